This design comes from an exercise in tuning for small area, a short achievable clock period and few clock cycles per item on the open sky130 flow, not from production work. RTL that was checked went through simulation tests only; none was proved equivalent to the original. Order is by start time. A run may have started before the one above it ended, and the first run may already hold edits. Not every run is shown, and edits may drop behaviour that the tests do not exercise. No functional check of the RTL was part of runs 2, 8 to 10, 21, 22, 28 and 29. No activity file was given, so power comes from the tool's default toggle rates.

[flow/config.mk]
export PLATFORM = sky130hd
export DESIGN_NAME = mod
export DESIGN_NICKNAME = mod
export VERILOG_FILES = /design/flow/design.v
export SDC_FILE = /design/flow/constraint.sdc
export NUM_CORES = 4
export LEC_CHECK = 0
export CAP_MARGIN = 20
export CORE_MARGIN = 2
export CORE_UTILIZATION = 40
export SLEW_MARGIN = 20
[flow/constraint.sdc]
create_clock -name core_clock -period 4.5 [get_ports {clk}]
set_input_delay 0.9000 -clock core_clock [delete_from_list [all_inputs] [get_ports {clk}]]
set_output_delay 0.9000 -clock core_clock [all_outputs]
set_load 0.01 [all_outputs]
[flow/design.v]
module mod_cu (
	input clk,
	input reset,
	input less_than, 
	output reg write_temp, 
	output reg write_result
);
reg [1:0] curr_state, next_state;
localparam 	START 	= 2'b00,
				SUB		= 2'b01,
				END 		= 2'b10;
always @ (posedge clk) begin
	if(reset)
		curr_state <= START;
	else
		curr_state <= next_state;
end
always @ (*) begin
	if(!reset) begin
		case (curr_state)
			START:  next_state = SUB;
			SUB: begin
					if (less_than)
						next_state = END;
					else
						next_state = SUB;
			end
			END:	begin
						next_state = END;
					end
			default: next_state = START;
		endcase
	end
	else begin
		next_state = START;  
	end
end
always @ (*) begin
	case (curr_state)
		START: 	begin
						write_temp = 1'b1;
						write_result = 1'b0;
					end
		SUB:	   begin
						write_temp = 1'b0;
						write_result = 1'b1;
					end
		END: 		begin
						write_temp = 1'b0;
						write_result = 1'b1;
					end
		default: begin
						write_temp = 1'b0;
						write_result = 1'b0;
					end
	endcase
end
endmodule
module mod_dp (
	input clk, 
	input [31:0] A, 
	input [31:0] B, 
	input write_temp, 
	input write_result, 
	output reg less_than, 
	output reg [31:0] R
); 
	reg [31:0] temp;
	always @(posedge clk) begin
		if (write_temp) begin
			temp <= A;
			less_than <= 1'b0;
		end
		if (write_result) begin
			if (temp >= B) begin
				 less_than <= 1'b0;
				 temp <= temp - B;
			end
			else begin
				less_than <= 1'b1;
				R <= temp; 
			end
		end
    end
endmodule
module mod(
	input [31:0] A,
	input [31:0] B,
	input clk,
	input reset,
	output [31:0] Result,
	output done
);
	wire isLessThan, writeTemp, writeResult;
	mod_cu io(.reset(reset), .clk(clk), .less_than(isLessThan), .write_temp(writeTemp), .write_result(writeResult));
	mod_dp i1(.clk(clk), .A(A), .B(B), .write_temp(writeTemp), .write_result(writeResult), .less_than(isLessThan), .R(Result));
	assign done = isLessThan & ~writeTemp;
endmodule
[flow/run.sh]
#!/bin/bash
# synth_recipe.tcl (not shown) runs the flow's synth.tcl, then flattens the netlist and writes it again
# the make line also repeats each setting of config.mk as NAME=value (left out here)
make -C /OpenROAD-flow-scripts/flow DESIGN_CONFIG=/design/flow/config.mk WORK_HOME=/design/flow/orfs CLKGATE_MAP_FILE= SYNTH_SCRIPT=/design/flow/synth_recipe.tcl finish
==> results of run 1 <==
[flip-flops by register name, summed over array words and instances (netlist names)]
| register | flops |
|---|---|
| i1.R | 32 |
| i1.less_than | 1 |
| i1.temp | 32 |
| io.curr_state | 2 |
[power breakdown]
group	switching (uW)	total (uW)	leakage (uW)	internal, uW
clock	233	485	0.0000894	252
combinational	1370	2510	0.00181	1140
sequential	162	1160	0.000597	999
[stage by stage]
stage	hold WS (ps)	util (%)	setup WS, ps
2_1_floorplan	429	-	559
3_3_place_gp	445	51.6	467
3_5_place_dp	448	51.6	348
4_1_cts	464	53.3	709
5_1_grt	489	53.3	444
6_report	465	53.3	771
[per-layer routing]
layer	global-route usage (%)	up-vias	part of all wire, %
li1	-	1908	-
met1	27.0	1776	47
met2	31.2	117	45
met3	3.82	16	5.9
met4	6.33	0	1.8
met5	0	-	0
[kinds of logic after synthesis]
logic type,count (synthesis),share of synthesized area (%)
AO/OA/AOI/OAI,121,17.7
AND/OR/NAND/NOR,110,12.2
flip-flops,67,37.1
buffers and inverters,65,6.00
multiplexers,53,11.9
adder cells (fa/ha/maj),36,10.2
XOR/XNOR,25,4.87
[cells in the final DEF, fill, tap and decap left out, drive strengths merged, types with 4 or more instances in the layout]
master | Yosys | layout
nand2 | 27 | 27
xor2 | 6 | 6
o21a | 4 | 4
a211oi | 7 | 7
nand4 | 8 | 8
o211ai | 6 | 6
a21boi | 4 | 4
inv | 43 | 43
xnor2 | 19 | 19
nand3 | 8 | 8
o21bai | 4 | 4
a31oi | 4 | 4
buf | 9 | 8
dfxtp | 34 | 34
mux2i | 48 | 48
clkdlybuf4s50 | 0 | 98
nor3 | 11 | 11
clkbuf | 13 | 12
a21o | 5 | 5
edfxtp | 33 | 33
nor2 | 28 | 28
mux2 | 5 | 5
a21oi | 42 | 42
nand2b | 6 | 6
o31ai | 6 | 6
ha | 35 | 35
o21ai | 27 | 27
[worst paths after layout]
kind / startpoint / to / slack, ps / cells past startpoint
max: B[28] / i1.temp[19] / 770 / 11
min: i1.temp[19] / i1.R[19] / 470 / 0
min reg2reg: i1.temp[19] / i1.R[19] / 470 / 0
max reg2reg: i1.temp[0] / i1.temp[30] / 1440 / 10
[final cells by class]
type | instances | area share, %
timing repair buffer | 106 | 17.9
clock inverter | 4 | 0.733
inverter | 43 | 2.78
clock buffer | 12 | 2.33
sequential | 67 | 28.8
multi-input combinational | 345 | 44.4
tap | 140 | 3.02
==> metrics.csv, run 1 <==
metric,value,unit
status,finished clean,
Die Wd,110,um
largest net degree at the start of global routing,34,
Pwr Density,717,mW/mm^2
max-slew violations,0,
full die area,0.0121,mm^2
layout net count,674,
worst-path maximum fanout,13,
clock latency (worst-skew pair),360,ps
chip height,110,um
synth-to-layout area growth,28.9,%
Num CTS Buffers,9,
Tmin final,3730,ps
"EDFF count, synth",33,
number of setup buffers added after CTS,0,
Final Skew,10.7,ps
DP HPWL,8.61,mm
"Primary FF master, synth",dfxtp_1,
vias per cell,5.32,
Synth area leader,edfxtp_1,
Setup Crit Path Kind,input port to register,
cells after synthesis,477,
CTS HTree Levels,3,
CP arrival,4000,ps
"Reg clk slew, reported paths",70,ps
io pins,99,
Cell Rows,38,
area occupied by multi-input gates,0.00257,mm^2
WP data required,4780,ps
drt first pass iters,5,
initial antenna violation count,0,
# fillers,1060,
"CP delay by family, top",compound AO/OA/AOI/OAI gates,
Final Total Pwr,4160,uW
TritonCTS clock tree,yes,
Root Driver,clkbuf_8,
Area contributors post-synth,"edfxtp_1, dfxtp_1, mux2i_1",
first-pass GRT wire length,18.5,mm
most common library cells after synthesis,"mux2i_1, inv_1, a21oi_1",
Final Hold Vio Count,0,
"Remaining Overflow, GRT",0,
syn_nets,579,
"IR drop worst, VDD",0.331,mV
TNS Setup,0,ps
final instance area,0.00580,mm^2
Worst setup SP type,input port,
top cell type's share of synthesized area,22.0,%
crit path cell chain,clkdlybuf4s50_1 > inv_1 > ha_1 > a21o_1 > a211oi_2 > o21ai_1 > a31o_2 > a211oi_2 > or2_1 > buf_4 > mux2i_1,
Placer Congestion,0.892,
GRT Total Usage,19.7,%
core area,0.0109,mm^2
period utilization,82.9,%
Iteration-0 DRC Markers,151,
"most used cell, CP",a211oi_2,
Max Root-Sink Buffers,2,
cts repair resizes,0,
Yosys cell types,58,
Lkg Pwr,0.00250,uW
IO buf count,98,
Placed Instance Area,0.00562,mm^2
dpl cells,701,
Least-Margin Pin Slew,764,ps
antenna cells,0,
Buf/Inv on CP,3,
Mean Syn Cell Area,9.44,um^2
Setup Viol. Count Final,0,
synth warn,2,
Hold Crit Class,register to register,
Residual DRC,0,
Critical Path Max Stage Delay,660,ps
starting density of the core,41.3,%
most frequent cell after synthesis,mux2i_1,
share of layout cells above drive strength 1,6.93,%
CTS sink cnt,67,
Rel. slew slack,49.0,%
Critical Path Sink Type,register,
routed wire length,11.3,mm
via count of the first global-routing pass,3847,
Yosys reg bits,67,
non-filler instance count after layout,717,
Mapped Area,0.00450,mm^2
post-synthesis sequential area ratio,37.1,%
RSZ-0062 raised after global routing,no,
post-route antenna net violation count,0,
hold buffer count at cts,0,
max cap viols,0,
drt wl/cell,15.7,um
Synth async-reset ratio,0,%
Register Area,0.00167,mm^2
slowest CP cell,a211oi_2,
via count,3817,
fmax,268,MHz
Testbench counts, summed over its fixed seeds: cycles 164,005, items 720.
==> run 2: changes to the inputs <==
==> flow/design.v (replaced) <==
module mod_cu (
	input clk,
	input reset,
	input fit1,
	input fit2,
	input last,
	output reg busy,
	output reg p1
);
always @(posedge clk) begin
	if (reset) begin
		busy <= 1'b1;
		p1 <= 1'b1;
	end else if (busy) begin
		if (!(p1 & fit1)) begin
			p1 <= 1'b0;
			if (last)
				busy <= 1'b0;
		end
	end
end
endmodule
module mod_dp (
	input clk,
	input reset,
	input [31:0] A,
	input [31:0] B,
	input busy,
	input p1,
	output fit1,
	output fit2,
	output last,
	output [31:0] R
);
	reg [31:0] r, d;
	reg [4:0] cnt;
	wire [31:0] s;
	genvar i;
	generate
		for (i = 0; i < 32; i = i + 1) begin : g_s
			assign s[i] = |r[31:i];
		end
	endgenerate
	assign fit1 = ~d[31] & ~|(d[30:0] & ~s[31:1]);
	assign fit2 = ~|d[31:30] & ~|(d[29:0] & ~s[31:2]);
	assign last = (cnt == 5'd0);
	wire [32:0] diff = {1'b0, r} - {1'b0, d};
	wire ge = ~diff[32];
	always @(posedge clk) begin
		if (reset) begin
			r <= A;
			d <= B;
			cnt <= 5'd0;
		end else if (busy) begin
			if (p1 & fit2) begin
				d <= {d[29:0], 2'b00};
				cnt <= cnt + 5'd2;
			end else if (p1 & fit1) begin
				d <= {d[30:0], 1'b0};
				cnt <= cnt + 5'd1;
			end else begin
				if (ge)
					r <= diff[31:0];
				if (!last) begin
					d <= {1'b0, d[31:1]};
					cnt <= cnt - 5'd1;
				end
			end
		end
	end
	assign R = r;
endmodule
module mod(
	input [31:0] A,
	input [31:0] B,
	input clk,
	input reset,
	output [31:0] Result,
	output done
);
	wire busy, p1, fit1, fit2, ge, last;
	mod_cu io(.clk(clk), .reset(reset), .fit1(fit1), .fit2(fit2), .last(last),
	          .busy(busy), .p1(p1));
	mod_dp i1(.clk(clk), .reset(reset), .A(A), .B(B), .busy(busy), .p1(p1),
	          .fit1(fit1), .fit2(fit2), .last(last), .R(Result));
	assign done = ~busy;
endmodule
==> run 2 against run 1 <==
Clock power is 35% higher. Final cell count is 35% higher. Via count is 43% higher. Core utilization is 3.0 points lower. Design area is 25% higher. Global-route usage is 1.8 points higher. Still clean on timing, DRC and antenna. Setup slack worse by 47 ps. Critical path type is now register to register. Area after synthesis is 30% higher. Register-to-register slack worse by 720 ps. Sequential share of layout area is 0.36 points lower. Sequential power is 43% higher.
==> metrics.csv, run 2 <==
metric,value,unit,change
hold buffer count at cts,0,,unchanged
Mean Syn Cell Area,8.43,um^2,-11%
Num CTS Buffers,9,,unchanged
Hold Crit Start,io.p1,,
Tmin final,3780,ps,+47.5 ps
top flop regs,"i1.d: 32 flops, i1.r: 32 flops, i1.cnt: 5 flops",,
post-synthesis sequential area ratio,35.2,%,-1.9 points
Register Area,0.00206,mm^2,+23%
final design utilization,50.2,%,-3.0 points
Worst setup SP type,register,,
cts repair resizes,0,,unchanged
"commonest non-fill, non-tap cells in the layout","clkdlybuf4s50_1, nand2_1, a21oi_1",,
Final Skew,9.55,ps,-1.20 ps
"Reg clk slew, reported paths",60,ps,about the same
CTS HTree Levels,3,,unchanged
Critical Path Sink Type,register,,
"commonest non-fill, non-tap cell in the layout",clkdlybuf4s50_1,,
routed wire length,16.5,mm,+47%
vias per cell,5.64,,+5.9%
first-pass GRT wire length,27.1,mm,+47%
Setup Crit Path Kind,register to register,,
flop-to-flop setup slack,720,ps,-720 ps
synth warn,2,,unchanged
crit path launch,i1.d[0],,
number of setup buffers added after CTS,0,,unchanged
Area contributors post-synth,"edfxtp_1, ha_1, a21oi_1",,
# fillers,1401,,+32%
starting density of the core,40.6,%,-0.77 points
Cell Rows,44,,+16%
drt wl/cell,17.0,um,+8.5%
Least-Margin Pin Slew,834,ps,+69.5 ps
via count,5471,,+43%
max cap viols,0,,unchanged
most frequent cell after synthesis,nand2_1,,
status,finished clean,,
reg2reg end,i1.r[12],,
GRT Total Usage,21.5,%,+1.8 points
TNS Setup,0,ps,unchanged
Iteration-0 DRC Markers,461,,+210%
Max Root-Sink Buffers,2,,unchanged
CP arrival,3770,ps,-230 ps
Root Driver,clkbuf_16,,
cells after synthesis,694,,+45%
Reg-to-Reg Start,i1.d[0],,
Synth area leader,edfxtp_1,,
area occupied by multi-input gates,0.00350,mm^2,+36%
Placer Congestion,0.902,,+1.1%
post-route antenna net violation count,0,,unchanged
via count of the first global-routing pass,5319,,+38%
final instance area,0.00724,mm^2,+25%
CP Capture Point,i1.r[12],,
DP HPWL,12.0,mm,+39%
layout net count,885,,+31%
"IR drop worst, VDD",0.354,mV,+7.1%
"Primary FF master, synth",edfxtp_1,,
worst hold slack,475,ps,+9.86 ps
Rel. slew slack,44.4,%,-4.5 points
Die Wd,125,um,+14%
CTS sink cnt,71,,+6.0%
fmax,265,MHz,-1.3%
chip height,125,um,+14%
Pwr Density,960,mW/mm^2,+34%
Placed Instance Area,0.00699,mm^2,+24%
most common library cells after synthesis,"nand2_1, a21oi_1, o21ai_0",,
WP data required,4490,ps,-290 ps
io pins,99,,unchanged
share of layout cells above drive strength 1,3.82,%,-3.1 points
Yosys cell types,56,,-3.4%
RSZ-0062 raised after global routing,no,,
Synth async-reset ratio,0,%,unchanged
"Remaining Overflow, GRT",0,,unchanged
max-slew violations,0,,unchanged
core area,0.0144,mm^2,+32%
Lkg Pwr,0.00287,uW,+15%
Setup Viol. Count Final,0,,unchanged
IO buf count,98,,unchanged
full die area,0.0156,mm^2,+29%
drt first pass iters,4,,-1
Yosys reg bits,71,,+6.0%
TritonCTS clock tree,yes,,
"EDFF count, synth",64,,+94%
antenna cells,0,,unchanged
period utilization,83.9,%,+1.1 points
top cell type's share of synthesized area,32.8,%,+11 points
clock latency (worst-skew pair),360,ps,about the same
largest net degree at the start of global routing,92,,+170%
worst-path maximum fanout,32,,+19
initial antenna violation count,0,,unchanged
r2r worst-path depth,12,,+2
synth-to-layout area growth,23.8,%,
Hold Crit Class,register to register,,
Final Hold Vio Count,0,,unchanged
Residual DRC,0,,unchanged
Mapped Area,0.00585,mm^2,+30%
syn_nets,798,,+38%
## run 2: cell type report
class                   instances  share of cell area [%]
clock buffers                  12                    3.26
clock inverters                 4                   0.207
inverters                      46                    2.38
multi-input cells             548                    48.3
flip-flops and latches         71                    28.5
well taps                     184                    3.18
repair buffers                105                    14.2
## run 2: per-stage QoR
stage                     total power, uW  cells  setup WS, ps
final                                6960    970           724
after global routing                 7580    970           427
after CTS                            6950    970           747
after detailed placement             6260    954           756
after global placement               6190    954           861
after floorplan                      4940    694           714
## run 2: per-layer routing
| metal | share of wire (%) | up-vias | GRT usage [%] |
|---|---|---|---|
| met5 | 0 | - | 0 |
| met4 | 1.8 | 0 | 7.32 |
| met3 | 5.4 | 21 | 4.45 |
| met2 | 45 | 157 | 33.3 |
| met1 | 47 | 2586 | 30.0 |
| li1 | - | 2707 | - |
## run 2: worst min-delay path by stage
stage	to	slack, ps	depth (start not counted)
2_1_floorplan	io.p1	440	2
3_3_place_gp	io.p1	460	2
3_5_place_dp	io.p1	460	2
4_1_cts	io.p1	470	2
5_1_grt	io.p1	500	2
6_report	io.p1	480	2
## run 2: logic make-up (layout without fill, tap and decap cells)
family | after synthesis | count (layout) | share of synthesized area, %
AOI/OAI and AO/OA | 247 | 247 | 25.3
and+or+nand+nor | 208 | 208 | 16.7
buffers and inverters | 75 | 167 | 5.43
DFF | 71 | 71 | 35.2
adders and majority gates | 38 | 38 | 8.38
muxes | 32 | 32 | 5.52
xor gates and xnor gates | 23 | 23 | 3.44
## run 2: power breakdown
part | internal, uW | switching [uW]
Combinational | 2010 | 2630
Clock | 366 | 288
Sequential | 1300 | 368
Total | 3670 | 3290
## run 2: worst max-delay path, stage by stage (launching register included)
cell and delay, ps:
edfxtp_1 450, ha_1 240, fa_1 400, nor2b_1 160, o31a_1 200, o31a_1 220
o21ai_1 160, a21oi_1 300, o22ai_1 170, o21ai_1 300, nand3_1 170, a31oi_4 170
buf_4 440
==> run 3: changes to the inputs <==
==> flow/design.v (replaced) <==
module mod_cu (
	input clk,
	input reset,
	input fit1,
	input fit3,
	input last,
	output reg busy,
	output reg p1
);
always @(posedge clk) begin
	if (reset) begin
		busy <= 1'b1;
		p1 <= 1'b1;
	end else if (busy) begin
		if (!(p1 & fit1)) begin
			p1 <= 1'b0;
			if (last)
				busy <= 1'b0;
		end
	end
end
endmodule
module mod_dp (
	input clk,
	input reset,
	input [31:0] A,
	input [31:0] B,
	input busy,
	input p1,
	output fit1,
	output fit3,
	output last,
	output [31:0] R
);
	reg [31:0] r, d;
	reg [4:0] cnt;
	wire [31:0] s;
	genvar i;
	generate
		for (i = 0; i < 32; i = i + 1) begin : g_s
			assign s[i] = |r[31:i];
		end
	endgenerate
	assign fit1 = ~d[31] & ~|(d[30:0] & ~s[31:1]);
	assign fit3 = ~|d[31:29] & ~|(d[28:0] & ~s[31:3]);
	assign last = (cnt == 5'd0);
	wire [32:0] diff = {1'b0, r} - {1'b0, d};
	wire ge = ~diff[32];
	wire sh3 = p1 & fit3;
	wire sh1 = p1 & fit1;
	always @(posedge clk) begin
		if (reset) begin
			d <= B;
			cnt <= 5'd0;
		end else if (sh3) begin
			d <= {d[28:0], 3'b000};
			cnt <= cnt + 5'd3;
		end else if (sh1) begin
			d <= {d[30:0], 1'b0};
			cnt <= cnt + 5'd1;
		end else begin
			d <= {1'b0, d[31:1]};
			cnt <= cnt - 5'd1;
		end
	end
	always @(posedge clk) begin
		if (reset)
			r <= A;
		else if (busy & ~sh1 & ge)
			r <= diff[31:0];
	end
	assign R = r;
endmodule
module mod(
	input [31:0] A,
	input [31:0] B,
	input clk,
	input reset,
	output [31:0] Result,
	output done
);
	wire busy, p1, fit1, fit3, ge, last;
	mod_cu io(.clk(clk), .reset(reset), .fit1(fit1), .fit3(fit3), .last(last),
	          .busy(busy), .p1(p1));
	mod_dp i1(.clk(clk), .reset(reset), .A(A), .B(B), .busy(busy), .p1(p1),
	          .fit1(fit1), .fit3(fit3), .last(last), .R(Result));
	assign done = ~busy;
endmodule
==> run 3 against run 2 <==
Routed wire length fell by 0.45%. Critical path type unchanged. Sequential power decreased by 12%. Clock skew hardly changed. Via count decreased by 5.0%. Global-route usage grew 1.4 points. Still clean on timing, DRC and antenna. Combinational power down 27%. Design area is 4.2% lower. Sequential share of layout area down 3.4 points.
==> metrics.csv, run 3 <==
metric,value,unit,change
"Reg clk slew, reported paths",60,ps,about the same
"commonest non-fill, non-tap cells in the layout","clkdlybuf4s50_1, nand2_1, o21ai_0",,
Lkg Pwr,0.00280,uW,-2.5%
GRT Total Usage,22.8,%,+1.4 points
grt met2 use,37.5,%,+4.1 points
full die area,0.0147,mm^2,-5.7%
CTS HTree Levels,3,,unchanged
GRT busiest layer,met2,,
Yosys cell types,76,,+36%
layout net count,826,,-6.7%
top cell type's share of synthesized area,17.4,%,-15 points
Die Wd,121,um,-2.9%
core area,0.0133,mm^2,-7.5%
Least-Margin Pin Slew,610,ps,-224 ps
CTS sink cnt,71,,unchanged
Register Area,0.00174,mm^2,-16%
hold buffer count at cts,0,,unchanged
met3 GRT Util,5.73,%,+1.3 points
max cap viols,0,,unchanged
drt first pass iters,5,,+1
# fillers,1277,,-8.9%
CP arrival,3700,ps,-70 ps
io pins,99,,unchanged
post-synthesis sequential area ratio,31.6,%,-3.6 points
Max Root-Sink Buffers,2,,unchanged
Rel. slew slack,59.0,%,+15 points
top flop regs,"i1.d: 32 flops, i1.r: 32 flops, i1.cnt: 5 flops",,
number of setup buffers added after CTS,0,,unchanged
post-route antenna net violation count,0,,unchanged
flop-to-flop setup slack,790,ps,+70 ps
via count of the first global-routing pass,5072,,-4.6%
"IR drop worst, VDD",0.369,mV,+4.3%
Iteration-0 DRC Markers,478,,+3.7%
TNS Setup,0,ps,unchanged
share of layout cells above drive strength 1,8.64,%,+4.8 points
fmax,270,MHz,+1.9%
Area contributors post-synth,"edfxtp_1, dfxtp_1, ha_1",,
WP data required,4490,ps,about the same
final design utilization,52.0,%,+1.8 points
Critical Path Sink Type,register,,
IO buf count,98,,unchanged
Worst setup SP type,register,,
starting density of the core,41.3,%,+0.71 points
Synth area leader,edfxtp_1,,
synth-to-layout area growth,26.0,%,
Final Hold Vio Count,0,,unchanged
cts repair resizes,0,,unchanged
initial antenna violation count,0,,unchanged
chip height,121,um,-2.9%
"commonest non-fill, non-tap cell in the layout",clkdlybuf4s50_1,,
"Primary FF master, synth",dfxtp_1,,
"EDFF count, synth",32,,-50%
Hold Crit Class,register to register,,
TritonCTS clock tree,yes,,
drt wl/cell,18.2,um,+6.7%
Setup Crit Path Kind,register to register,,
adder-cell area share of the yosys netlist,8.45,%,+0.066 points
worst-path maximum fanout,32,,unchanged
status,finished clean,,
RSZ-0062 raised after global routing,no,,
Cell Rows,42,,-4.5%
most frequent cell after synthesis,nand2_1,,
Num CTS Buffers,9,,unchanged
synth warn,2,,unchanged
largest net degree at the start of global routing,68,,-26%
max-slew violations,0,,unchanged
via count,5195,,-5.0%
Mapped Area,0.00551,mm^2,-5.8%
M1 GR Usage,30.4,%,+0.40 points
first-pass GRT wire length,26.3,mm,-3.1%
simple-gate area share of the yosys netlist,16.4,%,-0.35 points
Placer Congestion,0.892,,-1.2%
Yosys reg bits,71,,unchanged
syn_nets,739,,-7.4%
Pwr Density,805,mW/mm^2,-16%
area occupied by multi-input gates,0.00345,mm^2,-1.3%
Mean Syn Cell Area,8.65,um^2,+2.6%
worst hold slack,485,ps,+9.70 ps
cells after synthesis,637,,-8.2%
XOR/XNOR Fraction of Synth Area,4.13,%,+0.69 points
Setup Viol. Count Final,0,,unchanged
Tmin final,3710,ps,-69.7 ps
most common library cells after synthesis,"nand2_1, o21ai_0, inv_1",,
Synth async-reset ratio,0,%,unchanged
Residual DRC,0,,unchanged
compound-cell area share of the yosys netlist,32.5,%,+7.3 points
main combinational cell family by area after synthesis,compound AO/OA/AOI/OAI gates,,
mux share of post-synthesis cell area,0.954,%,-4.6 points
routed wire length,16.5,mm,-0.45%
antenna cells,0,,unchanged
DP HPWL,12.1,mm,+1.0%
vias per cell,5.74,,+1.8%
period utilization,82.4,%,-1.5 points
"Remaining Overflow, GRT",0,,unchanged
clock latency (worst-skew pair),350,ps,about the same
Final Skew,9.41,ps,-0.146 ps
Root Driver,clkbuf_16,,
[run 3: changes by cell type after synthesis, sizes merged, moves of 27 or more]
cell / delta
a21oi: -45
a221oi: +27
a2bb2oi: +27
dfxtp: +32
edfxtp: -32
mux2i: -27
[run 3: per-stage QoR]
step	total power, uW	cells	worst slack (ps)	cell area [um^2]
after detailed placement	4810	889	770	6630
after floorplan	3750	637	93.7	5510
after CTS	5580	905	753	6940
final	5580	905	793	6940
after global routing	6030	905	626	6940
after global placement	4760	889	844	6630
[run 3: layout make-up]
class,count,area share [%]
repair buffers,104,14.7
well taps,176,3.17
multi-input cells,486,49.8
clock buffers,14,4.27
clock inverters,2,0.144
flip-flops and latches,71,25.1
inverters,52,2.81
[run 3: path summary, 6_finish.rpt]
check,startpoint,to,cells after the start
worst max-delay path,i1.r[0],i1.r[12],12
worst min-delay path,i1.cnt[0],i1.cnt[0],1
worst max register to register,i1.r[0],i1.r[12],12
worst min register to register,i1.cnt[0],i1.cnt[0],1
[run 3: cell families after synthesis]
logic type | count (synthesis)
and+or+nand+nor | 187
xor gates and xnor gates | 26
buffers and inverters | 80
AOI/OAI and AO/OA | 232
adders and majority gates | 36
muxes | 5
DFF | 71
[run 3: critical path, cell delays in order, from the launching register on]
cell,delay [ps]
edfxtp_1,340
inv_1,50
ha_1,220
fa_1,420
and2b_1,230
o31a_2,180
o31ai_2,90
o211a_1,270
o31a_2,400
o311ai_4,330
a31oi_1,180
o31ai_4,180
buf_4,440
[run 3: where the power goes]
group	leakage (uW)	total (uW)	switching (uW)	internal (uW)
sequential	0.000653	1460	407	1050
clock	0.000153	736	282	454
combinational	0.00200	3390	1870	1510
total	0.00280	5580	2560	3020
[run 3: layer usage]
metal / vias up / wire, um
li1: 2548 / -
met1: 2475 / 7650
met2: 153 / 7700
met3: 19 / 866
met4: 0 / 238
met5: - / 0
Testbench counts for the RTL of run 3, summed over its fixed seeds: cycles 6,090, items 720.
==> run 4: changes to the inputs <==
--- a/flow/config.mk
+++ b/flow/config.mk
@@ -10,2 +10,3 @@
 export CORE_UTILIZATION = 40
+export CTS_BUF_LIST = sky130_fd_sc_hd__clkbuf_8
 export SLEW_MARGIN = 20
==> run 4 against run 3 <==
Total power fell by 2.9%. Area after synthesis did not move. Clock skew rose by 6.8 ps. Sequential cell count did not move. Final cell count did not move. Fmax barely moved. Die area did not move. Critical endpoint is now i1.r[15]. Via count fell by 0.13%.
==> metrics.csv, run 4 <==
metric,value,unit,change
Yosys reg bits,71,,unchanged
Max Used Layer,met4,,
number of setup buffers added after CTS,0,,unchanged
full die area,0.0147,mm^2,unchanged
largest net degree at the start of global routing,68,,unchanged
synth-to-layout area growth,24.3,%,
Max Root-Sink Buffers,2,,unchanged
DP HPWL,12.1,mm,unchanged
Mapped Area,0.00551,mm^2,unchanged
Synth area leader,edfxtp_1,,
power share of the sequential group,26.8,%,+0.7 points
RSZ-0062 raised after global routing,no,,
max-slew violations,0,,unchanged
TNS Setup,0,ps,unchanged
share of layout cells above drive strength 1,8.64,%,unchanged
Critical Path Max Stage Delay,440,ps,about the same
Worst setup SP type,register,,
cells after synthesis,637,,unchanged
Hold Crit Class,register to register,,
Lkg Pwr,0.00277,uW,-1.2%
"EDFF count, synth",32,,unchanged
TritonCTS clock tree,yes,,
Int Power,2890,uW,-4.5%
GRT Total Usage,22.9,%,about the same
io pins,99,,unchanged
top flop regs,"i1.d: 32 flops, i1.r: 32 flops, i1.cnt: 5 flops",,
antenna cells,0,,unchanged
crit path cell chain,inv_1 > ha_1 > fa_1 > and2b_1 > o31a_2 > o31ai_2 > o211a_1 > o31a_2 > o311ai_4 > a31oi_1 > o31ai_4 > buf_4,,
starting density of the core,41.3,%,unchanged
Setup Viol. Count Final,0,,unchanged
final design utilization,51.3,%,-0.68 points
IO buf count,98,,unchanged
Iteration-0 DRC Markers,457,,-4.4%
XOR/XNOR Fraction of Synth Area,4.13,%,unchanged
post-route antenna net violation count,0,,unchanged
via count,5188,,-0.13%
Placer Congestion,0.892,,unchanged
synth warn,2,,unchanged
vias per cell,5.73,,-0.13%
"commonest non-fill, non-tap cells in the layout","clkdlybuf4s50_1, nand2_1, o21ai_0",,
CP arrival,3720,ps,+20 ps
Area contributors post-synth,"edfxtp_1, dfxtp_1, ha_1",,
Tmin final,3710,ps,+3.17 ps
most frequent cell after synthesis,nand2_1,,
clock latency (worst-skew pair),380,ps,+30 ps
"Primary FF master, synth",dfxtp_1,,
Num CTS Buffers,9,,unchanged
Critical Path Sink Type,register,,
Setup Crit Path Kind,register to register,,
fmax,270,MHz,about the same
core area,0.0133,mm^2,unchanged
"Reg clk slew, reported paths",90,ps,+30 ps
cts repair resizes,0,,unchanged
mux share of post-synthesis cell area,0.954,%,unchanged
most common library cells after synthesis,"nand2_1, o21ai_0, inv_1",,
# fillers,1289,,+0.94%
Cell Rows,42,,unchanged
"commonest non-fill, non-tap cell in the layout",clkdlybuf4s50_1,,
Final Hold Vio Count,0,,unchanged
NetSw,2540,uW,-1.1%
compound-cell area share of the yosys netlist,32.5,%,unchanged
post-synthesis sequential area ratio,31.6,%,unchanged
drt wl/cell,18.2,um,-0.13%
Rel. slew slack,58.4,%,-0.60 points
initial antenna violation count,0,,unchanged
status,finished clean,,
simple-gate area share of the yosys netlist,16.4,%,unchanged
routed wire length,16.4,mm,-0.13%
Final Skew,16.2,ps,+6.83 ps
worst-path maximum fanout,32,,unchanged
Yosys cell types,76,,unchanged
main combinational cell family by area after synthesis,compound AO/OA/AOI/OAI gates,,
period utilization,82.4,%,about the same
met3 wire len,906,um,+4.6%
Pwr Density,792,mW/mm^2,-1.6%
DRT met1 WL,7.60,mm,-0.73%
WP data required,4520,ps,+30 ps
Die Wd,121,um,unchanged
Clock power frac,10.7,%,-2.5 points
Residual DRC,0,,unchanged
"Remaining Overflow, GRT",0,,unchanged
Switching Share,46.8,%,+0.86 points
syn_nets,739,,unchanged
Mean Syn Cell Area,8.65,um^2,unchanged
"IR drop worst, VDD",0.402,mV,+8.8%
drt first pass iters,5,,unchanged
top cell type's share of synthesized area,17.4,%,unchanged
chip height,121,um,unchanged
Comb power frac,62.5,%,+1.8 points
layout net count,826,,unchanged
length of routed met2 wiring,7.75,mm,+0.56%
CTS sink cnt,71,,unchanged
max cap viols,0,,unchanged
Least-Margin Pin Slew,624,ps,+14.3 ps
slowest CP cell,buf_4,,
hold buffer count at cts,0,,unchanged
"most used cell, CP",o31a_2,,
Synth async-reset ratio,0,%,unchanged
CTS HTree Levels,3,,unchanged
via count of the first global-routing pass,5050,,-0.43%
Root Driver,clkbuf_8,,
adder-cell area share of the yosys netlist,8.45,%,unchanged
first-pass GRT wire length,26.2,mm,about the same
## run 4: final timing paths
check	cells after the start	slack (ps)	from	to
min reg2reg	1	490	i1.cnt[0]	i1.cnt[0]
max	12	790	i1.r[0]	i1.r[15]
min	1	490	i1.cnt[0]	i1.cnt[0]
max reg2reg	12	790	i1.r[0]	i1.r[15]
## run 4: critical path, delay by kind of cell, from the launching register on
| kind | cells | cell delay (ps) |
|---|---|---|
| and+or+nand+nor | 1 | 230 |
| DFF | 1 | 350 |
| AOI/OAI and AO/OA | 7 | 1620 |
| adders and majority gates | 2 | 650 |
| buffers and inverters | 2 | 490 |
## run 4: stage by stage
stage          hold WS [ps]  area (um^2)  setup slack, ps  total power (uW)  std cells
3_5_place_dp            473         6630              770              4810        889
4_1_cts                 493         6850              758              5420        905
6_report                491         6850              790              5420        905
3_3_place_gp            465         6630              844              4760        889
5_1_grt                 501         6850              615              5870        905
2_1_floorplan           440         5510             93.7              3750        637
## run 4: power by group through the flow
stage / combinational [uW] / sequential (uW) / clock, uW
CTS: 3380 / 1450 / 597
global route: 3750 / 1500 / 618
floorplan: 2360 / 1390 / 0
finish: 3390 / 1460 / 578
detailed placement: 3350 / 1460 / 0
global placement: 3310 / 1460 / 0
## run 4: per-layer routing
layer  track usage [%]  up-vias
li1                  -     2554
met1              30.3     2456
met2              37.6      164
met3              5.40       14
met4              5.46        0
met5                 0        -
## run 4: cell type report
| class | instances | area (um^2) | share of cell area, % |
|---|---|---|---|
| tap | 176 | 220 | 3.22 |
| clock buffer | 10 | 138 | 2.01 |
| inverter | 52 | 195 | 2.85 |
| timing repair buffer | 104 | 1020 | 14.9 |
| clock inverter | 6 | 77.6 | 1.13 |
| sequential | 71 | 1740 | 25.4 |
| multi-input combinational | 486 | 3450 | 50.4 |
## run 4: cell families (layout without fill, tap and decap cells)
family	Yosys count	after routing
AO/OA/AOI/OAI	232	232
AND/OR/NAND/NOR	187	187
buffers and inverters	80	172
flip-flops	71	71
adder cells (fa/ha/maj)	36	36
XOR/XNOR	26	26
multiplexers	5	5
==> run 5: changes to the inputs <==
--- a/flow/config.mk
+++ b/flow/config.mk
@@ -10,3 +10,3 @@
 export CORE_UTILIZATION = 40
-export CTS_BUF_LIST = sky130_fd_sc_hd__clkbuf_8
+export SETUP_SLACK_MARGIN = 1.0
 export SLEW_MARGIN = 20
==> run 5 against run 4 <==
Critical path type unchanged. Clock-buffer cell count did not move. Synthesized cell count did not move. Sequential power is essentially flat. Critical endpoint is now i1.r[14].
==> metrics.csv, run 5 <==
metric,value,unit,change
status,finished clean,,
TNS Setup,0,ps,unchanged
Pwr Density,799,mW/mm^2,+0.99%
clock latency (worst-skew pair),350,ps,-30 ps
M1 GR Usage,31.5,%,+1.2 points
worst hold slack,485,ps,-6.51 ps
Setup Crit Path Kind,register to register,,
starting density of the core,41.3,%,unchanged
DP HPWL,12.6,mm,+4.2%
Comb power frac,61.9,%,-0.6 points
Num CTS Buffers,9,,unchanged
Critical Path Sink Type,register,,
max cap viols,0,,unchanged
Cell Rows,42,,unchanged
first-pass GRT wire length,26.5,mm,+1.0%
"commonest non-fill, non-tap cells in the layout","clkdlybuf4s50_1, nand2_1, o21ai_0",,
Mean Syn Cell Area,8.65,um^2,unchanged
full die area,0.0147,mm^2,unchanged
initial antenna violation count,0,,unchanged
Lkg Pwr,0.00281,uW,+1.4%
top flop regs,"i1.d: 32 flops, i1.r: 32 flops, i1.cnt: 5 flops",,
io pins,99,,unchanged
GRT busiest layer,met2,,
Rel. slew slack,57.9,%,-0.46 points
via count of the first global-routing pass,5049,,-0.020%
Least-Margin Pin Slew,626,ps,+1.60 ps
Int Power,2980,uW,+3.2%
Die Wd,121,um,unchanged
vias per cell,5.69,,-0.72%
post-route antenna net violation count,0,,unchanged
via count,5162,,-0.50%
Area contributors post-synth,"edfxtp_1, dfxtp_1, ha_1",,
met3 GRT Util,4.93,%,-0.47 points
most frequent cell after synthesis,nand2_1,,
Yosys cell types,76,,unchanged
Iteration-0 DRC Markers,355,,-22%
largest net degree at the start of global routing,62,,-8.8%
RSZ-0062 raised after global routing,yes,,
power share of the sequential group,26.1,%,-0.7 points
WP data required,4540,ps,+20 ps
NetSw,2600,uW,+2.4%
Synth async-reset ratio,0,%,unchanged
synth-to-layout area growth,26.6,%,
Final Skew,10.3,ps,-5.96 ps
post-synthesis sequential area ratio,31.6,%,unchanged
period utilization,74.4,%,-8.0 points
max-slew violations,0,,unchanged
CP arrival,3390,ps,-330 ps
Worst setup SP type,register,,
routed wire length,16.6,mm,+1.2%
Hold Crit Class,register to register,,
grt met2 use,37.0,%,-0.56 points
worst-path maximum fanout,15,,-53%
share of layout cells above drive strength 1,9.99,%,+1.3 points
final instance area,0.00697,mm^2,+1.8%
"EDFF count, synth",32,,unchanged
GRT Total Usage,23.3,%,+0.46 points
Mapped Area,0.00551,mm^2,unchanged
Residual DRC,0,,unchanged
cells after synthesis,637,,unchanged
"IR drop worst, VDD",0.345,mV,-14%
CTS HTree Levels,3,,unchanged
top cell type's share of synthesized area,17.4,%,unchanged
hold buffer count at cts,0,,unchanged
Max Root-Sink Buffers,2,,unchanged
syn_nets,739,,unchanged
"Primary FF master, synth",dfxtp_1,,
Switching Share,46.6,%,-0.19 points
Synth area leader,edfxtp_1,,
Placer Congestion,0.876,,-1.7%
Final Hold Vio Count,0,,unchanged
fmax,299,MHz,+11%
Setup Viol. Count Final,0,,unchanged
Tmin final,3350,ps,-362 ps
Clock power frac,11.9,%,+1.2 points
Yosys reg bits,71,,unchanged
"Remaining Overflow, GRT",0,,unchanged
layout net count,828,,+0.24%
CTS sink cnt,71,,unchanged
Root Driver,clkbuf_16,,
drt first pass iters,5,,unchanged
"Reg clk slew, reported paths",60,ps,-30 ps
Placed Instance Area,0.00665,mm^2,+0.28%
most common library cells after synthesis,"nand2_1, o21ai_0, inv_1",,
IO buf count,98,,unchanged
TritonCTS clock tree,yes,,
drt wl/cell,18.3,um,+0.98%
synth warn,2,,unchanged
chip height,121,um,unchanged
core area,0.0133,mm^2,unchanged
antenna cells,0,,unchanged
"commonest non-fill, non-tap cell in the layout",clkdlybuf4s50_1,,
-- run 5: cell count changes in the layout (fill, tap and decap cells not counted), sizes merged --
cell / delta
bufinv: -2
clkinv: +2
buf: +2
-- run 5: cells by family (layout without fill, tap and decap cells) --
group	count (synthesis)	after routing	synth area share (%)
AOI/OAI and AO/OA	232	232	32.5
adders and majority gates	36	36	8.45
buffers and inverters	80	174	5.95
and+or+nand+nor	187	187	16.4
xor gates and xnor gates	26	26	4.13
DFF	71	71	31.6
muxes	5	5	0.954
-- run 5: final timing paths --
path	startpoint	end	slack [ps]	depth (start not counted)
max reg2reg	i1.r[0]	i1.r[14]	1150	12
min	io.p1	io.p1	480	1
max	i1.r[0]	i1.r[14]	1150	12
min reg2reg	io.p1	io.p1	480	1
-- run 5: per-stage QoR --
step                      util, %  setup slack (ps)  cells  total power [uW]
after detailed placement     49.8              1070    890              4840
final                        52.2              1150    907              5580
after floorplan                 -               797    637              3770
after global routing         52.2               973    907              6030
after global placement       49.8              1120    890              4810
after CTS                    51.8              1060    906              5540
-- run 5: worst max-delay path, cell delays in order (launching register included) --
cell and delay [ps]:
edfxtp_1 340, inv_1 50, ha_2 190, fa_2 350, and2b_1 230, o31a_2 190, o31ai_2 90, o211a_1 270
o31a_2 350, o311ai_4 280, a31oi_2 180, o31ai_4 270, buf_6 260
-- run 5: layer usage --
metal	vias up	routed length, um
met5	-	0
met4	0	279
met3	20	962
met2	132	7680
met1	2460	7710
li1	2550	-
-- run 5: what timing repair did --
| item | CTS | global route |
|---|---|---|
| setup buffers | 0 | 1 |
| gates resized for setup | 0 | 12 |
| endpoints found under the setup margin | 0 | 34 |
| endpoints found under the hold margin | 0 | 0 |
-- run 5: cell type report --
cell class	count	area (um^2)
timing repair buffer	106	1050
multi-input combinational	486	3500
fill	1310	6370
clock inverter	6	36.3
sequential	71	1740
inverter	52	195
clock buffer	10	229
tap	176	220
-- run 5: power by group through the flow --
| stage | clock network (uW) | registers, uW | logic [uW] |
|---|---|---|---|
| 6_report | 666 | 1460 | 3450 |
| 5_1_grt | 708 | 1500 | 3820 |
| 4_1_cts | 682 | 1440 | 3420 |
| 3_5_place_dp | 0 | 1450 | 3390 |
| 3_3_place_gp | 0 | 1440 | 3370 |
| 2_1_floorplan | 0 | 1390 | 2380 |
==> run 6: changes to the inputs <==
--- a/flow/config.mk
+++ b/flow/config.mk
@@ -10,3 +10,3 @@
 export CORE_UTILIZATION = 40
-export SETUP_SLACK_MARGIN = 1.0
+export SETUP_SLACK_MARGIN = 1.6
 export SLEW_MARGIN = 20
==> run 6 against run 5 <==
Still clean. Worst hold slack better by 18 ps. Global-route usage is 0.33 points higher. Fmax is 0.85% higher. Setup slack better by 28 ps. Die area stayed put. Clock skew is 0.79 ps lower. Non-clock buffer count is 46 higher. Combinational power is 27% higher. Area after synthesis stayed put. Final cell count is 5.1% higher. Sequential share of layout area is 2.5 points lower.
==> metrics.csv, run 6 <==
metric,value,unit,change
status,finished clean,,
"Reg clk slew, reported paths",60,ps,about the same
via count of the first global-routing pass,5257,,+4.1%
top flop regs,"i1.d: 32 flops, i1.r: 32 flops, i1.cnt: 5 flops",,
fmax,301,MHz,+0.85%
"Remaining Overflow, GRT",0,,unchanged
r2r worst-path depth,13,,+1
starting density of the core,41.3,%,unchanged
"commonest non-fill, non-tap cells in the layout","clkdlybuf4s50_1, nand2_1, inv_1",,
Reg-to-Reg Start,i1.r[0],,
"Primary FF master, synth",dfxtp_1,,
synth-to-layout area growth,41.4,%,
WP data required,4560,ps,+20 ps
post-route antenna net violation count,0,,unchanged
via count,5484,,+6.2%
"commonest non-fill, non-tap cell in the layout",clkdlybuf4s50_1,,
Cell Rows,42,,unchanged
hold buffer count at cts,0,,unchanged
Yosys reg bits,71,,unchanged
Lkg Pwr,0.00314,uW,+12%
most common library cells after synthesis,"nand2_1, o21ai_0, inv_1",,
Setup Viol. Count Final,0,,unchanged
largest net degree at the start of global routing,69,,+11%
Register Area,0.00175,mm^2,+0.50%
chip height,121,um,unchanged
Final Skew,9.50,ps,-0.785 ps
CTS HTree Levels,3,,unchanged
period utilization,73.8,%,-0.63 points
Critical Path Sink Type,register,,
endpoint with the worst hold slack,io.p1,,
Mean Syn Cell Area,8.65,um^2,unchanged
most frequent cell after synthesis,nand2_1,,
drt first pass iters,5,,unchanged
Die Wd,121,um,unchanged
layout net count,874,,+5.6%
Worst setup SP type,register,,
io pins,99,,unchanged
Synth area leader,edfxtp_1,,
CP arrival,3380,ps,about the same
Iteration-0 DRC Markers,421,,+19%
DP HPWL,11.8,mm,-6.5%
Root Driver,clkbuf_16,,
Hold Crit Class,register to register,,
Tmin final,3320,ps,-28.4 ps
"EDFF count, synth",32,,unchanged
Max Root-Sink Buffers,2,,unchanged
GRT Total Usage,23.6,%,+0.33 points
routed wire length,17.7,mm,+6.1%
flop-to-flop setup slack,1180,ps,+30 ps
max cap viols,0,,unchanged
"IR drop worst, VDD",0.399,mV,+16%
Residual DRC,0,,unchanged
Rel. slew slack,42.3,%,-16 points
TritonCTS clock tree,yes,,
RSZ-0062 raised after global routing,yes,,
Pwr Density,841,mW/mm^2,+5.2%
CTS sink cnt,71,,unchanged
IO buf count,98,,unchanged
area occupied by multi-input gates,0.00380,mm^2,+8.7%
Cells on Worst Hold Path,1,,unchanged
worst hold slack,503,ps,+18.0 ps
first-pass GRT wire length,27.2,mm,+2.7%
Hold Crit Start,io.p1,,
top cell type's share of synthesized area,17.4,%,unchanged
Synth async-reset ratio,0,%,unchanged
antenna cells,0,,unchanged
worst-path maximum fanout,8,,-7
synth warn,2,,unchanged
Yosys cell types,76,,unchanged
Final Hold Vio Count,0,,unchanged
reg2reg end,i1.r[31],,
Least-Margin Pin Slew,865,ps,+239 ps
# fillers,1191,,-9.1%
Mapped Area,0.00551,mm^2,unchanged
Setup Crit Path Kind,register to register,,
drt wl/cell,18.5,um,+0.99%
max-slew violations,0,,unchanged
syn_nets,739,,unchanged
share of layout cells above drive strength 1,21.5,%,+12 points
cells after synthesis,637,,unchanged
initial antenna violation count,0,,unchanged
post-synthesis sequential area ratio,31.6,%,unchanged
Placer Congestion,0.901,,+2.9%
full die area,0.0147,mm^2,unchanged
vias per cell,5.75,,+1.1%
TNS Setup,0,ps,unchanged
Num CTS Buffers,9,,unchanged
core area,0.0133,mm^2,unchanged
clock latency (worst-skew pair),350,ps,about the same
Area contributors post-synth,"edfxtp_1, dfxtp_1, ha_1",,
-- run 6: layout make-up --
class,instances,share of cell area (%)
multi-input cells,486,48.8
flip-flops and latches,71,22.5
repair buffers,152,19.6
clock buffers,12,3.44
well taps,176,2.83
inverters,52,2.54
clock inverters,4,0.321
-- run 6: routing by layer --
| metal | share of wire (%) | up-vias | global-route usage [%] |
|---|---|---|---|
| met3 | 5.3 | 26 | 4.51 |
| met5 | 0 | - | 0 |
| met4 | 2.0 | 0 | 7.97 |
| met2 | 47 | 179 | 38.4 |
| met1 | 45 | 2631 | 31.5 |
| li1 | - | 2648 | - |
-- run 6: power breakdown --
part / internal (uW) / leakage, uW / switching [uW]
combinational: 2120 / 0.00234 / 2280
sequential: 1050 / 0.000653 / 394
clock: 422 / 0.000145 / 291
total: 3590 / 0.00314 / 2960
-- run 6: kinds of logic (layout without fill, tap and decap cells) --
group	after synthesis	in the layout	share of synthesized area [%]
adders and majority gates	36	36	8.45
AOI/OAI and AO/OA	232	232	32.5
and+or+nand+nor	187	187	16.4
DFF	71	71	31.6
xor gates and xnor gates	26	26	4.13
muxes	5	5	0.954
buffers and inverters	80	220	5.95
-- run 6: worst max-delay path by stage --
stage                            to  depth (start not counted)      from
after global placement     i1.r[11]                         12   i1.r[0]
final                      i1.r[31]                         13   i1.r[0]
after CTS                   i1.r[8]                         13   i1.r[0]
after global routing      i1.cnt[4]                         14  i1.r[23]
after floorplan             i1.r[0]                         11   i1.r[0]
after detailed placement   i1.r[12]                         12   i1.r[0]
-- run 6: critical path, stage by stage, from the launching register on --
cell and delay, ps:
edfxtp_1 340, inv_1 50, ha_2 190, fa_2 330, and2b_1 230, o31a_2 180, o31ai_4 80, o211a_1 290
o31a_4 320, o311ai_4 280, a31oi_2 160, o31ai_4 220, buf_12 170, clkbuf_16 170
-- run 6: stage by stage --
step	utilization [%]	area [um^2]	std cells	total power (uW)	setup WS, ps
3_5_place_dp	50.2	6700	888	4850	889
2_1_floorplan	-	5600	637	3830	797
3_3_place_gp	50.2	6700	888	4780	958
4_1_cts	55.8	7450	938	6070	1150
6_report	58.4	7790	953	6550	1180
5_1_grt	58.4	7790	953	7010	1070
-- run 6: timing repair --
| item | CTS | global route |
|---|---|---|
| buffers inserted | 32 | 13 |
| pin swaps | 21 | 31 |
| endpoints found under the setup margin | 74 | 68 |
| gates cloned | 2 | 2 |
| resized for setup | 37 | 51 |
| hold endpoints to repair | 0 | 0 |
==> run 7: changes to the inputs <==
==> flow/flow/run.sh (new file) <==
#!/bin/bash
# The standard layout, with the smallest buffer on each port instead of the
# delay cell buffer_ports picks by default.
set -euo pipefail
export BUFFER_PORTS_ARGS="-buffer_cell sky130_fd_sc_hd__buf_1"
bash standard.sh finish > standard.log 2>&1
==> flow/standard.sh (new file) <==
#!/bin/bash
# synth_recipe.tcl (not shown) runs the flow's synth.tcl, then flattens the netlist and writes it again
# the make line also repeats each setting of config.mk as NAME=value (left out here)
make -C /OpenROAD-flow-scripts/flow DESIGN_CONFIG=/design/flow/config.mk WORK_HOME=/design/flow/orfs CLKGATE_MAP_FILE= SYNTH_SCRIPT=/design/flow/synth_recipe.tcl "${@:-finish}"
--- a/flow/config.mk
+++ b/flow/config.mk
@@ -10,3 +10,4 @@
 export CORE_UTILIZATION = 40
-export SETUP_SLACK_MARGIN = 1.6
+export CTS_BUF_LIST = sky130_fd_sc_hd__clkbuf_8
+export SETUP_SLACK_MARGIN = 1.0
 export SLEW_MARGIN = 20
removed: flow/run.sh
==> run 7 against run 6 <==
Still clean. Sequential cell count stayed put. Setup slack worse by 100 ps. Register-to-register slack worse by 100 ps. Worst hold slack worse by 1.9 ps. Critical path depth is 1 lower. Routed wire length is 5.0% lower. Final cell count is 3.8% lower. Sequential share of layout area is 4.7 points higher. Clock skew is 4.4 ps higher. Die area stayed put. Largest power group unchanged.
==> metrics.csv, run 7 <==
metric,value,unit,change
"commonest non-fill, non-tap cells in the layout","buf_1, nand2_1, o21ai_0",,
Synth area leader,edfxtp_1,,
Comb power frac,62.8,%,-4.2 points
Hold Crit Class,register to register,,
most common library cells after synthesis,"nand2_1, o21ai_0, inv_1",,
Setup Viol. Count Final,0,,unchanged
TritonCTS clock tree,yes,,
core area,0.0133,mm^2,unchanged
main combinational cell family by area after synthesis,compound AO/OA/AOI/OAI gates,,
synth-to-layout area growth,16.5,%,
chip height,121,um,unchanged
most frequent cell after synthesis,nand2_1,,
Die Wd,121,um,unchanged
"IR drop worst, VDD",0.320,mV,-20%
drt wl/cell,18.3,um,-1.3%
initial antenna violation count,0,,unchanged
post-route antenna net violation count,0,,unchanged
largest net degree at the start of global routing,109,,+58%
Clock power frac,10.2,%,-0.7 points
fmax,292,MHz,-2.9%
via count,5309,,-3.2%
Critical Path Max Stage Delay,490,ps,+150 ps
"Reg clk slew, reported paths",90,ps,+30 ps
"Remaining Overflow, GRT",0,,unchanged
io pins,99,,unchanged
CTS HTree Levels,3,,unchanged
Mapped Area,0.00551,mm^2,unchanged
Area contributors post-synth,"edfxtp_1, dfxtp_1, ha_1",,
Mean Syn Cell Area,8.65,um^2,unchanged
Pwr Density,841,mW/mm^2,about the same
slowest CP cell,fa_1,,
CP arrival,3710,ps,+330 ps
Iteration-0 DRC Markers,394,,-6.4%
Rel. slew slack,30.6,%,-12 points
WP data required,4790,ps,+230 ps
TNS Setup,0,ps,unchanged
Placer Congestion,0.901,,unchanged
antenna cells,0,,unchanged
DP HPWL,11.9,mm,+1.1%
GRT busiest layer,met2,,
IO buf count,98,,unchanged
Setup Crit Path Kind,register to register,,
Int Power,2740,uW,-24%
Critical Path Sink Type,register,,
Reg-to-Reg Start,i1.r[18],,
"commonest non-fill, non-tap cell in the layout",buf_1,,
max-slew violations,0,,unchanged
period utilization,76.0,%,+2.2 points
layout net count,838,,-4.1%
"EDFF count, synth",32,,unchanged
final design utilization,48.1,%,-10 points
via count of the first global-routing pass,5175,,-1.6%
Cell Rows,42,,unchanged
RSZ-0062 raised after global routing,yes,,
crit path cell chain,or3_4 > o32ai_2 > a311o_1 > a211oi_1 > o2111a_1 > and4b_1 > inv_1 > fa_1 > o21ai_0 > nand2b_1 > mux2i_1 > mux2_2,,
NetSw,2660,uW,-10%
top cell type's share of synthesized area,17.4,%,unchanged
routed wire length,16.8,mm,-5.0%
Buf/Inv on CP,1,,-2
worst-path maximum fanout,4,,-4
power share of the sequential group,27.1,%,+5.0 points
CTS sink cnt,71,,unchanged
Tmin final,3420,ps,+99.7 ps
Least-Margin Pin Slew,1040,ps,+176 ps
Switching Share,49.3,%,+4.1 points
Lkg Pwr,0.00258,uW,-18%
"Primary FF master, synth",dfxtp_1,,
share of layout cells above drive strength 1,11.6,%,-9.9 points
compound-cell area share of the yosys netlist,32.5,%,unchanged
vias per cell,5.79,,+0.61%
Synth async-reset ratio,0,%,unchanged
mux share of post-synthesis cell area,0.954,%,unchanged
first-pass GRT wire length,26.3,mm,-3.4%
max cap viols,0,,unchanged
Residual DRC,0,,unchanged
"CP delay by family, top",compound AO/OA/AOI/OAI gates,,
worst hold slack,501,ps,-1.93 ps
cells after synthesis,637,,unchanged
Worst setup SP type,register,,
GRT Total Usage,22.8,%,-0.89 points
clock latency (worst-skew pair),390,ps,+40 ps
top flop regs,"i1.d: 32 flops, i1.r: 32 flops, i1.cnt: 5 flops",,
Hold Crit Start,i1.cnt[0],,
Max Root-Sink Buffers,2,,unchanged
drt first pass iters,5,,unchanged
Final Hold Vio Count,0,,unchanged
post-synthesis sequential area ratio,31.6,%,unchanged
Yosys reg bits,71,,unchanged
synth warn,2,,unchanged
status,finished clean,,
grt met2 use,36.6,%,-1.8 points
XOR/XNOR Fraction of Synth Area,4.13,%,unchanged
starting density of the core,41.3,%,unchanged
met3 GRT Util,3.62,%,-0.89 points
adder-cell area share of the yosys netlist,8.45,%,unchanged
M1 GR Usage,30.7,%,-0.87 points
Root Driver,clkbuf_8,,
simple-gate area share of the yosys netlist,16.4,%,unchanged
crit path launch,i1.r[18],,
Yosys cell types,76,,unchanged
syn_nets,739,,unchanged
Num CTS Buffers,9,,unchanged
Final Skew,13.9,ps,+4.41 ps
full die area,0.0147,mm^2,unchanged
[run 7: cell counts after synthesis]
No cell type changed its count.
[run 7: power groups by stage]
stage,clock [uW],sequential (uW),combinational [uW]
3_5_place_dp,0,1450,3140
3_3_place_gp,0,1450,3100
6_report,548,1460,3390
5_1_grt,576,1500,3750
2_1_floorplan,0,1390,2380
4_1_cts,554,1450,3180
[run 7: kinds of logic after synthesis]
| family | after synthesis |
|---|---|
| AO/OA/AOI/OAI | 232 |
| AND/OR/NAND/NOR | 187 |
| buffers and inverters | 80 |
| flip-flops | 71 |
| adder cells (fa/ha/maj) | 36 |
| XOR/XNOR | 26 |
| multiplexers | 5 |
[run 7: stage by stage]
step	power (uW)	setup WS [ps]	cells	area (um^2)
6_report	5400	1080	917	6420
5_1_grt	5820	936	917	6420
4_1_cts	5180	1010	904	6240
3_5_place_dp	4600	960	888	6030
3_3_place_gp	4550	956	888	6030
2_1_floorplan	3770	797	637	5530
[run 7: area by class of cell]
cell class | count | area [um^2]
Clock buffer | 9 | 124
Clock inverter | 7 | 73.8
Fill cell | 1332 | 6930
Inverter | 52 | 195
Multi-Input combinational cell | 486 | 3520
Sequential cell | 71 | 1740
Tap cell | 176 | 220
Timing Repair Buffer | 116 | 541
[run 7: what timing repair did]
action	CTS	global route
hold buffers	0	0
pin swaps	0	5
endpoints found under the hold margin	0	0
endpoints found under the setup margin	33	36
buffers inserted	0	11
cloned	0	2
gates resized for setup	2	16
[run 7: worst paths after layout]
path | endpoint | slack [ps] | cells past startpoint
setup / recovery | i1.cnt[4] | 1080 | 12
hold / removal | i1.cnt[0] | 500 | 1
setup reg to reg | i1.cnt[4] | 1080 | 12
hold reg to reg | i1.cnt[0] | 500 | 1
[run 7: metal layers]
layer / vias to the layer above / wire length (um)
met5: - / 0
met4: 0 / 344
met3: 28 / 899
met2: 180 / 7790
met1: 2522 / 7730
li1: 2579 / -
==> run 8: changes to the inputs <==
--- a/flow/design.v
+++ b/flow/design.v
@@ -46,4 +46,28 @@
 	assign last = (cnt == 5'd0);
-	wire [32:0] diff = {1'b0, r} - {1'b0, d};
-	wire ge = ~diff[32];
+	wire [31:0] diff = r - d;
+	wire [31:0] g0 = r & ~d;
+	wire [31:0] e0 = ~(r ^ d);
+	wire [15:0] g1, e1;
+	wire [7:0] g2, e2;
+	wire [3:0] g3, e3;
+	wire [1:0] g4, e4;
+	generate
+		for (i = 0; i < 16; i = i + 1) begin : g_c1
+			assign g1[i] = g0[2*i+1] | (e0[2*i+1] & g0[2*i]);
+			assign e1[i] = e0[2*i+1] & e0[2*i];
+		end
+		for (i = 0; i < 8; i = i + 1) begin : g_c2
+			assign g2[i] = g1[2*i+1] | (e1[2*i+1] & g1[2*i]);
+			assign e2[i] = e1[2*i+1] & e1[2*i];
+		end
+		for (i = 0; i < 4; i = i + 1) begin : g_c3
+			assign g3[i] = g2[2*i+1] | (e2[2*i+1] & g2[2*i]);
+			assign e3[i] = e2[2*i+1] & e2[2*i];
+		end
+		for (i = 0; i < 2; i = i + 1) begin : g_c4
+			assign g4[i] = g3[2*i+1] | (e3[2*i+1] & g3[2*i]);
+			assign e4[i] = e3[2*i+1] & e3[2*i];
+		end
+	endgenerate
+	wire ge = g4[1] | (e4[1] & (g4[0] | e4[0]));
 	wire sh3 = p1 & fit3;
@@ -69,3 +93,3 @@
 		else if (busy & ~sh1 & ge)
-			r <= diff[31:0];
+			r <= diff;
 	end
==> run 8 against run 7 <==
Critical endpoint unchanged. Area after synthesis decreased by 0.48%. Fmax increased by 0.91%. First-iteration DRC count increased by 32%. Die area decreased by 0.46%. Register-to-register slack improved by 30 ps. Combinational power increased by 13%. Global-route usage increased by 0.93 points. Via count increased by 2.9%. Still clean. Clock-buffer cell count increased by 1.
==> metrics.csv, run 8 <==
metric,value,unit,change
"EDFF count, synth",32,,unchanged
Mean Syn Cell Area,8.49,um^2,-1.9%
Area contributors post-synth,"edfxtp_1, dfxtp_1, ha_1",,
Int Power,3090,uW,+13%
layout net count,863,,+3.0%
via count,5464,,+2.9%
synth warn,2,,unchanged
vias per cell,5.81,,+0.29%
routed wire length,17.4,mm,+3.6%
Tmin final,3390,ps,-30.9 ps
Switching Share,48.3,%,-0.94 points
"IR drop worst, VDD",0.349,mV,+9.1%
Lkg Pwr,0.00266,uW,+3.3%
Rel. slew slack,52.8,%,+22 points
worst-path maximum fanout,18,,+14
GRT Total Usage,23.7,%,+0.93 points
status,finished clean,,
top cell type's share of synthesized area,17.5,%,+0.084 points
final instance area,0.00668,mm^2,+4.0%
Hold Crit Start,io.p1,,
Least-Margin Pin Slew,704,ps,-336 ps
Cells on Worst Hold Path,1,,unchanged
full die area,0.0147,mm^2,-0.46%
Residual DRC,0,,unchanged
post-route antenna net violation count,0,,unchanged
via count of the first global-routing pass,5152,,-0.44%
IO buf count,98,,unchanged
Root Driver,clkbuf_8,,
post-synthesis sequential area ratio,31.8,%,+0.15 points
"Primary FF master, synth",dfxtp_1,,
Die Wd,121,um,-0.23%
length of routed met2 wiring,8.05,mm,+3.3%
fmax,295,MHz,+0.91%
RSZ-0062 raised after global routing,no,,
TNS Setup,0,ps,unchanged
synth-to-layout area growth,21.7,%,
"commonest non-fill, non-tap cells in the layout","buf_1, o21ai_0, nand2_1",,
Placer Congestion,0.972,,+7.9%
Final Hold Vio Count,0,,unchanged
max cap viols,0,,unchanged
"Remaining Overflow, GRT",0,,unchanged
Worst setup SP type,register,,
Setup Viol. Count Final,0,,unchanged
hold buffer count at cts,0,,unchanged
most common library cells after synthesis,"o21ai_0, nand2_1, inv_1",,
reg2reg end,i1.cnt[4],,
cells after synthesis,646,,+1.4%
largest net degree at the start of global routing,60,,-45%
most frequent cell after synthesis,o21ai_0,,
drt first pass iters,5,,unchanged
Clock power frac,11.2,%,+1.0 points
TritonCTS clock tree,yes,,
io pins,99,,unchanged
chip height,121,um,-0.23%
# fillers,1283,,-3.7%
share of layout cells above drive strength 1,14.0,%,+2.4 points
Yosys cell types,59,,-22%
Synth async-reset ratio,0,%,unchanged
worst hold slack,459,ps,-41.6 ps
Cell Rows,42,,unchanged
top flop regs,"i1.d: 32 flops, i1.r: 32 flops, i1.cnt: 5 flops",,
drt wl/cell,18.5,um,+0.99%
endpoint with the worst hold slack,io.p1,,
clock latency (worst-skew pair),380,ps,about the same
max-slew violations,0,,unchanged
CTS HTree Levels,3,,unchanged
Max Root-Sink Buffers,2,,unchanged
Setup Crit Path Kind,register to register,,
Register Area,0.00174,mm^2,+0.14%
Synth area leader,edfxtp_1,,
Final Total Pwr,5990,uW,+11%
Max Used Layer,met4,,
Num CTS Buffers,9,,unchanged
Final Skew,15.5,ps,+1.64 ps
DRT met1 WL,8.01,mm,+3.7%
CTS sink cnt,71,,unchanged
initial antenna violation count,0,,unchanged
area occupied by multi-input gates,0.00359,mm^2,+1.9%
"commonest non-fill, non-tap cell in the layout",buf_1,,
Mapped Area,0.00548,mm^2,-0.48%
Reg-to-Reg Start,i1.r[29],,
CP arrival,3660,ps,-50 ps
core area,0.0133,mm^2,-0.39%
Yosys reg bits,71,,unchanged
Placed Instance Area,0.00599,mm^2,-0.66%
flop-to-flop setup slack,1110,ps,+30 ps
power share of the sequential group,24.6,%,-2.5 points
antenna cells,0,,unchanged
DP HPWL,12.1,mm,+1.4%
Critical Path Sink Type,register,,
Pwr Density,897,mW/mm^2,+6.6%
Comb power frac,64.2,%,+1.4 points
met3 wire len,970,um,+7.9%
starting density of the core,41.2,%,about the same
syn_nets,749,,+1.4%
period utilization,75.3,%,-0.69 points
NetSw,2890,uW,+8.8%
first-pass GRT wire length,27.3,mm,+3.7%
Hold Crit Class,register to register,,
Iteration-0 DRC Markers,522,,+32%
"Reg clk slew, reported paths",80,ps,about the same
WP data required,4770,ps,-20 ps
r2r worst-path depth,12,,unchanged
[run 8: cell types whose count changed after synthesis, sizes merged, moves of 6 or more]
cell / previous run / this run
a21o: 13 / 20
a2bb2oi: 27 / 0
o21ai: 62 / 87
nand2: 85 / 54
or3: 1 / 7
a221oi: 29 / 5
a22oi: 0 / 57
[run 8: kinds of logic (layout without fill, tap and decap cells)]
group	count (synthesis)	in the layout	synth area share, %
AO/OA/AOI/OAI	257	259	31.8
AND/OR/NAND/NOR	169	170	16.2
buffers and inverters	79	195	6.09
flip-flops	71	71	31.8
adder cells (fa/ha/maj)	37	37	8.72
XOR/XNOR	28	28	4.47
multiplexers	5	5	0.981
[run 8: area by class of cell]
type	instances	share of cell area (%)
clock buffer	10	2.06
timing repair buffer	131	10.3
tap	176	3.30
clock inverter	6	1.74
sequential	71	26.1
multi-input combinational	499	53.8
inverter	48	2.70
[run 8: routing by layer]
layer / global-route usage (%) / up-vias
li1: - / 2659
met2: 37.5 / 183
met5: 0 / -
met3: 2.68 / 23
met4: 8.07 / 0
met1: 33.4 / 2599
[run 8: through the flow]
| step | worst slack (ps) | std cells | util, % |
|---|---|---|---|
| after global placement | 855 | 895 | 45.1 |
| after floorplan | 1000 | 646 | - |
| after CTS | 985 | 930 | 48.9 |
| after global routing | 935 | 941 | 50.2 |
| after detailed placement | 735 | 895 | 45.1 |
| final | 1110 | 941 | 50.2 |
[run 8: worst max-delay path, cell delays in order, from the launching register on]
cell,delay (ps)
edfxtp_1,440
nor4_4,400
nand4b_4,190
or3_4,370
or3_1,420
nand4_4,120
or2_4,170
buf_12,150
ha_1,290
o21ai_2,80
nand2b_1,80
mux2i_1,210
mux2_1,350
[run 8: worst max-delay path by stage]
stage	from	to	depth (start not counted)
final	i1.r[29]	i1.cnt[4]	12
after CTS	i1.r[28]	i1.cnt[4]	12
after global routing	i1.r[6]	i1.cnt[4]	13
after floorplan	i1.r[30]	i1.cnt[4]	15
after global placement	i1.d[9]	i1.r[11]	11
after detailed placement	i1.r[30]	i1.cnt[4]	12
[run 8: power by group through the flow]
stage / clock (uW) / sequential [uW] / combinational (uW)
2_1_floorplan: 0 / 1430 / 2490
5_1_grt: 692 / 1510 / 4230
4_1_cts: 676 / 1460 / 3650
6_report: 668 / 1470 / 3840
3_3_place_gp: 0 / 1480 / 3270
3_5_place_dp: 0 / 1490 / 3320
[run 8: what timing repair did]
| item | CTS | global route |
|---|---|---|
| setup buffers | 16 | 10 |
| resized for setup | 15 | 18 |
| endpoints found under the setup margin | 35 | 41 |
| gates cloned | 3 | 1 |
| pin swaps | 7 | 15 |
==> run 9: changes to the inputs <==
--- a/flow/config.mk
+++ b/flow/config.mk
@@ -11,3 +11,3 @@
 export CTS_BUF_LIST = sky130_fd_sc_hd__clkbuf_8
-export SETUP_SLACK_MARGIN = 1.0
+export SETUP_SLACK_MARGIN = 2.0
 export SLEW_MARGIN = 20
==> run 9 against run 8 <==
Still clean on timing, DRC and antenna. Die area stayed put. Via count is 5.5% higher. Sequential share of layout area is 3.6 points lower. Design area is 17% higher. Total power is 22% higher. Final cell count is 6.4% higher. Register-to-register slack better by 80 ps. Area after synthesis stayed put. Setup slack better by 79 ps. Clock-buffer cell count stayed put. First-iteration DRC count is 26% lower. Clock skew is 6.7 ps lower.
==> metrics.csv, run 9 <==
metric,value,unit,change
status,finished clean,,
IO buf count,98,,unchanged
Yosys cell types,59,,unchanged
chip height,121,um,unchanged
Die Wd,121,um,unchanged
Cells on Worst Hold Path,1,,unchanged
worst-path maximum fanout,3,,-15
Buf/Inv on CP,1,,unchanged
syn_nets,749,,unchanged
Setup Viol. Count Final,0,,unchanged
Clock power frac,8.2,%,-3.0 points
flop-to-flop setup slack,1190,ps,+80 ps
most common library cells after synthesis,"o21ai_0, nand2_1, inv_1",,
Rel. slew slack,56.5,%,+3.7 points
Worst setup SP type,register,,
max cap viols,0,,unchanged
"commonest non-fill, non-tap cells in the layout","buf_1, buf_4, nand2_1",,
period utilization,73.6,%,-1.7 points
Synth async-reset ratio,0,%,unchanged
TNS Setup,0,ps,unchanged
Final Skew,8.87,ps,-6.67 ps
Synth area leader,edfxtp_1,,
Iteration-0 DRC Markers,384,,-26%
Area contributors post-synth,"edfxtp_1, dfxtp_1, ha_1",,
Critical Path Max Stage Delay,550,ps,+110 ps
reg2reg end,i1.cnt[4],,
max-slew violations,0,,unchanged
Reg-to-Reg Start,i1.r[6],,
crit path cell chain,or4_4 > nor3_4 > a31oi_1 > o221ai_1 > a21oi_2 > and4_4 > nor3_4 > inv_2 > fa_2 > o21ai_2 > nand2b_1 > mux2i_1 > mux2_1,,
first-pass GRT wire length,28.2,mm,+3.3%
Cell Rows,42,,unchanged
Mapped Area,0.00548,mm^2,unchanged
Pwr Density,939,mW/mm^2,+4.7%
share of layout cells above drive strength 1,29.9,%,+16 points
hold buffer count at cts,0,,unchanged
Placed Instance Area,0.00617,mm^2,+2.9%
starting density of the core,41.2,%,unchanged
Hold Crit Start,io.p1,,
layout net count,923,,+7.0%
# fillers,1177,,-8.3%
clock latency (worst-skew pair),380,ps,about the same
Tmin final,3310,ps,-78.7 ps
"CP delay by family, top",simple AND/OR/NAND/NOR gates,,
Critical Path Sink Type,register,,
post-synthesis sequential area ratio,31.8,%,unchanged
"commonest non-fill, non-tap cell in the layout",buf_1,,
Residual DRC,0,,unchanged
top cell type's share of synthesized area,17.5,%,unchanged
Placer Congestion,0.897,,-7.8%
Setup Crit Path Kind,register to register,,
drt first pass iters,5,,unchanged
Yosys reg bits,71,,unchanged
core area,0.0133,mm^2,unchanged
most frequent cell after synthesis,o21ai_0,,
Final Hold Vio Count,0,,unchanged
DP HPWL,12.2,mm,+1.3%
"Reg clk slew, reported paths",80,ps,about the same
TritonCTS clock tree,yes,,
"Remaining Overflow, GRT",0,,unchanged
via count of the first global-routing pass,5418,,+5.2%
NetSw,3430,uW,+19%
routed wire length,19.0,mm,+9.4%
full die area,0.0147,mm^2,unchanged
GRT Total Usage,24.7,%,+1.0 points
slowest CP cell,or4_4,,
Mean Syn Cell Area,8.49,um^2,unchanged
vias per cell,5.76,,-0.80%
endpoint with the worst hold slack,io.p1,,
Num CTS Buffers,9,,unchanged
CTS HTree Levels,3,,unchanged
Comb power frac,71.4,%,+7.2 points
via count,5766,,+5.5%
Lkg Pwr,0.00308,uW,+16%
cells after synthesis,646,,unchanged
drt wl/cell,19.0,um,+2.9%
RSZ-0062 raised after global routing,yes,,
fmax,302,MHz,+2.4%
Max Root-Sink Buffers,2,,unchanged
Int Power,3890,uW,+26%
Root Driver,clkbuf_8,,
CTS sink cnt,71,,unchanged
CP arrival,3580,ps,-80 ps
largest net degree at the start of global routing,64,,+6.7%
Least-Margin Pin Slew,653,ps,-51.0 ps
post-route antenna net violation count,0,,unchanged
Switching Share,46.9,%,-1.5 points
final instance area,0.00780,mm^2,+17%
r2r worst-path depth,13,,+1
synth warn,2,,unchanged
io pins,99,,unchanged
top flop regs,"i1.d: 32 flops, i1.r: 32 flops, i1.cnt: 5 flops",,
initial antenna violation count,0,,unchanged
"EDFF count, synth",32,,unchanged
synth-to-layout area growth,42.2,%,
antenna cells,0,,unchanged
"Primary FF master, synth",dfxtp_1,,
power share of the sequential group,20.4,%,-4.2 points
"most used cell, CP",nor3_4,,
Hold Crit Class,register to register,,
"IR drop worst, VDD",0.424,mV,+21%
WP data required,4770,ps,about the same
==> run 9: cell counts after synthesis <==
Identical to the previous run, type by type.
==> run 9: routing by layer <==
layer / global-route usage [%] / vias up / wire length (um)
met5: 0 / - / 0
met4: 9.45 / 0 / 505
met3: 4.51 / 40 / 1210
met2: 39.0 / 210 / 8940
met1: 33.4 / 2745 / 8350
li1: - / 2771 / -
==> run 9: power groups by stage <==
stage | sequential (uW) | combinational, uW | clock (uW)
floorplan | 1450 | 2760 | 0
CTS | 1480 | 4290 | 607
detailed placement | 1510 | 3550 | 0
finish | 1490 | 5230 | 603
global route | 1530 | 5620 | 639
global placement | 1500 | 3500 | 0
==> run 9: cells by family after synthesis <==
kind of cell             after synthesis  share of synthesized area (%)
flip-flops                            71                           31.8
AO/OA/AOI/OAI                        257                           31.8
adder cells (fa/ha/maj)               37                           8.72
XOR/XNOR                              28                           4.47
multiplexers                           5                          0.981
buffers and inverters                 79                           6.09
AND/OR/NAND/NOR                      169                           16.2
==> run 9: what timing repair did <==
item                       4_1_cts  5_1_grt
pin swaps                       27       42
cloned                           7        2
setup buffers                   40       43
resized for setup               65       90
setup endpoints to repair       88       89
==> run 9: worst max path at each step <==
stage                   from        end  slack (ps)  cells past startpoint
finish               i1.r[6]  i1.cnt[4]        1190                     13
global route         i1.r[6]  i1.cnt[3]        1000                     13
global placement    i1.r[24]  i1.cnt[4]         900                     12
detailed placement  i1.r[24]  i1.cnt[4]         770                     13
floorplan            i1.r[8]  i1.cnt[4]        1180                     15
CTS                  i1.r[8]  i1.cnt[4]        1210                     13
==> run 9: final cells by class <==
class	count	area, um^2	area share, %
multi-input cells	499	4140	53.1
flip-flops and latches	71	1760	22.5
well taps	176	220	2.82
clock inverters	6	83.8	1.08
clock buffers	10	138	1.77
repair buffers	191	1280	16.4
inverters	48	180	2.31
==> run 9: through the flow <==
step	setup slack (ps)	instances	hold slack, ps	utilization [%]	total power [uW]
final	1190	1001	483	58.6	7320
after global routing	1000	1001	504	58.6	7790
after CTS	1210	956	462	53.2	6380
after detailed placement	773	893	441	46.4	5060
after global placement	904	893	437	46.4	5000
after floorplan	1180	646	426	-	4210
==> run 10: changes to the inputs <==
--- a/flow/config.mk
+++ b/flow/config.mk
@@ -11,3 +11,3 @@
 export CTS_BUF_LIST = sky130_fd_sc_hd__clkbuf_8
-export SETUP_SLACK_MARGIN = 2.0
+export SETUP_SLACK_MARGIN = 1.5
 export SLEW_MARGIN = 20
==> run 10 against run 9 <==
First-iteration DRC count grew 28%. Clock skew grew 3.4 ps. Sequential cell count is the same. Sequential share of layout area grew 2.8 points. Clock-buffer cell count is the same. Synthesized cell count is the same. Worst hold slack lost 11 ps. Critical path type unchanged. Largest cell class unchanged. Highest routed layer unchanged.
==> metrics.csv, run 10 <==
metric,value,unit,change
Area contributors post-synth,"edfxtp_1, dfxtp_1, ha_1",,
initial antenna violation count,0,,unchanged
clock latency (worst-skew pair),380,ps,about the same
full die area,0.0147,mm^2,unchanged
Pwr Density,907,mW/mm^2,-3.4%
most common library cells after synthesis,"o21ai_0, nand2_1, inv_1",,
Final Skew,12.3,ps,+3.40 ps
synth warn,2,,unchanged
fmax,306,MHz,+1.2%
final design utilization,52.2,%,-6.4 points
Residual DRC,0,,unchanged
r2r worst-path depth,13,,unchanged
Reg-to-Reg Start,i1.r[9],,
GRT Total Usage,24.1,%,-0.55 points
via count,5615,,-2.6%
Levels on crit path,13,,unchanged
met3 wire len,1.12,mm,-7.3%
Placer Congestion,0.965,,+7.6%
Synth area leader,edfxtp_1,,
dpl cells,893,,unchanged
DP HPWL,12.2,mm,-0.29%
XOR/XNOR Fraction of Synth Area,4.47,%,unchanged
drt first pass iters,9,,+4
chip height,121,um,unchanged
mux share of post-synthesis cell area,0.981,%,unchanged
"Remaining Overflow, GRT",0,,unchanged
Rel. slew slack,33.1,%,-23 points
Setup Viol. Count Final,0,,unchanged
Hold Crit Start,io.p1,,
Least-Margin Pin Slew,1000,ps,+350 ps
"CP delay by family, top",simple AND/OR/NAND/NOR gates,,
drt wl/cell,18.9,um,-0.64%
"Primary FF master, synth",dfxtp_1,,
flop-to-flop setup slack,1230,ps,+40 ps
layout net count,875,,-5.2%
IO buf count,98,,unchanged
CTS sink cnt,71,,unchanged
via count of the first global-routing pass,5225,,-3.6%
Buf/Inv on CP,1,,unchanged
vias per cell,5.89,,+2.3%
Tmin final,3270,ps,-38.8 ps
Hold Crit Class,register to register,,
WP data required,4750,ps,-20 ps
starting density of the core,41.2,%,unchanged
Max Root-Sink Buffers,2,,unchanged
CP arrival,3520,ps,-60 ps
CP Capture Point,i1.cnt[4],,
largest net degree at the start of global routing,94,,+47%
Final Total Pwr,6300,uW,-14%
length of routed met2 wiring,8.20,mm,-8.3%
worst-path maximum fanout,4,,+1
Yosys reg bits,71,,unchanged
cells after synthesis,646,,unchanged
CTS HTree Levels,3,,unchanged
compound-cell area share of the yosys netlist,31.8,%,unchanged
DRT met1 WL,8.24,mm,-1.2%
slowest CP cell,edfxtp_1,,
Max Used Layer,met4,,
TritonCTS clock tree,yes,,
max-slew violations,0,,unchanged
Critical Path Max Stage Delay,490,ps,-60 ps
Yosys cell types,59,,unchanged
TNS Setup,0,ps,unchanged
"commonest non-fill, non-tap cells in the layout","buf_1, o21ai_0, nand2_1",,
"IR drop worst, VDD",0.383,mV,-9.8%
"most used cell, CP",nor3_4,,
simple-gate area share of the yosys netlist,16.2,%,unchanged
Lkg Pwr,0.00272,uW,-12%
post-synthesis sequential area ratio,31.8,%,unchanged
adder-cell area share of the yosys netlist,8.72,%,unchanged
main combinational cell family by area after synthesis,compound AO/OA/AOI/OAI gates,,
Worst setup SP type,register,,
Synth async-reset ratio,0,%,unchanged
Cell Rows,42,,unchanged
max cap viols,0,,unchanged
"Reg clk slew, reported paths",80,ps,about the same
Mapped Area,0.00548,mm^2,unchanged
synth-to-layout area growth,26.7,%,
first-pass GRT wire length,27.7,mm,-1.4%
"EDFF count, synth",32,,unchanged
Setup Crit Path Kind,register to register,,
status,finished clean,,
Num CTS Buffers,9,,unchanged
Root Driver,clkbuf_8,,
Critical Path Sink Type,register,,
io pins,99,,unchanged
crit path cell chain,or4_4 > nor3_4 > a31oi_1 > o221ai_1 > a21oi_2 > and4_4 > nor3_4 > inv_2 > fa_2 > o21ai_2 > nand2b_1 > mux2i_1 > mux2_1,,
post-route antenna net violation count,0,,unchanged
most frequent cell after synthesis,o21ai_0,,
core area,0.0133,mm^2,unchanged
antenna cells,0,,unchanged
share of layout cells above drive strength 1,20.5,%,-9.5 points
reg2reg end,i1.cnt[4],,
Final Hold Vio Count,0,,unchanged
RSZ-0062 raised after global routing,yes,,
Mean Syn Cell Area,8.49,um^2,unchanged
crit path launch,i1.r[9],,
top cell type's share of synthesized area,17.5,%,unchanged
routed wire length,18.0,mm,-5.4%
Die Wd,121,um,unchanged
Iteration-0 DRC Markers,490,,+28%
non-filler instance count after layout,953,,-4.8%
top flop regs,"i1.d: 32 flops, i1.r: 32 flops, i1.cnt: 5 flops",,
# fillers,1267,,+7.6%
syn_nets,749,,unchanged
period utilization,72.7,%,-0.86 points
"commonest non-fill, non-tap cell in the layout",buf_1,,
run 10: per-layer routing:
| metal | GRT usage [%] | vias to the layer above |
|---|---|---|
| li1 | - | 2673 |
| met1 | 34.2 | 2684 |
| met2 | 37.1 | 221 |
| met3 | 3.48 | 37 |
| met4 | 9.08 | 0 |
| met5 | 0 | - |
run 10: cell type report:
type	instances	area (um^2)	area share (%)
Multi-Input combinational cell	499	3840	55.3
Tap cell	176	220	3.17
Clock inverter	6	52.6	0.757
Timing Repair Buffer	143	752	10.8
Inverter	48	180	2.59
Sequential cell	71	1760	25.3
Clock buffer	10	138	1.98
run 10: kinds of logic after synthesis:
kind of cell             after synthesis
adder cells (fa/ha/maj)               37
XOR/XNOR                              28
flip-flops                            71
multiplexers                           5
buffers and inverters                 79
AO/OA/AOI/OAI                        257
AND/OR/NAND/NOR                      169
run 10: how the worst min path moves through the flow:
| stage | endpoint | slack (ps) | cells past startpoint |
|---|---|---|---|
| 3_3_place_gp | io.p1 | 440 | 1 |
| 6_report | io.p1 | 470 | 1 |
| 3_5_place_dp | io.p1 | 440 | 1 |
| 2_1_floorplan | io.p1 | 430 | 1 |
| 4_1_cts | io.p1 | 460 | 1 |
| 5_1_grt | io.p1 | 500 | 1 |
run 10: power by group:
part | internal (uW) | total (uW) | switching (uW) | leakage, uW
Sequential | 1070 | 1490 | 415 | 0.000655
Clock | 265 | 529 | 264 | 0.000108
Combinational | 1880 | 4290 | 2410 | 0.00195
run 10: what timing repair did:
action,CTS,global route
setup endpoints to repair,74,74
setup buffers,28,10
pin swaps,15,21
hold buffers,0,0
gates cloned,3,3
resized for setup,38,43
run 10: through the flow:
stage	hold slack [ps]	worst slack (ps)	cell area, um^2
finish	473	1230	6950
global route	499	1110	6950
CTS	462	1270	6640
detailed placement	445	712	6020
global placement	437	784	6020
floorplan	426	1180	5570
==> run 11: changes to the inputs <==
--- a/flow/design.v
+++ b/flow/design.v
@@ -74,2 +74,7 @@
 	wire sh1 = p1 & fit1;
+	wire [4:0] c = cnt;
+	wire [4:0] cnt_p1 = {c[4] ^ (&c[3:0]), c[3] ^ (&c[2:0]), c[2] ^ (&c[1:0]), c[1] ^ c[0], ~c[0]};
+	wire [4:0] cnt_m1 = {c[4] ^ ~|c[3:0], c[3] ^ ~|c[2:0], c[2] ^ ~|c[1:0], c[1] ^ ~c[0], ~c[0]};
+	wire k1 = c[1] | c[0];
+	wire [4:0] cnt_p3 = {c[4] ^ (c[3] & c[2] & k1), c[3] ^ (c[2] & k1), c[2] ^ k1, ~(c[1] ^ c[0]), ~c[0]};
 	always @(posedge clk) begin
@@ -80,9 +85,9 @@
 			d <= {d[28:0], 3'b000};
-			cnt <= cnt + 5'd3;
+			cnt <= cnt_p3;
 		end else if (sh1) begin
 			d <= {d[30:0], 1'b0};
-			cnt <= cnt + 5'd1;
+			cnt <= cnt_p1;
 		end else begin
 			d <= {1'b0, d[31:1]};
-			cnt <= cnt - 5'd1;
+			cnt <= cnt_m1;
 		end
--- a/flow/config.mk
+++ b/flow/config.mk
@@ -11,3 +11,3 @@
 export CTS_BUF_LIST = sky130_fd_sc_hd__clkbuf_8
-export SETUP_SLACK_MARGIN = 1.5
+export SETUP_SLACK_MARGIN = 1.0
 export SLEW_MARGIN = 20
==> run 11 against run 10 <==
Core utilization fell by 5.4 points. Combinational power fell by 19%. Critical path depth fell by 3. Critical path type unchanged. Largest power group unchanged.
==> metrics.csv, run 11 <==
metric,value,unit,change
routed wire length,17.0,mm,-5.2%
"most used cell, CP",a21oi_1,,
initial antenna violation count,0,,unchanged
most common library cells after synthesis,"nand2_1, o21ai_0, inv_1, mux2i_1, a21oi_1",,
layout net count,892,,+1.9%
"EDFF count, synth",32,,unchanged
CTS HTree Levels,3,,unchanged
period utilization,75.0,%,+2.3 points
via count,5599,,-0.28%
antenna cells,0,,unchanged
Worst setup SP type,register,,
starting density of the core,41.0,%,-0.24 points
Setup Viol. Count Final,0,,unchanged
worst-path maximum fanout,6,,+2
WP data required,4610,ps,-140 ps
Synth async-reset ratio,0,%,unchanged
"Primary FF master, synth",dfxtp_1,,
syn_nets,810,,+8.1%
first-pass GRT wire length,27.2,mm,-1.8%
DP HPWL,13.0,mm,+6.8%
power share of the sequential group,25.0,%,+1.4 points
Mapped Area,0.00571,mm^2,+4.2%
Least-Margin Pin Slew,638,ps,-365 ps
via count of the first global-routing pass,5418,,+3.7%
"CP delay by family, top",compound AO/OA/AOI/OAI gates,,
Lkg Pwr,0.00272,uW,+0.36%
Tmin final,3370,ps,+104 ps
# fillers,1405,,+11%
crit path cell chain,ha_1 > a21oi_1 > o221ai_1 > a21oi_1 > nor2b_1 > a311o_1 > o311ai_1 > and2_0 > xor2_1 > o21ai_0,,
"commonest non-fill, non-tap cells in the layout","buf_1, nand2_1, o21ai_0",,
Root Driver,clkbuf_8,,
Critical Path Sink Type,register,,
Residual DRC,0,,unchanged
Num CTS Buffers,9,,unchanged
Buf/Inv on CP,0,,-1
Final Hold Vio Count,0,,unchanged
core area,0.0139,mm^2,+4.8%
chip height,124,um,+2.0%
top flop regs,"i1.d: 32 flops, i1.r: 32 flops, i1.cnt: 5 flops",,
"IR drop worst, VDD",0.309,mV,-19%
Pwr Density,844,mW/mm^2,-7.0%
drt first pass iters,5,,-4
vias per cell,5.74,,-2.5%
Critical Path Max Stage Delay,490,ps,about the same
Int Power,2840,uW,-12%
Switching Share,48.5,%,-0.50 points
GRT Total Usage,23.0,%,-1.1 points
share of layout cells above drive strength 1,4.78,%,-16 points
Comb power frac,63.1,%,-4.9 points
synth-to-layout area growth,14.2,%,
max-slew violations,0,,unchanged
Yosys reg bits,71,,unchanged
fmax,296,MHz,-3.1%
Max Root-Sink Buffers,2,,unchanged
post-route antenna net violation count,0,,unchanged
Register Area,0.00174,mm^2,-1.0%
synth warn,2,,unchanged
Cell Rows,43,,+2.4%
TritonCTS clock tree,yes,,
status,finished clean,,
Mean Syn Cell Area,8.07,um^2,-4.9%
CTS sink cnt,71,,unchanged
TNS Setup,0,ps,unchanged
Final Total Pwr,5500,uW,-13%
Area contributors post-synth,"edfxtp_1, dfxtp_1, mux2i_1",,
IO buf count,98,,unchanged
Final Skew,9.79,ps,-2.48 ps
most frequent cell after synthesis,nand2_1,,
Synth area leader,edfxtp_1,,
Yosys cell types,67,,+14%
full die area,0.0153,mm^2,+4.1%
cells after synthesis,708,,+9.6%
NetSw,2670,uW,-14%
Setup Crit Path Kind,register to register,,
"Reg clk slew, reported paths",80,ps,about the same
RSZ-0062 raised after global routing,yes,,
number of setup buffers added after CTS,0,,-100%
"Remaining Overflow, GRT",0,,unchanged
Placer Congestion,0.920,,-4.7%
io pins,99,,unchanged
max cap viols,0,,unchanged
largest net degree at the start of global routing,73,,-22%
area occupied by multi-input gates,0.00368,mm^2,-4.3%
CP arrival,3490,ps,-30 ps
Hold Crit Class,register to register,,
drt wl/cell,17.5,um,-7.4%
Clock power frac,11.9,%,+3.5 points
post-synthesis sequential area ratio,30.5,%,-1.3 points
Die Wd,124,um,+2.0%
"commonest non-fill, non-tap cell in the layout",buf_1,,
clock latency (worst-skew pair),380,ps,about the same
Rel. slew slack,57.5,%,+24 points
top cell type's share of synthesized area,16.8,%,-0.71 points
slowest CP cell,o311ai_1,,
Iteration-0 DRC Markers,419,,-14%
hold buffer count at cts,0,,unchanged
-- run 11: cell count changes after synthesis, moves of 12 or more --
cell | previous run | this run
o21ai_1 | 20 | 8
a21oi_1 | 35 | 48
a22oi_2 | 20 | 0
a22oi_1 | 37 | 1
nand2_1 | 54 | 91
nor2_1 | 27 | 39
mux2i_1 | 2 | 52
-- run 11: power groups by stage --
stage	Clock, uW	Sequential (uW)	Combinational (uW)
after global routing	697	1420	3840
after detailed placement	0	1380	3390
after global placement	0	1370	3360
after floorplan	0	1340	2540
final	655	1370	3470
after CTS	668	1370	3410
-- run 11: worst paths after layout --
kind,startpoint,endpoint,slack (ps),cells past startpoint
setup / recovery,i1.r[11],i1.r[24],1130,10
hold / removal,i1.cnt[0],i1.cnt[0],440,1
setup reg to reg,i1.r[11],i1.r[24],1130,10
hold reg to reg,i1.cnt[0],i1.cnt[0],440,1
-- run 11: cells by family after synthesis --
logic type / after synthesis / synth area share [%]
adder cells (fa/ha/maj): 36 / 8.02
flip-flops: 71 / 30.5
buffers and inverters: 88 / 6.11
AO/OA/AOI/OAI: 220 / 24.1
XOR/XNOR: 25 / 3.83
multiplexers: 54 / 9.57
AND/OR/NAND/NOR: 214 / 17.9
-- run 11: cell type report --
| class | count | area share [%] |
|---|---|---|
| clock buffers | 10 | 2.11 |
| well taps | 180 | 3.45 |
| flip-flops and latches | 71 | 26.7 |
| clock inverters | 6 | 1.63 |
| multi-input cells | 549 | 56.4 |
| repair buffers | 105 | 6.62 |
| inverters | 54 | 3.11 |
-- run 11: repair_timing --
item | in CTS | in global routing
pin swaps | 0 | 0
resized for setup | 1 | 6
setup endpoints to repair | 25 | 52
-- run 11: through the flow --
step,utilization [%],instance area [um^2],cells,hold slack (ps),setup slack (ps)
final,46.8,6520,975,437,1130
after floorplan,-,5750,708,402,1010
after global routing,46.8,6520,975,451,963
after CTS,46.7,6500,975,441,1000
after detailed placement,44.9,6250,959,425,911
after global placement,44.9,6250,959,412,939
-- run 11: metal layers --
layer	vias up	GRT usage [%]	wire length [um]	part of all wire (%)
met1	2616	30.7	7940	47
met4	0	11.2	613	3.6
met2	185	36.4	7630	45
met3	42	3.37	854	5.0
li1	2756	-	-	-
met5	-	0	0	0
Testbench counts for the RTL of run 11, summed over its fixed seeds: cycles 6,090, items 720.
==> run 12: changes to the inputs <==
==> flow/design.v (replaced) <==
module mod_cu (
	input clk,
	input reset,
	input fit1,
	input fit3,
	input last,
	output reg busy,
	output reg p1
);
always @(posedge clk) begin
	if (reset) begin
		busy <= 1'b1;
		p1 <= 1'b1;
	end else if (busy) begin
		if (!(p1 & fit1)) begin
			p1 <= 1'b0;
			if (last)
				busy <= 1'b0;
		end
	end
end
endmodule
module mod_dp (
	input clk,
	input reset,
	input [31:0] A,
	input [31:0] B,
	input busy,
	input p1,
	output fit1,
	output fit3,
	output last,
	output [31:0] R
);
	reg [31:0] r, d;
	reg [4:0] cnt;
	wire [31:0] s;
	genvar i;
	generate
		for (i = 0; i < 32; i = i + 1) begin : g_s
			assign s[i] = |r[31:i];
		end
	endgenerate
	assign fit1 = ~d[31] & ~|(d[30:0] & ~s[31:1]);
	assign fit3 = ~|d[31:29] & ~|(d[28:0] & ~s[31:3]);
	assign last = (cnt == 5'd0);
	wire [32:0] diff = {1'b0, r} - {1'b0, d};
	wire ge = ~diff[32];
	wire sh3 = p1 & fit3;
	wire sh1 = p1 & fit1;
	always @(posedge clk) begin
		if (reset) begin
			d <= B;
			cnt <= 5'd0;
		end else if (sh3) begin
			d <= {d[28:0], 3'b000};
			cnt <= cnt + 5'd3;
		end else if (sh1) begin
			d <= {d[30:0], 1'b0};
			cnt <= cnt + 5'd1;
		end else begin
			d <= {1'b0, d[31:1]};
			cnt <= cnt - 5'd1;
		end
	end
	always @(posedge clk) begin
		if (reset)
			r <= A;
		else if (busy & ~sh1 & ge)
			r <= diff[31:0];
	end
	assign R = r;
endmodule
module mod(
	input [31:0] A,
	input [31:0] B,
	input clk,
	input reset,
	output [31:0] Result,
	output done
);
	wire busy, p1, fit1, fit3, ge, last;
	mod_cu io(.clk(clk), .reset(reset), .fit1(fit1), .fit3(fit3), .last(last),
	          .busy(busy), .p1(p1));
	mod_dp i1(.clk(clk), .reset(reset), .A(A), .B(B), .busy(busy), .p1(p1),
	          .fit1(fit1), .fit3(fit3), .last(last), .R(Result));
	assign done = ~busy;
endmodule
--- a/flow/config.mk
+++ b/flow/config.mk
@@ -9,3 +9,3 @@
 export CORE_MARGIN = 2
-export CORE_UTILIZATION = 40
+export CORE_UTILIZATION = 60
 export CTS_BUF_LIST = sky130_fd_sc_hd__clkbuf_8
==> run 12 against run 11 <==
First-iteration DRC count fell by 24%. Critical path depth rose by 3. Sequential cell count did not move. Largest cell class unchanged. Design area fell by 2.3%. Die area fell by 35%. Combinational power barely moved.
==> metrics.csv, run 12 <==
metric,value,unit,change
"EDFF count, synth",32,,unchanged
Hold Crit Start,io.busy,,
post-route antenna net violation count,0,,unchanged
IO buf count,98,,unchanged
"commonest non-fill, non-tap cells in the layout","buf_1, nand2_1, o21ai_0",,
Setup Crit Path Kind,register to register,,
post-synthesis sequential area ratio,31.6,%,+1.1 points
Cells on Worst Hold Path,2,,+1
CTS HTree Levels,3,,unchanged
"commonest non-fill, non-tap cell in the layout",buf_1,,
largest net degree at the start of global routing,67,,-8.2%
Rel. slew slack,56.9,%,-0.55 points
max-slew violations,0,,unchanged
drt wl/cell,19.1,um,+9.2%
most frequent cell after synthesis,nand2_1,,
worst-path maximum fanout,8,,+2
Tmin final,3420,ps,+42.1 ps
starting density of the core,62.6,%,+22 points
Critical Path Sink Type,register,,
Int Power,2730,uW,-3.9%
Mean Syn Cell Area,8.65,um^2,+7.2%
Placer Congestion,0.948,,+3.1%
Lkg Pwr,0.00258,uW,-5.5%
max cap viols,0,,unchanged
hold buffer count at cts,0,,unchanged
flop-to-flop setup slack,1080,ps,-40 ps
Final Skew,17.5,ps,+7.69 ps
# fillers,715,,-49%
RSZ-0062 raised after global routing,no,,
DP HPWL,11.4,mm,-12%
Switching Share,49.5,%,+1.0 points
r2r worst-path depth,13,,+3
cells after synthesis,637,,-10%
period utilization,75.9,%,+0.94 points
final instance area,0.00637,mm^2,-2.3%
Residual DRC,0,,unchanged
Synth async-reset ratio,0,%,unchanged
layout net count,835,,-6.4%
endpoint with the worst hold slack,io.busy,,
Synth area leader,edfxtp_1,,
Final Hold Vio Count,0,,unchanged
Hold Crit Class,register to register,,
Comb power frac,64.3,%,+1.2 points
Reg-to-Reg Start,i1.r[0],,
Least-Margin Pin Slew,646,ps,+8.19 ps
synth-to-layout area growth,15.6,%,
io pins,99,,unchanged
clock latency (worst-skew pair),370,ps,about the same
Die Wd,99.8,um,-19%
Clock power frac,8.7,%,-3.2 points
Num CTS Buffers,9,,unchanged
first-pass GRT wire length,25.3,mm,-7.2%
TritonCTS clock tree,yes,,
"IR drop worst, VDD",0.486,mV,+57%
CP arrival,3490,ps,about the same
routed wire length,16.1,mm,-5.3%
synth warn,2,,unchanged
WP data required,4580,ps,-30 ps
Cell Rows,34,,-21%
power share of the sequential group,27.0,%,+2.0 points
"Reg clk slew, reported paths",90,ps,about the same
share of layout cells above drive strength 1,11.4,%,+6.6 points
reg2reg end,i1.r[28],,
Mapped Area,0.00551,mm^2,-3.6%
via count,5407,,-3.4%
GRT Total Usage,31.6,%,+8.6 points
drt first pass iters,5,,unchanged
Area contributors post-synth,"edfxtp_1, dfxtp_1, ha_1",,
via count of the first global-routing pass,5074,,-6.3%
vias per cell,6.39,,+11%
core area,0.00881,mm^2,-37%
top flop regs,"i1.d: 32 flops, i1.r: 32 flops, i1.cnt: 5 flops",,
antenna cells,0,,unchanged
most common library cells after synthesis,"nand2_1, o21ai_0, inv_1",,
initial antenna violation count,0,,unchanged
"Remaining Overflow, GRT",0,,unchanged
syn_nets,739,,-8.8%
fmax,293,MHz,-1.2%
Worst setup SP type,register,,
Iteration-0 DRC Markers,320,,-24%
Pwr Density,847,mW/mm^2,+0.38%
chip height,99.8,um,-19%
full die area,0.00996,mm^2,-35%
status,finished clean,,
Max Root-Sink Buffers,2,,unchanged
Final Total Pwr,5400,uW,-2.0%
CTS sink cnt,71,,unchanged
NetSw,2670,uW,+0.12%
Root Driver,clkbuf_8,,
top cell type's share of synthesized area,17.4,%,+0.62 points
TNS Setup,0,ps,unchanged
Yosys cell types,76,,+13%
Placed Instance Area,0.00596,mm^2,-4.7%
Setup Viol. Count Final,0,,unchanged
"Primary FF master, synth",dfxtp_1,,
Yosys reg bits,71,,unchanged
## run 12: changes by cell type in the layout (fill, tap and decap cells not counted), sizes merged, moves of 5 or more
cell / change
nand2: -6
a21oi: -13
o211ai: +5
xor2: +5
nand4: -6
o31ai: +5
a21o: -7
o221ai: -5
mux2i: -49
nor2: -10
a2bb2oi: +26
o21ai: -19
a221oi: +25
buf: +5
## run 12: cell families after synthesis
logic type	Yosys count	synth area share (%)
and+or+nand+nor	187	16.4
xor gates and xnor gates	26	4.13
adders and majority gates	36	8.45
DFF	71	31.6
buffers and inverters	80	5.95
muxes	5	0.954
AOI/OAI and AO/OA	232	32.5
## run 12: worst max path at each step
| stage | start | to | slack (ps) |
|---|---|---|---|
| floorplan | i1.r[0] | i1.r[0] | 800 |
| finish | i1.r[0] | i1.r[28] | 1080 |
| global placement | i1.r[0] | i1.r[14] | 1110 |
| detailed placement | i1.r[1] | i1.r[13] | 1040 |
| global route | i1.r[1] | i1.r[28] | 980 |
| CTS | i1.r[1] | i1.r[13] | 990 |
## run 12: timing repair
action | 4_1_cts | 5_1_grt
cloned | 0 | 3
endpoints found under the setup margin | 18 | 35
gates resized for setup | 0 | 23
pin swaps | 0 | 7
buffers inserted | 0 | 5
## run 12: critical path: stages (launching register included)
cell	delay, ps
edfxtp_1	350
inv_1	50
ha_2	180
fa_2	340
and2b_1	250
o31a_4	180
o31ai_4	80
o211a_4	290
o31a_4	310
o311ai_4	370
a31oi_4	150
o31ai_4	220
buf_6	180
clkbuf_16	170
## run 12: layer usage
metal	track usage, %	routed length [um]	vias up
met2	50.3	7460	261
li1	-	-	2568
met3	4.81	1370	33
met4	11.9	318	0
met5	0	0	-
met1	43.8	6990	2545
## run 12: per-stage QoR
step	hold slack, ps	util (%)	setup slack (ps)	cells
after floorplan	440	-	797	637
after global placement	473	67.7	1110	822
after detailed placement	487	67.7	1040	822
after CTS	500	69.7	989	838
after global routing	537	72.3	978	846
final	507	72.3	1080	846
## run 12: power groups by stage
| stage | combinational, uW | sequential (uW) | clock [uW] |
|---|---|---|---|
| finish | 3470 | 1460 | 469 |
| global route | 3820 | 1490 | 502 |
| CTS | 3170 | 1430 | 470 |
| detailed placement | 3150 | 1440 | 0 |
| global placement | 3070 | 1420 | 0 |
| floorplan | 2380 | 1390 | 0 |
## run 12: area by class of cell
| type | instances | area [um^2] | share of cell area, % |
|---|---|---|---|
| Multi-Input combinational cell | 486 | 3560 | 55.8 |
| Tap cell | 108 | 135 | 2.12 |
| Inverter | 52 | 195 | 3.06 |
| Sequential cell | 71 | 1740 | 27.4 |
| Clock inverter | 7 | 50.0 | 0.786 |
| Timing Repair Buffer | 113 | 566 | 8.88 |
| Clock buffer | 9 | 124 | 1.94 |
Testbench counts for the RTL of run 12, summed over its fixed seeds: cycles 6,090, items 720.
==> run 13: changes to the inputs <==
--- a/flow/design.v
+++ b/flow/design.v
@@ -46,6 +46,35 @@
 	assign last = (cnt == 5'd0);
-	wire [32:0] diff = {1'b0, r} - {1'b0, d};
-	wire ge = ~diff[32];
+	wire [31:0] diff = r - d;
+	wire [31:0] g0 = r & ~d;
+	wire [31:0] e0 = ~(r ^ d);
+	wire [15:0] g1, e1;
+	wire [7:0] g2, e2;
+	wire [3:0] g3, e3;
+	wire [1:0] g4, e4;
+	generate
+		for (i = 0; i < 16; i = i + 1) begin : g_c1
+			assign g1[i] = g0[2*i+1] | (e0[2*i+1] & g0[2*i]);
+			assign e1[i] = e0[2*i+1] & e0[2*i];
+		end
+		for (i = 0; i < 8; i = i + 1) begin : g_c2
+			assign g2[i] = g1[2*i+1] | (e1[2*i+1] & g1[2*i]);
+			assign e2[i] = e1[2*i+1] & e1[2*i];
+		end
+		for (i = 0; i < 4; i = i + 1) begin : g_c3
+			assign g3[i] = g2[2*i+1] | (e2[2*i+1] & g2[2*i]);
+			assign e3[i] = e2[2*i+1] & e2[2*i];
+		end
+		for (i = 0; i < 2; i = i + 1) begin : g_c4
+			assign g4[i] = g3[2*i+1] | (e3[2*i+1] & g3[2*i]);
+			assign e4[i] = e3[2*i+1] & e3[2*i];
+		end
+	endgenerate
+	wire ge = g4[1] | (e4[1] & (g4[0] | e4[0]));
 	wire sh3 = p1 & fit3;
 	wire sh1 = p1 & fit1;
+	wire [4:0] c = cnt;
+	wire [4:0] cnt_p1 = {c[4] ^ (&c[3:0]), c[3] ^ (&c[2:0]), c[2] ^ (&c[1:0]), c[1] ^ c[0], ~c[0]};
+	wire [4:0] cnt_m1 = {c[4] ^ ~|c[3:0], c[3] ^ ~|c[2:0], c[2] ^ ~|c[1:0], c[1] ^ ~c[0], ~c[0]};
+	wire k1 = c[1] | c[0];
+	wire [4:0] cnt_p3 = {c[4] ^ (c[3] & c[2] & k1), c[3] ^ (c[2] & k1), c[2] ^ k1, ~(c[1] ^ c[0]), ~c[0]};
 	always @(posedge clk) begin
@@ -56,9 +85,9 @@
 			d <= {d[28:0], 3'b000};
-			cnt <= cnt + 5'd3;
+			cnt <= cnt_p3;
 		end else if (sh1) begin
 			d <= {d[30:0], 1'b0};
-			cnt <= cnt + 5'd1;
+			cnt <= cnt_p1;
 		end else begin
 			d <= {1'b0, d[31:1]};
-			cnt <= cnt - 5'd1;
+			cnt <= cnt_m1;
 		end
@@ -69,3 +98,3 @@
 		else if (busy & ~sh1 & ge)
-			r <= diff[31:0];
+			r <= diff;
 	end
--- a/flow/config.mk
+++ b/flow/config.mk
@@ -9,5 +9,5 @@
 export CORE_MARGIN = 2
-export CORE_UTILIZATION = 60
+export CORE_UTILIZATION = 40
 export CTS_BUF_LIST = sky130_fd_sc_hd__clkbuf_8
-export SETUP_SLACK_MARGIN = 1.0
+export SETUP_SLACK_MARGIN = 1.4
 export SLEW_MARGIN = 20
==> run 13 against run 12 <==
Still clean on timing, DRC and antenna. Total power grew 13%. First-iteration DRC count grew 48%. Area after synthesis grew 3.7%. Register-to-register slack gained 330 ps. Clock power grew 29%. Critical path depth shrank 4. Sequential cell count is the same. Clock-buffer cell count grew 2. Highest routed layer unchanged.
==> metrics.csv, run 13 <==
metric,value,unit,change
CP Capture Point,i1.cnt[4],,
layout net count,929,,+11%
post-synthesis sequential area ratio,30.5,%,-1.1 points
Root Driver,clkbuf_8,,
Synth area leader,edfxtp_1,,
Reg-to-Reg Start,i1.r[21],,
GRT busiest layer,met2,,
WP data required,4760,ps,+180 ps
Critical Path Sink Type,register,,
"commonest non-fill, non-tap cell in the layout",buf_1,,
"Reg clk slew, reported paths",80,ps,about the same
reg2reg end,i1.cnt[4],,
Iteration-0 DRC Markers,472,,+48%
non-filler instance count after layout,1012,,+20%
grt met2 use,38.7,%,-12 points
IO buf count,98,,unchanged
Setup Viol. Count Final,0,,unchanged
starting density of the core,41.0,%,-22 points
antenna cells,0,,unchanged
full die area,0.0153,mm^2,+53%
TritonCTS clock tree,yes,,
max-slew violations,0,,unchanged
compound-cell area share of the yosys netlist,24.1,%,-8.4 points
RSZ-0062 raised after global routing,yes,,
Register Area,0.00175,mm^2,+0.36%
# fillers,1340,,+87%
post-route antenna net violation count,0,,unchanged
Least-Margin Pin Slew,595,ps,-51.4 ps
Worst setup SP type,register,,
drt first pass iters,5,,unchanged
status,finished clean,,
Max Root-Sink Buffers,2,,unchanged
simple-gate area share of the yosys netlist,17.9,%,+1.5 points
"EDFF count, synth",32,,unchanged
TNS Setup,0,ps,unchanged
area occupied by multi-input gates,0.00393,mm^2,+10%
CTS sink cnt,71,,unchanged
Num CTS Buffers,9,,unchanged
clock latency (worst-skew pair),370,ps,about the same
XOR/XNOR Fraction of Synth Area,3.83,%,-0.30 points
via count of the first global-routing pass,5535,,+9.1%
initial antenna violation count,0,,unchanged
routed wire length,18.6,mm,+15%
Hold Crit Class,register to register,,
syn_nets,810,,+9.6%
"commonest non-fill, non-tap cells in the layout","buf_1, nand2_1, o21ai_0",,
Final Skew,10.7,ps,-6.76 ps
io pins,99,,unchanged
synth warn,2,,unchanged
final design utilization,50.9,%,-21 points
vias per cell,5.75,,-10%
Yosys reg bits,71,,unchanged
Synth async-reset ratio,0,%,unchanged
drt wl/cell,18.3,um,-3.9%
share of layout cells above drive strength 1,13.8,%,+2.4 points
"Remaining Overflow, GRT",0,,unchanged
Mapped Area,0.00571,mm^2,+3.7%
cells after synthesis,708,,+11%
Lkg Pwr,0.00295,uW,+15%
Cell Rows,43,,+26%
Pwr Density,859,mW/mm^2,+1.4%
worst-path maximum fanout,6,,-2
r2r worst-path depth,9,,-4
Placer Congestion,0.957,,+0.96%
Die Wd,124,um,+24%
Tmin final,3080,ps,-334 ps
crit path launch,i1.r[21],,
Final Hold Vio Count,0,,unchanged
M1 GR Usage,30.2,%,-14 points
most frequent cell after synthesis,nand2_1,,
via count,5816,,+7.6%
Mean Syn Cell Area,8.07,um^2,-6.7%
DP HPWL,13.2,mm,+16%
"Primary FF master, synth",dfxtp_1,,
Setup Crit Path Kind,register to register,,
CP arrival,3340,ps,-150 ps
fmax,324,MHz,+11%
max cap viols,0,,unchanged
Rel. slew slack,60.0,%,+3.1 points
Area contributors post-synth,"edfxtp_1, dfxtp_1, mux2i_1",,
Yosys cell types,67,,-12%
synth-to-layout area growth,24.0,%,
first-pass GRT wire length,27.6,mm,+9.1%
GRT Total Usage,23.3,%,-8.3 points
period utilization,68.5,%,-7.4 points
core area,0.0139,mm^2,+58%
top cell type's share of synthesized area,16.8,%,-0.62 points
chip height,124,um,+24%
mux share of post-synthesis cell area,9.57,%,+8.6 points
Residual DRC,0,,unchanged
most common library cells after synthesis,"nand2_1, o21ai_0, inv_1, mux2i_1, a21oi_1",,
adder-cell area share of the yosys netlist,8.02,%,-0.43 points
dpl cells,959,,+17%
"IR drop worst, VDD",0.314,mV,-35%
largest net degree at the start of global routing,60,,-10%
met3 GRT Util,3.09,%,-1.7 points
CTS HTree Levels,3,,unchanged
top flop regs,"i1.d: 32 flops, i1.r: 32 flops, i1.cnt: 5 flops",,
flop-to-flop setup slack,1420,ps,+330 ps
main combinational cell family by area after synthesis,compound AO/OA/AOI/OAI gates,,
[run 13: changes by cell type after synthesis, sizes merged, moves of 10 or more]
cell     previous run  this run
a221oi             29         4
mux2i               3        52
a2bb2oi            27         1
nor2               29        39
o21ai              62        81
a21oi              35        48
[run 13: cell families after synthesis]
logic type               count (synthesis)
XOR/XNOR                                25
multiplexers                            54
adder cells (fa/ha/maj)                 36
flip-flops                              71
buffers and inverters                   88
AND/OR/NAND/NOR                        214
AO/OA/AOI/OAI                          220
[run 13: repair_timing]
action,4_1_cts,5_1_grt
cloned,0,4
pin swaps,4,23
buffers inserted,4,29
hold buffers,0,0
setup endpoints to repair,71,64
gates resized for setup,17,48
[run 13: where the power goes]
part / switching [uW] / internal, uW
clock: 266 / 338
combinational: 2310 / 1790
sequential: 342 / 1050
[run 13: how the worst min path moves through the flow]
stage / start / to / slack (ps) / cells past startpoint
global route: i1.cnt[0] / i1.cnt[0] / 460 / 1
floorplan: i1.cnt[0] / i1.cnt[0] / 400 / 1
global placement: i1.cnt[0] / i1.cnt[0] / 410 / 1
finish: i1.cnt[0] / i1.cnt[0] / 440 / 1
detailed placement: i1.cnt[0] / i1.cnt[0] / 430 / 1
CTS: i1.cnt[0] / i1.cnt[0] / 440 / 1
[run 13: per-layer routing]
metal | part of all wire [%] | routed length, um
met2 | 47 | 8720
met4 | 2.8 | 528
met5 | 0 | 0
met1 | 45 | 8320
met3 | 5.3 | 977
[run 13: layout make-up]
type,count,area share (%)
clock buffers,11,2.14
inverters,54,2.86
repair buffers,141,10.7
multi-input cells,550,55.4
flip-flops and latches,71,24.7
well taps,180,3.18
clock inverters,5,1.02
[run 13: worst max-delay path, cell delays in order, from the launching register on]
cell	delay, ps
edfxtp_1	520
nor4_2	90
a21oi_1	140
o221ai_1	160
a221oi_2	350
o22ai_2	140
or4b_4	600
or4_4	520
o211a_1	160
mux2_4	290
[run 13: metrics by stage]
step	total power (uW)	hold WS (ps)	instance area (um^2)	worst slack [ps]
final	6090	444	7090	1420
after global routing	6520	464	7090	1330
after CTS	5530	445	6590	1390
after detailed placement	4800	431	6270	807
after global placement	4750	415	6270	891
after floorplan	3900	402	5770	1140
Testbench counts for the RTL of run 13, summed over its fixed seeds: cycles 6,090, items 720.
==> run 14: changes to the inputs <==
--- a/flow/config.mk
+++ b/flow/config.mk
@@ -11,3 +11,3 @@
 export CTS_BUF_LIST = sky130_fd_sc_hd__clkbuf_8
-export SETUP_SLACK_MARGIN = 1.4
+export SETUP_SLACK_MARGIN = 1.8
 export SLEW_MARGIN = 20
==> run 14 against run 13 <==
Still clean on timing, DRC and antenna. Routed wire length up 4.6%. Synthesized cell count unchanged. Sequential cell count unchanged. Core utilization up 6.2 points. Sequential share of layout area down 2.6 points. Worst hold slack worse by 5.9 ps. Clock-buffer cell count down 1. Via count up 5.6%. Design area up 12%. Largest power group unchanged.
==> metrics.csv, run 14 <==
metric,value,unit,change
top cell type's share of synthesized area,16.8,%,unchanged
max cap viols,0,,unchanged
Max Root-Sink Buffers,2,,unchanged
Pwr Density,889,mW/mm^2,+3.5%
antenna cells,0,,unchanged
first-pass GRT wire length,29.9,mm,+8.4%
Area contributors post-synth,"edfxtp_1, dfxtp_1, mux2i_1",,
compound-cell area share of the yosys netlist,24.1,%,unchanged
Worst setup SP type,register,,
full die area,0.0153,mm^2,unchanged
slowest CP cell,edfxtp_1,,
final design utilization,57.1,%,+6.2 points
Yosys cell types,67,,unchanged
Root Driver,clkbuf_8,,
Rel. slew slack,34.8,%,-25 points
"IR drop worst, VDD",0.458,mV,+46%
Max Used Layer,met4,,
Buf/Inv on CP,0,,unchanged
max-slew violations,0,,unchanged
"Primary FF master, synth",dfxtp_1,,
share of layout cells above drive strength 1,24.3,%,+11 points
hold buffer count at cts,0,,unchanged
period utilization,68.2,%,-0.34 points
chip height,124,um,unchanged
Lkg Pwr,0.00328,uW,+11%
Least-Margin Pin Slew,978,ps,+383 ps
non-filler instance count after layout,1059,,+4.6%
power share of the sequential group,19.6,%,-3.2 points
IO buf count,98,,unchanged
"commonest non-fill, non-tap cells in the layout","buf_1, nand2_1, buf_4",,
cells after synthesis,708,,unchanged
Switching Share,46.0,%,-2.0 points
TritonCTS clock tree,yes,,
Mean Syn Cell Area,8.07,um^2,unchanged
flop-to-flop setup slack,1430,ps,+20 ps
Comb power frac,71.1,%,+3.8 points
clock latency (worst-skew pair),380,ps,about the same
Iteration-0 DRC Markers,513,,+8.7%
Synth async-reset ratio,0,%,unchanged
"Remaining Overflow, GRT",0,,unchanged
most common library cells after synthesis,"nand2_1, o21ai_0, inv_1, mux2i_1, a21oi_1",,
DRT met1 WL,8.62,mm,+3.6%
top flop regs,"i1.d: 32 flops, i1.r: 32 flops, i1.cnt: 5 flops",,
Placer Congestion,0.912,,-4.7%
reg2reg end,i1.r[27],,
length of routed met2 wiring,9.21,mm,+5.6%
layout net count,976,,+5.1%
NetSw,3250,uW,+11%
main combinational cell family by area after synthesis,compound AO/OA/AOI/OAI gates,,
GRT Total Usage,25.2,%,+1.8 points
simple-gate area share of the yosys netlist,17.9,%,unchanged
Hold Crit Start,i1.cnt[0],,
starting density of the core,41.0,%,unchanged
initial antenna violation count,0,,unchanged
routed wire length,19.4,mm,+4.6%
Synth area leader,edfxtp_1,,
Mapped Area,0.00571,mm^2,unchanged
Cells on Worst Hold Path,1,,unchanged
worst-path maximum fanout,5,,-1
"CP delay by family, top",compound AO/OA/AOI/OAI gates,,
r2r worst-path depth,9,,unchanged
WP data required,4590,ps,-170 ps
Hold Crit Class,register to register,,
drt wl/cell,18.3,um,about the same
Tmin final,3070,ps,-15.5 ps
vias per cell,5.80,,+0.89%
"EDFF count, synth",32,,unchanged
post-synthesis sequential area ratio,30.5,%,unchanged
Yosys reg bits,71,,unchanged
synth warn,2,,unchanged
Clock power frac,9.3,%,-0.6 points
Cell Rows,43,,unchanged
Int Power,3820,uW,+21%
# fillers,1250,,-6.7%
Setup Viol. Count Final,0,,unchanged
Critical Path Sink Type,register,,
Final Hold Vio Count,0,,unchanged
CP arrival,3160,ps,-180 ps
TNS Setup,0,ps,unchanged
Num CTS Buffers,9,,unchanged
via count of the first global-routing pass,5874,,+6.1%
post-route antenna net violation count,0,,unchanged
dpl cells,958,,-0.10%
Critical Path Max Stage Delay,500,ps,-100 ps
DP HPWL,12.8,mm,-3.2%
io pins,99,,unchanged
fmax,326,MHz,+0.50%
crit path cell chain,ha_2 > a2111o_1 > o21ai_4 > o211ai_1 > a221o_1 > a211o_1 > a31oi_2 > xor2_1 > o21ai_1,,
worst hold slack,438,ps,-5.91 ps
syn_nets,810,,unchanged
status,finished clean,,
Setup Crit Path Kind,register to register,,
met3 wire len,1.08,mm,+10%
Reg-to-Reg Start,i1.r[4],,
most frequent cell after synthesis,nand2_1,,
adder-cell area share of the yosys netlist,8.02,%,unchanged
CTS HTree Levels,3,,unchanged
Die Wd,124,um,unchanged
core area,0.0139,mm^2,unchanged
XOR/XNOR Fraction of Synth Area,3.83,%,unchanged
"Reg clk slew, reported paths",90,ps,about the same
via count,6140,,+5.6%
"commonest non-fill, non-tap cell in the layout",buf_1,,
drt first pass iters,5,,unchanged
synth-to-layout area growth,39.2,%,
Final Skew,16.0,ps,+5.29 ps
RSZ-0062 raised after global routing,yes,,
Residual DRC,0,,unchanged
endpoint with the worst hold slack,i1.cnt[0],,
largest net degree at the start of global routing,97,,+62%
mux share of post-synthesis cell area,9.57,%,unchanged
CTS sink cnt,71,,unchanged
[run 14: per-stage QoR]
step                      setup WS [ps]  area (um^2)  total power, uW
after floorplan                    1140         5830             3970
after global placement             1080         6310             4790
after detailed placement            994         6310             4840
after CTS                          1390         7330             6280
after global routing               1330         7960             7550
final                              1430         7960             7080
[run 14: how the worst max path moves through the flow]
stage                      to  slack (ps)  depth (start not counted)  startpoint
CTS                  i1.r[27]        1390                         10     i1.r[1]
floorplan             i1.r[0]        1140                          9    i1.r[31]
global placement    i1.cnt[4]        1080                          9     i1.r[8]
finish               i1.r[27]        1430                          9     i1.r[4]
detailed placement  i1.cnt[3]         990                          9     i1.r[8]
global route          i1.r[0]        1330                         11    i1.r[11]
[run 14: final cells by class]
cell class | instances | area, um^2 | share of cell area [%]
Clock buffer | 10 | 138 | 1.73
Clock inverter | 6 | 106 | 1.34
Inverter | 54 | 203 | 2.55
Multi-Input combinational cell | 551 | 4270 | 53.6
Sequential cell | 71 | 1750 | 22.1
Tap cell | 180 | 225 | 2.83
Timing Repair Buffer | 187 | 1260 | 15.9
[run 14: timing repair]
item | in CTS | in global routing
pin swaps | 35 | 53
hold endpoints to repair | 0 | 0
cloned | 4 | 3
gates resized for setup | 70 | 99
setup endpoints to repair | 85 | 82
buffers inserted | 48 | 30
[run 14: logic make-up (layout without fill, tap and decap cells)]
| group | Yosys count | count (layout) |
|---|---|---|
| buffers and inverters | 88 | 257 |
| DFF | 71 | 71 |
| muxes | 54 | 54 |
| and+or+nand+nor | 214 | 216 |
| AOI/OAI and AO/OA | 220 | 220 |
| xor gates and xnor gates | 25 | 25 |
| adders and majority gates | 36 | 36 |
[run 14: metal layers]
| metal | vias up | track usage [%] |
|---|---|---|
| met3 | 42 | 5.03 |
| met4 | 0 | 8.03 |
| met2 | 241 | 41.2 |
| li1 | 2916 | - |
| met5 | - | 0 |
| met1 | 2941 | 33.2 |
[run 14: power groups by stage]
stage / clock network [uW] / logic (uW) / registers [uW]
4_1_cts: 669 / 4260 / 1350
6_report: 660 / 5030 / 1390
5_1_grt: 693 / 5440 / 1420
2_1_floorplan: 0 / 2620 / 1350
3_3_place_gp: 0 / 3400 / 1380
3_5_place_dp: 0 / 3440 / 1400
==> run 15: changes to the inputs <==
--- a/flow/config.mk
+++ b/flow/config.mk
@@ -11,3 +11,4 @@
 export CTS_BUF_LIST = sky130_fd_sc_hd__clkbuf_8
-export SETUP_SLACK_MARGIN = 1.8
+export SETUP_SLACK_MARGIN = 1.4
 export SLEW_MARGIN = 20
+export TNS_END_PERCENT = 0
==> run 15 against run 14 <==
Still clean on timing, DRC and antenna. First-iteration DRC count is 3.7% higher. Sequential cell count did not move. Clock-buffer cell count up 1. Sequential power hardly changed. Synthesized cell count stayed put. Fmax down 1.0%. Area after synthesis is the same. Register-to-register slack got worse by 30 ps. Combinational power down 19%. Routed wire length shrank 5.5%. Total power shrank 15%. Global-route usage shrank 1.8 points. Largest cell class unchanged. Highest routed layer unchanged.
==> metrics.csv, run 15 <==
metric,value,unit,change
status,finished clean,,
via count,5775,,-5.9%
Root Driver,clkbuf_8,,
Placer Congestion,0.957,,+4.9%
drt first pass iters,5,,unchanged
cells after synthesis,708,,unchanged
period utilization,68.8,%,+0.69 points
Tmin final,3100,ps,+31.0 ps
worst-path maximum fanout,6,,+1
Yosys cell types,67,,unchanged
reg2reg end,i1.r[7],,
"IR drop worst, VDD",0.307,mV,-33%
drt wl/cell,18.1,um,-1.3%
synth warn,2,,unchanged
antenna cells,0,,unchanged
r2r worst-path depth,10,,+1
Rel. slew slack,59.1,%,+24 points
clock latency (worst-skew pair),370,ps,about the same
"commonest non-fill, non-tap cell in the layout",buf_1,,
Mean Syn Cell Area,8.07,um^2,unchanged
routed wire length,18.3,mm,-5.5%
Area contributors post-synth,"edfxtp_1, dfxtp_1, mux2i_1",,
full die area,0.0153,mm^2,unchanged
worst hold slack,442,ps,+3.74 ps
Final Total Pwr,6030,uW,-15%
"EDFF count, synth",32,,unchanged
starting density of the core,41.0,%,unchanged
share of layout cells above drive strength 1,13.2,%,-11 points
Yosys reg bits,71,,unchanged
post-route antenna net violation count,0,,unchanged
Iteration-0 DRC Markers,532,,+3.7%
IO buf count,98,,unchanged
Hold Crit Start,i1.cnt[0],,
initial antenna violation count,0,,unchanged
"Remaining Overflow, GRT",0,,unchanged
Mapped Area,0.00571,mm^2,unchanged
Cell Rows,43,,unchanged
CP arrival,3200,ps,+40 ps
RSZ-0062 raised after global routing,yes,,
Die Wd,124,um,unchanged
GRT Total Usage,23.3,%,-1.8 points
via count of the first global-routing pass,5536,,-5.8%
most common library cells after synthesis,"nand2_1, o21ai_0, inv_1, mux2i_1, a21oi_1",,
Final Hold Vio Count,0,,unchanged
layout net count,931,,-4.6%
Synth async-reset ratio,0,%,unchanged
TritonCTS clock tree,yes,,
flop-to-flop setup slack,1400,ps,-30 ps
endpoint with the worst hold slack,i1.cnt[0],,
Pwr Density,850,mW/mm^2,-4.4%
CTS sink cnt,71,,unchanged
Final Skew,9.80,ps,-6.22 ps
Reg-to-Reg Start,i1.r[29],,
TNS Setup,0,ps,unchanged
Num CTS Buffers,9,,unchanged
Critical Path Sink Type,register,,
hold buffer count at cts,0,,unchanged
Cells on Worst Hold Path,1,,unchanged
Residual DRC,0,,unchanged
core area,0.0139,mm^2,unchanged
most frequent cell after synthesis,nand2_1,,
Hold Crit Class,register to register,,
vias per cell,5.70,,-1.8%
"Primary FF master, synth",dfxtp_1,,
post-synthesis sequential area ratio,30.5,%,unchanged
"Reg clk slew, reported paths",80,ps,about the same
CTS HTree Levels,3,,unchanged
top flop regs,"i1.d: 32 flops, i1.r: 32 flops, i1.cnt: 5 flops",,
Synth area leader,edfxtp_1,,
max-slew violations,0,,unchanged
Setup Viol. Count Final,0,,unchanged
io pins,99,,unchanged
fmax,323,MHz,-1.0%
first-pass GRT wire length,27.6,mm,-7.8%
synth-to-layout area growth,24.1,%,
top cell type's share of synthesized area,16.8,%,unchanged
chip height,124,um,unchanged
Setup Crit Path Kind,register to register,,
WP data required,4600,ps,about the same
"commonest non-fill, non-tap cells in the layout","buf_1, nand2_1, o21ai_0",,
max cap viols,0,,unchanged
DP HPWL,13.2,mm,+3.3%
Least-Margin Pin Slew,613,ps,-364 ps
syn_nets,810,,unchanged
Lkg Pwr,0.00297,uW,-9.5%
Worst setup SP type,register,,
largest net degree at the start of global routing,60,,-38%
Max Root-Sink Buffers,2,,unchanged
-- run 15: changes by cell type in the layout (fill, tap and decap cells not counted), sizes merged --
cell    change
buf        -44
bufinv      -1
clkbuf      +1
clkinv      +1
inv         -1
or4b        -1
-- run 15: worst max-delay path: stages (launching register included) --
cell and delay, ps:
edfxtp_1 390, or4_4 570, nand2b_4 210, or3_4 380, o22ai_4 210, or4b_4 210
buf_4 130, nand2_4 60, o31ai_4 320, buf_4 200, clkbuf_16 140
-- run 15: logic make-up (layout without fill, tap and decap cells) --
group,after synthesis,in the layout,share of synthesized area [%]
AOI/OAI and AO/OA,220,220,24.1
xor gates and xnor gates,25,25,3.83
adders and majority gates,36,36,8.02
buffers and inverters,88,213,6.11
DFF,71,71,30.5
muxes,54,54,9.57
and+or+nand+nor,214,215,17.9
-- run 15: worst max-delay path by stage --
stage	from	end	slack (ps)	cells after the start
final	i1.r[29]	i1.r[7]	1400	10
after global routing	i1.r[29]	i1.r[7]	1310	10
after CTS	i1.d[6]	i1.r[31]	1350	10
after detailed placement	i1.r[18]	i1.cnt[4]	810	10
after global placement	i1.r[18]	i1.cnt[4]	890	10
after floorplan	i1.r[31]	i1.r[0]	1140	9
-- run 15: final cells by class --
type                       count  area, um^2
clock buffer                  11         151
clock inverter                 5        72.6
fill                        1338        6840
inverter                      54         203
multi-input combinational    550        3910
sequential                    71        1750
tap                          180         225
timing repair buffer         143         781
-- run 15: metrics by stage --
stage,area [um^2],setup slack (ps),util (%),std cells
floorplan,5770,1140,-,708
global placement,6270,891,45.0,959
detailed placement,6270,807,45.0,959
CTS,6590,1350,47.3,979
global route,7090,1310,50.9,1014
finish,7090,1400,50.9,1014
-- run 15: metal layers --
metal / share of wire (%) / GRT usage [%] / vias up
met1: 45 / 30.2 / 2725
met4: 2.8 / 10.4 / 0
li1: - / - / 2824
met2: 47 / 38.7 / 188
met5: 0 / 0 / -
met3: 5.0 / 3.09 / 38
-- run 15: repair_timing --
item	4_1_cts	5_1_grt
resized for setup	15	45
buffers inserted	4	31
cloned	0	4
pin swaps	3	16
setup endpoints to repair	71	64
-- run 15: power by group --
| group | total (uW) | internal (uW) | switching, uW |
|---|---|---|---|
| Combinational | 4050 | 1770 | 2280 |
| Sequential | 1380 | 1040 | 335 |
| Clock | 605 | 338 | 267 |
| Total | 6030 | 3150 | 2880 |
==> run 16: changes to the inputs <==
--- a/flow/config.mk
+++ b/flow/config.mk
@@ -11,3 +11,3 @@
 export CTS_BUF_LIST = sky130_fd_sc_hd__clkbuf_8
-export SETUP_SLACK_MARGIN = 1.4
+export SETUP_SLACK_MARGIN = 1.2
 export SLEW_MARGIN = 20
==> run 16 against run 15 <==
Area after synthesis is the same. Worst hold slack gained 1.4 ps. Routed wire length shrank 5.4%. Register-to-register slack lost 160 ps. Still clean.
==> metrics.csv, run 16 <==
metric,value,unit,change
Place WS,807,ps,unchanged
TritonCTS clock tree,yes,,
RSZ-0062 raised after global routing,yes,,
IO buf count,98,,unchanged
Synth area leader,edfxtp_1,,
Die Wd,124,um,unchanged
via count,5607,,-2.9%
Yosys reg bits,71,,unchanged
via count of the first global-routing pass,5508,,-0.51%
Yosys cell types,67,,unchanged
Hold Crit Class,register to register,,
max cap viols,0,,unchanged
core area,0.0139,mm^2,unchanged
synth-to-layout area growth,14.8,%,
Num CTS Buffers,9,,unchanged
first-pass GRT wire length,27.6,mm,about the same
worst-path maximum fanout,22,,+16
top flop regs,"i1.d: 32 flops, i1.r: 32 flops, i1.cnt: 5 flops",,
drt first pass iters,5,,unchanged
vias per cell,5.74,,+0.77%
Reg-to-Reg Start,i1.r[31],,
DP HPWL,13.2,mm,unchanged
crit path cell chain,or4_4 > nand2b_4 > a2111oi_4 > a2111oi_0 > nor3b_2 > buf_4 > or4_1 > o211a_1 > mux2_4,,
antenna cells,0,,unchanged
Max Root-Sink Buffers,2,,unchanged
Iteration-0 DRC Markers,513,,-3.6%
GRT Total Usage,23.3,%,about the same
"Remaining Overflow, GRT",0,,unchanged
"commonest non-fill, non-tap cell in the layout",buf_1,,
Critical Path Max Stage Delay,600,ps,+30 ps
layout net count,894,,-4.0%
"Primary FF master, synth",dfxtp_1,,
Mean Syn Cell Area,8.07,um^2,unchanged
cells after synthesis,708,,unchanged
Final Skew,9.73,ps,-0.0670 ps
Hold Crit Start,i1.cnt[0],,
largest net degree at the start of global routing,60,,unchanged
CP arrival,3520,ps,+320 ps
"commonest non-fill, non-tap cells in the layout","buf_1, nand2_1, o21ai_0",,
most common library cells after synthesis,"nand2_1, o21ai_0, inv_1, mux2i_1, a21oi_1",,
post-route antenna net violation count,0,,unchanged
Synth async-reset ratio,0,%,unchanged
"CP delay by family, top",simple AND/OR/NAND/NOR gates,,
full die area,0.0153,mm^2,unchanged
status,finished clean,,
Tmin final,3260,ps,+161 ps
"Reg clk slew, reported paths",80,ps,about the same
CTS HTree Levels,3,,unchanged
Area contributors post-synth,"edfxtp_1, dfxtp_1, mux2i_1",,
Least-Margin Pin Slew,601,ps,-12.1 ps
TNS Setup,0,ps,unchanged
synth warn,2,,unchanged
WP data required,4760,ps,+160 ps
chip height,124,um,unchanged
initial antenna violation count,0,,unchanged
Root Driver,clkbuf_8,,
Pwr Density,841,mW/mm^2,-1.0%
Lkg Pwr,0.00273,uW,-7.9%
most frequent cell after synthesis,nand2_1,,
share of layout cells above drive strength 1,5.65,%,-7.5 points
final setup margin,1240,ps,-161 ps
Setup Viol. Count Final,0,,unchanged
starting density of the core,41.0,%,unchanged
CTS sink cnt,71,,unchanged
Setup Crit Path Kind,register to register,,
top cell type's share of synthesized area,16.8,%,unchanged
syn_nets,810,,unchanged
Final Hold Vio Count,0,,unchanged
drt wl/cell,17.8,um,-1.8%
Rel. slew slack,59.9,%,+0.81 points
Cell Rows,43,,unchanged
Placer Congestion,0.957,,unchanged
Worst setup SP type,register,,
max-slew violations,0,,unchanged
"IR drop worst, VDD",0.309,mV,+0.88%
slowest CP cell,or4_4,,
Critical Path Sink Type,register,,
Buf/Inv on CP,1,,-2
io pins,99,,unchanged
routed wire length,17.4,mm,-5.4%
post-synthesis sequential area ratio,30.5,%,unchanged
fmax,307,MHz,-4.9%
crit path launch,i1.r[31],,
period utilization,72.4,%,+3.6 points
clock latency (worst-skew pair),380,ps,about the same
Mapped Area,0.00571,mm^2,unchanged
Residual DRC,0,,unchanged
"EDFF count, synth",32,,unchanged
## run 16: cell counts after synthesis
No cell type changed its count.
## run 16: cell families (layout without fill, tap and decap cells)
kind of cell,count (synthesis),after routing,share of synthesized area [%]
buffers and inverters,88,177,6.11
AOI/OAI and AO/OA,220,220,24.1
and+or+nand+nor,214,214,17.9
adders and majority gates,36,36,8.02
xor gates and xnor gates,25,25,3.83
DFF,71,71,30.5
muxes,54,54,9.57
## run 16: per-layer routing
metal	wire length (um)	global-route usage [%]	part of all wire, %	vias to the layer above
met1	7710	30.4	44	2602
met4	468	9.80	2.7	0
met3	1070	2.91	6.2	30
met5	0	0	0	-
met2	8110	38.8	47	226
li1	-	-	-	2749
## run 16: per-stage QoR
step | hold WS [ps] | instance area, um^2 | std cells | utilization, % | power (uW)
after floorplan | 402 | 5770 | 708 | - | 3900
after global placement | 415 | 6270 | 959 | 45.0 | 4750
after detailed placement | 431 | 6270 | 959 | 45.0 | 4800
after CTS | 445 | 6500 | 975 | 46.6 | 5430
after global routing | 464 | 6560 | 977 | 47.1 | 5960
final | 443 | 6560 | 977 | 47.1 | 5520
## run 16: final cells by class
cell class / count / area (um^2)
inverter: 54 / 203
timing repair buffer: 107 / 443
sequential: 71 / 1740
multi-input combinational: 549 / 3720
clock buffer: 11 / 151
fill: 1391 / 7370
clock inverter: 5 / 72.6
tap: 180 / 225
## run 16: path summary, 6_finish.rpt
path,end,slack [ps],cells after the start
max reg2reg,i1.cnt[4],1240,9
min,i1.cnt[0],440,1
min reg2reg,i1.cnt[0],440,1
max,i1.cnt[4],1240,9
## run 16: power breakdown
part	internal, uW	switching [uW]
logic	1430	2090
registers	1040	346
clock network	338	270
## run 16: repair_timing
| action | CTS | global route |
|---|---|---|
| pin swaps | 0 | 2 |
| setup buffers | 0 | 2 |
| endpoints found under the hold margin | 0 | 0 |
| hold buffers | 0 | 0 |
| setup endpoints to repair | 17 | 67 |
| resized for setup | 4 | 8 |
## run 16: worst reg2reg max path: stages (launching register included)
cell,delay (ps)
edfxtp_1,500
or4_4,610
nand2b_4,200
a2111oi_4,370
a2111oi_0,110
nor3b_2,180
buf_4,240
or4_1,500
o211a_1,160
mux2_4,290
==> run 17: changes to the inputs <==
--- a/flow/config.mk
+++ b/flow/config.mk
@@ -10,3 +10,3 @@
 export CORE_UTILIZATION = 40
-export CTS_BUF_LIST = sky130_fd_sc_hd__clkbuf_8
+export CTS_BUF_LIST = sky130_fd_sc_hd__clkbuf_4 sky130_fd_sc_hd__clkbuf_8
 export SETUP_SLACK_MARGIN = 1.2
==> run 17 against run 16 <==
Non-clock buffer count did not move. Combinational power about the same. Final cell count did not move. Core utilization grew 0.054 points. Critical path depth unchanged. Die area unchanged. Sequential cell count did not move. Clock skew shrank 3.4 ps. Register-to-register slack is essentially flat. Design area increased by 0.11%. Critical endpoint unchanged. Largest power group unchanged.
==> metrics.csv, run 17 <==
metric,value,unit,change
Tmin final,3250,ps,-6.16 ps
Yosys cell types,67,,unchanged
hold buffer count at cts,0,,unchanged
"Primary FF master, synth",dfxtp_1,,
Residual DRC,0,,unchanged
CP arrival,3510,ps,about the same
vias per cell,5.73,,-0.11%
post-route antenna net violation count,0,,unchanged
Rel. slew slack,60.1,%,+0.21 points
"Reg clk slew, reported paths",80,ps,about the same
DP HPWL,13.2,mm,unchanged
"EDFF count, synth",32,,unchanged
period utilization,72.3,%,-0.14 points
crit path cell chain,or4_4 > nand2b_4 > a2111oi_4 > a2111oi_0 > nor3b_2 > buf_4 > or4_1 > o211a_1 > mux2_4,,
largest net degree at the start of global routing,60,,unchanged
"Remaining Overflow, GRT",0,,unchanged
flop-to-flop setup slack,1250,ps,about the same
reg2reg end,i1.cnt[4],,
most common library cells after synthesis,"nand2_1, o21ai_0, inv_1, mux2i_1, a21oi_1",,
Root Driver,clkbuf_8,,
synth-to-layout area growth,15.0,%,
Synth area leader,edfxtp_1,,
dpl cells,959,,unchanged
Area contributors post-synth,"edfxtp_1, dfxtp_1, mux2i_1",,
first-pass GRT wire length,27.6,mm,unchanged
slowest CP cell,or4_4,,
routed wire length,17.4,mm,unchanged
Synth async-reset ratio,0,%,unchanged
Setup Crit Path Kind,register to register,,
CTS sink cnt,71,,unchanged
starting density of the core,41.0,%,unchanged
Cells on Worst Hold Path,1,,unchanged
worst-path maximum fanout,22,,unchanged
antenna cells,0,,unchanged
Max Root-Sink Buffers,2,,unchanged
Hold Crit Class,register to register,,
"commonest non-fill, non-tap cell in the layout",buf_1,,
synth warn,2,,unchanged
"IR drop worst, VDD",0.309,mV,-0.28%
Mean Syn Cell Area,8.07,um^2,unchanged
drt first pass iters,5,,unchanged
cells after synthesis,708,,unchanged
Placer Congestion,0.957,,unchanged
GRT Total Usage,23.3,%,about the same
drt wl/cell,17.8,um,unchanged
Yosys reg bits,71,,unchanged
most frequent cell after synthesis,nand2_1,,
Worst setup SP type,register,,
Reg-to-Reg Start,i1.r[31],,
top cell type's share of synthesized area,16.8,%,unchanged
Final Skew,6.31,ps,-3.42 ps
core area,0.0139,mm^2,unchanged
fmax,307,MHz,+0.19%
Critical Path Sink Type,register,,
via count,5601,,-0.11%
"commonest non-fill, non-tap cells in the layout","buf_1, nand2_1, o21ai_0",,
chip height,124,um,unchanged
RSZ-0062 raised after global routing,yes,,
status,finished clean,,
io pins,99,,unchanged
clock latency (worst-skew pair),370,ps,about the same
max-slew violations,0,,unchanged
Least-Margin Pin Slew,598,ps,-3.08 ps
max cap viols,0,,unchanged
CTS HTree Levels,3,,unchanged
Lkg Pwr,0.00273,uW,about the same
TNS Setup,0,ps,unchanged
Mapped Area,0.00571,mm^2,unchanged
IO buf count,98,,unchanged
initial antenna violation count,0,,unchanged
share of layout cells above drive strength 1,5.90,%,+0.25 points
Final Hold Vio Count,0,,unchanged
endpoint with the worst hold slack,i1.cnt[0],,
Critical Path Max Stage Delay,600,ps,about the same
syn_nets,810,,unchanged
post-synthesis sequential area ratio,30.5,%,unchanged
Buf/Inv on CP,1,,unchanged
"CP delay by family, top",simple AND/OR/NAND/NOR gates,,
Setup Viol. Count Final,0,,unchanged
WP data required,4760,ps,about the same
TritonCTS clock tree,yes,,
full die area,0.0153,mm^2,unchanged
Hold Crit Start,i1.cnt[0],,
Cell Rows,43,,unchanged
Num CTS Buffers,9,,unchanged
crit path launch,i1.r[31],,
layout net count,894,,unchanged
non-filler instance count after layout,977,,unchanged
top flop regs,"i1.d: 32 flops, i1.r: 32 flops, i1.cnt: 5 flops",,
via count of the first global-routing pass,5513,,+0.091%
Die Wd,124,um,unchanged
Iteration-0 DRC Markers,489,,-4.7%
r2r worst-path depth,9,,unchanged
Pwr Density,843,mW/mm^2,+0.13%
==> run 17: cell families after synthesis <==
logic type	synth area share, %
compound gates	24.1
xor+xnor	3.83
fa+ha+maj	8.02
buf+inv	6.11
flops	30.5
mux	9.57
simple gates	17.9
==> run 17: layout make-up <==
class / count / area, um^2
Clock inverter: 3 / 65.1
Inverter: 54 / 203
Clock buffer: 13 / 166
Fill cell: 1394 / 7370
Multi-Input combinational cell: 549 / 3720
Sequential cell: 71 / 1740
Tap cell: 180 / 225
Timing Repair Buffer: 107 / 443
==> run 17: metal layers <==
layer / track usage [%] / routed length (um)
met1: 30.3 / 7800
met2: 38.8 / 8050
met3: 2.91 / 1020
met4: 9.80 / 490
met5: 0 / 0
==> run 17: how the worst max path moves through the flow <==
| stage | to | cells after the start |
|---|---|---|
| after CTS | i1.cnt[4] | 10 |
| after floorplan | i1.r[0] | 9 |
| final | i1.cnt[4] | 9 |
| after global routing | i1.cnt[4] | 9 |
| after global placement | i1.cnt[4] | 10 |
| after detailed placement | i1.cnt[4] | 10 |
==> run 17: stage by stage <==
stage	total power [uW]	setup slack, ps	cell area, um^2	util, %	hold slack (ps)
after floorplan	3900	1140	5770	-	402
after global placement	4750	891	6270	45.0	415
after detailed placement	4800	807	6270	45.0	431
after CTS	5450	1050	6510	46.7	445
after global routing	5980	1100	6570	47.1	464
final	5530	1250	6570	47.1	443
==> run 17: power breakdown <==
part	total [uW]	internal, uW	leakage (uW)	switching, uW
combinational	3530	1430	0.00196	2100
sequential	1390	1040	0.000651	346
clock	619	355	0.000120	265
==> run 17: what timing repair did <==
action / 4_1_cts / 5_1_grt
setup buffers: 0 / 2
pin swaps: 0 / 2
resized for setup: 4 / 8
endpoints found under the setup margin: 17 / 69
cloned: 0 / 0
==> run 18: changes to the inputs <==
==> flow/flow/run.sh (replaced) <==
#!/bin/bash
# The standard layout, with the smallest buffer on each port instead of the
# delay cell buffer_ports picks by default, and power recovery (downsizing
# of gates off the critical paths) after global routing.
set -euo pipefail
export BUFFER_PORTS_ARGS="-buffer_cell sky130_fd_sc_hd__buf_1"
export RECOVER_POWER=100
bash standard.sh finish > standard.log 2>&1
--- a/flow/config.mk
+++ b/flow/config.mk
@@ -10,3 +10,3 @@
 export CORE_UTILIZATION = 40
-export CTS_BUF_LIST = sky130_fd_sc_hd__clkbuf_4 sky130_fd_sc_hd__clkbuf_8
+export CTS_BUF_LIST = sky130_fd_sc_hd__clkbuf_8
 export SETUP_SLACK_MARGIN = 1.2
==> run 18 against run 17 <==
Clock skew increased by 3.3 ps. Routed wire length increased by 0.48%. Register-to-register slack got worse by 480 ps. Design area down 1.1%. Combinational power is 2% lower. Non-clock buffer count unchanged. Critical path type unchanged. Largest power group unchanged. Highest routed layer unchanged. Sequential power hardly changed. Clock power shrank 2%. Now fails the layout checks on max-capacitance violations, max-slew violations.
==> metrics.csv, run 18 <==
metric,value,unit,change
status,"complete, but fails checks",,
SO Viols,"max-capacitance violations, max-slew violations",,
post-synthesis sequential area ratio,30.5,%,unchanged
CTS HTree Levels,3,,unchanged
initial antenna violation count,0,,unchanged
Tmin final,3730,ps,+477 ps
"Reg clk slew, reported paths",80,ps,about the same
hold buffer count at cts,0,,unchanged
Area contributors post-synth,"edfxtp_1, dfxtp_1, mux2i_1",,
IO buf count,98,,unchanged
"commonest non-fill, non-tap cell in the layout",buf_1,,
Final Skew,9.62,ps,+3.31 ps
Yosys cell types,67,,unchanged
GRT Total Usage,23.3,%,about the same
r2r worst-path depth,8,,-1
DP HPWL,13.2,mm,unchanged
worst-path maximum fanout,19,,-14%
Cell Rows,43,,unchanged
top cell type's share of synthesized area,16.8,%,unchanged
cells after synthesis,708,,unchanged
Place WS,807,ps,unchanged
"commonest non-fill, non-tap cells in the layout","buf_1, nand2_1, o21ai_0",,
Placer Congestion,0.957,,unchanged
final design utilization,46.6,%,-0.52 points
synth warn,2,,unchanged
synth-to-layout area growth,13.7,%,
"IR drop worst, VDD",0.300,mV,-2.7%
Max Root-Sink Buffers,2,,unchanged
crit path cell chain,or4_1 > nand2b_1 > nor4_4 > a21boi_0 > or4b_1 > nand2_1 > o31ai_1 > buf_4,,
final setup margin,770,ps,-477 ps
Setup Crit Path Kind,register to register,,
slowest CP cell,or4_1,,
Mean Syn Cell Area,8.07,um^2,unchanged
simple-gate area share of the yosys netlist,17.9,%,unchanged
Synth area leader,edfxtp_1,,
routed wire length,17.4,mm,+0.48%
most common library cells after synthesis,"nand2_1, o21ai_0, inv_1, mux2i_1, a21oi_1",,
drt wl/cell,17.8,um,+0.48%
core area,0.0139,mm^2,unchanged
compound-cell area share of the yosys netlist,24.1,%,unchanged
post-route antenna net violation count,0,,unchanged
# fillers,1400,,+0.43%
Die Wd,124,um,unchanged
vias per cell,5.75,,+0.37%
Yosys reg bits,71,,unchanged
worst hold slack,444,ps,+0.209 ps
period utilization,82.9,%,+11 points
Final Hold Vio Count,0,,unchanged
largest net degree at the start of global routing,60,,unchanged
Mapped Area,0.00571,mm^2,unchanged
"Primary FF master, synth",dfxtp_1,,
Setup Viol. Count Final,0,,unchanged
main combinational cell family by area after synthesis,compound AO/OA/AOI/OAI gates,,
Residual DRC,0,,unchanged
TritonCTS clock tree,yes,,
syn_nets,810,,unchanged
max cap viols,1,,+1
Num CTS Buffers,9,,unchanged
antenna cells,0,,unchanged
top flop regs,"i1.d: 32 flops, i1.r: 32 flops, i1.cnt: 5 flops",,
mux share of post-synthesis cell area,9.57,%,unchanged
drt first pass iters,6,,+1
Worst setup SP type,register,,
Synth async-reset ratio,0,%,unchanged
"EDFF count, synth",32,,unchanged
Critical Path Max Stage Delay,630,ps,+30 ps
XOR/XNOR Fraction of Synth Area,3.83,%,unchanged
WP data required,4540,ps,-220 ps
"Remaining Overflow, GRT",0,,unchanged
Critical Path Sink Type,register,,
Hold Crit Class,register to register,,
Register Area,0.00174,mm^2,unchanged
chip height,124,um,unchanged
fmax,268,MHz,-13%
full die area,0.0153,mm^2,unchanged
clock latency (worst-skew pair),370,ps,about the same
Least-Margin Pin Slew,2460,ps,+1860 ps
via count of the first global-routing pass,5508,,-0.091%
layout net count,894,,unchanged
io pins,99,,unchanged
share of layout cells above drive strength 1,4.52,%,-1.4 points
CP arrival,3770,ps,+260 ps
most frequent cell after synthesis,nand2_1,,
adder-cell area share of the yosys netlist,8.02,%,unchanged
TNS Setup,0,ps,unchanged
first-pass GRT wire length,27.6,mm,unchanged
area occupied by multi-input gates,0.00366,mm^2,-1.6%
Root Driver,clkbuf_8,,
Pwr Density,839,mW/mm^2,-0.42%
via count,5622,,+0.37%
starting density of the core,41.0,%,unchanged
Lkg Pwr,0.00271,uW,-0.76%
Rel. slew slack,-64.0,%,-120 points
Iteration-0 DRC Markers,507,,+3.7%
Cells on Worst Hold Path,1,,unchanged
max-slew violations,60,,+60
CTS sink cnt,71,,unchanged
RSZ-0062 raised after global routing,yes,,
==> run 18: cell counts after synthesis <==
No cell type changed its count.
==> run 18: per-stage QoR <==
stage                     power (uW)  cells  instance area [um^2]
after floorplan                 3900    708                  5770
after global placement          4750    959                  6270
after detailed placement        4800    959                  6270
after CTS                       5430    975                  6500
after global routing            5890    977                  6490
final                           5450    977                  6490
==> run 18: power by group <==
| group | switching [uW] | internal, uW | leakage (uW) |
|---|---|---|---|
| combinational | 2060 | 1400 | 0.00194 |
| clock | 267 | 338 | 0.000122 |
| sequential | 343 | 1040 | 0.000651 |
| total | 2670 | 2780 | 0.00271 |
==> run 18: layout make-up <==
type / count / share of cell area, %
multi-input combinational: 549 / 56.4
sequential: 71 / 26.8
timing repair buffer: 107 / 6.72
tap: 180 / 3.47
inverter: 54 / 3.12
clock buffer: 11 / 2.33
clock inverter: 5 / 1.12
==> run 18: per-layer routing <==
metal	vias up	GRT usage, %	wire length [um]	share of wire [%]
li1	2741	-	-	-
met1	2626	30.4	7860	45
met2	221	38.8	8080	46
met3	34	2.91	1010	5.8
met4	0	9.80	497	2.8
met5	-	0	0	0
==> run 18: logic make-up after synthesis <==
family / after synthesis
compound gates: 220
xor+xnor: 25
fa+ha+maj: 36
buf+inv: 88
flops: 71
mux: 54
simple gates: 214
==> run 18: what timing repair did <==
action	CTS	global route
gates resized for setup	4	8
setup endpoints to repair	17	67
setup buffers	0	2
pin swaps	0	2
gates cloned	0	0
==> run 18: final timing paths <==
path              startpoint   endpoint  slack [ps]
setup / recovery    i1.r[31]   i1.r[19]         770
hold / removal     i1.cnt[0]  i1.cnt[0]         440
setup reg to reg    i1.r[31]   i1.r[19]         770
hold reg to reg    i1.cnt[0]  i1.cnt[0]         440
==> run 18: critical path: cells and delay by family, from the launching register on <==
family	cells	cell delay (ps)
and+or+nand+nor	5	1950
DFF	1	490
buffers and inverters	1	370
AOI/OAI and AO/OA	2	560
==> run 19: changes to the inputs <==
==> flow/design.v (replaced) <==
module mod_cu (
	input clk,
	input reset,
	input fit1,
	input fit3,
	input last,
	output reg busy,
	output reg p1
);
always @(posedge clk) begin
	if (reset) begin
		busy <= 1'b1;
		p1 <= 1'b1;
	end else if (busy) begin
		if (!(p1 & fit1)) begin
			p1 <= 1'b0;
			if (last)
				busy <= 1'b0;
		end
	end
end
endmodule
module mod_dp (
	input clk,
	input reset,
	input [31:0] A,
	input [31:0] B,
	input busy,
	input p1,
	output fit1,
	output fit3,
	output last,
	output [31:0] R
);
	reg [31:0] r, d;
	reg [4:0] cnt;
	wire [31:0] s;
	genvar i;
	generate
		for (i = 0; i < 32; i = i + 1) begin : g_s
			assign s[i] = |r[31:i];
		end
	endgenerate
	assign fit1 = ~d[31] & ~|(d[30:0] & ~s[31:1]);
	assign fit3 = ~|d[31:29] & ~|(d[28:0] & ~s[31:3]);
	assign last = (cnt == 5'd0);
	wire [32:0] diff = {1'b0, r} - {1'b0, d};
	wire ge = ~diff[32];
	wire sh3 = p1 & fit3;
	wire sh1 = p1 & fit1;
	always @(posedge clk) begin
		if (reset) begin
			d <= B;
			cnt <= 5'd0;
		end else if (sh3) begin
			d <= {d[28:0], 3'b000};
			cnt <= cnt + 5'd3;
		end else if (sh1) begin
			d <= {d[30:0], 1'b0};
			cnt <= cnt + 5'd1;
		end else begin
			d <= {1'b0, d[31:1]};
			cnt <= cnt - 5'd1;
		end
	end
	always @(posedge clk) begin
		if (reset)
			r <= A;
		else if (busy & ~sh1 & ge)
			r <= diff[31:0];
	end
	assign R = r;
endmodule
module mod(
	input [31:0] A,
	input [31:0] B,
	input clk,
	input reset,
	output [31:0] Result,
	output done
);
	wire busy, p1, fit1, fit3, ge, last;
	mod_cu io(.clk(clk), .reset(reset), .fit1(fit1), .fit3(fit3), .last(last),
	          .busy(busy), .p1(p1));
	mod_dp i1(.clk(clk), .reset(reset), .A(A), .B(B), .busy(busy), .p1(p1),
	          .fit1(fit1), .fit3(fit3), .last(last), .R(Result));
	assign done = ~busy;
endmodule
==> flow/flow/run.sh (replaced) <==
#!/bin/bash
# The standard layout, with the smallest buffer on each port instead of the
# delay cell buffer_ports picks by default.
set -euo pipefail
export BUFFER_PORTS_ARGS="-buffer_cell sky130_fd_sc_hd__buf_1"
bash standard.sh finish > standard.log 2>&1
==> run 19 against run 18 <==
Now clean on timing, DRC and antenna. Critical path depth increased by 4. Sequential power is 4% higher. Non-clock buffer count rose by 16. Die area down 3.5%. Final cell count down 5.4%. Critical path type unchanged.
==> metrics.csv, run 19 <==
metric,value,unit,change
Critical Path Sink Type,register,,
status,finished clean,,
Yosys reg bits,71,,unchanged
post-synthesis sequential area ratio,31.6,%,+1.1 points
WP data required,4780,ps,+240 ps
GRT Total Usage,23.3,%,about the same
Switching Share,48.9,%,about the same
largest net degree at the start of global routing,109,,+82%
Yosys cell types,76,,+13%
power share of the sequential group,26.2,%,+0.8 points
"IR drop worst, VDD",0.338,mV,+13%
initial antenna violation count,0,,unchanged
io pins,99,,unchanged
max-slew violations,0,,-100%
via count,5373,,-4.4%
chip height,121,um,-1.7%
Synth async-reset ratio,0,%,unchanged
final design utilization,49.0,%,+2.4 points
drt wl/cell,18.5,um,+3.5%
Lkg Pwr,0.00263,uW,-2.9%
RSZ-0062 raised after global routing,yes,,
clock latency (worst-skew pair),390,ps,+20 ps
Comb power frac,64.0,%,+0.5 points
final setup margin,1200,ps,+429 ps
CTS sink cnt,71,,unchanged
"Primary FF master, synth",dfxtp_1,,
most common library cells after synthesis,"nand2_1, o21ai_0, inv_1",,
Setup Crit Path Kind,register to register,,
Final Skew,13.0,ps,+3.34 ps
hold buffer count at cts,0,,unchanged
IO buf count,98,,unchanged
syn_nets,739,,-8.8%
period utilization,73.4,%,-9.5 points
antenna cells,0,,unchanged
fmax,303,MHz,+13%
vias per cell,5.81,,+1.1%
"commonest non-fill, non-tap cell in the layout",buf_1,,
Worst setup SP type,register,,
Place WS,960,ps,+153 ps
Least-Margin Pin Slew,1060,ps,-1400 ps
core area,0.0133,mm^2,-4.2%
Int Power,2830,uW,+1.8%
top cell type's share of synthesized area,17.4,%,+0.62 points
synth warn,2,,unchanged
"EDFF count, synth",32,,unchanged
Root Driver,clkbuf_8,,
top flop regs,"i1.d: 32 flops, i1.r: 32 flops, i1.cnt: 5 flops",,
Mapped Area,0.00551,mm^2,-3.6%
max cap viols,0,,-1
share of layout cells above drive strength 1,13.5,%,+9.0 points
# fillers,1330,,-5.0%
routed wire length,17.1,mm,-2.1%
NetSw,2710,uW,+1.6%
drt first pass iters,5,,-1
synth-to-layout area growth,18.8,%,
via count of the first global-routing pass,5266,,-4.4%
Die Wd,121,um,-1.7%
"Remaining Overflow, GRT",0,,unchanged
worst hold slack,502,ps,+58.4 ps
TritonCTS clock tree,yes,,
Iteration-0 DRC Markers,408,,-20%
Final Hold Vio Count,0,,unchanged
Cell Rows,42,,-2.3%
Setup Viol. Count Final,0,,unchanged
Clock power frac,9.8,%,-1.3 points
CTS HTree Levels,3,,unchanged
Area contributors post-synth,"edfxtp_1, dfxtp_1, ha_1",,
Tmin final,3300,ps,-429 ps
worst-path maximum fanout,3,,-16
Max Root-Sink Buffers,2,,unchanged
starting density of the core,41.3,%,+0.27 points
Placer Congestion,0.901,,-5.8%
most frequent cell after synthesis,nand2_1,,
cells after synthesis,637,,-10%
Residual DRC,0,,unchanged
CP arrival,3580,ps,-190 ps
DP HPWL,11.9,mm,-9.8%
Mean Syn Cell Area,8.65,um^2,+7.2%
Synth area leader,edfxtp_1,,
"Reg clk slew, reported paths",90,ps,about the same
layout net count,845,,-5.5%
"commonest non-fill, non-tap cells in the layout","buf_1, nand2_1, o21ai_0",,
full die area,0.0147,mm^2,-3.5%
TNS Setup,0,ps,unchanged
post-route antenna net violation count,0,,unchanged
Num CTS Buffers,9,,unchanged
Rel. slew slack,29.3,%,+93 points
Pwr Density,847,mW/mm^2,+0.93%
first-pass GRT wire length,27.0,mm,-2.2%
Hold Crit Class,register to register,,
## run 19: cell count changes after synthesis, moves of 10 or more
cell       delta
a21oi_1      -14
nor2_1       -10
mux2i_1      -49
o21ai_0      -14
a2bb2oi_2    +19
a221oi_1     +26
## run 19: through the flow
| step | total power, uW | cells | instance area [um^2] |
|---|---|---|---|
| 6_report | 5540 | 924 | 6540 |
| 5_1_grt | 5970 | 924 | 6540 |
| 4_1_cts | 5320 | 914 | 6370 |
| 3_5_place_dp | 4600 | 888 | 6030 |
| 3_3_place_gp | 4550 | 888 | 6030 |
| 2_1_floorplan | 3770 | 637 | 5530 |
## run 19: cell families after synthesis
| family | Yosys count | synth area share [%] |
|---|---|---|
| flip-flops | 71 | 31.6 |
| AND/OR/NAND/NOR | 187 | 16.4 |
| multiplexers | 5 | 0.954 |
| AO/OA/AOI/OAI | 232 | 32.5 |
| buffers and inverters | 80 | 5.95 |
| adder cells (fa/ha/maj) | 36 | 8.45 |
| XOR/XNOR | 26 | 4.13 |
## run 19: final cells by class
cell class	instances	area, um^2	area share, %
inverters	52	195	2.98
multi-input cells	486	3550	54.3
well taps	176	220	3.37
flip-flops and latches	71	1750	26.7
repair buffers	123	631	9.64
clock inverters	7	73.8	1.13
clock buffers	9	124	1.89
## run 19: final timing paths
| check | to | slack, ps | cells past startpoint | startpoint |
|---|---|---|---|---|
| max | i1.cnt[4] | 1200 | 12 | i1.r[19] |
| min | io.p1 | 500 | 1 | io.p1 |
| max reg2reg | i1.cnt[4] | 1200 | 12 | i1.r[19] |
| min reg2reg | io.p1 | 500 | 1 | io.p1 |
## run 19: timing repair
action / CTS / global route
pin swaps: 1 / 8
endpoints found under the setup margin: 36 / 49
setup buffers: 9 / 8
resized for setup: 13 / 15
cloned: 1 / 2
## run 19: worst max-delay path: stages (launching register included)
cell and delay, ps:
edfxtp_1 470, or3_4 410, o32ai_2 260, a311o_1 170, a211oi_1 100, o2111a_1 290, and4b_1 270, inv_1 80
fa_2 420, o21ai_0 170, nand2b_1 70, mux2i_1 140, mux2_2 340
## run 19: power groups by stage
stage / Combinational, uW / Sequential, uW / Clock [uW]
6_report: 3550 / 1450 / 543
5_1_grt: 3910 / 1480 / 575
4_1_cts: 3340 / 1430 / 554
3_5_place_dp: 3140 / 1450 / 0
3_3_place_gp: 3100 / 1450 / 0
2_1_floorplan: 2380 / 1390 / 0
## run 19: metal layers
metal  GRT usage (%)  part of all wire, %
met3            3.85                  5.9
met4            9.48                  2.2
met1            31.4                   46
met5               0                    0
met2            37.3                   46
Testbench counts for the RTL of run 19, summed over its fixed seeds: cycles 6,090, items 720.
==> run 20: changes to the inputs <==
--- a/flow/design.v
+++ b/flow/design.v
@@ -46,4 +46,5 @@
 	assign last = (cnt == 5'd0);
-	wire [32:0] diff = {1'b0, r} - {1'b0, d};
-	wire ge = ~diff[32];
+	wire [31:0] diff;
+	wire ge;
+	mod_sub_bk sub(.x(r), .y(d), .d(diff), .ge(ge));
 	wire sh3 = p1 & fit3;
@@ -69,5 +70,132 @@
 		else if (busy & ~sh1 & ge)
-			r <= diff[31:0];
+			r <= diff;
 	end
 	assign R = r;
+endmodule
+module mod_sub_bk (
+	input [31:0] x,
+	input [31:0] y,
+	output [31:0] d,
+	output ge
+);
+	wire [31:0] p0 = x ^ ~y;
+	wire [31:0] g0 = x & ~y;
+	wire c0_g = g0[0] | p0[0];
+	wire u0_g1 = g0[1] | (p0[1] & c0_g);
+	wire u0_p1 = p0[1] & p0[0];
+	wire u0_g3 = g0[3] | (p0[3] & g0[2]);
+	wire u0_p3 = p0[3] & p0[2];
+	wire u0_g5 = g0[5] | (p0[5] & g0[4]);
+	wire u0_p5 = p0[5] & p0[4];
+	wire u0_g7 = g0[7] | (p0[7] & g0[6]);
+	wire u0_p7 = p0[7] & p0[6];
+	wire u0_g9 = g0[9] | (p0[9] & g0[8]);
+	wire u0_p9 = p0[9] & p0[8];
+	wire u0_g11 = g0[11] | (p0[11] & g0[10]);
+	wire u0_p11 = p0[11] & p0[10];
+	wire u0_g13 = g0[13] | (p0[13] & g0[12]);
+	wire u0_p13 = p0[13] & p0[12];
+	wire u0_g15 = g0[15] | (p0[15] & g0[14]);
+	wire u0_p15 = p0[15] & p0[14];
+	wire u0_g17 = g0[17] | (p0[17] & g0[16]);
+	wire u0_p17 = p0[17] & p0[16];
+	wire u0_g19 = g0[19] | (p0[19] & g0[18]);
+	wire u0_p19 = p0[19] & p0[18];
+	wire u0_g21 = g0[21] | (p0[21] & g0[20]);
+	wire u0_p21 = p0[21] & p0[20];
+	wire u0_g23 = g0[23] | (p0[23] & g0[22]);
+	wire u0_p23 = p0[23] & p0[22];
+	wire u0_g25 = g0[25] | (p0[25] & g0[24]);
+	wire u0_p25 = p0[25] & p0[24];
+	wire u0_g27 = g0[27] | (p0[27] & g0[26]);
+	wire u0_p27 = p0[27] & p0[26];
+	wire u0_g29 = g0[29] | (p0[29] & g0[28]);
+	wire u0_p29 = p0[29] & p0[28];
+	wire u0_g31 = g0[31] | (p0[31] & g0[30]);
+	wire u0_p31 = p0[31] & p0[30];
+	wire u1_g3 = u0_g3 | (u0_p3 & u0_g1);
+	wire u1_p3 = u0_p3 & u0_p1;
+	wire u1_g7 = u0_g7 | (u0_p7 & u0_g5);
+	wire u1_p7 = u0_p7 & u0_p5;
+	wire u1_g11 = u0_g11 | (u0_p11 & u0_g9);
+	wire u1_p11 = u0_p11 & u0_p9;
+	wire u1_g15 = u0_g15 | (u0_p15 & u0_g13);
+	wire u1_p15 = u0_p15 & u0_p13;
+	wire u1_g19 = u0_g19 | (u0_p19 & u0_g17);
+	wire u1_p19 = u0_p19 & u0_p17;
+	wire u1_g23 = u0_g23 | (u0_p23 & u0_g21);
+	wire u1_p23 = u0_p23 & u0_p21;
+	wire u1_g27 = u0_g27 | (u0_p27 & u0_g25);
+	wire u1_p27 = u0_p27 & u0_p25;
+	wire u1_g31 = u0_g31 | (u0_p31 & u0_g29);
+	wire u1_p31 = u0_p31 & u0_p29;
+	wire u2_g7 = u1_g7 | (u1_p7 & u1_g3);
+	wire u2_p7 = u1_p7 & u1_p3;
+	wire u2_g15 = u1_g15 | (u1_p15 & u1_g11);
+	wire u2_p15 = u1_p15 & u1_p11;
+	wire u2_g23 = u1_g23 | (u1_p23 & u1_g19);
+	wire u2_p23 = u1_p23 & u1_p19;
+	wire u2_g31 = u1_g31 | (u1_p31 & u1_g27);
+	wire u2_p31 = u1_p31 & u1_p27;
+	wire u3_g15 = u2_g15 | (u2_p15 & u2_g7);
+	wire u3_p15 = u2_p15 & u2_p7;
+	wire u3_g31 = u2_g31 | (u2_p31 & u2_g23);
+	wire u3_p31 = u2_p31 & u2_p23;
+	wire u4_g31 = u3_g31 | (u3_p31 & u3_g15);
+	wire u4_p31 = u3_p31 & u3_p15;
+	wire v3_g23 = u2_g23 | (u2_p23 & u3_g15);
+	wire v3_p23 = u2_p23 & u3_p15;
+	wire v2_g11 = u1_g11 | (u1_p11 & u2_g7);
+	wire v2_p11 = u1_p11 & u2_p7;
+	wire v2_g19 = u1_g19 | (u1_p19 & u3_g15);
+	wire v2_p19 = u1_p19 & u3_p15;
+	wire v2_g27 = u1_g27 | (u1_p27 & v3_g23);
+	wire v2_p27 = u1_p27 & v3_p23;
+	wire v1_g5 = u0_g5 | (u0_p5 & u1_g3);
+	wire v1_p5 = u0_p5 & u1_p3;
+	wire v1_g9 = u0_g9 | (u0_p9 & u2_g7);
+	wire v1_p9 = u0_p9 & u2_p7;
+	wire v1_g13 = u0_g13 | (u0_p13 & v2_g11);
+	wire v1_p13 = u0_p13 & v2_p11;
+	wire v1_g17 = u0_g17 | (u0_p17 & u3_g15);
+	wire v1_p17 = u0_p17 & u3_p15;
+	wire v1_g21 = u0_g21 | (u0_p21 & v2_g19);
+	wire v1_p21 = u0_p21 & v2_p19;
+	wire v1_g25 = u0_g25 | (u0_p25 & v3_g23);
+	wire v1_p25 = u0_p25 & v3_p23;
+	wire v1_g29 = u0_g29 | (u0_p29 & v2_g27);
+	wire v1_p29 = u0_p29 & v2_p27;
+	wire v0_g2 = g0[2] | (p0[2] & u0_g1);
+	wire v0_p2 = p0[2] & u0_p1;
+	wire v0_g4 = g0[4] | (p0[4] & u1_g3);
+	wire v0_p4 = p0[4] & u1_p3;
+	wire v0_g6 = g0[6] | (p0[6] & v1_g5);
+	wire v0_p6 = p0[6] & v1_p5;
+	wire v0_g8 = g0[8] | (p0[8] & u2_g7);
+	wire v0_p8 = p0[8] & u2_p7;
+	wire v0_g10 = g0[10] | (p0[10] & v1_g9);
+	wire v0_p10 = p0[10] & v1_p9;
+	wire v0_g12 = g0[12] | (p0[12] & v2_g11);
+	wire v0_p12 = p0[12] & v2_p11;
+	wire v0_g14 = g0[14] | (p0[14] & v1_g13);
+	wire v0_p14 = p0[14] & v1_p13;
+	wire v0_g16 = g0[16] | (p0[16] & u3_g15);
+	wire v0_p16 = p0[16] & u3_p15;
+	wire v0_g18 = g0[18] | (p0[18] & v1_g17);
+	wire v0_p18 = p0[18] & v1_p17;
+	wire v0_g20 = g0[20] | (p0[20] & v2_g19);
+	wire v0_p20 = p0[20] & v2_p19;
+	wire v0_g22 = g0[22] | (p0[22] & v1_g21);
+	wire v0_p22 = p0[22] & v1_p21;
+	wire v0_g24 = g0[24] | (p0[24] & v3_g23);
+	wire v0_p24 = p0[24] & v3_p23;
+	wire v0_g26 = g0[26] | (p0[26] & v1_g25);
+	wire v0_p26 = p0[26] & v1_p25;
+	wire v0_g28 = g0[28] | (p0[28] & v2_g27);
+	wire v0_p28 = p0[28] & v2_p27;
+	wire v0_g30 = g0[30] | (p0[30] & v1_g29);
+	wire v0_p30 = p0[30] & v1_p29;
+	wire [31:0] gc = {u4_g31, v0_g30, v1_g29, v0_g28, v2_g27, v0_g26, v1_g25, v0_g24, v3_g23, v0_g22, v1_g21, v0_g20, v2_g19, v0_g18, v1_g17, v0_g16, u3_g15, v0_g14, v1_g13, v0_g12, v2_g11, v0_g10, v1_g9, v0_g8, u2_g7, v0_g6, v1_g5, v0_g4, u1_g3, v0_g2, u0_g1, c0_g};
+	assign d = p0 ^ {gc[30:0], 1'b1};
+	assign ge = gc[31];
 endmodule
==> run 20 against run 19 <==
Global-route usage shrank 3.6 points. Register-to-register slack improved by 30 ps. Design area shrank 9.2%. Non-clock buffer count down 12. Combinational power is 21% lower. Total power decreased by 15%. Worst hold slack worse by 24 ps. Clock power is 22% lower. Sequential cell count did not move. Largest power group unchanged.
==> metrics.csv, run 20 <==
metric,value,unit,change
status,finished clean,,
flop-to-flop setup slack,1230,ps,+30 ps
Final Total Pwr,4720,uW,-15%
Yosys reg bits,71,,unchanged
Synth area leader,edfxtp_1,,
# fillers,1280,,-3.8%
synth warn,2,,unchanged
Reg-to-Reg Start,i1.r[14],,
Tmin final,3270,ps,-26.4 ps
"Remaining Overflow, GRT",0,,unchanged
antenna cells,0,,unchanged
"commonest non-fill, non-tap cells in the layout","buf_1, nand2_1, inv_1",,
r2r worst-path depth,12,,unchanged
via count,4492,,-16%
CP Capture Point,i1.cnt[3],,
Worst setup SP type,register,,
routed wire length,13.3,mm,-22%
Setup Crit Path Kind,register to register,,
starting density of the core,40.9,%,-0.37 points
"commonest non-fill, non-tap cell in the layout",buf_1,,
"Primary FF master, synth",dfxtp_1,,
cells after synthesis,543,,-15%
most frequent cell after synthesis,nand2_1,,
Synth async-reset ratio,0,%,unchanged
DP HPWL,9.80,mm,-18%
"IR drop worst, VDD",0.382,mV,+13%
Mean Syn Cell Area,9.47,um^2,+9.5%
most common library cells after synthesis,"nand2_1, inv_1, o21ai_0",,
Rel. slew slack,41.0,%,+12 points
CP arrival,3500,ps,-80 ps
"Reg clk slew, reported paths",70,ps,-20 ps
largest net degree at the start of global routing,82,,-25%
Critical Path Sink Type,register,,
Cell Rows,41,,-2.4%
first-pass GRT wire length,22.4,mm,-17%
initial antenna violation count,0,,unchanged
clock latency (worst-skew pair),360,ps,-30 ps
io pins,99,,unchanged
Residual DRC,0,,unchanged
IO buf count,98,,unchanged
area occupied by multi-input gates,0.00315,mm^2,-11%
WP data required,4720,ps,-60 ps
Area contributors post-synth,"edfxtp_1, dfxtp_1, ha_1",,
Mapped Area,0.00514,mm^2,-6.7%
Num CTS Buffers,9,,unchanged
final design utilization,47.3,%,-1.7 points
synth-to-layout area growth,15.6,%,
non-filler instance count after layout,818,,-11%
max-slew violations,0,,unchanged
share of layout cells above drive strength 1,12.8,%,-0.65 points
max cap viols,0,,unchanged
GRT Total Usage,19.7,%,-3.6 points
via count of the first global-routing pass,4644,,-12%
drt wl/cell,16.3,um,-12%
post-route antenna net violation count,0,,unchanged
Root Driver,clkbuf_8,,
"EDFF count, synth",32,,unchanged
Least-Margin Pin Slew,885,ps,-176 ps
worst hold slack,478,ps,-23.7 ps
Iteration-0 DRC Markers,182,,-55%
core area,0.0126,mm^2,-5.8%
full die area,0.0138,mm^2,-6.5%
TNS Setup,0,ps,unchanged
Final Hold Vio Count,0,,unchanged
top flop regs,"i1.d: 32 flops, i1.r: 32 flops, i1.cnt: 5 flops",,
TritonCTS clock tree,yes,,
CTS HTree Levels,3,,unchanged
worst-path maximum fanout,2,,-1
layout net count,757,,-10%
Final Skew,8.33,ps,-4.64 ps
vias per cell,5.49,,-5.6%
Yosys cell types,59,,-22%
Lkg Pwr,0.00232,uW,-12%
syn_nets,659,,-11%
drt first pass iters,4,,-1
Hold Crit Class,register to register,,
Die Wd,117,um,-3.3%
Max Root-Sink Buffers,2,,unchanged
fmax,305,MHz,+0.81%
CTS sink cnt,71,,unchanged
Pwr Density,795,mW/mm^2,-6.1%
Placer Congestion,0.824,,-8.5%
Register Area,0.00174,mm^2,-0.21%
top cell type's share of synthesized area,18.7,%,+1.2 points
chip height,117,um,-3.3%
crit path launch,i1.r[14],,
dpl cells,794,,-11%
RSZ-0062 raised after global routing,yes,,
reg2reg end,i1.cnt[3],,
post-synthesis sequential area ratio,33.9,%,+2.3 points
Setup Viol. Count Final,0,,unchanged
period utilization,72.8,%,-0.59 points
-- run 20: kinds of logic (layout without fill, tap and decap cells) --
group | after synthesis | count (layout) | synth area share (%)
compound gates | 175 | 175 | 26.4
simple gates | 144 | 144 | 13.2
buf+inv | 77 | 180 | 7.08
flops | 71 | 71 | 33.9
fa+ha+maj | 51 | 51 | 14.8
xor+xnor | 19 | 19 | 3.24
mux | 6 | 6 | 1.29
-- run 20: how the worst min path moves through the flow --
stage,startpoint,endpoint,slack [ps],depth (start not counted)
6_report,io.p1,io.p1,480,1
5_1_grt,io.p1,io.p1,510,1
4_1_cts,io.p1,io.p1,480,1
3_5_place_dp,io.p1,io.p1,460,1
3_3_place_gp,io.p1,io.p1,460,1
2_1_floorplan,io.p1,io.p1,440,1
-- run 20: final cells by class --
type | count | share of cell area (%)
Clock buffer | 9 | 2.08
Tap cell | 172 | 3.62
Clock inverter | 7 | 0.463
Inverter | 53 | 3.35
Timing Repair Buffer | 111 | 8.23
Multi-Input combinational cell | 395 | 52.9
Sequential cell | 71 | 29.3
-- run 20: power breakdown --
group | total [uW] | internal, uW | switching [uW] | leakage [uW]
Combinational | 2820 | 1250 | 1570 | 0.00156
Clock | 425 | 187 | 238 | 0.000101
Sequential | 1480 | 1070 | 413 | 0.000652
Total | 4720 | 2500 | 2220 | 0.00232
-- run 20: timing repair --
action,CTS,global route
endpoints found under the setup margin,47,72
buffers inserted,5,3
hold buffers,0,0
resized for setup,9,12
pin swaps,3,10
-- run 20: layer usage --
| layer | part of all wire, % | wire length [um] | global-route usage, % | vias to the layer above |
|---|---|---|---|---|
| met1 | 45 | 6030 | 25.4 | 2188 |
| met5 | 0 | 0 | 0 | - |
| met2 | 49 | 6580 | 34.0 | 115 |
| met4 | 0.98 | 131 | 4.59 | 0 |
| met3 | 4.4 | 593 | 4.13 | 12 |
| li1 | - | - | - | 2177 |
-- run 20: critical path, cell delays in order (launching register included) --
cell      delay (ps)
edfxtp_1         420
or4_4            550
or4_4            430
nor2_2            90
nor2_1            40
a311o_1          360
a21oi_4          160
inv_2             60
ha_1             280
a21o_1           180
maj3_1           360
xnor2_1          160
nor2_1            50
-- run 20: stage by stage --
step / worst slack, ps / cell area (um^2)
4_1_cts: 1190 / 5870
3_3_place_gp: 834 / 5650
5_1_grt: 1130 / 5940
2_1_floorplan: 1170 / 5160
6_report: 1230 / 5940
3_5_place_dp: 682 / 5650
Testbench counts for the RTL of run 20, summed over its fixed seeds: cycles 6,090, items 720.
==> run 21: changes to the inputs <==
--- a/flow/design.v
+++ b/flow/design.v
@@ -34,3 +34,3 @@
 );
-	reg [31:0] r, d;
+	reg [31:0] r, dn;
 	reg [4:0] cnt;
@@ -43,4 +43,4 @@
 	endgenerate
-	assign fit1 = ~d[31] & ~|(d[30:0] & ~s[31:1]);
-	assign fit3 = ~|d[31:29] & ~|(d[28:0] & ~s[31:3]);
+	assign fit1 = dn[31] & &(dn[30:0] | s[31:1]);
+	assign fit3 = &dn[31:29] & &(dn[28:0] | s[31:3]);
 	assign last = (cnt == 5'd0);
@@ -48,3 +48,3 @@
 	wire ge;
-	mod_sub_bk sub(.x(r), .y(d), .d(diff), .ge(ge));
+	mod_sub_bk sub(.x(r), .yn(dn), .d(diff), .ge(ge));
 	wire sh3 = p1 & fit3;
@@ -53,12 +53,12 @@
 		if (reset) begin
-			d <= B;
+			dn <= ~B;
 			cnt <= 5'd0;
 		end else if (sh3) begin
-			d <= {d[28:0], 3'b000};
+			dn <= {dn[28:0], 3'b111};
 			cnt <= cnt + 5'd3;
 		end else if (sh1) begin
-			d <= {d[30:0], 1'b0};
+			dn <= {dn[30:0], 1'b1};
 			cnt <= cnt + 5'd1;
 		end else begin
-			d <= {1'b0, d[31:1]};
+			dn <= {1'b1, dn[31:1]};
 			cnt <= cnt - 5'd1;
@@ -76,3 +76,3 @@
 	input [31:0] x,
-	input [31:0] y,
+	input [31:0] yn,
 	output [31:0] d,
@@ -80,4 +80,4 @@
 );
-	wire [31:0] p0 = x ^ ~y;
-	wire [31:0] g0 = x & ~y;
+	wire [31:0] p0 = x ^ yn;
+	wire [31:0] g0 = x & yn;
 	wire c0_g = g0[0] | p0[0];
==> run 21 against run 20 <==
Design area down 0.48%. Setup slack worse by 220 ps. Global-route usage grew 2.9 points. Sequential power is 5% higher. Clock-buffer cell count is 1 higher. Non-clock buffer count up 11. Routed wire length increased by 4.8%. Combinational power is 11% higher. Register-to-register slack got worse by 220 ps. Clock skew about the same. Critical path depth increased by 3. Clock power up 5.9%. Critical path type unchanged.
==> metrics.csv, run 21 <==
metric,value,unit,change
post-route antenna net violation count,0,,unchanged
DP HPWL,9.86,mm,+0.64%
Max Root-Sink Buffers,2,,unchanged
io pins,99,,unchanged
Mean Syn Cell Area,9.65,um^2,+1.9%
drt wl/cell,17.5,um,+7.4%
Cell Rows,40,,-2.4%
share of layout cells above drive strength 1,12.7,%,-0.15 points
Reg-to-Reg Start,i1.r[0],,
"CP delay by family, top",compound AO/OA/AOI/OAI gates,,
Pwr Density,867,mW/mm^2,+9.0%
first-pass GRT wire length,23.5,mm,+5.0%
TritonCTS clock tree,yes,,
via count,4495,,+0.067%
RSZ-0062 raised after global routing,yes,,
post-synthesis sequential area ratio,35.0,%,+1.2 points
most frequent cell after synthesis,a22oi_1,,
vias per cell,5.63,,+2.6%
NetSw,2400,uW,+7.9%
Int Power,2720,uW,+9.0%
Least-Margin Pin Slew,716,ps,-169 ps
top flop regs,"i1.dn: 32 flops, i1.r: 32 flops, i1.cnt: 5 flops",,
hold buffer count at cts,0,,unchanged
area occupied by multi-input gates,0.00315,mm^2,about the same
CTS HTree Levels,3,,unchanged
Worst setup SP type,register,,
Residual DRC,0,,unchanged
# fillers,1194,,-6.7%
"Primary FF master, synth",dfxtp_1,,
synth warn,2,,unchanged
Yosys cell types,61,,+3.4%
CP arrival,3630,ps,+130 ps
Rel. slew slack,52.3,%,+11 points
routed wire length,14.0,mm,+4.8%
synth-to-layout area growth,19.0,%,
top cell type's share of synthesized area,19.3,%,+0.64 points
clock latency (worst-skew pair),370,ps,about the same
GRT Total Usage,22.7,%,+2.9 points
Critical Path Sink Type,register,,
Cells on Worst Hold Path,2,,+1
r2r worst-path depth,15,,+3
cells after synthesis,515,,-5.2%
"IR drop worst, VDD",0.372,mV,-2.6%
Placer Congestion,0.820,,-0.55%
Final Skew,8.17,ps,-0.154 ps
Area contributors post-synth,"edfxtp_1, dfxtp_1, ha_1",,
Tmin final,3500,ps,+223 ps
Clock power frac,8.8,%,-0.2 points
WP data required,4630,ps,-90 ps
chip height,115,um,-1.6%
Num CTS Buffers,9,,unchanged
"commonest non-fill, non-tap cell in the layout",buf_1,,
Lkg Pwr,0.00229,uW,-1.1%
Buf/Inv on CP,3,,+2
Critical Path Max Stage Delay,440,ps,-110 ps
status,finished clean,,
Hold Crit Start,io.p1,,
max cap viols,0,,unchanged
Switching Share,46.8,%,-0.25 points
full die area,0.0133,mm^2,-3.2%
via count of the first global-routing pass,4631,,-0.28%
drt first pass iters,5,,+1
"commonest non-fill, non-tap cells in the layout","buf_1, a22oi_1, a21oi_1",,
slowest CP cell,fa_1,,
initial antenna violation count,0,,unchanged
power share of the sequential group,30.3,%,-1.0 points
Setup Viol. Count Final,0,,unchanged
"EDFF count, synth",32,,unchanged
Hold Crit Class,register to register,,
max-slew violations,0,,unchanged
layout net count,741,,-2.1%
Synth async-reset ratio,0,%,unchanged
Comb power frac,60.9,%,+1.2 points
CTS sink cnt,71,,unchanged
Die Wd,115,um,-1.6%
crit path launch,i1.r[0],,
"Remaining Overflow, GRT",0,,unchanged
Iteration-0 DRC Markers,300,,+65%
antenna cells,0,,unchanged
TNS Setup,0,ps,unchanged
period utilization,77.7,%,+5.0 points
crit path cell chain,inv_1 > ha_1 > inv_1 > fa_2 > a21oi_2 > nor2_1 > nor3_2 > o21ai_2 > a21bo_2 > buf_4 > a21o_1 > a21o_1 > a31o_4 > fa_1 > mux2_2,,
worst-path maximum fanout,3,,+1
most common library cells after synthesis,"a22oi_1, a21oi_1, o21ai_0",,
fmax,286,MHz,-6.4%
Setup Crit Path Kind,register to register,,
Yosys reg bits,71,,unchanged
final design utilization,49.0,%,+1.7 points
Mapped Area,0.00497,mm^2,-3.3%
syn_nets,631,,-4.2%
Levels on crit path,15,,+3
starting density of the core,41.2,%,+0.30 points
Register Area,0.00174,mm^2,unchanged
IO buf count,98,,unchanged
core area,0.0121,mm^2,-4.0%
Final Hold Vio Count,0,,unchanged
"Reg clk slew, reported paths",80,ps,about the same
Synth area leader,edfxtp_1,,
Root Driver,clkbuf_8,,
largest net degree at the start of global routing,61,,-26%
[run 21: cell types whose count changed after synthesis, moves of 6 or more]
cell	change
nand2_1	-35
or4_1	+10
mux2_2	+6
o21ai_0	-11
a21oi_1	+25
o221ai_2	-21
a22oi_1	+27
inv_1	-31
[run 21: tightest hold or removal path, stage by stage (launching register included)]
cell and delay [ps]:
dfxtp_1 320, o21ai_1 70, nand2b_1 50
[run 21: power by group through the flow]
stage | Sequential [uW] | Clock (uW) | Combinational (uW)
3_5_place_dp | 1620 | 0 | 2780
2_1_floorplan | 1540 | 0 | 2040
6_report | 1550 | 450 | 3120
5_1_grt | 1610 | 490 | 3550
3_3_place_gp | 1620 | 0 | 2700
4_1_cts | 1550 | 467 | 3080
[run 21: worst paths after layout]
check,to,slack [ps]
worst max-delay path,i1.r[20],1000
worst min-delay path,io.p1,490
worst max register to register,i1.r[20],1000
worst min register to register,io.p1,490
[run 21: per-layer routing]
metal,global-route usage [%],routed length [um],vias up
met3,6.01,853,23
li1,-,-,2179
met5,0,0,-
met2,36.3,6680,141
met4,6.18,224,0
met1,30.4,6220,2152
[run 21: cell families (layout without fill, tap and decap cells)]
kind of cell | Yosys count | after routing | synth area share (%)
AND/OR/NAND/NOR | 111 | 111 | 11.7
multiplexers | 15 | 15 | 3.32
buffers and inverters | 47 | 162 | 4.05
XOR/XNOR | 17 | 17 | 3.00
flip-flops | 71 | 71 | 35.0
adder cells (fa/ha/maj) | 50 | 50 | 15.2
AO/OA/AOI/OAI | 204 | 204 | 27.7
[run 21: stage by stage]
| step | worst slack [ps] | hold slack [ps] | total power [uW] | instances | cell area [um^2] |
|---|---|---|---|---|---|
| detailed placement | 423 | 476 | 4400 | 765 | 5560 |
| CTS | 1010 | 490 | 5100 | 796 | 5880 |
| finish | 1000 | 486 | 5120 | 798 | 5910 |
| floorplan | 749 | 433 | 3580 | 515 | 5020 |
| global route | 835 | 539 | 5650 | 798 | 5910 |
| global placement | 522 | 452 | 4320 | 765 | 5560 |
[run 21: timing repair]
item,in CTS,in global routing
buffers inserted,15,2
pin swaps,8,8
setup endpoints to repair,45,45
hold endpoints to repair,0,0
cloned,0,0
gates resized for setup,13,3
[run 21: final cells by class]
cell class / count / area share (%)
Sequential cell: 71 / 29.4
Tap cell: 168 / 3.55
Timing Repair Buffer: 122 / 9.33
Clock inverter: 6 / 0.381
Clock buffer: 10 / 2.33
Multi-Input combinational cell: 397 / 53.2
Inverter: 24 / 1.73
==> run 22: changes to the inputs <==
--- a/flow/design.v
+++ b/flow/design.v
@@ -51,16 +51,14 @@
 	wire sh1 = p1 & fit1;
+	wire sel_b = reset;
+	wire sel_3 = ~reset & sh3;
+	wire sel_1 = ~reset & sh1 & ~fit3;
+	wire sel_r = ~reset & ~sh1;
 	always @(posedge clk) begin
-		if (reset) begin
-			dn <= ~B;
-			cnt <= 5'd0;
-		end else if (sh3) begin
-			dn <= {dn[28:0], 3'b111};
-			cnt <= cnt + 5'd3;
-		end else if (sh1) begin
-			dn <= {dn[30:0], 1'b1};
-			cnt <= cnt + 5'd1;
-		end else begin
-			dn <= {1'b1, dn[31:1]};
-			cnt <= cnt - 5'd1;
-		end
+		dn <= ({32{sel_b}} & ~B)
+		    | ({32{sel_3}} & {dn[28:0], 3'b111})
+		    | ({32{sel_1}} & {dn[30:0], 1'b1})
+		    | ({32{sel_r}} & {1'b1, dn[31:1]});
+		cnt <= ({5{sel_3}} & (cnt + 5'd3))
+		     | ({5{sel_1}} & (cnt + 5'd1))
+		     | ({5{sel_r}} & (cnt - 5'd1));
 	end
==> run 22 against run 21 <==
Critical path depth is 2 lower. Clock power is 59% higher. Clock skew is 2.9 ps higher. Sequential cell count stayed put. Still clean. Register-to-register slack better by 150 ps. Synthesized cell count is 5.6% higher. Design area is 1.0% higher. Global-route usage is 1.8 points lower. Sequential share of layout area is 0.28 points lower. Fmax is 4.5% higher. Routed wire length is 1.6% lower.
==> metrics.csv, run 22 <==
metric,value,unit,change
crit path launch,i1.dn[0],,
Pwr Density,859,mW/mm^2,-0.86%
CP arrival,3460,ps,-170 ps
syn_nets,660,,+4.6%
fmax,299,MHz,+4.5%
Residual DRC,0,,unchanged
Synth area leader,edfxtp_1,,
drt wl/cell,16.9,um,-3.5%
Worst setup SP type,register,,
Area contributors post-synth,"edfxtp_1, dfxtp_1, ha_1",,
Final Hold Vio Count,0,,unchanged
"commonest non-fill, non-tap cells in the layout","buf_1, nand2_1, o21ai_0",,
max-slew violations,0,,unchanged
first-pass GRT wire length,22.2,mm,-5.5%
dpl cells,795,,+3.9%
Mean Syn Cell Area,9.34,um^2,-3.2%
"EDFF count, synth",32,,unchanged
Num CTS Buffers,9,,unchanged
r2r worst-path depth,13,,-2
WP data required,4620,ps,about the same
full die area,0.0136,mm^2,+2.2%
routed wire length,13.8,mm,-1.6%
flop-to-flop setup slack,1150,ps,+150 ps
Lkg Pwr,0.00242,uW,+5.7%
Max Root-Sink Buffers,2,,unchanged
"Remaining Overflow, GRT",0,,unchanged
Max Used Layer,met4,,
max cap viols,0,,unchanged
"commonest non-fill, non-tap cell in the layout",buf_1,,
Final Skew,11.1,ps,+2.90 ps
post-synthesis sequential area ratio,34.3,%,-0.78 points
antenna cells,0,,unchanged
Hold Crit Start,i1.cnt[0],,
Setup Viol. Count Final,0,,unchanged
"IR drop worst, VDD",0.367,mV,-1.2%
Rel. slew slack,58.7,%,+6.4 points
reg2reg end,i1.r[30],,
clock latency (worst-skew pair),360,ps,about the same
DP HPWL,9.92,mm,+0.62%
Reg-to-Reg Start,i1.dn[0],,
most frequent cell after synthesis,nand2_1,,
CTS sink cnt,71,,unchanged
Cell Rows,41,,+2.5%
length of routed met2 wiring,6.16,mm,-7.8%
Cells on Worst Hold Path,1,,-1
CTS HTree Levels,3,,unchanged
top cell type's share of synthesized area,18.9,%,-0.43 points
non-filler instance count after layout,814,,+2.0%
Placed Instance Area,0.00563,mm^2,+1.4%
period utilization,74.3,%,-3.4 points
starting density of the core,40.6,%,-0.60 points
Tmin final,3350,ps,-152 ps
endpoint with the worst hold slack,i1.cnt[0],,
Critical Path Sink Type,register,,
worst hold slack,490,ps,+3.52 ps
GRT Total Usage,20.8,%,-1.8 points
hold buffer count at cts,0,,unchanged
most common library cells after synthesis,"nand2_1, o21ai_0, dfxtp_1",,
DRT met1 WL,6.58,mm,+5.8%
"Primary FF master, synth",dfxtp_1,,
synth-to-layout area growth,17.6,%,
top flop regs,"i1.dn: 32 flops, i1.r: 32 flops, i1.cnt: 5 flops",,
Iteration-0 DRC Markers,372,,+24%
Setup Crit Path Kind,register to register,,
TritonCTS clock tree,yes,,
Die Wd,117,um,+1.1%
met3 wire len,877,um,+2.8%
Root Driver,clkbuf_8,,
via count,4602,,+2.4%
Synth async-reset ratio,0,%,unchanged
post-route antenna net violation count,0,,unchanged
synth warn,2,,unchanged
Place WS,804,ps,+381 ps
worst-path maximum fanout,4,,+1
share of layout cells above drive strength 1,8.10,%,-4.6 points
chip height,117,um,+1.1%
vias per cell,5.65,,+0.37%
drt first pass iters,5,,unchanged
Placer Congestion,0.815,,-0.55%
via count of the first global-routing pass,4274,,-7.7%
IO buf count,98,,unchanged
Hold Crit Class,register to register,,
io pins,99,,unchanged
initial antenna violation count,0,,unchanged
Yosys cell types,61,,unchanged
final instance area,0.00597,mm^2,+1.0%
final setup margin,1150,ps,+152 ps
status,finished clean,,
Least-Margin Pin Slew,614,ps,-102 ps
layout net count,753,,+1.6%
Yosys reg bits,71,,unchanged
TNS Setup,0,ps,unchanged
cells after synthesis,544,,+5.6%
RSZ-0062 raised after global routing,yes,,
Mapped Area,0.00508,mm^2,+2.3%
core area,0.0125,mm^2,+3.8%
"Reg clk slew, reported paths",80,ps,about the same
largest net degree at the start of global routing,50,,-18%
run 22: changes by cell type after synthesis, moves of 15 or more:
cell / change
nand2_1: +40
a221o_1: +29
a22o_1: +28
a22oi_1: -47
inv_1: +15
a21oi_1: -21
run 22: layout make-up:
class | instances | area, um^2
inverter | 37 | 139
fill | 1248 | 6540
timing repair buffer | 107 | 452
multi-input combinational | 411 | 3150
tap | 172 | 215
clock inverter | 5 | 126
sequential | 71 | 1740
clock buffer | 11 | 151
run 22: what timing repair did:
item / in CTS / in global routing
endpoints found under the setup margin: 44 / 44
buffers inserted: 2 / 1
gates resized for setup: 9 / 0
pin swaps: 6 / 2
run 22: kinds of logic after synthesis:
group,share of synthesized area (%)
compound gates,27.0
xor+xnor,3.10
fa+ha+maj,14.7
buf+inv,4.80
flops,34.3
mux,1.77
simple gates,14.4
run 22: stage by stage:
| stage | total power [uW] | util (%) |
|---|---|---|
| after floorplan | 3490 | - |
| after global placement | 4240 | 45.0 |
| after detailed placement | 4320 | 45.0 |
| after CTS | 5140 | 47.7 |
| after global routing | 5630 | 47.7 |
| final | 5130 | 47.7 |
run 22: metal layers:
layer	up-vias	track usage, %
met1	2190	31.0
met3	9	2.59
met5	-	0
li1	2244	-
met2	159	32.0
met4	0	5.41
run 22: worst max path at each step:
stage / end / slack, ps / cells after the start
after global routing: i1.r[30] / 950 / 13
after CTS: i1.r[30] / 1090 / 13
after floorplan: i1.r[30] / 1240 / 13
after detailed placement: i1.r[12] / 800 / 13
final: i1.r[30] / 1150 / 13
after global placement: i1.r[21] / 870 / 13
run 22: worst max-delay path, cell delays in order, from the launching register on:
cell and delay (ps):
dfxtp_2 360, inv_1 60, ha_1 170, inv_1 60, fa_2 190, a21o_1 130, nand4_1 110, a21boi_2 260
a2111oi_4 120, o31a_1 320, or4_4 460, a21oi_4 180, fa_1 420, mux2_2 260
run 22: where the power goes:
part           internal (uW)  switching [uW]  total (uW)  leakage (uW)
logic                   1260            1470        2730       0.00163
registers               1100             591        1690      0.000654
clock network            455             258         714      0.000140
total                   2820            2320        5130       0.00242
==> run 23: changes to the inputs <==
--- a/flow/design.v
+++ b/flow/design.v
@@ -34,3 +34,3 @@
 );
-	reg [31:0] r, dn;
+	reg [31:0] r, d;
 	reg [4:0] cnt;
@@ -43,4 +43,4 @@
 	endgenerate
-	assign fit1 = dn[31] & &(dn[30:0] | s[31:1]);
-	assign fit3 = &dn[31:29] & &(dn[28:0] | s[31:3]);
+	assign fit1 = ~d[31] & ~|(d[30:0] & ~s[31:1]);
+	assign fit3 = ~|d[31:29] & ~|(d[28:0] & ~s[31:3]);
 	assign last = (cnt == 5'd0);
@@ -48,3 +48,3 @@
 	wire ge;
-	mod_sub_bk sub(.x(r), .yn(dn), .d(diff), .ge(ge));
+	mod_sub_bk sub(.x(r), .y(d), .d(diff), .ge(ge));
 	wire sh3 = p1 & fit3;
@@ -56,6 +56,6 @@
 	always @(posedge clk) begin
-		dn <= ({32{sel_b}} & ~B)
-		    | ({32{sel_3}} & {dn[28:0], 3'b111})
-		    | ({32{sel_1}} & {dn[30:0], 1'b1})
-		    | ({32{sel_r}} & {1'b1, dn[31:1]});
+		d <= ({32{sel_b}} & B)
+		   | ({32{sel_3}} & {d[28:0], 3'b000})
+		   | ({32{sel_1}} & {d[30:0], 1'b0})
+		   | ({32{sel_r}} & {1'b0, d[31:1]});
 		cnt <= ({5{sel_3}} & (cnt + 5'd3))
@@ -74,3 +74,3 @@
 	input [31:0] x,
-	input [31:0] yn,
+	input [31:0] y,
 	output [31:0] d,
@@ -78,4 +78,4 @@
 );
-	wire [31:0] p0 = x ^ yn;
-	wire [31:0] g0 = x & yn;
+	wire [31:0] p0 = x ^ ~y;
+	wire [31:0] g0 = x & ~y;
 	wire c0_g = g0[0] | p0[0];
==> run 23 against run 22 <==
Design area decreased by 0.75%. Clock skew increased by 1.6 ps. Sequential cell count stayed put. Still clean. Largest cell class unchanged. Core utilization shrank 0.36 points. Clock power down 38%. Final cell count rose by 4.1%. Area after synthesis down 0.25%. Total power decreased by 8.0%. Global-route usage grew 0.16 points. Die area fell by 0.24%. Synthesized cell count rose by 4.2%. Routed wire length rose by 2.9%.
==> metrics.csv, run 23 <==
metric,value,unit,change
via count of the first global-routing pass,4430,,+3.6%
initial antenna violation count,0,,unchanged
length of routed met2 wiring,6.73,mm,+9.1%
Hold Crit Start,i1.cnt[0],,
layout net count,786,,+4.4%
synth warn,2,,unchanged
Tmin final,3200,ps,-145 ps
io pins,99,,unchanged
Yosys reg bits,71,,unchanged
Int Power,2490,uW,-11%
Max Root-Sink Buffers,2,,unchanged
"IR drop worst, VDD",0.338,mV,-7.9%
Setup Crit Path Kind,register to register,,
"Remaining Overflow, GRT",0,,unchanged
starting density of the core,40.5,%,-0.10 points
IO buf count,98,,unchanged
NetSw,2230,uW,-3.7%
Final Skew,12.7,ps,+1.63 ps
status,finished clean,,
drt first pass iters,8,,+3
Lkg Pwr,0.00245,uW,+1.2%
non-filler instance count after layout,847,,+4.1%
largest net degree at the start of global routing,77,,+54%
top flop regs,"i1.d: 32 flops, i1.r: 32 flops, i1.cnt: 5 flops",,
routed wire length,14.2,mm,+2.9%
vias per cell,5.58,,-1.3%
Worst setup SP type,register,,
most common library cells after synthesis,"nand2_1, inv_1, dfxtp_1, o21ai_0, ha_1",,
Yosys cell types,64,,+4.9%
first-pass GRT wire length,22.2,mm,-0.18%
top cell type's share of synthesized area,19.0,%,+0.047 points
Clock power frac,9.4,%,-4.5 points
syn_nets,683,,+3.5%
Final Hold Vio Count,0,,unchanged
post-synthesis sequential area ratio,34.4,%,+0.085 points
share of layout cells above drive strength 1,10.2,%,+2.1 points
Num CTS Buffers,9,,unchanged
Switching Share,47.2,%,+2.1 points
Least-Margin Pin Slew,715,ps,+101 ps
antenna cells,0,,unchanged
RSZ-0062 raised after global routing,yes,,
full die area,0.0136,mm^2,-0.24%
drt wl/cell,16.7,um,-1.1%
Die Wd,117,um,-0.12%
Pwr Density,797,mW/mm^2,-7.3%
Mapped Area,0.00507,mm^2,-0.25%
Reg-to-Reg Start,i1.r[0],,
clock latency (worst-skew pair),370,ps,about the same
CTS sink cnt,71,,unchanged
max-slew violations,0,,unchanged
Setup Viol. Count Final,0,,unchanged
max cap viols,0,,unchanged
most frequent cell after synthesis,nand2_1,,
cells after synthesis,567,,+4.2%
"Reg clk slew, reported paths",80,ps,about the same
fmax,312,MHz,+4.5%
Iteration-0 DRC Markers,444,,+19%
Placer Congestion,0.934,,+14%
hold buffer count at cts,0,,unchanged
Hold Crit Class,register to register,,
"EDFF count, synth",32,,unchanged
DRT met1 WL,6.32,mm,-4.0%
chip height,117,um,-0.12%
TNS Setup,0,ps,unchanged
CP arrival,3290,ps,-170 ps
Synth async-reset ratio,0,%,unchanged
synth-to-layout area growth,17.0,%,
"commonest non-fill, non-tap cells in the layout","nand2_1, buf_1, inv_1",,
Mean Syn Cell Area,8.94,um^2,-4.3%
Final Total Pwr,4720,uW,-8.0%
period utilization,71.1,%,-3.2 points
"commonest non-fill, non-tap cell in the layout",nand2_1,,
Critical Path Sink Type,register,,
CTS HTree Levels,3,,unchanged
crit path launch,i1.r[0],,
TritonCTS clock tree,yes,,
power share of the sequential group,33.0,%,about the same
DP HPWL,10.6,mm,+6.4%
Synth area leader,edfxtp_1,,
Area contributors post-synth,"edfxtp_1, dfxtp_1, ha_1",,
Comb power frac,57.6,%,+4.4 points
Cell Rows,41,,unchanged
core area,0.0125,mm^2,unchanged
post-route antenna net violation count,0,,unchanged
Root Driver,clkbuf_8,,
WP data required,4590,ps,-30 ps
via count,4728,,+2.7%
worst-path maximum fanout,2,,-2
Max Used Layer,met4,,
GRT Total Usage,21.0,%,+0.16 points
Residual DRC,0,,unchanged
"Primary FF master, synth",dfxtp_1,,
met3 wire len,911,um,+3.9%
Rel. slew slack,52.4,%,-6.4 points
dpl cells,821,,+3.3%
run 23: cell types whose count changed in the layout (fill, tap and decap cells not counted), sizes merged, moves of 5 or more:
cell	delta
nor4	-6
clkinv	+5
a21o	+8
a221o	-26
o211a	-5
nand4	-5
a222oi	+27
nor3	-5
o31ai	-5
nand2	+36
inv	+14
buf	+7
a22o	-28
run 23: layout make-up:
class	instances	area (um^2)
clock buffer	9	124
clock inverter	7	32.5
fill	1274	6590
inverter	50	188
multi-input combinational	424	3110
sequential	71	1740
tap	172	215
timing repair buffer	114	517
run 23: cells by family after synthesis:
family / after synthesis / share of synthesized area, %
XOR/XNOR: 16 / 2.76
AND/OR/NAND/NOR: 190 / 17.4
flip-flops: 71 / 34.4
multiplexers: 11 / 2.42
AO/OA/AOI/OAI: 157 / 22.3
buffers and inverters: 72 / 6.05
adder cells (fa/ha/maj): 50 / 14.7
run 23: timing repair:
action | CTS | global route
pin swaps | 1 | 8
endpoints found under the setup margin | 65 | 77
resized for setup | 0 | 23
setup buffers | 1 | 9
run 23: critical path: stages, from the launching register on:
cell      delay [ps]
edfxtp_1         350
inv_1             50
ha_2             190
fa_2             390
nand3b_1         200
a21oi_2          190
o21ai_2          110
a211oi_4         280
buf_4            150
o21a_1           130
nor2_2            50
o21bai_1         180
a21oi_2           80
fa_2             520
o21ai_1           60
run 23: final timing paths:
path | slack, ps | cells after the start | end
worst max-delay path | 1300 | 14 | i1.r[26]
worst min-delay path | 480 | 1 | i1.cnt[0]
worst max register to register | 1300 | 14 | i1.r[26]
worst min register to register | 480 | 1 | i1.cnt[0]
run 23: power groups by stage:
stage / clock, uW / sequential (uW) / combinational, uW
final: 446 / 1560 / 2720
after floorplan: 0 / 1480 / 1830
after detailed placement: 0 / 1560 / 2520
after CTS: 459 / 1550 / 2560
after global placement: 0 / 1550 / 2470
after global routing: 481 / 1610 / 3090
run 23: per-stage QoR:
step           hold slack [ps]  cell area (um^2)  setup WS [ps]  util [%]
3_5_place_dp               469              5610            903      44.8
5_1_grt                    511              5930           1110      47.4
4_1_cts                    485              5780            917      46.2
3_3_place_gp               465              5610            907      44.8
6_report                   485              5930           1300      47.4
2_1_floorplan              437              5080           1460         -
run 23: routing by layer:
metal  global-route usage, %  vias up
met3                    3.79       18
li1                        -     2283
met2                    33.6      184
met5                       0        -
met4                    7.29        0
met1                    28.7     2243
Testbench counts for the RTL of run 23, summed over its fixed seeds: cycles 6,090, items 720.
==> run 24: changes to the inputs <==
--- a/flow/config.mk
+++ b/flow/config.mk
@@ -11,3 +11,3 @@
 export CTS_BUF_LIST = sky130_fd_sc_hd__clkbuf_8
-export SETUP_SLACK_MARGIN = 1.2
+export SETUP_SLACK_MARGIN = 1.0
 export SLEW_MARGIN = 20
==> run 24 against run 23 <==
Die area stayed put. Combinational power fell by 6%. Design area is 2.4% lower. Critical path depth shrank 6. Highest routed layer unchanged. Final cell count shrank 1.1%. Via count fell by 0.44%. Clock power up 4%. Worst hold slack gained 3.6 ps.
==> metrics.csv, run 24 <==
metric,value,unit,change
Final Hold Vio Count,0,,unchanged
Area contributors post-synth,"edfxtp_1, dfxtp_1, ha_1",,
power share of the sequential group,34.4,%,+1.4 points
"commonest non-fill, non-tap cell in the layout",nand2_1,,
Yosys reg bits,71,,unchanged
Final Skew,9.64,ps,-3.06 ps
DP HPWL,10.9,mm,+2.9%
routed wire length,14.3,mm,+1.3%
cells after synthesis,567,,unchanged
chip height,117,um,unchanged
Comb power frac,55.6,%,-2.0 points
Residual DRC,0,,unchanged
layout net count,777,,-1.1%
"IR drop worst, VDD",0.303,mV,-11%
io pins,99,,unchanged
TritonCTS clock tree,yes,,
synth warn,2,,unchanged
Pwr Density,796,mW/mm^2,about the same
"commonest non-fill, non-tap cells in the layout","nand2_1, buf_1, inv_1",,
Iteration-0 DRC Markers,423,,-4.7%
hold buffer count at cts,0,,unchanged
Switching Share,47.2,%,about the same
"Reg clk slew, reported paths",70,ps,about the same
via count,4707,,-0.44%
vias per cell,5.62,,+0.63%
max cap viols,0,,unchanged
status,finished clean,,
post-synthesis sequential area ratio,34.4,%,unchanged
post-route antenna net violation count,0,,unchanged
Least-Margin Pin Slew,708,ps,-6.60 ps
most frequent cell after synthesis,nand2_1,,
drt first pass iters,6,,-2
core area,0.0125,mm^2,unchanged
"EDFF count, synth",32,,unchanged
Cell Rows,41,,unchanged
Root Driver,clkbuf_8,,
Clock power frac,10.1,%,+0.7 points
largest net degree at the start of global routing,55,,-29%
Hold Crit Class,register to register,,
fmax,299,MHz,-4.4%
Setup Crit Path Kind,register to register,,
r2r worst-path depth,8,,-6
Mapped Area,0.00507,mm^2,unchanged
via count of the first global-routing pass,4596,,+3.7%
Setup Viol. Count Final,0,,unchanged
Placer Congestion,0.861,,-7.8%
Die Wd,117,um,unchanged
Synth async-reset ratio,0,%,unchanged
CTS HTree Levels,3,,unchanged
Mean Syn Cell Area,8.94,um^2,unchanged
cts repair resizes,0,,unchanged
synth-to-layout area growth,14.1,%,
Synth area leader,edfxtp_1,,
WP data required,4580,ps,about the same
most common library cells after synthesis,"nand2_1, inv_1, dfxtp_1, o21ai_0, ha_1",,
Final Total Pwr,4610,uW,-2.5%
CP arrival,3420,ps,+130 ps
"Remaining Overflow, GRT",0,,unchanged
Reg-to-Reg Start,i1.r[22],,
Yosys cell types,64,,unchanged
starting density of the core,40.5,%,unchanged
max-slew violations,0,,unchanged
syn_nets,683,,unchanged
clock latency (worst-skew pair),370,ps,about the same
IO buf count,98,,unchanged
first-pass GRT wire length,23.1,mm,+4.1%
reg2reg end,i1.r[14],,
Rel. slew slack,52.6,%,+0.26 points
full die area,0.0136,mm^2,unchanged
CP Capture Point,i1.r[14],,
number of setup buffers added after CTS,0,,-1
crit path launch,i1.r[22],,
period utilization,74.4,%,+3.3 points
antenna cells,0,,unchanged
drt wl/cell,17.1,um,+2.4%
flop-to-flop setup slack,1150,ps,-150 ps
top cell type's share of synthesized area,19.0,%,unchanged
top flop regs,"i1.d: 32 flops, i1.r: 32 flops, i1.cnt: 5 flops",,
Num CTS Buffers,9,,unchanged
initial antenna violation count,0,,unchanged
Lkg Pwr,0.00239,uW,-2.3%
Cells on Worst Hold Path,1,,unchanged
TNS Setup,0,ps,unchanged
Max Root-Sink Buffers,2,,unchanged
Tmin final,3350,ps,+148 ps
CTS sink cnt,71,,unchanged
Int Power,2430,uW,-2.5%
NetSw,2170,uW,-2.5%
RSZ-0062 raised after global routing,yes,,
Critical Path Sink Type,register,,
"Primary FF master, synth",dfxtp_1,,
Worst setup SP type,register,,
worst-path maximum fanout,17,,+15
share of layout cells above drive strength 1,6.61,%,-3.6 points
GRT Total Usage,21.9,%,+0.92 points
[run 24: cell count changes in the layout (fill, tap and decap cells not counted), moves of 3 or more]
cell	delta
a21oi_1	+3
a21oi_2	-3
clkinv_2	-5
o21ai_1	-4
o21ai_0	+5
buf_4	-8
[run 24: layout make-up]
cell class                      count  area, um^2
Timing Repair Buffer              105         437
Sequential cell                    71        1740
Tap cell                          172         215
Fill cell                        1305        6730
Clock inverter                      5        18.8
Multi-Input combinational cell    424        3030
Clock buffer                       11         151
Inverter                           50         188
[run 24: through the flow]
stage	worst slack, ps	util (%)	cell area (um^2)	cells	hold WS, ps
6_report	1150	46.2	5790	838	489
5_1_grt	914	46.2	5790	838	524
4_1_cts	1100	46.2	5780	838	485
3_5_place_dp	1120	44.9	5610	822	473
3_3_place_gp	1180	44.9	5610	822	465
2_1_floorplan	1180	-	5070	567	437
[run 24: cells by family (layout without fill, tap and decap cells)]
| logic type | after synthesis | in the layout | share of synthesized area (%) |
|---|---|---|---|
| compound gates | 157 | 157 | 22.3 |
| xor+xnor | 16 | 16 | 2.76 |
| fa+ha+maj | 50 | 50 | 14.7 |
| buf+inv | 72 | 171 | 6.05 |
| flops | 71 | 71 | 34.4 |
| mux | 11 | 11 | 2.42 |
| simple gates | 190 | 190 | 17.4 |
[run 24: how the worst min path moves through the flow]
stage,from,to
floorplan,i1.cnt[0],i1.cnt[0]
global placement,i1.cnt[0],i1.cnt[0]
detailed placement,i1.cnt[0],i1.cnt[0]
CTS,i1.d[10],i1.d[9]
global route,i1.d[18],i1.d[17]
finish,i1.cnt[0],i1.cnt[0]
[run 24: critical path: stages, from the launching register on]
cell and delay (ps):
edfxtp_1 510, or4_4 590, or3_1 350, nor3_2 230, a211oi_1 170, nand3_2 230
nand3_1 150, o21ai_4 580, buf_12 250
[run 24: power groups by stage]
stage	logic (uW)	clock network [uW]	registers (uW)
3_5_place_dp	2550	0	1590
6_report	2560	463	1580
3_3_place_gp	2510	0	1570
2_1_floorplan	1820	0	1490
4_1_cts	2580	478	1570
5_1_grt	2910	499	1640
[run 24: metal layers]
layer | vias to the layer above | track usage (%) | routed length [um]
met5 | - | 0 | 0
met4 | 0 | 7.29 | 221
met3 | 15 | 4.20 | 830
met2 | 162 | 36.7 | 6930
met1 | 2264 | 28.5 | 6350
li1 | 2266 | - | -
==> run 25: changes to the inputs <==
--- a/flow/config.mk
+++ b/flow/config.mk
@@ -11,3 +11,3 @@
 export CTS_BUF_LIST = sky130_fd_sc_hd__clkbuf_8
-export SETUP_SLACK_MARGIN = 1.0
+export SETUP_SLACK_MARGIN = 1.4
 export SLEW_MARGIN = 20
==> run 25 against run 24 <==
Still clean. Clock power decreased by 3%. Routed wire length down 1.3%. Clock skew is 3.0 ps higher. Critical endpoint is now i1.r[10].
==> metrics.csv, run 25 <==
metric,value,unit,change
Worst setup SP type,register,,
starting density of the core,40.5,%,unchanged
GRT Total Usage,21.3,%,-0.64 points
Clock power frac,9.5,%,-0.6 points
share of layout cells above drive strength 1,9.62,%,+3.0 points
Area contributors post-synth,"edfxtp_1, dfxtp_1, ha_1",,
CTS HTree Levels,3,,unchanged
DP HPWL,10.6,mm,-2.8%
Critical Path Sink Type,register,,
M1 GR Usage,29.0,%,+0.51 points
Hold Crit Class,register to register,,
period utilization,71.3,%,-3.1 points
cells after synthesis,567,,unchanged
chip height,117,um,unchanged
layout net count,787,,+1.3%
antenna cells,0,,unchanged
Least-Margin Pin Slew,717,ps,+8.54 ps
Iteration-0 DRC Markers,513,,+21%
Placer Congestion,0.934,,+8.5%
Root Driver,clkbuf_8,,
"Reg clk slew, reported paths",80,ps,about the same
worst-path maximum fanout,6,,-11
RSZ-0062 raised after global routing,yes,,
NetSw,2220,uW,+2.1%
Pwr Density,795,mW/mm^2,-0.11%
CTS sink cnt,71,,unchanged
synth warn,2,,unchanged
Int Power,2490,uW,+2.5%
TritonCTS clock tree,yes,,
core area,0.0125,mm^2,unchanged
fmax,312,MHz,+4.3%
"commonest non-fill, non-tap cell in the layout",nand2_1,,
grt met2 use,34.2,%,-2.5 points
Rel. slew slack,52.2,%,-0.39 points
status,finished clean,,
first-pass GRT wire length,22.5,mm,-2.6%
Synth area leader,edfxtp_1,,
Comb power frac,57.7,%,+2.1 points
Setup Crit Path Kind,register to register,,
Mean Syn Cell Area,8.94,um^2,unchanged
"Remaining Overflow, GRT",0,,unchanged
"commonest non-fill, non-tap cells in the layout","nand2_1, buf_1, inv_1",,
Residual DRC,0,,unchanged
"EDFF count, synth",32,,unchanged
Yosys reg bits,71,,unchanged
Final Hold Vio Count,0,,unchanged
Final Skew,12.6,ps,+2.96 ps
Cell Rows,41,,unchanged
Mapped Area,0.00507,mm^2,unchanged
TNS Setup,0,ps,unchanged
via count of the first global-routing pass,4481,,-2.5%
GRT busiest layer,met2,,
post-route antenna net violation count,0,,unchanged
max-slew violations,0,,unchanged
Max Root-Sink Buffers,2,,unchanged
Synth async-reset ratio,0,%,unchanged
Num CTS Buffers,9,,unchanged
most common library cells after synthesis,"nand2_1, inv_1, dfxtp_1, o21ai_0, ha_1",,
power share of the sequential group,32.8,%,-1.6 points
max cap viols,0,,unchanged
initial antenna violation count,0,,unchanged
routed wire length,14.2,mm,-1.3%
drt wl/cell,16.7,um,-2.4%
Tmin final,3210,ps,-139 ps
Switching Share,47.1,%,-0.11 points
io pins,99,,unchanged
Setup Viol. Count Final,0,,unchanged
synth-to-layout area growth,16.9,%,
drt first pass iters,9,,+3
"IR drop worst, VDD",0.338,mV,+12%
IO buf count,98,,unchanged
CP arrival,3330,ps,-90 ps
met3 GRT Util,3.79,%,-0.42 points
WP data required,4620,ps,+40 ps
post-synthesis sequential area ratio,34.4,%,unchanged
via count,4718,,+0.23%
"Primary FF master, synth",dfxtp_1,,
clock latency (worst-skew pair),370,ps,about the same
most frequent cell after synthesis,nand2_1,,
hold buffer count at cts,0,,unchanged
Die Wd,117,um,unchanged
syn_nets,683,,unchanged
full die area,0.0136,mm^2,unchanged
Yosys cell types,64,,unchanged
top cell type's share of synthesized area,19.0,%,unchanged
Lkg Pwr,0.00244,uW,+2.1%
vias per cell,5.56,,-0.95%
largest net degree at the start of global routing,77,,+40%
final design utilization,47.3,%,+1.1 points
top flop regs,"i1.d: 32 flops, i1.r: 32 flops, i1.cnt: 5 flops",,
-- run 25: cell counts after synthesis --
No cell type changed its count.
-- run 25: cell families (layout without fill, tap and decap cells) --
| group | after synthesis | after routing | share of synthesized area, % |
|---|---|---|---|
| and+or+nand+nor | 190 | 190 | 17.4 |
| AOI/OAI and AO/OA | 157 | 157 | 22.3 |
| buffers and inverters | 72 | 181 | 6.05 |
| DFF | 71 | 71 | 34.4 |
| adders and majority gates | 50 | 50 | 14.7 |
| xor gates and xnor gates | 16 | 16 | 2.76 |
| muxes | 11 | 11 | 2.42 |
-- run 25: worst paths after layout --
check | from | endpoint | slack (ps) | depth (start not counted)
setup / recovery | i1.d[3] | i1.r[10] | 1290 | 11
hold / removal | i1.cnt[0] | i1.cnt[0] | 480 | 1
setup reg to reg | i1.d[3] | i1.r[10] | 1290 | 11
hold reg to reg | i1.cnt[0] | i1.cnt[0] | 480 | 1
-- run 25: power by group through the flow --
stage               clock, uW  sequential, uW  combinational [uW]
finish                    447            1550                2720
global route              481            1600                3090
CTS                       459            1540                2630
detailed placement          0            1560                2520
global placement            0            1550                2470
floorplan                   0            1480                1830
-- run 25: final cells by class --
type,count,area (um^2)
Fill cell,1274,6590
Tap cell,172,215
Sequential cell,71,1740
Timing Repair Buffer,115,524
Clock inverter,7,32.5
Clock buffer,9,124
Multi-Input combinational cell,424,3100
Inverter,50,188
-- run 25: through the flow --
step	power [uW]	setup slack (ps)	instances	instance area, um^2	hold slack [ps]
after detailed placement	4090	903	821	5610	469
after CTS	4630	1290	843	5860	485
after floorplan	3310	1460	567	5080	437
final	4710	1290	848	5930	485
after global routing	5170	1090	848	5930	511
after global placement	4020	907	821	5610	465
-- run 25: critical path: stages, from the launching register on --
cell     delay, ps
dfxtp_1        460
inv_1           70
ha_1           320
a21oi_1        230
a21oi_2        110
or2_2          320
a21o_1         180
a21o_1         190
a21o_1         180
a21o_1         190
fa_1           440
mux2_2         260
-- run 25: what timing repair did --
item	4_1_cts	5_1_grt
buffers inserted	6	5
gates resized for setup	11	6
setup endpoints to repair	75	78
gates cloned	0	0
pin swaps	5	3
-- run 25: routing by layer --
metal,up-vias,wire (um)
met4,0,187
met5,-,0
li1,2290,-
met2,155,6720
met1,2259,6370
met3,14,880
==> run 26: changes to the inputs <==
--- a/flow/config.mk
+++ b/flow/config.mk
@@ -11,3 +11,4 @@
 export CTS_BUF_LIST = sky130_fd_sc_hd__clkbuf_8
-export SETUP_SLACK_MARGIN = 1.4
+export PLACE_DENSITY = 0.75
+export SETUP_SLACK_MARGIN = 1.2
 export SLEW_MARGIN = 20
==> run 26 against run 25 <==
Still clean. Fmax is 3.8% lower. Sequential cell count stayed put. Register-to-register slack worse by 130 ps. Global-route usage decreased by 1.1 points. Sequential share of layout area increased by 0.30 points. Die area unchanged. Total power increased by 0.39%. Worst hold slack better by 1.0 ps. Clock skew up 2.7 ps. Area after synthesis did not move. Final cell count fell by 1.2%. Critical endpoint is now i1.r[18]. Largest cell class unchanged.
==> metrics.csv, run 26 <==
metric,value,unit,change
status,finished clean,,
crit path launch,i1.r[22],,
cells after synthesis,567,,unchanged
Iteration-0 DRC Markers,413,,-19%
post-route antenna net violation count,0,,unchanged
share of layout cells above drive strength 1,7.96,%,-1.7 points
most frequent cell after synthesis,nand2_1,,
Hold Crit Class,register to register,,
"Remaining Overflow, GRT",0,,unchanged
max cap viols,0,,unchanged
DP HPWL,9.96,mm,-5.6%
synth warn,2,,unchanged
via count of the first global-routing pass,4267,,-4.8%
most common library cells after synthesis,"nand2_1, inv_1, dfxtp_1, o21ai_0, ha_1",,
post-synthesis sequential area ratio,34.4,%,unchanged
Placer Congestion,0.873,,-6.5%
Cells on Worst Hold Path,1,,unchanged
antenna cells,0,,unchanged
Die Wd,117,um,unchanged
non-filler instance count after layout,838,,-1.2%
Final Total Pwr,4730,uW,+0.39%
Setup Viol. Count Final,0,,unchanged
period utilization,74.2,%,+2.8 points
routed wire length,13.4,mm,-5.2%
Root Driver,clkbuf_8,,
"commonest non-fill, non-tap cell in the layout",nand2_1,,
core area,0.0125,mm^2,unchanged
TritonCTS clock tree,yes,,
full die area,0.0136,mm^2,unchanged
clock latency (worst-skew pair),360,ps,about the same
fmax,300,MHz,-3.8%
Mapped Area,0.00507,mm^2,unchanged
"commonest non-fill, non-tap cells in the layout","nand2_1, buf_1, inv_1",,
Setup Crit Path Kind,register to register,,
CP arrival,3400,ps,+70 ps
Mean Syn Cell Area,8.94,um^2,unchanged
syn_nets,683,,unchanged
Num CTS Buffers,9,,unchanged
GRT Total Usage,20.1,%,-1.1 points
Reg-to-Reg Start,i1.r[22],,
layout net count,777,,-1.3%
Max Root-Sink Buffers,2,,unchanged
drt first pass iters,7,,-2
Final Skew,15.3,ps,+2.65 ps
Rel. slew slack,36.0,%,-16 points
Yosys reg bits,71,,unchanged
max-slew violations,0,,unchanged
RSZ-0062 raised after global routing,yes,,
starting density of the core,40.5,%,unchanged
Register Area,0.00174,mm^2,unchanged
IO buf count,98,,unchanged
# fillers,1223,,-4.0%
Residual DRC,0,,unchanged
area occupied by multi-input gates,0.00305,mm^2,-1.5%
top cell type's share of synthesized area,19.0,%,unchanged
"EDFF count, synth",32,,unchanged
synth-to-layout area growth,15.7,%,
hold buffer count at cts,0,,unchanged
Critical Path Sink Type,register,,
WP data required,4560,ps,-60 ps
final instance area,0.00587,mm^2,-1.0%
Placed Instance Area,0.00561,mm^2,unchanged
"Reg clk slew, reported paths",90,ps,about the same
"Primary FF master, synth",dfxtp_1,,
Yosys cell types,64,,unchanged
Final Hold Vio Count,0,,unchanged
CTS sink cnt,71,,unchanged
Hold Crit Start,i1.cnt[0],,
CTS HTree Levels,3,,unchanged
Synth area leader,edfxtp_1,,
TNS Setup,0,ps,unchanged
Cell Rows,41,,unchanged
"IR drop worst, VDD",0.368,mV,+8.8%
top flop regs,"i1.d: 32 flops, i1.r: 32 flops, i1.cnt: 5 flops",,
r2r worst-path depth,8,,-3
Worst setup SP type,register,,
Least-Margin Pin Slew,960,ps,+244 ps
vias per cell,5.60,,+0.72%
worst-path maximum fanout,18,,+12
via count,4696,,-0.47%
Pwr Density,807,mW/mm^2,+1.4%
Area contributors post-synth,"edfxtp_1, dfxtp_1, ha_1",,
Tmin final,3340,ps,+128 ps
first-pass GRT wire length,21.5,mm,-4.5%
dpl cells,821,,unchanged
initial antenna violation count,0,,unchanged
final design utilization,46.9,%,-0.48 points
io pins,99,,unchanged
largest net degree at the start of global routing,99,,+29%
Lkg Pwr,0.00241,uW,-1.2%
drt wl/cell,16.0,um,-4.1%
chip height,117,um,unchanged
Synth async-reset ratio,0,%,unchanged
run 26: cell counts after synthesis:
Identical to the previous run, type by type.
run 26: logic make-up after synthesis:
| kind of cell | after synthesis | share of synthesized area [%] |
|---|---|---|
| mux | 11 | 2.42 |
| buf+inv | 72 | 6.05 |
| compound gates | 157 | 22.3 |
| simple gates | 190 | 17.4 |
| xor+xnor | 16 | 2.76 |
| flops | 71 | 34.4 |
| fa+ha+maj | 50 | 14.7 |
run 26: through the flow:
stage | setup slack [ps] | hold WS [ps]
2_1_floorplan | 1460 | 437
3_3_place_gp | 1160 | 464
3_5_place_dp | 1120 | 469
4_1_cts | 1100 | 489
5_1_grt | 1020 | 526
6_report | 1160 | 486
run 26: final timing paths:
check / end / slack (ps)
setup / recovery: i1.r[18] / 1160
setup reg to reg: i1.r[18] / 1160
hold / removal: i1.cnt[0] / 490
hold reg to reg: i1.cnt[0] / 490
run 26: final cells by class:
cell class	count	share of cell area (%)
multi-input combinational	424	52.1
tap	172	3.67
clock inverter	5	1.34
sequential	71	29.7
timing repair buffer	105	7.44
clock buffer	11	2.58
inverter	50	3.20
run 26: power by group:
part,internal (uW),switching (uW)
clock,343,256
sequential,1080,495
combinational,1140,1420
total,2560,2170
run 26: layer usage:
layer	global-route usage, %	vias to the layer above	wire length [um]
li1	-	2272	-
met1	29.9	2210	6200
met2	30.6	198	6020
met3	2.34	16	988
met4	6.67	0	205
met5	0	-	0
run 26: critical path: stages (launching register included):
cell and delay (ps):
edfxtp_1 520, or4_4 590, or3_1 350, nor3_2 220
a211oi_1 160, nand3_2 240, nand3_1 150, o21ai_4 520
buf_12 250
run 26: repair_timing:
action                     4_1_cts  5_1_grt
setup endpoints to repair       28       64
buffers inserted                 0        1
cloned                           0        0
gates resized for setup          1        6
==> run 27: changes to the inputs <==
--- a/flow/design.v
+++ b/flow/design.v
@@ -36,2 +36,3 @@
 	reg [4:0] cnt;
+	wire [7:0] gq, gs;
 	wire [31:0] s;
@@ -39,4 +40,12 @@
 	generate
+		for (i = 0; i < 8; i = i + 1) begin : g_q
+			assign gq[i] = |r[4*i+3:4*i];
+			if (i == 7) begin : g_top
+				assign gs[i] = 1'b0;
+			end else begin : g_low
+				assign gs[i] = |gq[7:i+1];
+			end
+		end
 		for (i = 0; i < 32; i = i + 1) begin : g_s
-			assign s[i] = |r[31:i];
+			assign s[i] = |r[4*(i/4)+3:i] | gs[i/4];
 		end
--- a/flow/config.mk
+++ b/flow/config.mk
@@ -11,3 +11,2 @@
 export CTS_BUF_LIST = sky130_fd_sc_hd__clkbuf_8
-export PLACE_DENSITY = 0.75
 export SETUP_SLACK_MARGIN = 1.2
==> run 27 against run 26 <==
Via count fell by 0.38%. Setup slack improved by 140 ps. Sequential share of layout area is essentially flat. Critical path depth up 6. Worst hold slack lost 12 ps. Die area down 0.55%. Register-to-register slack improved by 140 ps. Total power grew 2.8%. Clock-buffer cell count decreased by 2. Fmax grew 4.5%. Non-clock buffer count unchanged. Combinational power is 3% higher. Highest routed layer unchanged.
==> metrics.csv, run 27 <==
metric,value,unit,change
status,finished clean,,
worst-path maximum fanout,4,,-14
hold buffer count at cts,0,,unchanged
Cells on Worst Hold Path,2,,+1
GRT Total Usage,21.6,%,+1.5 points
CTS HTree Levels,3,,unchanged
Final Total Pwr,4860,uW,+2.8%
io pins,99,,unchanged
syn_nets,676,,-1.0%
Root Driver,clkbuf_8,,
drt first pass iters,14,,+7
worst hold slack,474,ps,-11.6 ps
synth warn,2,,unchanged
Final Hold Vio Count,0,,unchanged
core area,0.0125,mm^2,-0.41%
max cap viols,0,,unchanged
Mapped Area,0.00504,mm^2,-0.57%
Synth async-reset ratio,0,%,unchanged
cells after synthesis,560,,-1.2%
WP data required,4620,ps,+60 ps
most frequent cell after synthesis,nand2_1,,
clock latency (worst-skew pair),370,ps,about the same
Rel. slew slack,26.5,%,-9.5 points
"Primary FF master, synth",dfxtp_1,,
Max Root-Sink Buffers,2,,unchanged
share of layout cells above drive strength 1,7.89,%,-0.067 points
Pwr Density,828,mW/mm^2,+2.7%
Num CTS Buffers,9,,unchanged
full die area,0.0135,mm^2,-0.55%
Setup Crit Path Kind,register to register,,
r2r worst-path depth,14,,+6
Yosys cell types,63,,-1.6%
layout net count,770,,-0.90%
Synth area leader,edfxtp_1,,
max-slew violations,0,,unchanged
largest net degree at the start of global routing,79,,-20%
Residual DRC,0,,unchanged
Lkg Pwr,0.00235,uW,-2.7%
Placer Congestion,0.869,,-0.47%
"Remaining Overflow, GRT",0,,unchanged
Cell Rows,41,,unchanged
IO buf count,98,,unchanged
Tmin final,3190,ps,-143 ps
"commonest non-fill, non-tap cell in the layout",nand2_1,,
Iteration-0 DRC Markers,370,,-10%
top flop regs,"i1.d: 32 flops, i1.r: 32 flops, i1.cnt: 5 flops",,
routed wire length,14.2,mm,+5.6%
Register Area,0.00174,mm^2,unchanged
RSZ-0062 raised after global routing,yes,,
"EDFF count, synth",32,,unchanged
Hold Crit Start,io.p1,,
period utilization,71.0,%,-3.2 points
synth-to-layout area growth,16.5,%,
most common library cells after synthesis,"nand2_1, inv_1, o21ai_0",,
TritonCTS clock tree,yes,,
drt wl/cell,17.1,um,+6.5%
Setup Viol. Count Final,0,,unchanged
Die Wd,116,um,-0.27%
"Reg clk slew, reported paths",80,ps,about the same
Least-Margin Pin Slew,1100,ps,+141 ps
CTS sink cnt,71,,unchanged
top cell type's share of synthesized area,19.1,%,+0.11 points
post-synthesis sequential area ratio,34.5,%,+0.20 points
first-pass GRT wire length,22.7,mm,+5.7%
Final Skew,11.8,ps,-3.43 ps
DP HPWL,10.4,mm,+4.4%
post-route antenna net violation count,0,,unchanged
Mean Syn Cell Area,9.00,um^2,+0.68%
"IR drop worst, VDD",0.358,mV,-2.8%
Yosys reg bits,71,,unchanged
starting density of the core,40.4,%,-0.064 points
Hold Crit Class,register to register,,
fmax,313,MHz,+4.5%
chip height,116,um,-0.27%
via count,4678,,-0.38%
initial antenna violation count,0,,unchanged
Critical Path Sink Type,register,,
vias per cell,5.63,,+0.46%
crit path launch,i1.r[0],,
antenna cells,0,,unchanged
Worst setup SP type,register,,
Reg-to-Reg Start,i1.r[0],,
Area contributors post-synth,"edfxtp_1, dfxtp_1, ha_1",,
# fillers,1223,,unchanged
via count of the first global-routing pass,4635,,+8.6%
TNS Setup,0,ps,unchanged
area occupied by multi-input gates,0.00305,mm^2,about the same
CP arrival,3320,ps,-80 ps
"commonest non-fill, non-tap cells in the layout","nand2_1, buf_1, inv_1",,
## run 27: worst paths after layout
check / to / slack (ps)
min reg2reg: io.p1 / 470
max reg2reg: i1.r[18] / 1310
max: i1.r[18] / 1310
min: io.p1 / 470
## run 27: layout make-up
class	instances	area share, %
repair buffers	105	7.29
multi-input cells	414	52.0
flip-flops and latches	71	29.7
well taps	172	3.66
clock inverters	7	1.92
inverters	53	3.39
clock buffers	9	2.11
## run 27: logic make-up (layout without fill, tap and decap cells)
family / count (synthesis) / after routing / synth area share (%)
adders and majority gates: 50 / 50 / 14.8
buffers and inverters: 76 / 174 / 6.18
DFF: 71 / 71 / 34.5
AOI/OAI and AO/OA: 155 / 156 / 22.6
xor gates and xnor gates: 17 / 17 / 2.95
and+or+nand+nor: 181 / 181 / 16.7
muxes: 10 / 10 / 2.21
## run 27: critical path, stage by stage, from the launching register on
cell and delay (ps):
edfxtp_1 360, inv_1 50, ha_2 190, fa_2 360, nand3b_1 200, a21oi_2 200, o21ai_2 100, a21oi_4 230
a21oi_1 120, o21bai_2 160, buf_4 130, nand3_1 70, nand2_1 100, fa_1 420, mux2_2 270
## run 27: per-stage QoR
step,utilization (%),instances,area (um^2),setup slack (ps)
after floorplan,-,560,5060,1040
after global placement,44.8,812,5580,1190
after CTS,46.8,828,5830,1190
final,47.1,831,5870,1310
after global routing,47.1,831,5870,1100
after detailed placement,44.8,812,5580,1120
## run 27: routing by layer
metal  track usage [%]  part of all wire [%]  up-vias  routed length, um
met5                 0                     0        -                  0
met4              6.11                   1.2        0                176
met3              5.14                   6.0       15                848
met2              37.6                    49      163               6960
met1              26.9                    44     2249               6190
li1                  -                     -     2251                  -
## run 27: power by group
group	internal, uW	switching, uW	total [uW]
Clock	365	263	628
Sequential	1100	508	1610
Combinational	1150	1480	2630
Total	2620	2250	4860
## run 27: repair_timing
item	in CTS	in global routing
buffers inserted	0	2
gates cloned	0	1
resized for setup	2	2
endpoints found under the setup margin	36	54
endpoints found under the hold margin	0	0
pin swaps	0	3
Testbench counts for the RTL of run 27, summed over its fixed seeds: cycles 6,090, items 720.
==> run 28: changes to the inputs <==
==> flow/design.v (replaced) <==
module mod_cu (
	input clk,
	input reset,
	input fit1,
	input fit3,
	input last,
	output reg busy,
	output reg p1
);
always @(posedge clk) begin
	if (reset) begin
		busy <= 1'b1;
		p1 <= 1'b1;
	end else if (busy) begin
		if (!(p1 & fit1)) begin
			p1 <= 1'b0;
			if (last)
				busy <= 1'b0;
		end
	end
end
endmodule
module mod_dp (
	input clk,
	input reset,
	input [31:0] A,
	input [31:0] B,
	input busy,
	input p1,
	output fit1,
	output fit3,
	output last,
	output [31:0] R
);
	reg [31:0] r, d;
	reg [4:0] cnt;
	wire [7:0] gq, gs;
	wire [31:0] s;
	genvar i;
	generate
		for (i = 0; i < 8; i = i + 1) begin : g_q
			assign gq[i] = |A[4*i+3:4*i];
			if (i == 7) begin : g_top
				assign gs[i] = 1'b0;
			end else begin : g_low
				assign gs[i] = |gq[7:i+1];
			end
		end
		for (i = 0; i < 32; i = i + 1) begin : g_s
			assign s[i] = |A[4*(i/4)+3:i] | gs[i/4];
		end
	endgenerate
	reg f1, f3;
	wire b1 = ~B[31] & ~|(B[30:0] & ~s[31:1]);
	wire b3 = ~|B[31:29] & ~|(B[28:0] & ~s[31:3]);
	wire d2 = ~|d[31:30] & ~|(d[29:0] & ~s[31:2]);
	wire d4 = ~|d[31:28] & ~|(d[27:0] & ~s[31:4]);
	wire d6 = ~|d[31:26] & ~|(d[25:0] & ~s[31:6]);
	assign fit1 = f1;
	assign fit3 = f3;
	assign last = (cnt == 5'd0);
	wire [31:0] diff;
	wire ge;
	mod_sub_sk sub(.x(r), .y(d), .d(diff), .ge(ge));
	wire sh3 = p1 & fit3;
	wire sh1 = p1 & fit1;
	wire sel_b = reset;
	wire sel_3 = ~reset & sh3;
	wire sel_1 = ~reset & sh1 & ~fit3;
	wire sel_r = ~reset & ~sh1;
	always @(posedge clk) begin
		f3 <= (sel_b & b3) | (sel_3 & d6) | (sel_1 & d4);
		f1 <= (sel_b & b1) | (sel_3 & d4) | (sel_1 & d2);
		d <= ({32{sel_b}} & B)
		   | ({32{sel_3}} & {d[28:0], 3'b000})
		   | ({32{sel_1}} & {d[30:0], 1'b0})
		   | ({32{sel_r}} & {1'b0, d[31:1]});
		cnt <= ({5{sel_3}} & (cnt + 5'd3))
		     | ({5{sel_1}} & (cnt + 5'd1))
		     | ({5{sel_r}} & (cnt - 5'd1));
	end
	always @(posedge clk) begin
		if (reset)
			r <= A;
		else if (busy & ~sh1 & ge)
			r <= diff;
	end
	assign R = r;
endmodule
module mod_sub_sk (
	input [31:0] x,
	input [31:0] y,
	output [31:0] d,
	output ge
);
	wire [31:0] p0 = x ^ ~y;
	wire [31:0] g0 = x & ~y;
	wire c0_g = g0[0] | p0[0];
	wire s0_g1 = g0[1] | (p0[1] & c0_g);
	wire s0_p1 = p0[1] & p0[0];
	wire s0_g3 = g0[3] | (p0[3] & g0[2]);
	wire s0_p3 = p0[3] & p0[2];
	wire s0_g5 = g0[5] | (p0[5] & g0[4]);
	wire s0_p5 = p0[5] & p0[4];
	wire s0_g7 = g0[7] | (p0[7] & g0[6]);
	wire s0_p7 = p0[7] & p0[6];
	wire s0_g9 = g0[9] | (p0[9] & g0[8]);
	wire s0_p9 = p0[9] & p0[8];
	wire s0_g11 = g0[11] | (p0[11] & g0[10]);
	wire s0_p11 = p0[11] & p0[10];
	wire s0_g13 = g0[13] | (p0[13] & g0[12]);
	wire s0_p13 = p0[13] & p0[12];
	wire s0_g15 = g0[15] | (p0[15] & g0[14]);
	wire s0_p15 = p0[15] & p0[14];
	wire s0_g17 = g0[17] | (p0[17] & g0[16]);
	wire s0_p17 = p0[17] & p0[16];
	wire s0_g19 = g0[19] | (p0[19] & g0[18]);
	wire s0_p19 = p0[19] & p0[18];
	wire s0_g21 = g0[21] | (p0[21] & g0[20]);
	wire s0_p21 = p0[21] & p0[20];
	wire s0_g23 = g0[23] | (p0[23] & g0[22]);
	wire s0_p23 = p0[23] & p0[22];
	wire s0_g25 = g0[25] | (p0[25] & g0[24]);
	wire s0_p25 = p0[25] & p0[24];
	wire s0_g27 = g0[27] | (p0[27] & g0[26]);
	wire s0_p27 = p0[27] & p0[26];
	wire s0_g29 = g0[29] | (p0[29] & g0[28]);
	wire s0_p29 = p0[29] & p0[28];
	wire s0_g31 = g0[31] | (p0[31] & g0[30]);
	wire s0_p31 = p0[31] & p0[30];
	wire s1_g2 = g0[2] | (p0[2] & s0_g1);
	wire s1_p2 = p0[2] & s0_p1;
	wire s1_g3 = s0_g3 | (s0_p3 & s0_g1);
	wire s1_p3 = s0_p3 & s0_p1;
	wire s1_g6 = g0[6] | (p0[6] & s0_g5);
	wire s1_p6 = p0[6] & s0_p5;
	wire s1_g7 = s0_g7 | (s0_p7 & s0_g5);
	wire s1_p7 = s0_p7 & s0_p5;
	wire s1_g10 = g0[10] | (p0[10] & s0_g9);
	wire s1_p10 = p0[10] & s0_p9;
	wire s1_g11 = s0_g11 | (s0_p11 & s0_g9);
	wire s1_p11 = s0_p11 & s0_p9;
	wire s1_g14 = g0[14] | (p0[14] & s0_g13);
	wire s1_p14 = p0[14] & s0_p13;
	wire s1_g15 = s0_g15 | (s0_p15 & s0_g13);
	wire s1_p15 = s0_p15 & s0_p13;
	wire s1_g18 = g0[18] | (p0[18] & s0_g17);
	wire s1_p18 = p0[18] & s0_p17;
	wire s1_g19 = s0_g19 | (s0_p19 & s0_g17);
	wire s1_p19 = s0_p19 & s0_p17;
	wire s1_g22 = g0[22] | (p0[22] & s0_g21);
	wire s1_p22 = p0[22] & s0_p21;
	wire s1_g23 = s0_g23 | (s0_p23 & s0_g21);
	wire s1_p23 = s0_p23 & s0_p21;
	wire s1_g26 = g0[26] | (p0[26] & s0_g25);
	wire s1_p26 = p0[26] & s0_p25;
	wire s1_g27 = s0_g27 | (s0_p27 & s0_g25);
	wire s1_p27 = s0_p27 & s0_p25;
	wire s1_g30 = g0[30] | (p0[30] & s0_g29);
	wire s1_p30 = p0[30] & s0_p29;
	wire s1_g31 = s0_g31 | (s0_p31 & s0_g29);
	wire s1_p31 = s0_p31 & s0_p29;
	wire s2_g4 = g0[4] | (p0[4] & s1_g3);
	wire s2_p4 = p0[4] & s1_p3;
	wire s2_g5 = s0_g5 | (s0_p5 & s1_g3);
	wire s2_p5 = s0_p5 & s1_p3;
	wire s2_g6 = s1_g6 | (s1_p6 & s1_g3);
	wire s2_p6 = s1_p6 & s1_p3;
	wire s2_g7 = s1_g7 | (s1_p7 & s1_g3);
	wire s2_p7 = s1_p7 & s1_p3;
	wire s2_g12 = g0[12] | (p0[12] & s1_g11);
	wire s2_p12 = p0[12] & s1_p11;
	wire s2_g13 = s0_g13 | (s0_p13 & s1_g11);
	wire s2_p13 = s0_p13 & s1_p11;
	wire s2_g14 = s1_g14 | (s1_p14 & s1_g11);
	wire s2_p14 = s1_p14 & s1_p11;
	wire s2_g15 = s1_g15 | (s1_p15 & s1_g11);
	wire s2_p15 = s1_p15 & s1_p11;
	wire s2_g20 = g0[20] | (p0[20] & s1_g19);
	wire s2_p20 = p0[20] & s1_p19;
	wire s2_g21 = s0_g21 | (s0_p21 & s1_g19);
	wire s2_p21 = s0_p21 & s1_p19;
	wire s2_g22 = s1_g22 | (s1_p22 & s1_g19);
	wire s2_p22 = s1_p22 & s1_p19;
	wire s2_g23 = s1_g23 | (s1_p23 & s1_g19);
	wire s2_p23 = s1_p23 & s1_p19;
	wire s2_g28 = g0[28] | (p0[28] & s1_g27);
	wire s2_p28 = p0[28] & s1_p27;
	wire s2_g29 = s0_g29 | (s0_p29 & s1_g27);
	wire s2_p29 = s0_p29 & s1_p27;
	wire s2_g30 = s1_g30 | (s1_p30 & s1_g27);
	wire s2_p30 = s1_p30 & s1_p27;
	wire s2_g31 = s1_g31 | (s1_p31 & s1_g27);
	wire s2_p31 = s1_p31 & s1_p27;
	wire s3_g8 = g0[8] | (p0[8] & s2_g7);
	wire s3_p8 = p0[8] & s2_p7;
	wire s3_g9 = s0_g9 | (s0_p9 & s2_g7);
	wire s3_p9 = s0_p9 & s2_p7;
	wire s3_g10 = s1_g10 | (s1_p10 & s2_g7);
	wire s3_p10 = s1_p10 & s2_p7;
	wire s3_g11 = s1_g11 | (s1_p11 & s2_g7);
	wire s3_p11 = s1_p11 & s2_p7;
	wire s3_g12 = s2_g12 | (s2_p12 & s2_g7);
	wire s3_p12 = s2_p12 & s2_p7;
	wire s3_g13 = s2_g13 | (s2_p13 & s2_g7);
	wire s3_p13 = s2_p13 & s2_p7;
	wire s3_g14 = s2_g14 | (s2_p14 & s2_g7);
	wire s3_p14 = s2_p14 & s2_p7;
	wire s3_g15 = s2_g15 | (s2_p15 & s2_g7);
	wire s3_p15 = s2_p15 & s2_p7;
	wire s3_g24 = g0[24] | (p0[24] & s2_g23);
	wire s3_p24 = p0[24] & s2_p23;
	wire s3_g25 = s0_g25 | (s0_p25 & s2_g23);
	wire s3_p25 = s0_p25 & s2_p23;
	wire s3_g26 = s1_g26 | (s1_p26 & s2_g23);
	wire s3_p26 = s1_p26 & s2_p23;
	wire s3_g27 = s1_g27 | (s1_p27 & s2_g23);
	wire s3_p27 = s1_p27 & s2_p23;
	wire s3_g28 = s2_g28 | (s2_p28 & s2_g23);
	wire s3_p28 = s2_p28 & s2_p23;
	wire s3_g29 = s2_g29 | (s2_p29 & s2_g23);
	wire s3_p29 = s2_p29 & s2_p23;
	wire s3_g30 = s2_g30 | (s2_p30 & s2_g23);
	wire s3_p30 = s2_p30 & s2_p23;
	wire s3_g31 = s2_g31 | (s2_p31 & s2_g23);
	wire s3_p31 = s2_p31 & s2_p23;
	wire s4_g16 = g0[16] | (p0[16] & s3_g15);
	wire s4_p16 = p0[16] & s3_p15;
	wire s4_g17 = s0_g17 | (s0_p17 & s3_g15);
	wire s4_p17 = s0_p17 & s3_p15;
	wire s4_g18 = s1_g18 | (s1_p18 & s3_g15);
	wire s4_p18 = s1_p18 & s3_p15;
	wire s4_g19 = s1_g19 | (s1_p19 & s3_g15);
	wire s4_p19 = s1_p19 & s3_p15;
	wire s4_g20 = s2_g20 | (s2_p20 & s3_g15);
	wire s4_p20 = s2_p20 & s3_p15;
	wire s4_g21 = s2_g21 | (s2_p21 & s3_g15);
	wire s4_p21 = s2_p21 & s3_p15;
	wire s4_g22 = s2_g22 | (s2_p22 & s3_g15);
	wire s4_p22 = s2_p22 & s3_p15;
	wire s4_g23 = s2_g23 | (s2_p23 & s3_g15);
	wire s4_p23 = s2_p23 & s3_p15;
	wire s4_g24 = s3_g24 | (s3_p24 & s3_g15);
	wire s4_p24 = s3_p24 & s3_p15;
	wire s4_g25 = s3_g25 | (s3_p25 & s3_g15);
	wire s4_p25 = s3_p25 & s3_p15;
	wire s4_g26 = s3_g26 | (s3_p26 & s3_g15);
	wire s4_p26 = s3_p26 & s3_p15;
	wire s4_g27 = s3_g27 | (s3_p27 & s3_g15);
	wire s4_p27 = s3_p27 & s3_p15;
	wire s4_g28 = s3_g28 | (s3_p28 & s3_g15);
	wire s4_p28 = s3_p28 & s3_p15;
	wire s4_g29 = s3_g29 | (s3_p29 & s3_g15);
	wire s4_p29 = s3_p29 & s3_p15;
	wire s4_g30 = s3_g30 | (s3_p30 & s3_g15);
	wire s4_p30 = s3_p30 & s3_p15;
	wire s4_g31 = s3_g31 | (s3_p31 & s3_g15);
	wire s4_p31 = s3_p31 & s3_p15;
	wire [31:0] gc = {s4_g31, s4_g30, s4_g29, s4_g28, s4_g27, s4_g26, s4_g25, s4_g24, s4_g23, s4_g22, s4_g21, s4_g20, s4_g19, s4_g18, s4_g17, s4_g16, s3_g15, s3_g14, s3_g13, s3_g12, s3_g11, s3_g10, s3_g9, s3_g8, s2_g7, s2_g6, s2_g5, s2_g4, s1_g3, s1_g2, s0_g1, c0_g};
	assign d = p0 ^ {gc[30:0], 1'b1};
	assign ge = gc[31];
endmodule
module mod(
	input [31:0] A,
	input [31:0] B,
	input clk,
	input reset,
	output [31:0] Result,
	output done
);
	wire busy, p1, fit1, fit3, ge, last;
	mod_cu io(.clk(clk), .reset(reset), .fit1(fit1), .fit3(fit3), .last(last),
	          .busy(busy), .p1(p1));
	mod_dp i1(.clk(clk), .reset(reset), .A(A), .B(B), .busy(busy), .p1(p1),
	          .fit1(fit1), .fit3(fit3), .last(last), .R(Result));
	assign done = ~busy;
endmodule
==> run 28 against run 27 <==
Total power is 23% lower. Worst hold slack gained 6.7 ps. Clock skew is 2.6 ps higher. Sequential cell count up 2. Final cell count grew 20%. Still clean on timing, DRC and antenna.
==> metrics.csv, run 28 <==
metric,value,unit,change
XOR/XNOR Fraction of Synth Area,3.18,%,+0.23 points
TritonCTS clock tree,yes,,
first-pass GRT wire length,28.6,mm,+26%
Tmin final,3150,ps,-48.5 ps
status,finished clean,,
CP arrival,3270,ps,-50 ps
adder-cell area share of the yosys netlist,9.27,%,-5.5 points
TNS Setup,0,ps,unchanged
Max Root-Sink Buffers,2,,unchanged
Pwr Density,569,mW/mm^2,-31%
dpl cells,979,,+21%
"Primary FF master, synth",dfxtp_1,,
worst hold slack,481,ps,+6.73 ps
Least-Margin Pin Slew,920,ps,-181 ps
largest net degree at the start of global routing,72,,-8.9%
number of setup buffers added after CTS,0,,unchanged
Yosys cell types,73,,+16%
Mean Syn Cell Area,7.96,um^2,-12%
Synth area leader,edfxtp_1,,
Synth async-reset ratio,0,%,unchanged
Num CTS Buffers,9,,unchanged
Rel. slew slack,38.6,%,+12 points
Die Wd,124,um,+6.8%
final design utilization,46.8,%,-0.29 points
top cell type's share of synthesized area,16.6,%,-2.4 points
top flop regs,"i1.d: 32 flops, i1.r: 32 flops, i1.cnt: 5 flops",,
io pins,99,,unchanged
Hold Crit Class,register to register,,
cts repair resizes,1,,-1
r2r worst-path depth,10,,-4
IO buf count,98,,unchanged
mux share of post-synthesis cell area,0.953,%,-1.3 points
WP data required,4620,ps,about the same
post-synthesis sequential area ratio,30.8,%,-3.7 points
layout net count,915,,+19%
drt wl/cell,17.8,um,+4.2%
max-slew violations,0,,unchanged
Yosys reg bits,73,,+2.8%
Root Driver,clkbuf_8,,
Residual DRC,0,,unchanged
main combinational cell family by area after synthesis,compound AO/OA/AOI/OAI gates,,
Cell Rows,43,,+4.9%
Hold Crit Start,i1.cnt[4],,
non-filler instance count after layout,995,,+20%
synth warn,2,,unchanged
clock latency (worst-skew pair),370,ps,about the same
Worst setup SP type,register,,
fmax,318,MHz,+1.5%
antenna cells,0,,unchanged
drt first pass iters,6,,-8
starting density of the core,41.3,%,+0.87 points
GRT Total Usage,23.7,%,+2.1 points
via count,5857,,+25%
"commonest non-fill, non-tap cell in the layout",nand2_1,,
"Remaining Overflow, GRT",0,,unchanged
syn_nets,831,,+23%
Switching Share,41.6,%,-4.7 points
full die area,0.0154,mm^2,+14%
flop-to-flop setup slack,1350,ps,+50 ps
Setup Viol. Count Final,0,,unchanged
compound-cell area share of the yosys netlist,29.8,%,+7.2 points
DP HPWL,13.2,mm,+27%
most frequent cell after synthesis,nand2_1,,
Comb power frac,50.4,%,-3.7 points
max cap viols,0,,unchanged
chip height,124,um,+6.8%
power share of the sequential group,32.3,%,-0.7 points
"EDFF count, synth",32,,unchanged
Cells on Worst Hold Path,1,,-1
Critical Path Sink Type,register,,
Int Power,2180,uW,-17%
initial antenna violation count,0,,unchanged
Setup Crit Path Kind,register to register,,
Reg-to-Reg Start,i1.d[0],,
simple-gate area share of the yosys netlist,19.4,%,+2.7 points
synth-to-layout area growth,13.4,%,
reg2reg end,i1.r[26],,
Lkg Pwr,0.00263,uW,+12%
cells after synthesis,726,,+30%
RSZ-0062 raised after global routing,no,,
Mapped Area,0.00578,mm^2,+15%
CTS sink cnt,73,,+2.8%
"IR drop worst, VDD",0.278,mV,-22%
Area contributors post-synth,"edfxtp_1, dfxtp_1, o21ai_0",,
routed wire length,17.7,mm,+25%
post-route antenna net violation count,0,,unchanged
Clock power frac,17.4,%,+4.5 points
CTS HTree Levels,3,,unchanged
NetSw,1550,uW,-31%
"Reg clk slew, reported paths",80,ps,about the same
vias per cell,5.89,,+4.6%
period utilization,69.9,%,-1.1 points
core area,0.0140,mm^2,+12%
endpoint with the worst hold slack,i1.cnt[4],,
worst-path maximum fanout,7,,+3
Final Skew,14.4,ps,+2.56 ps
via count of the first global-routing pass,5667,,+22%
Iteration-0 DRC Markers,605,,+64%
Placer Congestion,0.860,,-1.0%
Final Hold Vio Count,0,,unchanged
hold buffer count at cts,0,,unchanged
share of layout cells above drive strength 1,5.89,%,-2.0 points
most common library cells after synthesis,"nand2_1, o21ai_0, a21oi_1",,
"commonest non-fill, non-tap cells in the layout","nand2_1, buf_1, o21ai_0",,
[run 28: layer usage]
metal	wire length, um	share of wire [%]	vias up	track usage [%]
met4	284	1.6	0	6.11
met5	0	0	-	0
met1	8020	45	2766	31.8
li1	-	-	2847	-
met3	1200	6.8	19	4.99
met2	8180	46	225	38.8
[run 28: cells by family after synthesis]
family                   count (synthesis)
AND/OR/NAND/NOR                        225
adder cells (fa/ha/maj)                 40
buffers and inverters                   94
AO/OA/AOI/OAI                          268
flip-flops                              73
multiplexers                             5
XOR/XNOR                                21
[run 28: layout make-up]
cell class | instances | area [um^2]
repair buffers | 104 | 417
flip-flops and latches | 73 | 1780
inverters | 63 | 236
clock inverters | 6 | 105
multi-input cells | 559 | 3650
fillers | 1427 | 7440
well taps | 180 | 225
clock buffers | 10 | 138
[run 28: worst max-delay path, stage by stage, from the launching register on]
cell and delay (ps):
dfxtp_1 370, ha_1 210, fa_1 380, nand2b_1 180, a21o_1 210, a211oi_2 380
o2111ai_1 290, a21boi_2 400, o21ai_0 210, mux2i_1 200, nand2_1 80
[run 28: worst max-delay path by stage]
stage                       start  endpoint  slack [ps]  cells past startpoint
final                     i1.d[0]  i1.r[26]        1350                     10
after CTS                 i1.d[5]  i1.r[19]        1230                     10
after global placement    i1.r[0]  i1.r[12]        1190                     11
after detailed placement  i1.d[0]  i1.r[12]        1160                     10
after global routing      i1.r[0]  i1.r[14]        1220                     11
after floorplan           i1.r[0]   i1.r[0]        1450                     10
[run 28: stage by stage]
step	setup WS, ps	cell area (um^2)	total power [uW]
after global routing	1220	6550	4040
after CTS	1230	6540	3730
after detailed placement	1160	6300	3060
after global placement	1190	6300	3010
after floorplan	1450	5790	2540
final	1350	6550	3720
[run 28: power by group through the flow]
stage | logic (uW) | clock network, uW | registers, uW
2_1_floorplan | 1310 | 0 | 1230
3_3_place_gp | 1800 | 0 | 1210
3_5_place_dp | 1850 | 0 | 1220
4_1_cts | 1870 | 665 | 1200
5_1_grt | 2110 | 685 | 1240
6_report | 1880 | 647 | 1200
==> run 29: changes to the inputs <==
==> flow/design.v (replaced) <==
module mod_cu (
	input clk,
	input reset,
	input fit1,
	input fit3,
	input last,
	output reg busy,
	output reg p1
);
always @(posedge clk) begin
	if (reset) begin
		busy <= 1'b1;
		p1 <= 1'b1;
	end else if (busy) begin
		if (!(p1 & fit1)) begin
			p1 <= 1'b0;
			if (last)
				busy <= 1'b0;
		end
	end
end
endmodule
module mod_dp (
	input clk,
	input reset,
	input [31:0] A,
	input [31:0] B,
	input busy,
	input p1,
	output fit1,
	output fit3,
	output last,
	output [31:0] R
);
	reg [31:0] r, d;
	reg [4:0] cnt;
	wire [7:0] gq, gs;
	wire [31:0] s;
	genvar i;
	generate
		for (i = 0; i < 8; i = i + 1) begin : g_q
			assign gq[i] = |A[4*i+3:4*i];
			if (i == 7) begin : g_top
				assign gs[i] = 1'b0;
			end else begin : g_low
				assign gs[i] = |gq[7:i+1];
			end
		end
		for (i = 0; i < 32; i = i + 1) begin : g_s
			assign s[i] = |A[4*(i/4)+3:i] | gs[i/4];
		end
	endgenerate
	reg f1, f3;
	wire b1 = ~B[31] & ~|(B[30:0] & ~s[31:1]);
	wire b3 = ~|B[31:29] & ~|(B[28:0] & ~s[31:3]);
	wire d2 = ~|d[31:30] & ~|(d[29:0] & ~s[31:2]);
	wire d4 = ~|d[31:28] & ~|(d[27:0] & ~s[31:4]);
	wire d6 = ~|d[31:26] & ~|(d[25:0] & ~s[31:6]);
	assign fit1 = f1;
	assign fit3 = f3;
	assign last = (cnt == 5'd0);
	wire [31:0] diff;
	wire ge;
	mod_sub_bk sub(.x(r), .y(d), .d(diff), .ge(ge));
	wire sh3 = p1 & fit3;
	wire sh1 = p1 & fit1;
	wire sel_b = reset;
	wire sel_3 = ~reset & sh3;
	wire sel_1 = ~reset & sh1 & ~fit3;
	wire sel_r = ~reset & ~sh1;
	always @(posedge clk) begin
		f3 <= (sel_b & b3) | (sel_3 & d6) | (sel_1 & d4);
		f1 <= (sel_b & b1) | (sel_3 & d4) | (sel_1 & d2);
		d <= ({32{sel_b}} & B)
		   | ({32{sel_3}} & {d[28:0], 3'b000})
		   | ({32{sel_1}} & {d[30:0], 1'b0})
		   | ({32{sel_r}} & {1'b0, d[31:1]});
		cnt <= ({5{sel_3}} & (cnt + 5'd3))
		     | ({5{sel_1}} & (cnt + 5'd1))
		     | ({5{sel_r}} & (cnt - 5'd1));
	end
	always @(posedge clk) begin
		if (reset)
			r <= A;
		else if (busy & ~sh1 & ge)
			r <= diff;
	end
	assign R = r;
endmodule
module mod_sub_bk (
	input [31:0] x,
	input [31:0] y,
	output [31:0] d,
	output ge
);
	wire [31:0] p0 = x ^ ~y;
	wire [31:0] g0 = x & ~y;
	wire c0_g = g0[0] | p0[0];
	wire u0_g1 = g0[1] | (p0[1] & c0_g);
	wire u0_p1 = p0[1] & p0[0];
	wire u0_g3 = g0[3] | (p0[3] & g0[2]);
	wire u0_p3 = p0[3] & p0[2];
	wire u0_g5 = g0[5] | (p0[5] & g0[4]);
	wire u0_p5 = p0[5] & p0[4];
	wire u0_g7 = g0[7] | (p0[7] & g0[6]);
	wire u0_p7 = p0[7] & p0[6];
	wire u0_g9 = g0[9] | (p0[9] & g0[8]);
	wire u0_p9 = p0[9] & p0[8];
	wire u0_g11 = g0[11] | (p0[11] & g0[10]);
	wire u0_p11 = p0[11] & p0[10];
	wire u0_g13 = g0[13] | (p0[13] & g0[12]);
	wire u0_p13 = p0[13] & p0[12];
	wire u0_g15 = g0[15] | (p0[15] & g0[14]);
	wire u0_p15 = p0[15] & p0[14];
	wire u0_g17 = g0[17] | (p0[17] & g0[16]);
	wire u0_p17 = p0[17] & p0[16];
	wire u0_g19 = g0[19] | (p0[19] & g0[18]);
	wire u0_p19 = p0[19] & p0[18];
	wire u0_g21 = g0[21] | (p0[21] & g0[20]);
	wire u0_p21 = p0[21] & p0[20];
	wire u0_g23 = g0[23] | (p0[23] & g0[22]);
	wire u0_p23 = p0[23] & p0[22];
	wire u0_g25 = g0[25] | (p0[25] & g0[24]);
	wire u0_p25 = p0[25] & p0[24];
	wire u0_g27 = g0[27] | (p0[27] & g0[26]);
	wire u0_p27 = p0[27] & p0[26];
	wire u0_g29 = g0[29] | (p0[29] & g0[28]);
	wire u0_p29 = p0[29] & p0[28];
	wire u0_g31 = g0[31] | (p0[31] & g0[30]);
	wire u0_p31 = p0[31] & p0[30];
	wire u1_g3 = u0_g3 | (u0_p3 & u0_g1);
	wire u1_p3 = u0_p3 & u0_p1;
	wire u1_g7 = u0_g7 | (u0_p7 & u0_g5);
	wire u1_p7 = u0_p7 & u0_p5;
	wire u1_g11 = u0_g11 | (u0_p11 & u0_g9);
	wire u1_p11 = u0_p11 & u0_p9;
	wire u1_g15 = u0_g15 | (u0_p15 & u0_g13);
	wire u1_p15 = u0_p15 & u0_p13;
	wire u1_g19 = u0_g19 | (u0_p19 & u0_g17);
	wire u1_p19 = u0_p19 & u0_p17;
	wire u1_g23 = u0_g23 | (u0_p23 & u0_g21);
	wire u1_p23 = u0_p23 & u0_p21;
	wire u1_g27 = u0_g27 | (u0_p27 & u0_g25);
	wire u1_p27 = u0_p27 & u0_p25;
	wire u1_g31 = u0_g31 | (u0_p31 & u0_g29);
	wire u1_p31 = u0_p31 & u0_p29;
	wire u2_g7 = u1_g7 | (u1_p7 & u1_g3);
	wire u2_p7 = u1_p7 & u1_p3;
	wire u2_g15 = u1_g15 | (u1_p15 & u1_g11);
	wire u2_p15 = u1_p15 & u1_p11;
	wire u2_g23 = u1_g23 | (u1_p23 & u1_g19);
	wire u2_p23 = u1_p23 & u1_p19;
	wire u2_g31 = u1_g31 | (u1_p31 & u1_g27);
	wire u2_p31 = u1_p31 & u1_p27;
	wire u3_g15 = u2_g15 | (u2_p15 & u2_g7);
	wire u3_p15 = u2_p15 & u2_p7;
	wire u3_g31 = u2_g31 | (u2_p31 & u2_g23);
	wire u3_p31 = u2_p31 & u2_p23;
	wire u4_g31 = u3_g31 | (u3_p31 & u3_g15);
	wire u4_p31 = u3_p31 & u3_p15;
	wire v3_g23 = u2_g23 | (u2_p23 & u3_g15);
	wire v3_p23 = u2_p23 & u3_p15;
	wire v2_g11 = u1_g11 | (u1_p11 & u2_g7);
	wire v2_p11 = u1_p11 & u2_p7;
	wire v2_g19 = u1_g19 | (u1_p19 & u3_g15);
	wire v2_p19 = u1_p19 & u3_p15;
	wire v2_g27 = u1_g27 | (u1_p27 & v3_g23);
	wire v2_p27 = u1_p27 & v3_p23;
	wire v1_g5 = u0_g5 | (u0_p5 & u1_g3);
	wire v1_p5 = u0_p5 & u1_p3;
	wire v1_g9 = u0_g9 | (u0_p9 & u2_g7);
	wire v1_p9 = u0_p9 & u2_p7;
	wire v1_g13 = u0_g13 | (u0_p13 & v2_g11);
	wire v1_p13 = u0_p13 & v2_p11;
	wire v1_g17 = u0_g17 | (u0_p17 & u3_g15);
	wire v1_p17 = u0_p17 & u3_p15;
	wire v1_g21 = u0_g21 | (u0_p21 & v2_g19);
	wire v1_p21 = u0_p21 & v2_p19;
	wire v1_g25 = u0_g25 | (u0_p25 & v3_g23);
	wire v1_p25 = u0_p25 & v3_p23;
	wire v1_g29 = u0_g29 | (u0_p29 & v2_g27);
	wire v1_p29 = u0_p29 & v2_p27;
	wire v0_g2 = g0[2] | (p0[2] & u0_g1);
	wire v0_p2 = p0[2] & u0_p1;
	wire v0_g4 = g0[4] | (p0[4] & u1_g3);
	wire v0_p4 = p0[4] & u1_p3;
	wire v0_g6 = g0[6] | (p0[6] & v1_g5);
	wire v0_p6 = p0[6] & v1_p5;
	wire v0_g8 = g0[8] | (p0[8] & u2_g7);
	wire v0_p8 = p0[8] & u2_p7;
	wire v0_g10 = g0[10] | (p0[10] & v1_g9);
	wire v0_p10 = p0[10] & v1_p9;
	wire v0_g12 = g0[12] | (p0[12] & v2_g11);
	wire v0_p12 = p0[12] & v2_p11;
	wire v0_g14 = g0[14] | (p0[14] & v1_g13);
	wire v0_p14 = p0[14] & v1_p13;
	wire v0_g16 = g0[16] | (p0[16] & u3_g15);
	wire v0_p16 = p0[16] & u3_p15;
	wire v0_g18 = g0[18] | (p0[18] & v1_g17);
	wire v0_p18 = p0[18] & v1_p17;
	wire v0_g20 = g0[20] | (p0[20] & v2_g19);
	wire v0_p20 = p0[20] & v2_p19;
	wire v0_g22 = g0[22] | (p0[22] & v1_g21);
	wire v0_p22 = p0[22] & v1_p21;
	wire v0_g24 = g0[24] | (p0[24] & v3_g23);
	wire v0_p24 = p0[24] & v3_p23;
	wire v0_g26 = g0[26] | (p0[26] & v1_g25);
	wire v0_p26 = p0[26] & v1_p25;
	wire v0_g28 = g0[28] | (p0[28] & v2_g27);
	wire v0_p28 = p0[28] & v2_p27;
	wire v0_g30 = g0[30] | (p0[30] & v1_g29);
	wire v0_p30 = p0[30] & v1_p29;
	wire [31:0] gc = {u4_g31, v0_g30, v1_g29, v0_g28, v2_g27, v0_g26, v1_g25, v0_g24, v3_g23, v0_g22, v1_g21, v0_g20, v2_g19, v0_g18, v1_g17, v0_g16, u3_g15, v0_g14, v1_g13, v0_g12, v2_g11, v0_g10, v1_g9, v0_g8, u2_g7, v0_g6, v1_g5, v0_g4, u1_g3, v0_g2, u0_g1, c0_g};
	assign d = p0 ^ {gc[30:0], 1'b1};
	assign ge = gc[31];
endmodule
module mod(
	input [31:0] A,
	input [31:0] B,
	input clk,
	input reset,
	output [31:0] Result,
	output done
);
	wire busy, p1, fit1, fit3, ge, last;
	mod_cu io(.clk(clk), .reset(reset), .fit1(fit1), .fit3(fit3), .last(last),
	          .busy(busy), .p1(p1));
	mod_dp i1(.clk(clk), .reset(reset), .A(A), .B(B), .busy(busy), .p1(p1),
	          .fit1(fit1), .fit3(fit3), .last(last), .R(Result));
	assign done = ~busy;
endmodule
==> run 29 against run 28 <==
Critical path depth increased by 3. Design area shrank 5.2%. Sequential cell count stayed put. Non-clock buffer count increased by 6. First-iteration DRC count shrank 32%. Worst hold slack gained 6.6 ps. Register-to-register slack lost 490 ps. Clock skew shrank 5.5 ps. Total power decreased by 5.8%. Routed wire length fell by 6.9%. Combinational power decreased by 4%. Sequential power is essentially flat.
==> metrics.csv, run 29 <==
metric,value,unit,change
"Primary FF master, synth",dfxtp_1,,
largest net degree at the start of global routing,85,,+18%
"Remaining Overflow, GRT",0,,unchanged
drt first pass iters,5,,-1
routed wire length,16.5,mm,-6.9%
Final Hold Vio Count,0,,unchanged
status,finished clean,,
Hold Crit Class,register to register,,
Least-Margin Pin Slew,952,ps,+31.7 ps
top cell type's share of synthesized area,17.7,%,+1.0 points
"most used cell, CP",o31a_1,,
drt wl/cell,18.2,um,+2.3%
"Reg clk slew, reported paths",70,ps,about the same
Rel. slew slack,36.5,%,-2.1 points
most frequent cell after synthesis,a21oi_1,,
max-slew violations,0,,unchanged
first-pass GRT wire length,26.4,mm,-7.8%
Area contributors post-synth,"edfxtp_1, dfxtp_1, ha_1",,
period utilization,80.8,%,+11 points
Yosys reg bits,73,,unchanged
core area,0.0132,mm^2,-5.3%
final design utilization,46.9,%,+0.086 points
reg2reg end,i1.r[30],,
Root Driver,clkbuf_8,,
CP arrival,3730,ps,+460 ps
post-synthesis sequential area ratio,32.7,%,+1.9 points
Final Skew,8.87,ps,-5.53 ps
layout net count,841,,-8.1%
"IR drop worst, VDD",0.339,mV,+22%
Placer Congestion,0.883,,+2.7%
Yosys cell types,61,,-16%
io pins,99,,unchanged
flop-to-flop setup slack,860,ps,-490 ps
crit path cell chain,inv_1 > ha_1 > fa_2 > nor2b_2 > or3_4 > a21oi_2 > o31a_1 > o31a_1 > o31a_1 > o31a_1 > o21a_1 > fa_2 > o21ai_0,,
max cap viols,0,,unchanged
CTS sink cnt,73,,unchanged
Synth async-reset ratio,0,%,unchanged
r2r worst-path depth,13,,+3
Critical Path Max Stage Delay,520,ps,+120 ps
Iteration-0 DRC Markers,410,,-32%
via count,5352,,-8.6%
most common library cells after synthesis,"a21oi_1, inv_1, o21ai_0",,
Worst setup SP type,register,,
Synth area leader,edfxtp_1,,
clock latency (worst-skew pair),370,ps,about the same
starting density of the core,41.1,%,-0.21 points
non-filler instance count after layout,905,,-9.0%
"EDFF count, synth",32,,unchanged
Reg-to-Reg Start,i1.r[0],,
Die Wd,121,um,-2.8%
worst-path maximum fanout,3,,-4
Max Root-Sink Buffers,2,,unchanged
Tmin final,3640,ps,+491 ps
RSZ-0062 raised after global routing,yes,,
synth-to-layout area growth,14.1,%,
Hold Crit Start,io.busy,,
Cells on Worst Hold Path,2,,+1
Placed Instance Area,0.00599,mm^2,-4.9%
WP data required,4590,ps,-30 ps
fmax,275,MHz,-14%
Residual DRC,0,,unchanged
GRT Total Usage,23.0,%,-0.66 points
endpoint with the worst hold slack,io.busy,,
initial antenna violation count,0,,unchanged
vias per cell,5.91,,+0.47%
DP HPWL,12.3,mm,-7.0%
TNS Setup,0,ps,unchanged
Cell Rows,42,,-2.3%
Setup Crit Path Kind,register to register,,
share of layout cells above drive strength 1,6.86,%,+0.97 points
antenna cells,0,,unchanged
Critical Path Sink Type,register,,
IO buf count,98,,unchanged
Num CTS Buffers,9,,unchanged
TritonCTS clock tree,yes,,
hold buffer count at cts,0,,unchanged
synth warn,2,,unchanged
dpl cells,885,,-9.6%
Mapped Area,0.00544,mm^2,-5.8%
via count of the first global-routing pass,5262,,-7.1%
CTS HTree Levels,3,,unchanged
post-route antenna net violation count,0,,unchanged
full die area,0.0146,mm^2,-5.6%
Mean Syn Cell Area,8.64,um^2,+8.6%
slowest CP cell,fa_2,,
cells after synthesis,630,,-13%
"commonest non-fill, non-tap cells in the layout","buf_1, inv_1, a21oi_1",,
"commonest non-fill, non-tap cell in the layout",buf_1,,
syn_nets,746,,-10%
Pwr Density,565,mW/mm^2,-0.69%
worst hold slack,488,ps,+6.61 ps
chip height,121,um,-2.8%
Setup Viol. Count Final,0,,unchanged
final instance area,0.00621,mm^2,-5.2%
Lkg Pwr,0.00246,uW,-6.5%
top flop regs,"i1.d: 32 flops, i1.r: 32 flops, i1.cnt: 5 flops",,
## run 29: cell count changes after synthesis, sizes merged, moves of 6 or more
cell / change
o211ai: +11
nor3b: -6
fa: +11
o21ai: -33
o221ai: +17
nand3: -6
nand2: -45
a22oi: +27
a221o: -26
## run 29: cells by family (layout without fill, tap and decap cells)
| kind of cell | Yosys count | in the layout | share of synthesized area, % |
|---|---|---|---|
| DFF | 73 | 73 | 32.7 |
| and+or+nand+nor | 144 | 144 | 12.6 |
| AOI/OAI and AO/OA | 249 | 249 | 30.0 |
| buffers and inverters | 89 | 188 | 6.44 |
| muxes | 9 | 9 | 1.86 |
| adders and majority gates | 50 | 50 | 13.7 |
| xor gates and xnor gates | 16 | 16 | 2.57 |
## run 29: stage by stage
step	power (uW)	setup WS (ps)
floorplan	2460	884
global placement	2930	707
detailed placement	2980	641
CTS	3510	803
global route	3830	737
finish	3510	863
## run 29: critical path, delay by kind of cell, from the launching register on
family          cells  cell delay [ps]
compound gates      7             1580
fa+ha+maj           3             1080
buf+inv             1               50
flops               1              370
simple gates        2              270
## run 29: final cells by class
cell class | count | area, um^2
timing repair buffer | 110 | 463
fill | 1324 | 7030
tap | 176 | 220
clock inverter | 4 | 15.0
inverter | 63 | 236
clock buffer | 11 | 151
sequential | 73 | 1780
multi-input combinational | 468 | 3340
## run 29: layer usage
metal | wire length, um | part of all wire (%) | track usage [%] | up-vias
li1 | - | - | - | 2533
met1 | 7120 | 43 | 29.7 | 2559
met2 | 7820 | 48 | 38.3 | 229
met3 | 1220 | 7.4 | 5.24 | 31
met4 | 304 | 1.8 | 7.27 | 0
met5 | 0 | 0 | 0 | -
## run 29: worst max path at each step
stage,start,endpoint,slack (ps)
global placement,A[31],i1.f1,710
CTS,i1.r[0],i1.r[31],800
finish,i1.r[0],i1.r[30],860
detailed placement,A[31],i1.f1,640
floorplan,A[31],i1.f1,880
global route,i1.r[0],i1.r[30],740
## run 29: report_power, final
part / switching (uW) / total, uW / internal [uW]
registers: 216 / 1220 / 1010
logic: 996 / 1810 / 816
clock network: 253 / 473 / 220
total: 1460 / 3510 / 2040
## run 29: repair_timing
item | CTS | global route
pin swaps | 6 | 4
endpoints found under the setup margin | 44 | 50
gates resized for setup | 4 | 3
setup buffers | 3 | 2
endpoints found under the hold margin | 0 | 0

port drivers added, routing unchanged:
Ports are ideal in the flow. The routed layouts listed here were re-timed in OpenROAD.
Step 1 (the two cells are an assumption about what drives the block):
set clk [get_ports {clk}]
set_driving_cell -lib_cell sky130_fd_sc_hd__clkbuf_16 $clk
set_driving_cell -lib_cell sky130_fd_sc_hd__buf_2 [delete_from_list [all_inputs] $clk]
Step 2 adds t to the input delays and takes it off the output delays; t is the mean of the earliest and latest rising clock arrival at the registers after step 1. Input paths then give back, and output paths get back, about the clock's delay inside the block.
Three values: ideal ports, drivers, drivers and shift; two values: the first two.
run	shift t [ns]	setup WS [ns]	slew at the worst register clock pin (ns)
run 1	0.385	0.771 / 0.782 / 0.397	0.07 / 0.07
run 2	0.394	0.724 / 0.724 / 0.724	0.06 / 0.06
run 3	0.385	0.793 / 0.793 / 0.793	0.06 / 0.06
run 4	0.407	0.790 / 0.790 / 0.790	0.09 / 0.09
run 5	0.390	1.152 / 1.152 / 1.152	0.07 / 0.07
run 6	0.385	1.180 / 1.180 / 1.180	0.06 / 0.06
run 7	0.423	1.081 / 1.081 / 1.081	0.09 / 0.09
run 8	0.406	1.111 / 1.111 / 1.111	0.09 / 0.09
run 9	0.409	1.190 / 1.190 / 1.190	0.09 / 0.09
run 10	0.405	1.229 / 1.229 / 1.229	0.09 / 0.09
run 11	0.412	1.125 / 1.125 / 1.125	0.08 / 0.08
run 12	0.391	1.083 / 1.083 / 1.083	0.09 / 0.09
run 13	0.403	1.418 / 1.418 / 1.418	0.09 / 0.09
run 14	0.411	1.433 / 1.433 / 1.416	0.09 / 0.09
run 15	0.403	1.402 / 1.402 / 1.402	0.08 / 0.08
run 16	0.405	1.241 / 1.241 / 1.241	0.09 / 0.09
run 17	0.400	1.247 / 1.247 / 1.247	0.08 / 0.08
run 18	0.401	0.770 / 0.770 / 0.511	0.08 / 0.08
run 19	0.418	1.199 / 1.199 / 1.199	0.09 / 0.09
run 20	0.386	1.225 / 1.225 / 1.225	0.08 / 0.08
run 21	0.396	1.002 / 1.002 / 1.002	0.08 / 0.08
run 22	0.388	1.154 / 1.154 / 1.154	0.08 / 0.08
run 23	0.403	1.300 / 1.300 / 1.300	0.08 / 0.08
run 24	0.399	1.152 / 1.152 / 1.152	0.08 / 0.08
run 25	0.403	1.291 / 1.291 / 1.291	0.08 / 0.08
run 26	0.390	1.163 / 1.163 / 1.163	0.09 / 0.09
run 27	0.402	1.306 / 1.306 / 1.306	0.08 / 0.08
run 28	0.402	1.354 / 1.354 / 1.144	0.09 / 0.09
run 29	0.402	0.863 / 0.863 / 0.620	0.08 / 0.08
The setup slack of run 1, which loses most, moves by +0.011 ns with the drivers and by -0.374 ns with both steps.
